Context: an optimization exercise on an open-source flow, tuned for small area. The choices shown serve that exercise and are no tape-out recipe. Where RTL was checked, it was by simulation tests only, not by an equivalence proof against the original. Order is by start time. A run may have started before the one above it ended, and the first run may already hold edits. Not every run is shown, and edits may drop behaviour that the tests do not exercise. For runs 2, 8, 11, 13, 20, 22 and 23, only the layout was checked, not whether the RTL still works. Power figures rest on the tool's default switching activity, not on a simulated workload.

[flow/config.mk]
export PLATFORM = sky130hd
export DESIGN_NAME = LEGLiteSingle
export DESIGN_NICKNAME = LEGLiteSingle
export VERILOG_FILES = /design/flow/design.v
export SDC_FILE = /design/flow/constraint.sdc
export NUM_CORES = 4
export LEC_CHECK = 0
export CAP_MARGIN = 20
export CORE_MARGIN = 2
export CORE_UTILIZATION = 40
export SLEW_MARGIN = 20
[flow/constraint.sdc]
create_clock -name core_clock -period 12.0 [get_ports {clock}]
set_input_delay 2.4000 -clock core_clock [delete_from_list [all_inputs] [get_ports {clock}]]
set_output_delay 2.4000 -clock core_clock [all_outputs]
set_load 0.01 [all_outputs]
[flow/design.v]
module RegFile(
     output logic [15:0] rdata1,   
     output logic [15:0] rdata2,   
     input logic clock,		
     input logic [15:0] wdata,    
     input logic [2:0] waddr,    
     input logic [2:0] raddr1,   
     input logic [2:0] raddr2,   
     input logic write     
     );			
reg [15:0] regcell[0:7];		 
always_ff @(posedge clock) 
     if (write==1) regcell[waddr]<=wdata;
always_comb
     begin
     if (raddr1 == 7) 	rdata1 = 0;
     else rdata1 = regcell[raddr1];
     end
always_comb
     begin
     if (raddr2 == 7) 	rdata2 = 0;
     else rdata2 = regcell[raddr2];
     end
endmodule
module ALU(
     output logic [15:0] result,  
     output logic zero_result,  
     input logic [15:0] indata0,      
     input logic [15:0] indata1,      
     input logic [2:0] select        
     );		
always_comb
	case(select)
	0: result = indata0 + indata1;
	1: result = indata0 - indata1;
	2: result = indata0;
	3: result = indata0 | indata1;
	4: result = indata0 & indata1;
	default: result = 0;
	endcase
always_comb  
	if (result == 0) 	zero_result = 1;
	else 			  	zero_result = 0;
endmodule
module MUX2(
     output logic [15:0] result,    
     input logic [15:0] indata0,   
     input logic [15:0] indata1,   
     input logic select     
     );	
always_comb
	case(select)
	0: result = indata0;
	1: result = indata1;
	endcase
endmodule
module Control(
     output logic reg2loc,
     output logic uncondbranch,
     output logic branch,
     output logic memread,
     output logic memtoreg,
     output logic [2:0] alu_select,
     output logic memwrite,
     output logic alusrc,
     output logic regwrite,
     input logic [3:0] opcode
     );
always_comb
	case(opcode)
	0:	 
		begin
		reg2loc = 0;		 
		uncondbranch = 0;	 
		branch = 0;   		 
		memread = 0;  		 
		memtoreg = 0;		 
		alu_select = 0; 	 
		memwrite = 0; 		 
		alusrc = 0; 		 
		regwrite = 1;		 
		end
	1:	 
		begin
		reg2loc = 0;		 
		uncondbranch = 0;	 
		branch = 0;   		 
		memread = 0;  		 
		memtoreg = 0;		 
		alu_select = 1; 	 
		memwrite = 0; 		 
		alusrc = 0; 		 
		regwrite = 1;		 
		end
	4:	 
		begin
		reg2loc = 1;		 
		uncondbranch = 1;	 
		branch = 1;   		 
		memread = 0;  		 
		memtoreg = 0;		 
		alu_select = 0; 	 
		memwrite = 0; 		 
		alusrc = 0; 		 
		regwrite = 0;		 
		end
	5:	 
		begin
		reg2loc = 1;		 
		uncondbranch = 0;	 
		branch = 0;   		 
		memread = 1;  		 
		memtoreg = 1;		 
		alu_select = 0; 	 
		memwrite = 0; 		 
		alusrc = 1; 		 
		regwrite = 1;		 
		end
	6:	 
		begin
		reg2loc = 1;		 
		uncondbranch = 0;	 
		branch = 0;   		 
		memread = 0;  		 
		memtoreg = 0;		 
		alu_select = 0; 	 
		memwrite = 1; 		 
		alusrc = 1; 		 
		regwrite = 0;		 
		end
	7:	 
		begin
		reg2loc = 1;		 
		uncondbranch = 0;	 
		branch = 1;   		 
		memread = 0;  		 
		memtoreg = 0;		 
		alu_select = 2; 	 
		memwrite = 0; 		 
		alusrc = 1; 		 
		regwrite = 0;		 
		end
	8:	 
		begin
		reg2loc = 0;		 
		uncondbranch = 0;	 
		branch = 0;   		 
		memread = 0;  		 
		memtoreg = 0;		 
		alu_select = 0; 	 
		memwrite = 0; 		 
		alusrc = 1; 		 
		regwrite = 1;		 
		end
	9:	 
		begin
		reg2loc = 0;		 
		uncondbranch = 0;	 
		branch = 0;   		 
		memread = 0;  		 
		memtoreg = 0;		 
		alu_select = 4; 	 
		memwrite = 0; 		 
		alusrc = 1; 		 
		regwrite = 1;		 
		end
	10:	 
		begin
		reg2loc = 0;		 
		uncondbranch = 0;	 
		branch = 0;   		 
		memread = 0;  		 
		memtoreg = 0;		 
		alu_select = 1; 	 
		memwrite = 0; 		 
		alusrc = 1; 		 
		regwrite = 1;		 
		end
	default:
		begin
		reg2loc = 0;
		uncondbranch = 0;
		branch = 0;   
		memread = 0;   
		memtoreg = 0;  
		alu_select = 0; 
		memwrite = 0; 
		alusrc = 0;    
		regwrite = 0;
		end
	endcase
endmodule
module PCLogic(
     output logic [15:0] pc,   
     input logic clock,  
     input logic [15:0] signext,	 
     input logic uncondbranch,
     input logic branch,	
     input logic alu_zero,	
     input logic reset	
     );
always_ff @(posedge clock)
	begin
	if (reset==1) 
		pc <= 0;
    else if(branch == 1 && alu_zero ==1) 
		pc <= pc + (signext << 1) ;
   	else if( uncondbranch == 1) 
		pc <= pc + (signext << 1) ;
	else 
		pc <= pc+2;  
	end
endmodule
module LEGLiteSingle(
	iaddr,		 
	daddr,		 
	dwrite,		 
	dread,		 
	dwdata,		 
	alu_out,	 
	clock,
	idata,		 
	ddata,		 
	reset,
	probe
	);
output [15:0] iaddr; 	 
output [15:0] daddr;	 
output dwrite;			 
output dread;			 
output [15:0] dwdata;	 
output [15:0] alu_out;	 
input clock;			 
input [15:0] idata; 	 
input [15:0] ddata;		 
input reset;
output [15:0] probe;
wire reg2loc;
wire uncondbranch;
wire branch;
wire memtoreg;
wire [2:0] alu_selec;
wire alusrc;
wire regwrite;
wire [15:0] rdata1;
wire [15:0] rdata2;
wire [15:0] readReg1;
wire [15:0] readReg2;
wire [15:0] writeDataReg;
wire [15:0] ALU_input2;
wire  mainALU_z_out;
assign alu_out = daddr;
wire [15:0] signextension;
assign signextension = {{10{idata[11]}}, idata[11:6]};
assign probe = signextension;
assign dwdata = rdata2;
Control legv8_control(
	reg2loc, 
	uncondbranch, 
	branch, 
	dread, 
	memtoreg, 
	alu_selec, 
	dwrite, 
	alusrc , 
	regwrite, 
	{idata [15:12]}
	);
RegFile legv8_register(
	rdata1, 
	rdata2, 
	clock, 
	writeDataReg, 
	{idata [2:0]}, 
	{idata [5:3]},  
	readReg2[2:0], 		 
	regwrite
	);
MUX2 reg2loc_mux(
	readReg2, 
	{{13'b0},idata [11:9]}, 
	{{13'b0},idata [2:0]}, 
	reg2loc
	);
MUX2 alusrc_mux(
	ALU_input2, 
	rdata2, 
	signextension, 
	alusrc
	);
MUX2 memtoreg_mux(
	writeDataReg,
	daddr,
  	ddata,
	memtoreg
	);
ALU legv8_mainALU(
	daddr,
	mainALU_z_out,
	rdata1,
	ALU_input2,
	alu_selec
	);
PCLogic legv8_pclogic(
	iaddr,
	clock,
	signextension,
	uncondbranch,
	branch,
	mainALU_z_out,
	reset
	);
endmodule
[flow/run.sh]
#!/bin/bash
# synth_recipe.tcl (not shown) runs the flow's synth.tcl, then flattens the netlist and writes it again
# the make line also repeats each setting of config.mk as NAME=value (left out here)
make -C /OpenROAD-flow-scripts/flow DESIGN_CONFIG=/design/flow/config.mk WORK_HOME=/design/flow/orfs CLKGATE_MAP_FILE= SYNTH_SCRIPT=/design/flow/synth_recipe.tcl finish
==> out/metrics.csv, run 1 <==
metric;value;unit
synth_edf_count;121;
post-dp-hpwl;23.6;mm
drt-initial-drc-count;839;
grt_usage;0.242;
relSlewSlack;0.309;
cts.hold.buffers_added;0;
power_density;167;nW/um2
yosys_most_used_dff;edfxtp_1;
p_leak;0.00434;uW
crit_slowest_cell;clkdlybuf4s50_1;
drtPass1Iterations;5;
cp_max_fo;22;
ys_seq_area_frac;0.393;
overflow;0;
placed_cell_area;11200;um2
skew;0.0124;ns
setup_viol;0;
vdd_drop_max;85.8;uV
start_kind;input pin;
hold_violations;0;
slew_violations;0;
clock_sinks;136;
yosysWarnings;5;
drc;0;
finalSetupTns;0;ns
netlist-cell-type-count;91;
wirelength;31.7;mm
dpl.cell_count;1340;
min_period;11.44;ns
fmax;87.4;MHz
cap_violations;0;
cts_root_buf;clkbuf_16;
postSynthAreaPerCell;10.5;um2
synth_area_leaders;edfxtp_1 36%, mux4_2 5.6%, ha_1 4.9%, mux2i_1 4.8%, dfxtp_1 3.0%;
clk_pin_slew;0.06;ns
final_util;0.480;
path_cells;clkdlybuf4s50_1, and3b_1, a21o_1, buf_4, mux2i_1, o221ai_1, nand4_1, or2_2, o21ai_0, xnor2_1, o21ai_0, ha_1, o21ai_0, o21ai_0, o311a_1, a31oi_1, a31oi_1, or2_1, o311ai_1, nor3b_2, inv_1, clkdlybuf4s50_1;
arrival;9.04;ns
path_delay_family;compound AO/OA/AOI/OAI gates;
power_frac_comb;0.434;
initial_core_util;0.409;
power.internal;1250;uW
grt_setup_unrepaired;no;
crit_top_cell;o21ai_0;
die-width;162;um
ys_top_cells_by_count;121 x edfxtp_1, 74 x nand2_1, 73 x nor2_1;
p_clk_frac;0.246;
final_cells;1370;
synth_top_area_frac;0.363;
clk_latency;0.42;ns
ios;116;
gp_congestion;0.911;
grt_pass1_vias;7841;
worst_slew_pin_slew;1.03;ns
hp-class;flip-flop to flip-flop;
grt_start_max_net_pins;30;
yosysMostFrequentCell;edfxtp_1;
insertedDiodeCount;0;
dieArea;26300;um2
cts.repair.resized;0;
syn_inst;954;
slowest_delay;0.71;ns
ctsLongestPathBuffers;2;
period_share;0.953;
fin_area;11700;um2
cp.required;9.60;ns
crit_type;input pin to primary output;
rows;57;
switching_power;706;uW
yosys.area.top_type;edfxtp_1;
seqPwrFrac;0.320;
synth-async-reset-ratio;0;
nets;1110;
end_kind;primary output;
syn_area;10000;um2
grt_pass1_wl;47.6;mm
placeableCoreArea;24500;um2
area_delta_synth_final;17.3;%
path_buf_inv;4;
ys_ff_latch;136;
cts_setup_buffers;0;
die_y;162;um
outcome;complete, no violations;
port_buffers;114;
layout-drive-gt1-share;0.131;
cts_tree;done;
cts-htree-levels;4;
viasPerCell;5.98;
num_vias;8189;
wl_per_cell;23.1;um
numCtsBuffers;17;
antenna_found_initial;0;
fillers;2269;
power_switching_share;0.360;
antenna_left;0;
==> worst reg2reg max path: cells and delay by family, from the launching register on <==
family,cells,cell delay [ns]
adders and majority gates,2,0.69
buffers and inverters,1,0.08
DFF,1,0.39
AOI/OAI and AO/OA,9,1.92
and+or+nand+nor,8,2.70
xor gates and xnor gates,1,0.13
==> final timing paths <==
kind,startpoint,end,slack [ns],cells after the start
max,idata[14],alu_out[15],0.56,22
min,legv8_pclogic.pc[12]$_SDFF_PP0_,legv8_pclogic.pc[12]$_SDFF_PP0_,0.63,2
max reg2reg,legv8_register.regcell[0][1]$_DFFE_PP_,legv8_pclogic.pc[3]$_SDFF_PP0_,5.99,21
min reg2reg,legv8_pclogic.pc[12]$_SDFF_PP0_,legv8_pclogic.pc[12]$_SDFF_PP0_,0.63,2
==> logic make-up (layout without fill, tap and decap cells) <==
| logic type | after synthesis | count (layout) | synth area share |
|---|---|---|---|
| compound gates | 250 | 250 | 0.174 |
| xor+xnor | 46 | 46 | 0.0403 |
| fa+ha+maj | 41 | 41 | 0.0528 |
| buf+inv | 110 | 202 | 0.0691 |
| flops | 136 | 136 | 0.393 |
| mux | 94 | 94 | 0.131 |
| other cells | 1 | 1 | 0.000375 |
| simple gates | 276 | 276 | 0.140 |
==> area by class of cell <==
cell class | count | area [um2] | area share
Sequential cell | 136 | 3930 | 0.335
Multi-Input combinational cell | 708 | 5400 | 0.460
Timing Repair Buffer | 144 | 1360 | 0.116
Clock buffer | 18 | 429 | 0.0366
Tap cell | 324 | 405 | 0.0345
Inverter | 28 | 105 | 0.00896
Clock inverter | 12 | 105 | 0.00896
==> placed cells by master, fill, tap and decap left out, drive strengths merged, types with 4 or more instances in the layout <==
| cell | count |
|---|---|
| edfxtp | 121 |
| clkdlybuf4s50 | 112 |
| nand2 | 77 |
| nor2 | 73 |
| a21oi | 53 |
| mux2i | 49 |
| ha | 39 |
| o21ai | 38 |
| a211oi | 34 |
| buf | 32 |
| inv | 30 |
| xor2 | 27 |
| mux4 | 26 |
| nand3 | 20 |
| xnor2 | 19 |
| mux2 | 19 |
| nor3 | 19 |
| clkbuf | 18 |
| a31oi | 17 |
| dfxtp | 15 |
| nand2b | 15 |
| a21o | 15 |
| o211ai | 14 |
| and3 | 13 |
| and2 | 9 |
| or2 | 9 |
| o32ai | 8 |
| or3 | 8 |
| nor4 | 8 |
| a22oi | 7 |
| o21a | 7 |
| o31ai | 7 |
| clkinv | 7 |
| nor2b | 6 |
| a211o | 6 |
| o22ai | 5 |
| o311ai | 5 |
| nor4b | 4 |
| o221ai | 4 |
==> power groups by stage <==
stage               combinational, uW  sequential (uW)  clock (uW)
floorplan                         526              633           0
global placement                  834              637           0
detailed placement                836              637           0
CTS                               841              627         487
global route                      917              630         507
finish                            850              627         483
==> registers in the layout (all words and copies together) (netlist names) <==
| register | flops |
|---|---|
| legv8_pclogic.pc | 15 |
| legv8_register.regcell | 121 |
==> through the flow <==
step / setup WS, ns / hold slack (ns) / total power, uW
floorplan: 2.55 / 0.622 / 1160
global placement: 0.740 / 0.622 / 1470
detailed placement: 0.579 / 0.628 / 1470
CTS: 0.571 / 0.637 / 1950
finish: 0.559 / 0.629 / 1960
global route: 0.110 / 0.694 / 2050
==> routing by layer <==
metal	part of all wire	track usage	routed length, um
met1	0.44	0.337	13800
met2	0.45	0.373	14300
met3	0.087	0.0562	2760
met4	0.025	0.0809	789
met5	0	0	0
==> inputs of run 2 (changes only) <==
==> flow/design.v (replaced) <==
module RegFile(
	input  logic clock,
	input  logic [15:0] wdata,
	input  logic [2:0] waddr,
	input  logic write,
	input  logic [2:0] raddr_a,
	output logic [15:0] rdata_a,
	input  logic [2:0] raddr_b,
	input  logic en_b,
	output logic [15:0] rdata_b
	);
logic [6:0][15:0] x;
genvar k;
generate for (k = 0; k < 7; k = k + 1) begin : regs
	always_ff @(posedge clock)
		if (write && waddr == k) x[k] <= wdata;
end endgenerate
always_comb begin
	rdata_a = 16'd0;
	rdata_b = 16'd0;
	for (int j = 0; j < 7; j = j + 1) begin
		rdata_a = rdata_a | (x[j] & {16{raddr_a == j}});
		rdata_b = rdata_b | (x[j] & {16{en_b && raddr_b == j}});
	end
end
endmodule
module ALU(
	input  logic [15:0] a,
	input  logic [15:0] b,
	input  logic sub,
	output logic [15:0] sum
	);
logic [15:0] bx;
logic [16:0] c;
assign bx = b ^ {16{sub}};
assign c[0] = sub;
genvar i;
generate for (i = 0; i < 16; i = i + 1) begin : add
	assign sum[i] = a[i] ^ bx[i] ^ c[i];
	assign c[i+1] = (a[i] & bx[i]) | (a[i] & c[i]) | (bx[i] & c[i]);
end endgenerate
endmodule
module Control(
	input  logic [3:0] opcode,
	output logic is_ld,
	output logic is_st,
	output logic is_b,
	output logic is_cbz,
	output logic is_andi,
	output logic sub,        
	output logic regwrite,   
	output logic useimm,     
	output logic b_en        
	);
always_comb begin
	is_ld    = opcode == 4'd5;
	is_st    = opcode == 4'd6;
	is_b     = opcode == 4'd4;
	is_cbz   = opcode == 4'd7;
	is_andi  = opcode == 4'd9;
	sub      = opcode == 4'd1 || opcode == 4'd10;
	regwrite = opcode == 4'd0 || opcode == 4'd1 || opcode == 4'd5 ||
	           opcode == 4'd8 || opcode == 4'd9 || opcode == 4'd10;
	useimm   = opcode == 4'd5 || opcode == 4'd6 ||
	           opcode == 4'd8 || opcode == 4'd9 || opcode == 4'd10;
	b_en     = !(opcode == 4'd5 || opcode == 4'd8 || opcode == 4'd9 || opcode == 4'd10);
end
endmodule
module PCLogic(
	input  logic clock,
	input  logic reset,
	input  logic taken,
	input  logic [14:0] simm,
	output logic [14:0] pc
	);
logic [14:0] inc;
logic [14:0] nxt;
logic [15:0] c;
assign inc = taken ? simm : 15'd1;
assign c[0] = 1'b0;
genvar i;
generate for (i = 0; i < 15; i = i + 1) begin : add
	assign nxt[i] = pc[i] ^ inc[i] ^ c[i];
	assign c[i+1] = (pc[i] & inc[i]) | (pc[i] & c[i]) | (inc[i] & c[i]);
end endgenerate
always_ff @(posedge clock)
	if (reset) pc <= 15'd0;
	else       pc <= nxt;
endmodule
module LEGLiteSingle(
	iaddr,		 
	daddr,		 
	dwrite,		 
	dread,		 
	dwdata,		 
	alu_out,	 
	clock,
	idata,		 
	ddata,		 
	reset,
	probe
	);
output [15:0] iaddr;
output [15:0] daddr;
output dwrite;
output dread;
output [15:0] dwdata;
output [15:0] alu_out;
input clock;
input [15:0] idata;
input [15:0] ddata;
input reset;
output [15:0] probe;
wire [15:0] simm = {{10{idata[11]}}, idata[11:6]};
assign probe = simm;
wire is_ld, is_st, is_b, is_cbz, is_andi, sub, regwrite, useimm, b_en;
Control ctrl(
	.opcode(idata[15:12]),
	.is_ld(is_ld), .is_st(is_st), .is_b(is_b), .is_cbz(is_cbz),
	.is_andi(is_andi), .sub(sub), .regwrite(regwrite),
	.useimm(useimm), .b_en(b_en)
	);
assign dread = is_ld;
assign dwrite = is_st;
wire [15:0] rda, rdb, wd;
wire [2:0] rb_addr = is_st ? idata[2:0] : idata[11:9];
RegFile rf(
	.clock(clock),
	.wdata(wd), .waddr(idata[2:0]), .write(regwrite),
	.raddr_a(idata[5:3]), .rdata_a(rda),
	.raddr_b(rb_addr), .en_b(b_en), .rdata_b(rdb)
	);
assign dwdata = rdb;
wire [15:0] simmg = simm & {16{useimm}};
wire [15:0] opb = (rdb & {16{~is_st}}) | simmg;
wire [15:0] sum;
ALU alu(.a(rda), .b(opb), .sub(sub), .sum(sum));
assign daddr = sum;
assign alu_out = is_andi ? (rda & simm) : sum;
assign wd = is_ld ? ddata : alu_out;
wire zero = ~|rda;
wire taken = is_b | (is_cbz & zero);
wire [14:0] pc;
PCLogic pcl(.clock(clock), .reset(reset), .taken(taken), .simm(simm[14:0]), .pc(pc));
assign iaddr = {pc, 1'b0};
endmodule
==> run 2 against run 1 <==
Now fails the layout checks on negative setup slack. Routed wire length decreased by 15%. Hold slack got worse by 0.031 ns. Sequential cell count is 9 lower. Final area fell by 11%. Combinational power shrank about 30%. Global-route usage rose by 2.9 points. Final cell count decreased by 18%. Non-clock buffer count increased by 104. Via count shrank 18%. Critical path type unchanged. Largest power group unchanged.
==> out/metrics.csv, run 2 <==
metric;value;unit
clk_pin_slew;0.06;ns
power_frac_comb;0.357;
placed_cell_area;9680;um2
synth_edf_count;112;
largest-register;rf.x;
vdd_drop_max;122;uV
syn_inst;660;
timing.final.ws_setup;-0.569;ns
multi_input_area;3660;um2
syn_area;7590;um2
grt_setup_unrepaired;yes;
holdPathEnd;pcl.pc[0]$_SDFF_PP0_;
layout-drive-gt1-share;0.271;
whs;0.598;ns
insertedDiodeCount;0;
ys_ff_latch;127;
num_vias;6683;
seqPwrFrac;0.340;
grt_pass1_wl;39.9;mm
cts-htree-levels;4;
dr_wl_met2;12.6;mm
gp_congestion;1.05;
antenna_left;0;
overflow;0;
grt_start_max_net_pins;23;
reg2reg_to;pcl.pc[14]$_SDFF_PP0_;
setup_viol;4;
cap_violations;0;
ys_seq_area_frac;0.483;
numCtsBuffers;17;
crit_type;input pin to primary output;
ios;116;
dieArea;20100;um2
drt-initial-drc-count;826;
yosysMostFrequentCell;edfxtp_1;
slew_violations;0;
seq_area;3660;um2
min_period;12.57;ns
die-width;142;um
port_buffers;114;
yosys.area.top_type;edfxtp_1;
failed_checks;negative setup slack;
power.internal;1150;uW
fmax;79.6;MHz
finalSetupTns;-1.54;ns
wirelength;26.9;mm
die_y;142;um
hp-class;flip-flop to flip-flop;
worst_slew_pin_slew;0.884;ns
start_kind;input pin;
holdPathStages;2;
top_layer;met4;
cts.hold.buffers_added;0;
grt_pass1_vias;6687;
wl_met3;2.32;mm
largest_reg_flops;112;
power_switching_share;0.313;
final_common_cell;buf_4;
final_util;0.561;
hold_violations;0;
rrSetupSlack;3.61;ns
ctsLongestPathBuffers;2;
ff2ff_path_depth;24;
post-dp-hpwl;19.6;mm
wl_per_cell;24.1;um
outcome;failed layout checks;
fillers;1600;
synth_area_leaders;edfxtp_1 44%, fa_1 7.1%, mux2i_1 4.6%, a22oi_1 4.1%, dfxtp_1 4.0%;
p_clk_frac;0.303;
synth_top_area_frac;0.443;
antenna_found_initial;0;
synth-async-reset-ratio;0;
ys_top_cells_by_count;112 x edfxtp_1, 66 x nor2_1, 41 x a22oi_1;
nets;935;
fin_area;10500;um2
period_share;1.05;
drc;0;
cp_max_fo;8;
reg.largest.list;rf.x x112, pcl.pc x15;
p_leak;0.00411;uW
power_density;160;nW/um2
min_from;pcl.pc[0]$_SDFF_PP0_;
wl_met1;11.1;mm
postSynthAreaPerCell;11.5;um2
grt_usage;0.271;
r2r_start;rf.x[69]$_DFFE_PP_;
drtPass1Iterations;6;
cts_tree;done;
yosysWarnings;3;
clk_latency;0.44;ns
rows;50;
area_delta_synth_final;37.9;%
cts_root_buf;clkbuf_16;
yosys_most_used_dff;edfxtp_1;
skew;0.0148;ns
viasPerCell;5.97;
relSlewSlack;0.408;
switching_power;523;uW
netlist-cell-type-count;73;
clock_sinks;127;
arrival;10.17;ns
layout_common_cells;125 x buf_4, 112 x edfxtp_1, 96 x clkdlybuf4s50_1;
placeableCoreArea;18600;um2
initial_core_util;0.407;
cp.required;9.60;ns
end_kind;primary output;
==> run 2: per-layer routing <==
layer | vias up | global-route usage
li1 | 2930 | -
met1 | 3293 | 0.350
met2 | 394 | 0.442
met3 | 66 | 0.0577
met4 | 0 | 0.122
met5 | - | 0
==> run 2: critical path, cell delays in order <==
cell and delay (ns):
buf_6 0.09, nand4bb_4 0.32, mux2_4 0.37, o211ai_1 0.11
o2111ai_2 0.17, or3_4 0.43, mux2i_1 0.14, a211o_1 0.26
fa_2 0.35, fa_2 0.35, fa_2 0.35, fa_2 0.37
fa_2 0.35, fa_2 0.35, fa_2 0.37, fa_2 0.35
fa_2 0.36, fa_2 0.38, fa_2 0.38, fa_2 0.38
fa_2 0.35, fa_2 0.38, xnor2_2 0.16, xnor2_2 0.15
xnor2_2 0.20, buf_4 0.15, inv_2 0.03, buf_6 0.10
==> run 2: layout make-up <==
type                    count  share of cell area
flip-flops and latches    127               0.350
clock buffers              19              0.0414
inverters                  27             0.00968
well taps                 234              0.0280
multi-input cells         452               0.350
clock inverters            12              0.0130
repair buffers            248               0.208
==> run 2: timing repair <==
action                                  CTS  global route
pin swaps                                12             3
buffers inserted                         14             1
resized for setup                        71            13
endpoints found under the setup margin    9             7
endpoints found under the hold margin     0             0
==> run 2: kinds of logic after synthesis <==
logic type,Yosys count,share of synthesized area
AND/OR/NAND/NOR,186,0.125
adder cells (fa/ha/maj),28,0.0729
multiplexers,55,0.0763
XOR/XNOR,15,0.0173
buffers and inverters,81,0.0562
flip-flops,127,0.483
other,1,0.000494
AO/OA/AOI/OAI,167,0.169
==> run 2: worst max path at each step <==
stage / from / end / slack (ns) / cells after the start
floorplan: idata[12] / alu_out[15] / -0.02 / 27
finish: idata[15] / daddr[15] / -0.57 / 28
detailed placement: idata[14] / alu_out[15] / -1.40 / 27
global placement: idata[13] / alu_out[15] / -1.19 / 28
CTS: idata[15] / daddr[15] / -0.59 / 28
global route: idata[12] / daddr[15] / -0.75 / 30
==> run 2: power by group through the flow <==
stage	Combinational [uW]	Sequential, uW	Clock, uW
4_1_cts	579	567	510
3_3_place_gp	557	575	0
3_5_place_dp	566	576	0
6_report	596	568	506
2_1_floorplan	264	573	0
5_1_grt	633	569	528
==> run 2: metrics by stage <==
step,setup WS [ns],cells,total power [uW]
detailed placement,-1.40,1073,1140
global placement,-1.19,1071,1130
finish,-0.569,1119,1670
CTS,-0.590,1118,1660
floorplan,-0.0205,660,838
global route,-0.746,1119,1730
==> inputs of run 3 (changes only) <==
--- a/flow/design.v
+++ b/flow/design.v
@@ -32,12 +32,25 @@
 	);
 logic [15:0] bx;
-logic [16:0] c;
+logic [8:0] c;      
+logic [15:8] s0;    
+logic [16:8] d;     
+logic [15:8] p;     
 assign bx = b ^ {16{sub}};
 assign c[0] = sub;
 genvar i;
-generate for (i = 0; i < 16; i = i + 1) begin : add
+generate for (i = 0; i < 8; i = i + 1) begin : lo
 	assign sum[i] = a[i] ^ bx[i] ^ c[i];
 	assign c[i+1] = (a[i] & bx[i]) | (a[i] & c[i]) | (bx[i] & c[i]);
 end endgenerate
+assign d[8] = 1'b0;
+generate for (i = 8; i < 16; i = i + 1) begin : hi
+	assign s0[i] = a[i] ^ bx[i] ^ d[i];
+	assign d[i+1] = (a[i] & bx[i]) | (a[i] & d[i]) | (bx[i] & d[i]);
+end endgenerate
+assign p[8] = 1'b1;
+generate for (i = 9; i < 16; i = i + 1) begin : pre
+	assign p[i] = p[i-1] & s0[i-1];
+end endgenerate
+assign sum[15:8] = s0 ^ (p & {8{c[8]}});
 endmodule
 module Control(
==> flow/flow/run.sh (new file) <==
#!/bin/bash
# Layout flow: the standard layout (standard.sh), except that synthesis maps
# the combinational logic with an area-oriented ABC script (flow/abc.script).
# Registers, their names and cell types are as in the standard synthesis.
set -euo pipefail
W=$(pwd)
F=$(cd "$(dirname "${BASH_SOURCE[0]}")" && pwd)

# ORFS's synth.tcl with the ABC script replaced
sed '/synth_preamble.tcl/a lset abc_args 1 '"$F"'/abc.script' \
    "$FLOW_HOME/scripts/synth.tcl" > "$W/area_synth.tcl"
grep -q "lset abc_args 1" "$W/area_synth.tcl"
# The standard flow's synthesis wrapper, sourcing the copy above
sed 's#source \$::env(SCRIPTS_DIR)/synth.tcl#source '"$W"'/area_synth.tcl#' \
    "$W/synth_recipe.tcl" > "$W/area_synth_recipe.tcl"
grep -q "area_synth.tcl" "$W/area_synth_recipe.tcl"
# standard.sh with that synthesis script
sed -E 's#SYNTH_SCRIPT=[^ ]+#SYNTH_SCRIPT='"$W"'/area_synth_recipe.tcl#' \
    "$W/standard.sh" > "$W/area_standard.sh"
grep -q "area_synth_recipe.tcl" "$W/area_standard.sh"

bash "$W/area_standard.sh" > "$W/make_finish.log" 2>&1 || { tail -50 "$W/make_finish.log"; exit 1; }
tail -5 "$W/make_finish.log"
==> flow/flow/abc.script (new file) <==
strash
&get -n
&fraig -x
&put
scorr
dc2
strash
&get -n
&dch -f
&nf -p -a
&put
==> flow/standard.sh (new file) <==
#!/bin/bash
# synth_recipe.tcl (not shown) runs the flow's synth.tcl, then flattens the netlist and writes it again
# the make line also repeats each setting of config.mk as NAME=value (left out here)
make -C /OpenROAD-flow-scripts/flow DESIGN_CONFIG=/design/flow/config.mk WORK_HOME=/design/flow/orfs CLKGATE_MAP_FILE= SYNTH_SCRIPT=/design/flow/synth_recipe.tcl "${@:-finish}"
removed: flow/run.sh
==> run 3 against run 2 <==
Now clean on timing, DRC and antenna. Die area shrank 12%. Hold slack gained 0.0092 ns. Synthesized area shrank 13%. Register-to-register slack gained 0.24 ns. Critical path depth shrank 2. Sequential power is essentially flat. Routed wire length shrank 14%. Non-clock buffer count shrank 61. Power grew 2.6%. Sequential share of layout area grew 3.8 points. Critical endpoint unchanged. Largest power group is now the clock network.
==> out/metrics.csv, run 3 <==
metric;value;unit
outcome;complete, no violations;
dieArea;17600;um2
hp-class;flip-flop to flip-flop;
synth_area_leaders;edfxtp_1 51%, fa_1 7.9%, a222oi_1 6.9%, dfxtp_1 4.5%, a22oi_1 4.3%;
synth_edf_count;112;
syn_inst;500;
slowest_delay;0.52;ns
ys_seq_area_frac;0.553;
nets;752;
yosysMostFrequentCell;edfxtp_1;
finalSetupTns;0;ns
crit_top_cell;fa_2;
ff2ff_path_depth;26;
num_vias;5728;
hold_violations;0;
timing.final.ws_setup;0.237;ns
worst_slew_pin_slew;1.08;ns
wirelength;23.2;mm
numCtsBuffers;17;
setup_viol;0;
power_density;181;nW/um2
area_delta_synth_final;42.5;%
drc;0;
holdPathStages;3;
crit_slowest_cell;clkdlybuf4s50_1;
period_share;0.980;
start_kind;input pin;
arrival;9.36;ns
min_period;11.76;ns
dp_slack;-0.365;ns
clk_latency;0.43;ns
synth-async-reset-ratio;0;
layout_common_cells;112 x clkdlybuf4s50_1, 112 x edfxtp_1, 67 x buf_4;
rows;47;
rrSetupSlack;3.85;ns
placed_cell_area;8670;um2
cts_tree;done;
whs;0.607;ns
insertedDiodeCount;0;
cts_root_buf;clkbuf_16;
antenna_found_initial;0;
largest-register;rf.x;
reg2reg_to;pcl.pc[14]$_SDFF_PP0_;
ios;116;
ctsLongestPathBuffers;2;
dpl.cell_count;888;
netlist-cell-type-count;41;
holdPathEnd;pcl.pc[2]$_SDFF_PP0_;
skew;0.00824;ns
slew_violations;0;
end_kind;primary output;
yosys.area.top_type;edfxtp_1;
final_cells;922;
wl_per_cell;25.1;um
r2r_start;rf.x[28]$_DFFE_PP_;
antenna_left;0;
vdd_drop_max;113;uV
fmax;85.0;MHz
syn_area;6630;um2
yosys_most_used_dff;edfxtp_1;
grt_start_max_net_pins;19;
die-width;133;um
cts-htree-levels;4;
initial_core_util;0.404;
overflow;0;
port_buffers;114;
relSlewSlack;0.276;
reg.largest.list;rf.x x112, pcl.pc x15;
cp_max_fo;9;
postSynthAreaPerCell;13.3;um2
layout-drive-gt1-share;0.188;
ys_top_cells_by_count;112 x edfxtp_1, 46 x a222oi_1, 38 x a22oi_1;
ys_ff_latch;127;
viasPerCell;6.21;
drt-initial-drc-count;1079;
die_y;133;um
grt_pass1_vias;5657;
crit_type;input pin to primary output;
cp.required;9.60;ns
gp_congestion;0.969;
clk_pin_slew;0.06;ns
yosysWarnings;3;
post-dp-hpwl;16.3;mm
cap_violations;0;
min_from;pcl.pc[2]$_SDFF_PP0_;
placeableCoreArea;16400;um2
p_leak;0.00335;uW
clock_sinks;127;
synth_top_area_frac;0.507;
drtPass1Iterations;8;
fin_area;9450;um2
grt_usage;0.262;
largest_reg_flops;112;
grt_pass1_wl;34.4;mm
## run 3: kinds of logic after synthesis
family / share of synthesized area
xor+xnor: 0.0330
fa+ha+maj: 0.0842
flops: 0.553
simple gates: 0.108
buf+inv: 0.0362
mux: 0.0383
other cells: 0.000566
compound gates: 0.148
## run 3: where the power goes
group	switching [uW]	internal (uW)	total, uW
combinational	286	269	555
sequential	10.9	560	571
clock	199	389	588
total	496	1220	1710
## run 3: how the worst max path moves through the flow
stage                     slack (ns)     endpoint  cells past startpoint  startpoint
after floorplan                 0.05  alu_out[15]                     21   idata[12]
after global placement         -0.25  alu_out[15]                     25   idata[12]
after detailed placement       -0.37  alu_out[15]                     25   idata[12]
after CTS                       0.05  alu_out[15]                     25   idata[13]
after global routing           -0.05    daddr[15]                     26   idata[13]
final                           0.24    daddr[15]                     26   idata[13]
## run 3: timing repair
item | in CTS | in global routing
buffers inserted | 1 | 1
resized for setup | 11 | 11
setup endpoints to repair | 9 | 7
hold buffers | 0 | 0
pin swaps | 3 | 7
## run 3: stage by stage
stage	power [uW]	utilization
after global placement	1100	0.525
final	1710	0.576
after CTS	1700	0.571
after global routing	1770	0.576
after floorplan	830	-
after detailed placement	1110	0.528
## run 3: layout make-up
class                      count  area (um2)
fill                        1307        6960
sequential                   127        3660
multi-input combinational    326        3000
timing repair buffer         187        1730
clock buffer                  17         425
tap                          220         275
clock inverter                15         239
inverter                      30         113
## run 3: per-layer routing
metal	routed length, um	vias to the layer above	GRT usage
met4	775	0	0.0986
met5	0	-	0
met3	2730	71	0.0590
met2	10600	483	0.415
met1	9020	2780	0.354
li1	-	2394	-
## run 3: critical path: cells and delay by family
family	cells	cell delay, ns
xor gates and xnor gates	2	0.30
buffers and inverters	6	1.65
and+or+nand+nor	7	1.34
adders and majority gates	7	3.00
AOI/OAI and AO/OA	3	0.56
muxes	1	0.11
==> inputs of run 4 (changes only) <==
--- a/flow/flow/run.sh
+++ b/flow/flow/run.sh
@@ -20,4 +20,7 @@
 grep -q "area_synth_recipe.tcl" "$W/area_standard.sh"
 
+# port buffers: the smallest buffer; no dummy clock-tree loads
+export BUFFER_PORTS_ARGS="-buffer_cell sky130_fd_sc_hd__buf_1"
+export CTS_ARGS="-sink_clustering_enable -repair_clock_nets -dont_use_dummy_load"
 bash "$W/area_standard.sh" > "$W/make_finish.log" 2>&1 || { tail -50 "$W/make_finish.log"; exit 1; }
 tail -5 "$W/make_finish.log"
--- a/flow/config.mk
+++ b/flow/config.mk
@@ -6,6 +6,7 @@
 export NUM_CORES = 4
 export LEC_CHECK = 0
-export CAP_MARGIN = 20
+export CAP_MARGIN = 0
 export CORE_MARGIN = 2
 export CORE_UTILIZATION = 40
-export SLEW_MARGIN = 20
+export GPL_TIMING_DRIVEN = 0
+export SLEW_MARGIN = 0
==> run 4 against run 3 <==
Routed wire length fell by 4.1%. Hold slack got worse by 0.0059 ns. Global-route usage fell by 0.68 points. Maximum frequency rose by 0.89%. Combinational power fell by 24%. Critical path type unchanged. Critical path depth fell by 1. Power fell by 19%. Largest power group is now registers.
==> out/metrics.csv, run 4 <==
metric;value;unit
grt_pass1_vias;5478;
vdd_drop_max;123;uV
dp_slack;-1.99;ns
insertedDiodeCount;0;
yosys_most_used_dff;edfxtp_1;
yosysWarnings;3;
clock_sinks;127;
synth_top_area_frac;0.507;
cts_tree;done;
hp-class;flip-flop to flip-flop;
hold_violations;0;
ctsLongestPathBuffers;2;
cap_violations;0;
wl_per_cell;24.9;um
start_kind;input pin;
die_y;133;um
area_delta_synth_final;27.5;%
viasPerCell;6.18;
antenna_found_initial;0;
cp-startpoint;idata[15];
worst_slew_pin_slew;1.03;ns
layout_common_cells;112 x edfxtp_1, 109 x buf_1, 46 x a222oi_1;
cp-endpoint;alu_out[15];
outcome;complete, no violations;
numCtsBuffers;17;
ff2ff_path_depth;26;
overflow;0;
finalSetupTns;0;ns
dieArea;17600;um2
reg2reg_to;pcl.pc[14]$_SDFF_PP0_;
yosys.area.top_type;edfxtp_1;
yosysMostFrequentCell;edfxtp_1;
final_cells;892;
wl_met3;2.65;mm
die-width;133;um
clk_latency;0.43;ns
fmax;85.8;MHz
final_common_cell;edfxtp_1;
synth-async-reset-ratio;0;
grt_start_max_net_pins;18;
initial_core_util;0.404;
dr_wl_met2;10.2;mm
ios;116;
period_share;0.972;
drt-initial-drc-count;906;
ys_ff_latch;127;
rows;47;
cts.hold.buffers_added;0;
drc;0;
timing.final.ws_setup;0.341;ns
synth_edf_count;112;
skew;0.0250;ns
reg.largest.list;rf.x x112, pcl.pc x15;
slew_violations;0;
placeableCoreArea;16400;um2
dpl.cell_count;851;
largest_reg_flops;112;
grt_pass1_wl;32.8;mm
wirelength;22.2;mm
netlist-cell-type-count;41;
drtPass1Iterations;6;
gp_congestion;0.859;
min_period;11.66;ns
clk_pin_slew;0.05;ns
arrival;9.26;ns
antenna_left;0;
ys_seq_area_frac;0.553;
wl_met1;8.51;mm
crit_type;input pin to primary output;
relSlewSlack;0.315;
post-dp-hpwl;14.9;mm
cp.required;9.60;ns
top_layer;met4;
p_leak;0.00284;uW
port_buffers;114;
syn_inst;500;
layout-drive-gt1-share;0.165;
largest-register;rf.x;
num_vias;5514;
rrSetupSlack;4.07;ns
cts_root_buf;clkbuf_16;
cts-htree-levels;4;
end_kind;primary output;
r2r_start;rf.x[28]$_DFFE_PP_;
nets;737;
syn_area;6630;um2
cp_max_fo;6;
grt_setup_unrepaired;no;
grt_usage;0.255;
power_density;165;nW/um2
postSynthAreaPerCell;13.3;um2
ys_top_cells_by_count;112 x edfxtp_1, 46 x a222oi_1, 38 x a22oi_1;
synth_area_leaders;edfxtp_1 51%, fa_1 7.9%, a222oi_1 6.9%, dfxtp_1 4.5%, a22oi_1 4.3%;
setup_viol;0;
run 4: cell counts after synthesis:
No cell type changed its count.
run 4: metal layers:
layer  global-route usage  vias up
met4                0.133        0
met3               0.0755       74
met2                0.392      421
met1                0.327     2663
met5                    0        -
li1                     -     2356
run 4: where the power goes:
part / switching (uW) / total [uW] / leakage, uW / internal [uW]
Sequential: 10.2 / 571 / 0.00114 / 561
Clock: 157 / 400 / 0.000209 / 243
Combinational: 269 / 420 / 0.00149 / 151
Total: 436 / 1390 / 0.00284 / 955
run 4: timing repair:
| action | in CTS | in global routing |
|---|---|---|
| buffers inserted | 14 | 9 |
| setup endpoints to repair | 19 | 2 |
| cloned | 1 | 0 |
| gates resized for setup | 18 | 9 |
| pin swaps | 9 | 8 |
run 4: stage by stage:
stage	hold WS (ns)	utilization	total power, uW	area (um2)
2_1_floorplan	0.623	-	830	6760
3_3_place_gp	0.580	0.455	963	7460
3_5_place_dp	0.589	0.472	978	7740
4_1_cts	0.601	0.509	1380	8350
5_1_grt	0.630	0.515	1450	8460
6_report	0.601	0.515	1390	8460
run 4: worst min path at each step:
stage,from,to,cells after the start,slack (ns)
5_1_grt,pcl.pc[0]$_SDFF_PP0_,pcl.pc[0]$_SDFF_PP0_,2,0.63
4_1_cts,pcl.pc[0]$_SDFF_PP0_,pcl.pc[0]$_SDFF_PP0_,2,0.60
2_1_floorplan,pcl.pc[2]$_SDFF_PP0_,pcl.pc[2]$_SDFF_PP0_,3,0.62
3_3_place_gp,pcl.pc[0]$_SDFF_PP0_,pcl.pc[0]$_SDFF_PP0_,2,0.58
6_report,pcl.pc[0]$_SDFF_PP0_,pcl.pc[0]$_SDFF_PP0_,2,0.60
3_5_place_dp,pcl.pc[0]$_SDFF_PP0_,pcl.pc[0]$_SDFF_PP0_,2,0.59
run 4: critical path, cell delays in order:
cell and delay [ns]:
buf_2 0.15, nand4bb_4 0.28, buf_4 0.19, mux2_4 0.36, nor4_4 0.31, buf_4 0.19, a222oi_1 0.06, nand3_1 0.15
a22oi_1 0.11, xnor2_1 0.19, fa_1 0.45, fa_1 0.48, fa_1 0.47, fa_2 0.42, fa_1 0.46, fa_1 0.48
fa_1 0.48, nor3b_2 0.28, and2_4 0.22, nand4_1 0.15, nand2b_1 0.21, xnor2_1 0.14, xnor2_1 0.22, a22o_1 0.22
buf_1 0.17
run 4: cell families after synthesis:
logic type	share of synthesized area
simple gates	0.108
flops	0.553
other cells	0.000566
fa+ha+maj	0.0842
buf+inv	0.0362
mux	0.0383
xor+xnor	0.0330
compound gates	0.148
run 4: layout make-up:
| type | count | area, um2 |
|---|---|---|
| tap | 220 | 275 |
| inverter | 30 | 113 |
| fill | 1395 | 7950 |
| timing repair buffer | 154 | 853 |
| buffer | 17 | 128 |
| clock buffer | 17 | 425 |
| multi-input combinational | 327 | 3000 |
| sequential | 127 | 3660 |
==> inputs of run 5 (changes only) <==
--- a/flow/design.v
+++ b/flow/design.v
@@ -6,5 +6,7 @@
 	input  logic [2:0] raddr_a,
 	output logic [15:0] rdata_a,
-	input  logic [2:0] raddr_b,
+	input  logic [2:0] raddr_b0,    
+	input  logic [2:0] raddr_b1,    
+	input  logic sel_b1,
 	input  logic en_b,
 	output logic [15:0] rdata_b
@@ -21,5 +23,5 @@
 	for (int j = 0; j < 7; j = j + 1) begin
 		rdata_a = rdata_a | (x[j] & {16{raddr_a == j}});
-		rdata_b = rdata_b | (x[j] & {16{en_b && raddr_b == j}});
+		rdata_b = rdata_b | (x[j] & {16{en_b && (sel_b1 ? raddr_b1 == j : raddr_b0 == j)}});
 	end
 end
@@ -32,25 +34,26 @@
 	);
 logic [15:0] bx;
-logic [8:0] c;      
-logic [15:8] s0;    
-logic [16:8] d;     
-logic [15:8] p;     
+logic [16:0] c;      
+logic [15:0] s0;     
+logic [15:0] p;      
+logic c6, c11;       
 assign bx = b ^ {16{sub}};
-assign c[0] = sub;
 genvar i;
-generate for (i = 0; i < 8; i = i + 1) begin : lo
-	assign sum[i] = a[i] ^ bx[i] ^ c[i];
-	assign c[i+1] = (a[i] & bx[i]) | (a[i] & c[i]) | (bx[i] & c[i]);
+generate for (i = 0; i < 16; i = i + 1) begin : add
+	logic ci;
+	if (i == 0)                 assign ci = sub;
+	else if (i == 6 || i == 11) assign ci = 1'b0;
+	else                        assign ci = c[i];
+	assign s0[i] = a[i] ^ bx[i] ^ ci;
+	assign c[i+1] = (a[i] & bx[i]) | (a[i] & ci) | (bx[i] & ci);
+	if (i == 6 || i == 11) assign p[i] = 1'b1;
+	else if (i > 6)        assign p[i] = p[i-1] & s0[i-1];
+	else                   assign p[i] = 1'b0;
 end endgenerate
-assign d[8] = 1'b0;
-generate for (i = 8; i < 16; i = i + 1) begin : hi
-	assign s0[i] = a[i] ^ bx[i] ^ d[i];
-	assign d[i+1] = (a[i] & bx[i]) | (a[i] & d[i]) | (bx[i] & d[i]);
-end endgenerate
-assign p[8] = 1'b1;
-generate for (i = 9; i < 16; i = i + 1) begin : pre
-	assign p[i] = p[i-1] & s0[i-1];
-end endgenerate
-assign sum[15:8] = s0 ^ (p & {8{c[8]}});
+assign c6  = c[6];
+assign c11 = c[11] | (c6 & p[10] & s0[10]);
+assign sum[5:0]   = s0[5:0];
+assign sum[10:6]  = s0[10:6]  ^ (p[10:6]  & {5{c6}});
+assign sum[15:11] = s0[15:11] ^ (p[15:11] & {5{c11}});
 endmodule
 module Control(
@@ -76,5 +79,5 @@
 	           opcode == 4'd8 || opcode == 4'd9 || opcode == 4'd10;
 	useimm   = opcode == 4'd5 || opcode == 4'd6 ||
-	           opcode == 4'd8 || opcode == 4'd9 || opcode == 4'd10;
+	           opcode == 4'd8 || opcode == 4'd10;
 	b_en     = !(opcode == 4'd5 || opcode == 4'd8 || opcode == 4'd9 || opcode == 4'd10);
 end
@@ -137,20 +140,21 @@
 assign dwrite = is_st;
 wire [15:0] rda, rdb, wd;
-wire [2:0] rb_addr = is_st ? idata[2:0] : idata[11:9];
 RegFile rf(
 	.clock(clock),
 	.wdata(wd), .waddr(idata[2:0]), .write(regwrite),
 	.raddr_a(idata[5:3]), .rdata_a(rda),
-	.raddr_b(rb_addr), .en_b(b_en), .rdata_b(rdb)
+	.raddr_b0(idata[11:9]), .raddr_b1(idata[2:0]), .sel_b1(is_st), .en_b(b_en), .rdata_b(rdb)
 	);
 assign dwdata = rdb;
+wire [15:0] amask = simm | {16{~is_andi}};
+wire [15:0] opa = rda & amask;
 wire [15:0] simmg = simm & {16{useimm}};
 wire [15:0] opb = (rdb & {16{~is_st}}) | simmg;
 wire [15:0] sum;
-ALU alu(.a(rda), .b(opb), .sub(sub), .sum(sum));
+ALU alu(.a(opa), .b(opb), .sub(sub), .sum(sum));
 assign daddr = sum;
-assign alu_out = is_andi ? (rda & simm) : sum;
-assign wd = is_ld ? ddata : alu_out;
-wire zero = ~|rda;
+assign alu_out = sum;
+assign wd = is_ld ? ddata : sum;
+wire zero = ~|opa;    
 wire taken = is_b | (is_cbz & zero);
 wire [14:0] pc;
==> flow/flow/abc.script (replaced) <==
strash
&get -n
&fraig -x
&put
scorr
dc2
strash
&get -n
&dch -f
&nf -p -a -R 1000
&put
--- a/flow/config.mk
+++ b/flow/config.mk
@@ -9,4 +9,5 @@
 export CORE_MARGIN = 2
 export CORE_UTILIZATION = 40
+export CTS_BUF_LIST = sky130_fd_sc_hd__clkbuf_4
 export GPL_TIMING_DRIVEN = 0
 export SLEW_MARGIN = 0
==> run 5 against run 4 <==
Still clean on timing, DRC and antenna. Global-route usage decreased by 1.0 points. Sequential share of layout area increased by 0.21 points. Combinational power increased by 12%. Critical path type unchanged. Largest cell class unchanged.
==> out/metrics.csv, run 5 <==
metric;value;unit
outcome;complete, no violations;
drc;0;
crit_type;input pin to primary output;
start_kind;input pin;
synth_area_leaders;edfxtp_1 51%, fa_1 7.6%, a222oi_1 6.2%, a22oi_1 5.6%, dfxtp_1 4.5%;
reg.largest.list;rf.x x112, pcl.pc x15;
arrival;9.29;ns
rows;47;
ys_seq_area_frac;0.553;
final_util;0.513;
skew;0.0181;ns
overflow;0;
hp-class;flip-flop to flip-flop;
grt_pass1_wl;32.0;mm
cp.required;9.60;ns
layout_common_cells;112 x edfxtp_1, 110 x buf_1, 48 x a22oi_1;
p_leak;0.00288;uW
yosys.area.top_type;edfxtp_1;
drtPass1Iterations;8;
port_buffers;114;
switching_power;454;uW
placeableCoreArea;16400;um2
cts_root_buf;clkbuf_16;
setup_viol;0;
seqPwrFrac;0.402;
clk_pin_slew;0.06;ns
power_switching_share;0.312;
layout-drive-gt1-share;0.178;
area_delta_synth_final;27.1;%
slew_violations;0;
min_period;11.69;ns
power_frac_comb;0.322;
die_y;133;um
post-dp-hpwl;14.7;mm
synth_edf_count;112;
fin_area;8420;um2
synth_top_area_frac;0.508;
gp_congestion;0.862;
syn_inst;495;
placed_cell_area;7820;um2
cts-htree-levels;4;
syn_area;6620;um2
wirelength;21.3;mm
crit_slowest_cell;fa_1;
yosysWarnings;3;
grt_usage;0.245;
antenna_found_initial;0;
cts.hold.buffers_added;0;
fmax;85.5;MHz
num_vias;5376;
ys_ff_latch;127;
p_clk_frac;0.275;
vdd_drop_max;120;uV
ys_top_cells_by_count;112 x edfxtp_1, 49 x a22oi_1, 41 x a222oi_1;
grt_start_max_net_pins;32;
viasPerCell;6.10;
die-width;133;um
largest-register;rf.x;
ios;116;
clk_latency;0.42;ns
insertedDiodeCount;0;
worst_slew_pin_slew;1.32;ns
period_share;0.974;
relSlewSlack;0.113;
dieArea;17600;um2
antenna_left;0;
cts_tree;done;
power_density;173;nW/um2
grt_pass1_vias;5397;
hold_violations;0;
synth-async-reset-ratio;0;
cp_max_fo;16;
ctsLongestPathBuffers;2;
drt-initial-drc-count;998;
yosys_most_used_dff;edfxtp_1;
netlist-cell-type-count;43;
numCtsBuffers;17;
largest_reg_flops;112;
end_kind;primary output;
final_cells;882;
final_common_cell;edfxtp_1;
cap_violations;0;
nets;729;
dpl.cell_count;853;
initial_core_util;0.404;
wl_per_cell;24.2;um
crit_top_cell;fa_1;
yosysMostFrequentCell;edfxtp_1;
postSynthAreaPerCell;13.4;um2
power.internal;1000;uW
slowest_delay;0.49;ns
clock_sinks;127;
## run 5: cell types whose count changed after synthesis, sizes merged, moves of 9 or more
cell    before  now
o22ai       11    0
clkinv      30   13
a31oi        0   13
nand2       27   18
nor2         6   21
a22oi       38   49
a22o         3   13
buf         17   33
a21oi       16    3
o21ai        2   11
## run 5: path summary, 6_finish.rpt
path                              from                    end  slack, ns  cells after the start
hold / removal    pcl.pc[0]$_SDFF_PP0_   pcl.pc[0]$_SDFF_PP0_       0.61                      2
setup / recovery             idata[14]              daddr[15]       0.31                     29
setup reg to reg    rf.x[60]$_DFFE_PP_  pcl.pc[14]$_SDFF_PP0_       3.56                     24
hold reg to reg   pcl.pc[0]$_SDFF_PP0_   pcl.pc[0]$_SDFF_PP0_       0.61                      2
## run 5: cell families (layout without fill, tap and decap cells)
kind of cell    count (synthesis)  count (layout)  share of synthesized area
mux                            12              12                     0.0202
other cells                     1               1                   0.000566
compound gates                141             141                      0.171
simple gates                  113             114                     0.0915
flops                         127             127                      0.553
fa+ha+maj                      31              31                     0.0869
buf+inv                        46             212                     0.0448
xor+xnor                       24              24                     0.0317
## run 5: worst max-delay path, delay by kind of cell
family | cells | cell delay (ns)
compound gates | 3 | 0.87
mux | 1 | 0.16
xor+xnor | 3 | 0.66
fa+ha+maj | 6 | 2.53
simple gates | 10 | 1.73
buf+inv | 6 | 0.94
## run 5: timing repair
action / 4_1_cts / 5_1_grt
gates cloned: 1 / 0
buffers inserted: 2 / 9
endpoints found under the setup margin: 11 / 2
pin swaps: 3 / 5
resized for setup: 10 / 14
## run 5: cell type report
cell class,instances,area [um2]
Fill cell,1400,7990
Timing Repair Buffer,149,893
Multi-Input combinational cell,323,2860
Tap cell,220,275
Sequential cell,127,3660
Inverter,13,51.3
Buffer,33,248
Clock buffer,17,425
## run 5: metrics by stage
step                      total power [uW]  worst slack [ns]  hold slack (ns)  TNS, ns
final                                 1460             0.309            0.610        0
after global routing                  1520           -0.0112            0.636  -0.0112
after CTS                             1450            0.0336            0.615        0
after detailed placement              1040             -1.27            0.602    -5.54
after global placement                1020             -2.75            0.577   -36.87
after floorplan                        878             0.293            0.629        0
## run 5: layer usage
layer / vias to the layer above / wire (um) / share of wire / global-route usage
li1: 2321 / - / - / -
met1: 2644 / 8020 / 0.38 / 0.307
met2: 363 / 10800 / 0.50 / 0.412
met3: 48 / 1950 / 0.091 / 0.0441
met4: 0 / 611 / 0.029 / 0.115
met5: - / 0 / 0 / 0
## run 5: power by group through the flow
| stage | clock network (uW) | registers, uW | logic, uW |
|---|---|---|---|
| 2_1_floorplan | 0 | 591 | 287 |
| 3_3_place_gp | 0 | 593 | 430 |
| 3_5_place_dp | 0 | 593 | 451 |
| 4_1_cts | 404 | 585 | 458 |
| 5_1_grt | 426 | 587 | 509 |
| 6_report | 401 | 586 | 469 |
==> inputs of run 6 (changes only) <==
--- a/flow/flow/run.sh
+++ b/flow/flow/run.sh
@@ -22,5 +22,7 @@
 # port buffers: the smallest buffer; no dummy clock-tree loads
 export BUFFER_PORTS_ARGS="-buffer_cell sky130_fd_sc_hd__buf_1"
-export CTS_ARGS="-sink_clustering_enable -repair_clock_nets -dont_use_dummy_load"
+export CTS_ARGS="-sink_clustering_enable -repair_clock_nets -dont_use_dummy_load -buf_list {sky130_fd_sc_hd__clkbuf_4 sky130_fd_sc_hd__clkbuf_8} -root_buf sky130_fd_sc_hd__clkbuf_8"
+# repair with small buffers (and upsizing) rather than 6x-16x buffers
+export DONT_USE_CELLS="sky130_fd_sc_hd__buf_6 sky130_fd_sc_hd__buf_8 sky130_fd_sc_hd__buf_12 sky130_fd_sc_hd__buf_16"
 bash "$W/area_standard.sh" > "$W/make_finish.log" 2>&1 || { tail -50 "$W/make_finish.log"; exit 1; }
 tail -5 "$W/make_finish.log"
==> run 6 against run 5 <==
Still clean on timing, DRC and antenna. Register-to-register slack better by 0.03 ns. Non-clock buffer count is 2 lower. Synthesized area stayed put. Via count hardly changed. Clock skew is 0.0092 ns higher. Maximum frequency hardly changed. Critical path type unchanged. Largest cell class unchanged. Largest power group unchanged. Highest routed layer unchanged.
==> out/metrics.csv, run 6 <==
metric;value;unit
outcome;complete, no violations;
nets;727;
ys_ff_latch;127;
num_vias;5381;
hold_violations;0;
yosysWarnings;3;
die-width;133;um
grt_start_max_net_pins;32;
slowest_delay;0.50;ns
viasPerCell;6.11;
synth_edf_count;112;
largest_reg_flops;112;
clk_pin_slew;0.08;ns
worst_slew_pin_slew;1.21;ns
path_buf_inv;6;
whs;0.611;ns
hp-class;flip-flop to flip-flop;
grt_usage;0.242;
cap_violations;0;
vdd_drop_max;88.9;uV
synth_area_leaders;edfxtp_1 51%, fa_1 7.6%, a222oi_1 6.2%, a22oi_1 5.6%, dfxtp_1 4.5%;
end_kind;primary output;
postSynthAreaPerCell;13.4;um2
dieArea;17600;um2
ys_top_cells_by_count;112 x edfxtp_1, 49 x a22oi_1, 41 x a222oi_1;
p_leak;0.00277;uW
clock_sinks;127;
power;1320;uW
ios;116;
drt-initial-drc-count;983;
start_kind;input pin;
setup_viol;0;
cts-htree-levels;4;
largest-register;rf.x;
arrival;9.30;ns
ys_seq_area_frac;0.553;
antenna_left;0;
grt_pass1_wl;31.8;mm
yosysMostFrequentCell;edfxtp_1;
initial_core_util;0.404;
cp_max_fo;16;
drtPass1Iterations;6;
syn_inst;495;
fillers;1414;
placed_cell_area;7820;um2
crit_type;input pin to primary output;
overflow;0;
skew;0.0273;ns
clk_latency;0.44;ns
cts_tree;done;
numCtsBuffers;17;
power_density;161;nW/um2
seq_area;3660;um2
crit_slowest_cell;fa_1;
cp.required;9.60;ns
rows;47;
layout-drive-gt1-share;0.171;
layout_common_cells;112 x buf_1, 112 x edfxtp_1, 48 x a22oi_1;
drc;0;
insertedDiodeCount;0;
placeableCoreArea;16400;um2
fmax;85.5;MHz
gp_congestion;0.862;
synth_top_area_frac;0.508;
cts.hold.buffers_added;0;
crit_top_cell;fa_1;
ctsLongestPathBuffers;2;
cts_root_buf;clkbuf_8;
grt_pass1_vias;5405;
multi_input_area;2860;um2
port_buffers;114;
relSlewSlack;0.193;
antenna_found_initial;0;
netlist-cell-type-count;43;
min_period;11.70;ns
wl_per_cell;24.2;um
synth-async-reset-ratio;0;
fin_area;8200;um2
reg.largest.list;rf.x x112, pcl.pc x15;
yosys_most_used_dff;edfxtp_1;
slew_violations;0;
final_util;0.500;
wirelength;21.3;mm
path_delay_family;adder cells;
yosys.area.top_type;edfxtp_1;
period_share;0.975;
die_y;133;um
post-dp-hpwl;14.7;mm
area_delta_synth_final;23.8;%
syn_area;6620;um2
==> run 6: final timing paths <==
kind                              from               endpoint  slack (ns)  cells past startpoint
setup / recovery             idata[14]              daddr[15]        0.30                     29
hold / removal    pcl.pc[0]$_SDFF_PP0_   pcl.pc[0]$_SDFF_PP0_        0.61                      2
setup reg to reg    rf.x[60]$_DFFE_PP_  pcl.pc[14]$_SDFF_PP0_        3.59                     24
hold reg to reg   pcl.pc[0]$_SDFF_PP0_   pcl.pc[0]$_SDFF_PP0_        0.61                      2
==> run 6: timing repair <==
| item | in CTS | in global routing |
|---|---|---|
| setup endpoints to repair | 11 | 2 |
| cloned | 1 | 0 |
| resized for setup | 10 | 9 |
| hold endpoints to repair | 0 | 0 |
| pin swaps | 3 | 6 |
| setup buffers | 2 | 6 |
==> run 6: per-stage QoR <==
stage / setup slack (ns) / setup TNS, ns / instances
2_1_floorplan: 0.293 / 0 / 495
3_3_place_gp: -2.75 / -36.87 / 829
3_5_place_dp: -1.27 / -5.54 / 853
4_1_cts: 0.0358 / 0 / 873
5_1_grt: -0.0491 / -0.0491 / 880
6_report: 0.300 / 0 / 880
==> run 6: cells by family after synthesis <==
| kind of cell | Yosys count | synth area share |
|---|---|---|
| other cells | 1 | 0.000566 |
| mux | 12 | 0.0202 |
| simple gates | 113 | 0.0915 |
| compound gates | 141 | 0.171 |
| xor+xnor | 24 | 0.0317 |
| flops | 127 | 0.553 |
| fa+ha+maj | 31 | 0.0869 |
| buf+inv | 46 | 0.0448 |
==> run 6: layout make-up <==
class                   instances  share of cell area
well taps                     220              0.0336
clock buffers                  17              0.0285
multi-input cells             323               0.349
repair buffers                147               0.106
flip-flops and latches        127               0.447
plain buffers                  33              0.0302
inverters                      13             0.00610
==> run 6: tightest hold or removal path, delay by kind of cell, from the launching register on <==
family | cells | cell delay, ns
adder cells (fa/ha/maj) | 1 | 0.13
flip-flops | 1 | 0.35
AND/OR/NAND/NOR | 1 | 0.10
==> run 6: power by group <==
group	internal (uW)	switching (uW)
logic	184	285
registers	573	11.8
clock network	124	140
total	881	437
==> run 6: routing by layer <==
metal	up-vias	GRT usage	wire length, um
met5	-	0	0
met4	0	0.123	664
met3	54	0.0406	1850
met2	362	0.404	10700
met1	2653	0.303	8040
li1	2312	-	-
==> inputs of run 7 (changes only) <==
--- a/flow/flow/run.sh
+++ b/flow/flow/run.sh
@@ -22,7 +22,10 @@
 # port buffers: the smallest buffer; no dummy clock-tree loads
 export BUFFER_PORTS_ARGS="-buffer_cell sky130_fd_sc_hd__buf_1"
-export CTS_ARGS="-sink_clustering_enable -repair_clock_nets -dont_use_dummy_load -buf_list {sky130_fd_sc_hd__clkbuf_4 sky130_fd_sc_hd__clkbuf_8} -root_buf sky130_fd_sc_hd__clkbuf_8"
-# repair with small buffers (and upsizing) rather than 6x-16x buffers
-export DONT_USE_CELLS="sky130_fd_sc_hd__buf_6 sky130_fd_sc_hd__buf_8 sky130_fd_sc_hd__buf_12 sky130_fd_sc_hd__buf_16"
-bash "$W/area_standard.sh" > "$W/make_finish.log" 2>&1 || { tail -50 "$W/make_finish.log"; exit 1; }
+export CTS_ARGS="-sink_clustering_enable -repair_clock_nets -dont_use_dummy_load -sink_clustering_size 8 -buf_list {sky130_fd_sc_hd__clkbuf_4} -root_buf sky130_fd_sc_hd__clkbuf_8"
+# repair with small buffers (and upsizing) rather than 6x-16x buffers:
+# the platform's don't-use cells plus the large buffers
+DU=$(make -s -C "$FLOW_HOME" DESIGN_CONFIG="$W/config.mk" WORK_HOME="$W/orfs" print-DONT_USE_CELLS | sed -n 's/^DONT_USE_CELLS: //p')
+[ -n "$DU" ]
+DU="$DU sky130_fd_sc_hd__buf_6 sky130_fd_sc_hd__buf_8 sky130_fd_sc_hd__buf_12 sky130_fd_sc_hd__buf_16"
+bash "$W/area_standard.sh" "DONT_USE_CELLS=$DU" finish > "$W/make_finish.log" 2>&1 || { tail -50 "$W/make_finish.log"; exit 1; }
 tail -5 "$W/make_finish.log"
--- a/flow/config.mk
+++ b/flow/config.mk
@@ -8,6 +8,5 @@
 export CAP_MARGIN = 0
 export CORE_MARGIN = 2
-export CORE_UTILIZATION = 40
-export CTS_BUF_LIST = sky130_fd_sc_hd__clkbuf_4
+export CORE_UTILIZATION = 50
 export GPL_TIMING_DRIVEN = 0
 export SLEW_MARGIN = 0
==> run 7 against run 6 <==
Clock-buffer cell count did not move. Clock skew rose by 0.0012 ns. Sequential power barely moved. Sequential share of layout area rose by 2.2 points. Critical path type unchanged.
==> out/metrics.csv, run 7 <==
metric;value;unit
outcome;complete, no violations;
reg.largest.list;rf.x x112, pcl.pc x15;
cp.required;9.60;ns
area_delta_synth_final;18.1;%
dieArea;14200;um2
slowest_delay;0.51;ns
overflow;0;
gp_congestion;0.882;
drt-initial-drc-count;1186;
grt_usage;0.299;
finalSetupTns;0;ns
path_delay_family;adder cells;
grt_pass1_wl;30.9;mm
yosysMostFrequentCell;edfxtp_1;
placed_cell_area;7580;um2
rrSetupSlack;3.51;ns
cts_root_buf;clkbuf_8;
arrival;9.42;ns
cp_max_fo;10;
cts.hold.buffers_added;0;
grt_start_max_net_pins;25;
ctsLongestPathBuffers;2;
port_buffers;114;
viasPerCell;6.49;
initial_core_util;0.506;
drtPass1Iterations;7;
cap_violations;0;
clock_sinks;127;
crit_slowest_cell;fa_1;
post-dp-hpwl;14.3;mm
min_from;pcl.pc[0]$_SDFF_PP0_;
syn_inst;495;
clk_pin_slew;0.09;ns
largest_reg_flops;112;
die_y;119;um
vdd_drop_max;98.7;uV
power_density;157;nW/um2
holdPathEnd;pcl.pc[0]$_SDFF_PP0_;
ys_top_cells_by_count;112 x edfxtp_1, 49 x a22oi_1, 41 x a222oi_1;
hold_violations;0;
ios;116;
hp-class;flip-flop to flip-flop;
wl_per_cell;25.6;um
drc;0;
crit_type;input pin to primary output;
clk_latency;0.43;ns
reg2reg_to;pcl.pc[14]$_SDFF_PP0_;
layout_common_cells;112 x edfxtp_1, 111 x buf_1, 55 x buf_4;
ys_seq_area_frac;0.553;
min_period;11.82;ns
start_kind;input pin;
p_leak;0.00266;uW
final_common_cell;edfxtp_1;
ff2ff_path_depth;24;
yosys.area.top_type;edfxtp_1;
antenna_left;0;
ys_ff_latch;127;
synth_area_leaders;edfxtp_1 51%, fa_1 7.6%, a222oi_1 6.2%, a22oi_1 5.6%, dfxtp_1 4.5%;
grt_pass1_vias;5232;
num_vias;5392;
synth_top_area_frac;0.508;
multi_input_area;2850;um2
antenna_found_initial;0;
end_kind;primary output;
synth_edf_count;112;
seq_area;3660;um2
final_cells;831;
path_buf_inv;7;
skew;0.0285;ns
fmax;84.6;MHz
slew_violations;0;
syn_area;6620;um2
synth-async-reset-ratio;0;
setup_viol;0;
holdPathStages;2;
yosysWarnings;3;
cts_tree;done;
worst_slew_pin_slew;1.28;ns
fillers;1093;
die-width;119;um
yosys_most_used_dff;edfxtp_1;
relSlewSlack;0.140;
numCtsBuffers;17;
wirelength;21.3;mm
layout-drive-gt1-share;0.165;
netlist-cell-type-count;43;
fin_area;7820;um2
largest-register;rf.x;
grt_setup_unrepaired;yes;
nets;722;
placeableCoreArea;13100;um2
crit_top_cell;fa_1;
cts-htree-levels;4;
r2r_start;rf.x[60]$_DFFE_PP_;
insertedDiodeCount;0;
dpl.cell_count;810;
rows;42;
postSynthAreaPerCell;13.4;um2
period_share;0.985;
==> run 7: cell count changes in the layout (fill, tap and decap cells not counted), moves of 2 or more <==
cell and delta:
xnor2_1 +2, buf_8 -10, buf_16 -4, xnor2_2 -2
buf_4 +12, buf_2 +2, buf_6 -8, clkbuf_4 +15
clkbuf_8 -15
==> run 7: cells by family (layout without fill, tap and decap cells) <==
family                   Yosys count  count (layout)  synth area share
AO/OA/AOI/OAI                    141             141             0.171
flip-flops                       127             127             0.553
AND/OR/NAND/NOR                  113             115            0.0915
buffers and inverters             46             204            0.0448
adder cells (fa/ha/maj)           31              31            0.0869
XOR/XNOR                          24              24            0.0317
multiplexers                      12              12            0.0202
other                              1               1          0.000566
==> run 7: how the worst max path moves through the flow <==
| stage | from | end | slack (ns) | cells past startpoint |
|---|---|---|---|---|
| floorplan | idata[12] | daddr[15] | 0.29 | 24 |
| global placement | idata[14] | daddr[15] | -2.45 | 28 |
| detailed placement | idata[14] | daddr[15] | -1.10 | 29 |
| CTS | idata[14] | daddr[15] | 0.02 | 30 |
| global route | idata[15] | daddr[15] | -0.06 | 28 |
| finish | idata[14] | daddr[15] | 0.18 | 30 |
==> run 7: worst reg2reg max path, delay by kind of cell, from the launching register on <==
kind / cells / cell delay, ns
XOR/XNOR: 2 / 0.32
AO/OA/AOI/OAI: 3 / 0.86
flip-flops: 1 / 0.41
AND/OR/NAND/NOR: 5 / 1.45
adder cells (fa/ha/maj): 14 / 5.31
==> run 7: final cells by class <==
cell class	instances	share of cell area
Timing Repair Buffer	141	0.0835
Buffer	33	0.0317
Multi-Input combinational cell	324	0.364
Tap cell	176	0.0282
Clock buffer	17	0.0171
Sequential cell	127	0.469
Inverter	13	0.00640
==> run 7: repair_timing <==
item | in CTS | in global routing
gates resized for setup | 10 | 9
hold endpoints to repair | 0 | 0
gates cloned | 1 | 1
setup endpoints to repair | 10 | 3
buffers inserted | 1 | 2
pin swaps | 0 | 2
==> run 7: routing by layer <==
layer,global-route usage,part of all wire
met1,0.400,0.38
met2,0.478,0.48
met3,0.0666,0.12
met4,0.112,0.020
met5,0,0
==> run 7: through the flow <==
| step | power (uW) | setup slack, ns | hold WS, ns | utilization |
|---|---|---|---|---|
| after global placement | 1010 | -2.45 | 0.577 | 0.556 |
| after floorplan | 878 | 0.293 | 0.629 | - |
| after global routing | 1280 | -0.0577 | 0.674 | 0.597 |
| final | 1230 | 0.177 | 0.624 | 0.597 |
| after detailed placement | 1030 | -1.10 | 0.603 | 0.579 |
| after CTS | 1220 | 0.0168 | 0.629 | 0.593 |
==> run 7: power breakdown <==
part	internal (uW)	switching, uW	leakage (uW)
sequential	572	11.9	0.00114
clock	69.2	131	0.0000808
combinational	172	269	0.00144
==> inputs of run 8 (changes only) <==
--- a/flow/design.v
+++ b/flow/design.v
@@ -50,10 +50,26 @@
 	else if (i > 6)        assign p[i] = p[i-1] & s0[i-1];
 	else                   assign p[i] = 1'b0;
+	if (i < 6)       assign sum[i] = s0[i];
+	else if (i < 11) IncBit inc(.s(s0[i]), .p(p[i]), .c(c6), .y(sum[i]));
+	else             IncBit inc(.s(s0[i]), .p(p[i]), .c(c11), .y(sum[i]));
 end endgenerate
-assign c6  = c[6];
-assign c11 = c[11] | (c6 & p[10] & s0[10]);
-assign sum[5:0]   = s0[5:0];
-assign sum[10:6]  = s0[10:6]  ^ (p[10:6]  & {5{c6}});
-assign sum[15:11] = s0[15:11] ^ (p[15:11] & {5{c11}});
+assign c6 = c[6];
+CarryOr c11or(.g(c[11]), .p(p[10] & s0[10]), .c(c6), .y(c11));
+endmodule
+module IncBit(
+	input  logic s,
+	input  logic p,
+	input  logic c,
+	output logic y
+	);
+assign y = s ^ (p & c);
+endmodule
+module CarryOr(
+	input  logic g,
+	input  logic p,
+	input  logic c,
+	output logic y
+	);
+assign y = g | (p & c);
 endmodule
 module Control(
--- a/flow/flow/run.sh
+++ b/flow/flow/run.sh
@@ -1,5 +1,6 @@
 #!/bin/bash
 # Layout flow: the standard layout (standard.sh), except that synthesis maps
-# the combinational logic with an area-oriented ABC script (flow/abc.script).
+# the combinational logic with an area-oriented ABC script (flow/abc.script)
+# and keeps the modules IncBit and CarryOr apart until after mapping.
 # Registers, their names and cell types are as in the standard synthesis.
 set -euo pipefail
@@ -28,4 +29,4 @@
 [ -n "$DU" ]
 DU="$DU sky130_fd_sc_hd__buf_6 sky130_fd_sc_hd__buf_8 sky130_fd_sc_hd__buf_12 sky130_fd_sc_hd__buf_16"
-bash "$W/area_standard.sh" "DONT_USE_CELLS=$DU" finish > "$W/make_finish.log" 2>&1 || { tail -50 "$W/make_finish.log"; exit 1; }
+bash "$W/area_standard.sh" "DONT_USE_CELLS=$DU" "SYNTH_KEEP_MODULES=IncBit CarryOr" finish > "$W/make_finish.log" 2>&1 || { tail -50 "$W/make_finish.log"; exit 1; }
 tail -5 "$W/make_finish.log"
==> run 8 against run 7 <==
Synthesized cell count increased by 4.6%. Register-to-register slack improved by 0.09 ns. Final cell count increased by 2.4%. Non-clock buffer count increased by 3. Routed wire length decreased by 2.8%. Still clean on timing, DRC and antenna. Final area increased by 0.14%. Synthesized area increased by 1.7%. Setup slack improved by 0.12 ns. Critical path type unchanged. Hold slack improved by 0.0035 ns.
==> out/metrics.csv, run 8 <==
metric;value;unit
outcome;complete, no violations;
yosys_most_used_dff;edfxtp_1;
slew_violations;0;
cts.hold.buffers_added;0;
power;1260;uW
dieArea;14400;um2
yosysWarnings;3;
num_vias;5346;
whs;0.628;ns
cap_violations;0;
die-width;120;um
numCtsBuffers;17;
ctsLongestPathBuffers;2;
post-dp-hpwl;14.1;mm
finalSetupTns;0;ns
synth_top_area_frac;0.499;
gp_congestion;0.829;
antenna_found_initial;0;
grt.busiest_layer;met2;
cts_root_buf;clkbuf_8;
nets;739;
seq_area;3660;um2
wirelength;20.7;mm
initial_core_util;0.511;
power_density;161;nW/um2
reg.largest.list;rf.x x112, pcl.pc x15;
skew;0.0446;ns
die_y;120;um
drtPass1Iterations;8;
period_share;0.975;
arrival;9.30;ns
netlist-cell-type-count;40;
worst_slew_pin_slew;1.21;ns
met2_usage;0.433;
grtUsageMet1;0.417;
hp-class;flip-flop to flip-flop;
layout_common_cells;113 x buf_1, 112 x edfxtp_1, 57 x buf_4;
timing.final.ws_setup;0.300;ns
fmax;85.5;MHz
clock_sinks;127;
globalRouteMet3Util;0.0737;
setup_viol;0;
synth_area_leaders;edfxtp_1 50%, fa_1 7.4%, a222oi_1 6.1%, a22oi_1 4.9%, dfxtp_1 4.5%;
synth-async-reset-ratio;0;
end_kind;primary output;
drt-initial-drc-count;1027;
area_delta_synth_final;16.2;%
cp_max_fo;11;
yosysMostFrequentCell;edfxtp_1;
ios;116;
port_buffers;114;
antenna_left;0;
viasPerCell;6.28;
dp_slack;0.0999;ns
ys_top_cells_by_count;112 x edfxtp_1, 44 x a22oi_1, 41 x a222oi_1;
drc;0;
final_common_cell;buf_1;
largest_reg_flops;112;
relSlewSlack;0.189;
ys_ff_latch;127;
hold_violations;0;
rows;42;
grt_usage;0.293;
yosys.area.top_type;edfxtp_1;
start_kind;input pin;
cp.required;9.60;ns
largest-register;rf.x;
cts_tree;done;
clk_latency;0.42;ns
grt_start_max_net_pins;32;
wl_per_cell;24.3;um
vdd_drop_max;87.4;uV
placeableCoreArea;13200;um2
synth_edf_count;112;
fillers;1094;
cts-htree-levels;4;
layout-drive-gt1-share;0.144;
postSynthAreaPerCell;13.0;um2
ys_seq_area_frac;0.544;
p_leak;0.00265;uW
multi_input_area;2830;um2
grt_pass1_wl;30.5;mm
clk_pin_slew;0.11;ns
overflow;0;
grt_setup_unrepaired;no;
grt_pass1_vias;5147;
syn_inst;518;
crit_type;input pin to primary output;
min_period;11.70;ns
syn_area;6740;um2
insertedDiodeCount;0;
## run 8: cell type report
| type | count | share of cell area |
|---|---|---|
| plain buffers | 39 | 0.0374 |
| inverters | 19 | 0.00911 |
| repair buffers | 138 | 0.0783 |
| well taps | 176 | 0.0281 |
| multi-input cells | 335 | 0.362 |
| clock buffers | 17 | 0.0171 |
| flip-flops and latches | 127 | 0.468 |
## run 8: repair_timing
item | 4_1_cts | 5_1_grt
buffers inserted | 0 | 5
resized for setup | 0 | 0
setup endpoints to repair | 0 | 11
## run 8: kinds of logic after synthesis
logic type      synth area share
compound gates             0.168
flops                      0.544
simple gates              0.0927
buf+inv                   0.0541
xor+xnor                  0.0390
fa+ha+maj                 0.0799
mux                       0.0215
other cells              0.00112
## run 8: critical path: stages
cell and delay (ns):
buf_1 0.25, nand3b_1 0.59, clkinv_1 0.63, or4_1 0.59, a21oi_2 0.54, buf_4 0.33, nand2_1 0.07, nand3_1 0.15
a22o_1 0.24, mux2i_1 0.13, fa_1 0.49, fa_1 0.51, fa_1 0.49, fa_1 0.45, clkinv_1 0.10, fa_1 0.31
a21o_1 0.23, nand2_1 0.10, xnor2_1 0.35, buf_4 0.18, buf_1 0.14
## run 8: worst paths after layout
path / from / end / slack [ns] / cells past startpoint
worst max-delay path: idata[12] / daddr[15] / 0.30 / 21
worst min register to register: pcl.pc[0]$_SDFF_PP0_ / pcl.pc[0]$_SDFF_PP0_ / 0.63 / 2
worst min-delay path: pcl.pc[0]$_SDFF_PP0_ / pcl.pc[0]$_SDFF_PP0_ / 0.63 / 2
worst max register to register: rf.x[43]$_DFFE_PP_ / pcl.pc[14]$_SDFF_PP0_ / 3.60 / 24
## run 8: report_power, final
part | switching [uW] | total [uW] | internal [uW]
registers | 11.8 | 583 | 571
clock network | 131 | 200 | 69.4
logic | 285 | 474 | 189
## run 8: Yosys stat by module, one instance, submodules excluded
module / cells inside / flops+latches / times used
CarryOr: 1 / 0 / 1
LEGLiteSingle: 497 / 127 / 1
IncBit: 2 / 0 / 10
## run 8: stage by stage
stage           util  std cells  area (um2)
2_1_floorplan      -        519        6740
3_3_place_gp   0.560        809        7390
3_5_place_dp   0.579        828        7640
4_1_cts        0.590        845        7780
5_1_grt        0.594        851        7830
6_report       0.594        851        7830
## run 8: routing by layer
metal	share of wire	vias to the layer above
met3	0.11	43
li1	-	2355
met2	0.45	340
met1	0.42	2608
met5	0	-
met4	0.025	0
==> inputs of run 9 (changes only) <==
--- a/flow/design.v
+++ b/flow/design.v
@@ -50,26 +50,10 @@
 	else if (i > 6)        assign p[i] = p[i-1] & s0[i-1];
 	else                   assign p[i] = 1'b0;
-	if (i < 6)       assign sum[i] = s0[i];
-	else if (i < 11) IncBit inc(.s(s0[i]), .p(p[i]), .c(c6), .y(sum[i]));
-	else             IncBit inc(.s(s0[i]), .p(p[i]), .c(c11), .y(sum[i]));
 end endgenerate
-assign c6 = c[6];
-CarryOr c11or(.g(c[11]), .p(p[10] & s0[10]), .c(c6), .y(c11));
-endmodule
-module IncBit(
-	input  logic s,
-	input  logic p,
-	input  logic c,
-	output logic y
-	);
-assign y = s ^ (p & c);
-endmodule
-module CarryOr(
-	input  logic g,
-	input  logic p,
-	input  logic c,
-	output logic y
-	);
-assign y = g | (p & c);
+assign c6  = c[6];
+assign c11 = c[11] | (c6 & p[10] & s0[10]);
+assign sum[5:0]   = s0[5:0];
+assign sum[10:6]  = s0[10:6]  ^ (p[10:6]  & {5{c6}});
+assign sum[15:11] = s0[15:11] ^ (p[15:11] & {5{c11}});
 endmodule
 module Control(
--- a/flow/flow/run.sh
+++ b/flow/flow/run.sh
@@ -1,6 +1,5 @@
 #!/bin/bash
 # Layout flow: the standard layout (standard.sh), except that synthesis maps
-# the combinational logic with an area-oriented ABC script (flow/abc.script)
-# and keeps the modules IncBit and CarryOr apart until after mapping.
+# the combinational logic with an area-oriented ABC script (flow/abc.script).
 # Registers, their names and cell types are as in the standard synthesis.
 set -euo pipefail
@@ -29,4 +28,4 @@
 [ -n "$DU" ]
 DU="$DU sky130_fd_sc_hd__buf_6 sky130_fd_sc_hd__buf_8 sky130_fd_sc_hd__buf_12 sky130_fd_sc_hd__buf_16"
-bash "$W/area_standard.sh" "DONT_USE_CELLS=$DU" "SYNTH_KEEP_MODULES=IncBit CarryOr" finish > "$W/make_finish.log" 2>&1 || { tail -50 "$W/make_finish.log"; exit 1; }
+bash "$W/area_standard.sh" "DONT_USE_CELLS=$DU" finish > "$W/make_finish.log" 2>&1 || { tail -50 "$W/make_finish.log"; exit 1; }
 tail -5 "$W/make_finish.log"
--- a/flow/config.mk
+++ b/flow/config.mk
@@ -8,5 +8,5 @@
 export CAP_MARGIN = 0
 export CORE_MARGIN = 2
-export CORE_UTILIZATION = 50
+export CORE_UTILIZATION = 60
 export GPL_TIMING_DRIVEN = 0
 export SLEW_MARGIN = 0
==> run 9 against run 8 <==
Still clean on timing, DRC and antenna. Sequential cell count did not move. Clock-buffer cell count did not move. Final area rose by 0.78%. Non-clock buffer count rose by 6. Combinational power fell by 5.3%. Core utilization rose by 14 points. Critical path depth rose by 7. Critical path type unchanged. Largest power group unchanged.
==> out/metrics.csv, run 9 <==
metric;value;unit
seqPwrFrac;0.473;
yosys.area_share.simple;0.0915;
dieArea;11900;um2
antenna_left;0;
clk_latency;0.42;ns
drtPass1Iterations;8;
synth_area_leaders;edfxtp_1 51%, fa_1 7.6%, a222oi_1 6.2%, a22oi_1 5.6%, dfxtp_1 4.5%;
insertedDiodeCount;0;
final_common_cell;edfxtp_1;
syn_area;6620;um2
drt-initial-drc-count;1050;
ys_ff_latch;127;
power_density;157;nW/um2
yosys.area.top_type;edfxtp_1;
initial_core_util;0.613;
post-dp-hpwl;13.8;mm
ios;116;
muxShareOfSynthArea;0.0202;
worst_slew_pin_slew;1.28;ns
hold_violations;0;
power_frac_comb;0.363;
grt_setup_unrepaired;no;
cts_tree;done;
num_vias;5520;
drc;0;
die-width;109;um
gp_congestion;0.870;
synth_xor_area_frac;0.0317;
skew;0.0304;ns
yosys_most_used_dff;edfxtp_1;
layout-drive-gt1-share;0.157;
vdd_drop_max;112;uV
grt_pass1_vias;5266;
slowest_delay;0.51;ns
cts-htree-levels;4;
slew_violations;0;
synth_edf_count;112;
cts.hold.buffers_added;0;
cp.required;9.60;ns
grt_pass1_wl;30.2;mm
p_clk_frac;0.164;
syn_inst;495;
power.internal;817;uW
overflow;0;
holdPathStages;2;
synth_top_family_by_area;compound AO/OA/AOI/OAI gates;
reg.largest.list;rf.x x112, pcl.pc x15;
hp-class;flip-flop to flip-flop;
clock_sinks;127;
power_switching_share;0.339;
rows;38;
synthAdderAreaFrac;0.0869;
wirelength;20.6;mm
yosysWarnings;3;
end_kind;primary output;
postSynthAreaPerCell;13.4;um2
p_leak;0.00274;uW
ys_seq_area_frac;0.553;
synth-compound-area-share;0.171;
ctsLongestPathBuffers;2;
cp_max_fo;15;
synth_top_area_frac;0.508;
numCtsBuffers;17;
viasPerCell;6.87;
largest-register;rf.x;
largest_reg_flops;112;
netlist-cell-type-count;43;
relSlewSlack;0.141;
finalSetupTns;0;ns
placeableCoreArea;10800;um2
ff2ff_path_depth;24;
start_kind;input pin;
ys_top_cells_by_count;112 x edfxtp_1, 49 x a22oi_1, 41 x a222oi_1;
synth-async-reset-ratio;0;
crit_type;input pin to primary output;
arrival;9.26;ns
yosysMostFrequentCell;edfxtp_1;
clk_pin_slew;0.09;ns
cap_violations;0;
layout_common_cells;112 x edfxtp_1, 111 x buf_1, 52 x buf_4;
wl_per_cell;25.7;um
grt_usage;0.358;
area_delta_synth_final;19.2;%
outcome;complete, no violations;
crit_top_cell;fa_1;
min_period;11.66;ns
cts_root_buf;clkbuf_8;
grt_start_max_net_pins;32;
port_buffers;114;
period_share;0.972;
switching_power;418;uW
power;1230;uW
crit_slowest_cell;fa_1;
antenna_found_initial;0;
nets;730;
setup_viol;0;
fmax;85.8;MHz
die_y;109;um
==> run 9: worst max-delay path, delay by kind of cell <==
| kind | cells | cell delay (ns) |
|---|---|---|
| xor+xnor | 3 | 0.59 |
| buf+inv | 5 | 1.00 |
| mux | 1 | 0.17 |
| simple gates | 10 | 1.69 |
| fa+ha+maj | 6 | 2.52 |
| compound gates | 3 | 0.85 |
==> run 9: final timing paths <==
check                           slack [ns]                 start                    end
worst max-delay path                  0.34             idata[13]              daddr[15]
worst min register to register        0.61  pcl.pc[0]$_SDFF_PP0_   pcl.pc[0]$_SDFF_PP0_
worst max register to register        3.37    rf.x[60]$_DFFE_PP_  pcl.pc[14]$_SDFF_PP0_
worst min-delay path                  0.61  pcl.pc[0]$_SDFF_PP0_   pcl.pc[0]$_SDFF_PP0_
==> run 9: area by class of cell <==
class,count,area [um2]
flip-flops and latches,127,3660
repair buffers,150,777
well taps,140,175
multi-input cells,323,2840
plain buffers,33,248
fillers,754,2900
inverters,13,51.3
clock buffers,17,134
==> run 9: what timing repair did <==
action,in CTS,in global routing
gates resized for setup,11,12
setup endpoints to repair,10,3
cloned,1,0
setup buffers,9,6
pin swaps,5,4
==> run 9: layer usage <==
| metal | vias to the layer above | GRT usage | share of wire |
|---|---|---|---|
| li1 | 2327 | - | - |
| met1 | 2641 | 0.477 | 0.36 |
| met2 | 468 | 0.552 | 0.48 |
| met3 | 84 | 0.0885 | 0.12 |
| met4 | 0 | 0.179 | 0.038 |
| met5 | - | 0 | 0 |
==> run 9: power by group through the flow <==
| stage | registers (uW) | logic (uW) | clock network (uW) |
|---|---|---|---|
| after floorplan | 591 | 287 | 0 |
| after global placement | 593 | 412 | 0 |
| after detailed placement | 593 | 434 | 0 |
| after CTS | 583 | 441 | 204 |
| after global routing | 586 | 490 | 221 |
| final | 584 | 449 | 202 |
==> run 9: kinds of logic (layout without fill, tap and decap cells) <==
kind of cell    Yosys count  after routing
compound gates          141            141
flops                   127            127
simple gates            113            114
buf+inv                  46            213
fa+ha+maj                31             31
xor+xnor                 24             24
mux                      12             12
other cells               1              1
==> run 9: stage by stage <==
step / cells / setup slack [ns] / utilization / cell area [um2] / hold slack [ns]
CTS: 798 / 0.0291 / 0.722 / 7790 / 0.608
global route: 803 / 0.0159 / 0.731 / 7890 / 0.633
detailed placement: 771 / -0.993 / 0.697 / 7520 / 0.587
global placement: 749 / -2.14 / 0.669 / 7220 / 0.572
floorplan: 495 / 0.293 / - / 6620 / 0.629
finish: 803 / 0.340 / 0.731 / 7890 / 0.609
==> inputs of run 10 (changes only) <==
--- a/flow/config.mk
+++ b/flow/config.mk
@@ -8,5 +8,5 @@
 export CAP_MARGIN = 0
 export CORE_MARGIN = 2
-export CORE_UTILIZATION = 60
+export CORE_UTILIZATION = 55
 export GPL_TIMING_DRIVEN = 0
 export SLEW_MARGIN = 0
==> run 10 against run 9 <==
Combinational power is 0.9% lower. First-iteration DRC count shrank 1.7%. Global-route usage shrank 3.7 points. Routed wire length fell by 0.91%. Clock-buffer cell count stayed put. Still clean on timing, DRC and antenna. Hold slack improved by 0.016 ns. Final area down 1.3%. Register-to-register slack improved by 0.05 ns. Sequential power barely moved. Power shrank 0.71%. Maximum frequency up 0.33%. Core utilization is 7.4 points lower.
==> out/metrics.csv, run 10 <==
metric;value;unit
ctsLongestPathBuffers;2;
synth-async-reset-ratio;0;
syn_inst;495;
reg2reg_to;pcl.pc[14]$_SDFF_PP0_;
r2r_start;rf.x[60]$_DFFE_PP_;
cts_tree;done;
wirelength;20.4;mm
grt.busiest_layer;met2;
crit_type;input pin to primary output;
dieArea;12900;um2
gp_congestion;0.853;
reg.largest.list;rf.x x112, pcl.pc x15;
area_delta_synth_final;17.6;%
synth_edf_count;112;
hold_violations;0;
die_y;114;um
ys_ff_latch;127;
cts-htree-levels;4;
slowest_delay;0.50;ns
finalSetupTns;0;ns
grt_pass1_vias;5249;
yosysWarnings;3;
overflow;0;
crit_slowest_cell;fa_1;
post-dp-hpwl;13.9;mm
numCtsBuffers;17;
cts.hold.buffers_added;0;
nets;723;
min_period;11.62;ns
end_kind;primary output;
yosys_most_used_dff;edfxtp_1;
setup_viol;0;
power;1230;uW
cp_max_fo;15;
largest-register;rf.x;
holdPathStages;2;
ff2ff_path_depth;24;
period_share;0.969;
ios;116;
postSynthAreaPerCell;13.4;um2
layout_common_cells;113 x buf_1, 112 x edfxtp_1, 53 x buf_4;
globalRouteMet3Util;0.103;
arrival;9.22;ns
num_vias;5415;
rows;40;
initial_core_util;0.558;
layout-drive-gt1-share;0.154;
ys_seq_area_frac;0.553;
final_util;0.657;
vdd_drop_max;143;uV
drc;0;
power_density;157;nW/um2
insertedDiodeCount;0;
drtPass1Iterations;8;
whs;0.625;ns
netlist-cell-type-count;43;
synth_area_leaders;edfxtp_1 51%, fa_1 7.6%, a222oi_1 6.2%, a22oi_1 5.6%, dfxtp_1 4.5%;
relSlewSlack;0.0723;
holdPathEnd;pcl.pc[0]$_SDFF_PP0_;
ys_top_cells_by_count;112 x edfxtp_1, 49 x a22oi_1, 41 x a222oi_1;
cts_root_buf;clkbuf_8;
syn_area;6620;um2
rrSetupSlack;3.42;ns
die-width;114;um
fmax;86.0;MHz
clk_latency;0.42;ns
clk_pin_slew;0.11;ns
grt_start_max_net_pins;32;
min_from;pcl.pc[0]$_SDFF_PP0_;
port_buffers;114;
grt_pass1_wl;30.0;mm
timing.final.ws_setup;0.378;ns
antenna_left;0;
cp.required;9.60;ns
placeableCoreArea;11900;um2
wl_per_cell;25.4;um
dp_slack;-0.962;ns
crit_top_cell;fa_1;
hp-class;flip-flop to flip-flop;
viasPerCell;6.74;
grtUsageMet1;0.419;
skew;0.0553;ns
drt-initial-drc-count;1032;
start_kind;input pin;
grt_setup_unrepaired;yes;
met2_usage;0.509;
largest_reg_flops;112;
clock_sinks;127;
synth_top_area_frac;0.508;
worst_slew_pin_slew;1.38;ns
yosysMostFrequentCell;edfxtp_1;
slew_violations;0;
yosys.area.top_type;edfxtp_1;
outcome;complete, no violations;
grt_usage;0.321;
p_leak;0.00265;uW
cap_violations;0;
final_common_cell;buf_1;
antenna_found_initial;0;
[run 10: routing by layer]
metal / share of wire / vias to the layer above
met3: 0.13 / 46
met2: 0.48 / 418
met4: 0.025 / 0
met1: 0.37 / 2640
met5: 0 / -
li1: - / 2311
[run 10: how the worst max path moves through the flow]
| stage | from | end | slack [ns] | cells after the start |
|---|---|---|---|---|
| 6_report | idata[12] | daddr[15] | 0.38 | 27 |
| 5_1_grt | idata[14] | daddr[15] | -0.04 | 28 |
| 4_1_cts | idata[12] | daddr[15] | 0.01 | 27 |
| 3_5_place_dp | idata[14] | daddr[15] | -0.96 | 28 |
| 3_3_place_gp | idata[14] | daddr[15] | -2.53 | 28 |
| 2_1_floorplan | idata[12] | daddr[15] | 0.29 | 24 |
[run 10: report_power, final]
part	internal, uW	switching (uW)
combinational	173	272
sequential	572	11.8
clock	69.3	128
[run 10: area by class of cell]
cell class | count | area, um2
plain buffers | 33 | 248
clock buffers | 17 | 134
repair buffers | 143 | 673
flip-flops and latches | 127 | 3660
multi-input cells | 323 | 2840
well taps | 147 | 184
inverters | 13 | 51.3
fillers | 919 | 4070
[run 10: cells by family (layout without fill, tap and decap cells)]
kind of cell | Yosys count | count (layout) | share of synthesized area
buffers and inverters | 46 | 206 | 0.0448
and+or+nand+nor | 113 | 114 | 0.0915
adders and majority gates | 31 | 31 | 0.0869
other | 1 | 1 | 0.000566
muxes | 12 | 12 | 0.0202
xor gates and xnor gates | 24 | 24 | 0.0317
DFF | 127 | 127 | 0.553
AOI/OAI and AO/OA | 141 | 141 | 0.171
[run 10: critical path: cells and delay by family]
kind,cells,cell delay (ns)
and+or+nand+nor,10,1.90
buffers and inverters,4,0.75
AOI/OAI and AO/OA,3,0.91
muxes,1,0.15
adders and majority gates,6,2.54
xor gates and xnor gates,3,0.58
[run 10: repair_timing]
item | in CTS | in global routing
endpoints found under the setup margin | 10 | 3
gates cloned | 1 | 0
pin swaps | 2 | 1
hold endpoints to repair | 0 | 0
gates resized for setup | 8 | 11
buffers inserted | 6 | 0
[run 10: stage by stage]
stage	cells	area (um2)
6_report	803	7790
5_1_grt	803	7790
4_1_cts	802	7750
3_5_place_dp	778	7520
3_3_place_gp	756	7230
2_1_floorplan	495	6620
==> inputs of run 11 (changes only) <==
--- a/flow/design.v
+++ b/flow/design.v
@@ -1,2 +1,19 @@
+module Dec7(
+	input  logic [2:0] a,
+	input  logic en,
+	output logic [6:0] y
+	);
+always_comb
+	for (int k = 0; k < 7; k = k + 1)
+		y[k] = en && a == k;
+endmodule
+module Dec7n(
+	input  logic [2:0] a,
+	output logic [6:0] y
+	);
+always_comb
+	for (int k = 0; k < 7; k = k + 1)
+		y[k] = a == k;
+endmodule
 module RegFile(
 	input  logic clock,
@@ -13,17 +30,26 @@
 	);
 logic [6:0][15:0] x;
-genvar k;
-generate for (k = 0; k < 7; k = k + 1) begin : regs
-	always_ff @(posedge clock)
-		if (write && waddr == k) x[k] <= wdata;
+logic [1:0][6:0] we, sa, sb;
+logic [2:0] raddr_b;
+assign raddr_b = sel_b1 ? raddr_b1 : raddr_b0;
+genvar h, k;
+generate for (h = 0; h < 2; h = h + 1) begin : half
+	Dec7 wdec(.a(waddr), .en(write), .y(we[h]));
+	Dec7n adec(.a(raddr_a), .y(sa[h]));
+	Dec7 bdec(.a(raddr_b), .en(en_b), .y(sb[h]));
+	for (k = 0; k < 7; k = k + 1) begin : regs
+		always_ff @(posedge clock)
+			if (we[h][k]) x[k][8*h +: 8] <= wdata[8*h +: 8];
+	end
+	logic [55:0] ta, tb;    
+	for (k = 0; k < 7; k = k + 1) begin : terms
+		assign ta[8*k +: 8] = x[k][8*h +: 8] & {8{sa[h][k]}};
+		assign tb[8*k +: 8] = x[k][8*h +: 8] & {8{sb[h][k]}};
+	end
+	assign rdata_a[8*h +: 8] = ta[7:0] | ta[15:8] | ta[23:16] | ta[31:24] |
+	                           ta[39:32] | ta[47:40] | ta[55:48];
+	assign rdata_b[8*h +: 8] = tb[7:0] | tb[15:8] | tb[23:16] | tb[31:24] |
+	                           tb[39:32] | tb[47:40] | tb[55:48];
 end endgenerate
-always_comb begin
-	rdata_a = 16'd0;
-	rdata_b = 16'd0;
-	for (int j = 0; j < 7; j = j + 1) begin
-		rdata_a = rdata_a | (x[j] & {16{raddr_a == j}});
-		rdata_b = rdata_b | (x[j] & {16{en_b && (sel_b1 ? raddr_b1 == j : raddr_b0 == j)}});
-	end
-end
 endmodule
 module ALU(
@@ -59,13 +85,16 @@
 module Control(
 	input  logic [3:0] opcode,
-	output logic is_ld,
-	output logic is_st,
-	output logic is_b,
-	output logic is_cbz,
-	output logic is_andi,
+	output logic is_ld,      
+	output logic is_st,      
+	output logic is_b,       
+	output logic is_cbz,     
+	output logic regwrite,   
+	output logic ld_data,    
+	output logic is_andi,    
 	output logic sub,        
-	output logic regwrite,   
 	output logic useimm,     
-	output logic b_en        
+	output logic b_en,       
+	output logic b_rt,       
+	output logic b_keep      
 	);
 always_comb begin
@@ -74,11 +103,13 @@
 	is_b     = opcode == 4'd4;
 	is_cbz   = opcode == 4'd7;
-	is_andi  = opcode == 4'd9;
-	sub      = opcode == 4'd1 || opcode == 4'd10;
 	regwrite = opcode == 4'd0 || opcode == 4'd1 || opcode == 4'd5 ||
 	           opcode == 4'd8 || opcode == 4'd9 || opcode == 4'd10;
-	useimm   = opcode == 4'd5 || opcode == 4'd6 ||
-	           opcode == 4'd8 || opcode == 4'd10;
-	b_en     = !(opcode == 4'd5 || opcode == 4'd8 || opcode == 4'd9 || opcode == 4'd10);
+	ld_data  = opcode[2];
+	is_andi  = opcode[3] & opcode[0];
+	sub      = opcode[3] ? opcode[1] : (opcode[0] & ~opcode[2]);
+	useimm   = opcode[3] ? ~opcode[0] : opcode[2];
+	b_en     = ~opcode[3] & ~(opcode[2] & opcode[0]);
+	b_rt     = opcode[1];
+	b_keep   = ~opcode[2];
 end
 endmodule
@@ -130,10 +161,10 @@
 wire [15:0] simm = {{10{idata[11]}}, idata[11:6]};
 assign probe = simm;
-wire is_ld, is_st, is_b, is_cbz, is_andi, sub, regwrite, useimm, b_en;
+wire is_ld, is_st, is_b, is_cbz, regwrite, ld_data, is_andi, sub, useimm, b_en, b_rt, b_keep;
 Control ctrl(
 	.opcode(idata[15:12]),
 	.is_ld(is_ld), .is_st(is_st), .is_b(is_b), .is_cbz(is_cbz),
-	.is_andi(is_andi), .sub(sub), .regwrite(regwrite),
-	.useimm(useimm), .b_en(b_en)
+	.regwrite(regwrite), .ld_data(ld_data), .is_andi(is_andi), .sub(sub),
+	.useimm(useimm), .b_en(b_en), .b_rt(b_rt), .b_keep(b_keep)
 	);
 assign dread = is_ld;
@@ -144,5 +175,5 @@
 	.wdata(wd), .waddr(idata[2:0]), .write(regwrite),
 	.raddr_a(idata[5:3]), .rdata_a(rda),
-	.raddr_b0(idata[11:9]), .raddr_b1(idata[2:0]), .sel_b1(is_st), .en_b(b_en), .rdata_b(rdb)
+	.raddr_b0(idata[11:9]), .raddr_b1(idata[2:0]), .sel_b1(b_rt), .en_b(b_en), .rdata_b(rdb)
 	);
 assign dwdata = rdb;
@@ -150,10 +181,10 @@
 wire [15:0] opa = rda & amask;
 wire [15:0] simmg = simm & {16{useimm}};
-wire [15:0] opb = (rdb & {16{~is_st}}) | simmg;
+wire [15:0] opb = (rdb & {16{b_keep}}) | simmg;
 wire [15:0] sum;
 ALU alu(.a(opa), .b(opb), .sub(sub), .sum(sum));
 assign daddr = sum;
 assign alu_out = sum;
-assign wd = is_ld ? ddata : sum;
+assign wd = ld_data ? ddata : sum;
 wire zero = ~|opa;    
 wire taken = is_b | (is_cbz & zero);
--- a/flow/flow/run.sh
+++ b/flow/flow/run.sh
@@ -1,5 +1,7 @@
 #!/bin/bash
 # Layout flow: the standard layout (standard.sh), except that synthesis maps
-# the combinational logic with an area-oriented ABC script (flow/abc.script).
+# the combinational logic with an area-oriented ABC script (flow/abc.script)
+# and keeps the decoder modules Dec7 and Dec7n apart, so that their two copies per
+# port stay.
 # Registers, their names and cell types are as in the standard synthesis.
 set -euo pipefail
@@ -28,4 +30,4 @@
 [ -n "$DU" ]
 DU="$DU sky130_fd_sc_hd__buf_6 sky130_fd_sc_hd__buf_8 sky130_fd_sc_hd__buf_12 sky130_fd_sc_hd__buf_16"
-bash "$W/area_standard.sh" "DONT_USE_CELLS=$DU" finish > "$W/make_finish.log" 2>&1 || { tail -50 "$W/make_finish.log"; exit 1; }
+bash "$W/area_standard.sh" "DONT_USE_CELLS=$DU" "SYNTH_KEEP_MODULES=Dec7 Dec7n" finish > "$W/make_finish.log" 2>&1 || { tail -50 "$W/make_finish.log"; exit 1; }
 tail -5 "$W/make_finish.log"
--- a/flow/config.mk
+++ b/flow/config.mk
@@ -8,5 +8,5 @@
 export CAP_MARGIN = 0
 export CORE_MARGIN = 2
-export CORE_UTILIZATION = 55
+export CORE_UTILIZATION = 50
 export GPL_TIMING_DRIVEN = 0
 export SLEW_MARGIN = 0
==> run 11 against run 10 <==
The layout now fails its checks (max-capacitance violations, max-slew violations). Clock power about the same. Hold slack got worse by 0.0052 ns. Critical path depth decreased by 3. Clock skew decreased by 0.013 ns. First-iteration DRC count unchanged. Clock-buffer cell count unchanged. Global-route usage decreased by 3.4 points. Sequential cell count unchanged. Core utilization decreased by 8.3 points. Combinational power decreased by 24%. Final cell count increased by 3.9%. Sequential share of layout area increased by 1.4 points. Critical endpoint unchanged. Highest routed layer unchanged.
==> out/metrics.csv, run 11 <==
metric;value;unit
top_layer;met4;
syn_inst;525;
fmax;87.2;MHz
grt_start_max_net_pins;26;
drtPass1Iterations;9;
yosysWarnings;5;
skew;0.0421;ns
ios;116;
cap_violations;4;
antenna_found_initial;0;
ff2ff_path_depth;23;
switching_power;345;uW
ys_seq_area_frac;0.545;
synth_edf_count;112;
syn_area;6720;um2
ctsLongestPathBuffers;2;
reg2reg_to;pcl.pc[14]$_SDFF_PP0_;
dr_wl_met2;9.22;mm
crit_slowest_cell;nor2_1;
layout_common_cells;112 x buf_1, 112 x edfxtp_1, 52 x a22oi_1;
reg.largest.list;rf.x x112, pcl.pc x15;
seqPwrFrac;0.497;
cts.hold.buffers_added;0;
path_cells;buf_1, mux2_1, nand2b_1, nor2_1, a222oi_1, nand3_1, a22o_1, mux2i_1, fa_1, fa_1, fa_1, fa_1, fa_1, clkinv_1, nand4_1, nor2b_1, ha_1, or2_0, nand4_1, nor2b_1, xnor2_1, xnor2_1, buf_4, buf_1;
placeableCoreArea;13200;um2
start_kind;input pin;
postSynthAreaPerCell;12.8;um2
num_vias;5401;
dieArea;14400;um2
cts-htree-levels;4;
post-dp-hpwl;13.9;mm
r2r_start;rf.x[10]$_DFFE_PP_;
drt-initial-drc-count;1032;
cts_root_buf;clkbuf_8;
gp_congestion;0.859;
yosysMostFrequentCell;edfxtp_1;
clk_pin_slew;0.08;ns
antenna_left;0;
yosys_most_used_dff;edfxtp_1;
clk_latency;0.41;ns
grt_usage;0.287;
hp-class;flip-flop to flip-flop;
die_y;120;um
slowest_delay;0.72;ns
clock_sinks;127;
outcome;failed layout checks;
rrSetupSlack;3.64;ns
setup_viol;0;
hold_violations;0;
crit_top_cell;fa_1;
viasPerCell;6.48;
largest-register;rf.x;
wl_per_cell;24.4;um
cts_setup_buffers;0;
timing.final.ws_setup;0.533;ns
cp-endpoint;daddr[15];
fillers;1129;
ys_top_cells_by_count;112 x edfxtp_1, 52 x a22oi_1, 45 x nand2_1;
slew_violations;10;
overflow;0;
insertedDiodeCount;0;
cts_tree;done;
ys_ff_latch;127;
yosys.area.top_type;edfxtp_1;
synth_top_area_frac;0.500;
synth-async-reset-ratio;0;
largest_reg_flops;112;
drc;0;
cts.repair.resized;2;
worst_slew_pin_slew;1.60;ns
power;1070;uW
power_frac_comb;0.316;
crit_type;input pin to primary output;
power_density;141;nW/um2
numCtsBuffers;17;
rows;42;
end_kind;primary output;
p_clk_frac;0.187;
cp_max_fo;10;
initial_core_util;0.510;
cp.required;9.60;ns
synth_area_leaders;edfxtp_1 50%, fa_1 7.4%, a222oi_1 6.1%, a22oi_1 5.8%, dfxtp_1 4.5%;
area_delta_synth_final;12.6;%
port_buffers;114;
p_leak;0.00259;uW
failed_checks;max-capacitance violations, max-slew violations;
wl_met3;2.40;mm
grt_pass1_wl;30.1;mm
power.internal;722;uW
min_period;11.47;ns
grt_setup_unrepaired;no;
power_switching_share;0.323;
relSlewSlack;-0.0714;
period_share;0.956;
arrival;9.07;ns
wl_met1;8.20;mm
vdd_drop_max;80.7;uV
netlist-cell-type-count;32;
finalSetupTns;0;ns
wirelength;20.3;mm
grt_pass1_vias;5118;
cp-startpoint;idata[13];
nets;725;
die-width;120;um
dp_slack;-0.0129;ns
layout-drive-gt1-share;0.0988;
==> run 11: worst max-delay path, delay by kind of cell <==
family                     cells  cell delay (ns)
adders and majority gates      6             2.55
and+or+nand+nor                8             1.97
buffers and inverters          4             0.70
muxes                          2             0.66
AOI/OAI and AO/OA              2             0.45
xor gates and xnor gates       2             0.33
==> run 11: routing by layer <==
layer | up-vias | GRT usage
met3 | 46 | 0.0784
met1 | 2635 | 0.400
met5 | - | 0
met4 | 0 | 0.104
met2 | 390 | 0.433
li1 | 2330 | -
==> run 11: layout make-up <==
cell class,instances,area [um2],share of cell area
clock buffers,17,134,0.0177
plain buffers,33,248,0.0327
repair buffers,116,445,0.0588
well taps,176,220,0.0291
flip-flops and latches,127,3660,0.484
inverters,7,26.3,0.00347
multi-input cells,358,2830,0.374
==> run 11: cells by family after synthesis <==
kind of cell	Yosys count	synth area share
multiplexers	9	0.0149
AO/OA/AOI/OAI	129	0.155
flip-flops	127	0.545
AND/OR/NAND/NOR	159	0.120
other	1	0.000558
buffers and inverters	40	0.0408
XOR/XNOR	29	0.0378
adder cells (fa/ha/maj)	31	0.0856
==> run 11: how the worst min path moves through the flow <==
stage	start	end	slack (ns)	cells after the start
finish	pcl.pc[0]$_SDFF_PP0_	pcl.pc[0]$_SDFF_PP0_	0.62	2
global route	pcl.pc[0]$_SDFF_PP0_	pcl.pc[0]$_SDFF_PP0_	0.64	2
CTS	pcl.pc[0]$_SDFF_PP0_	pcl.pc[0]$_SDFF_PP0_	0.62	2
detailed placement	pcl.pc[0]$_SDFF_PP0_	pcl.pc[0]$_SDFF_PP0_	0.60	2
global placement	pcl.pc[0]$_SDFF_PP0_	pcl.pc[0]$_SDFF_PP0_	0.58	2
floorplan	pcl.pc[0]$_SDFF_PP0_	pcl.pc[0]$_SDFF_PP0_	0.63	2
==> run 11: stage by stage <==
step / area [um2] / utilization / hold WS (ns) / cells
6_report: 7570 / 0.574 / 0.620 / 834
4_1_cts: 7550 / 0.573 / 0.619 / 834
2_1_floorplan: 6720 / - / 0.629 / 525
5_1_grt: 7570 / 0.574 / 0.638 / 834
3_5_place_dp: 7410 / 0.562 / 0.598 / 817
3_3_place_gp: 7370 / 0.559 / 0.579 / 815
==> run 11: Yosys stat by module (local to each module, per instance) <==
module,cells inside,copies in the design
Dec7,12,4
LEGLiteSingle,461,1
Dec7n,8,2
==> run 11: power groups by stage <==
stage	sequential (uW)	combinational (uW)	clock, uW
after floorplan	539	221	0
after global placement	539	330	0
after detailed placement	540	336	0
after CTS	530	337	204
after global routing	532	369	222
final	530	338	199
==> inputs of run 12 (changes only) <==
--- a/flow/design.v
+++ b/flow/design.v
@@ -1,19 +1,2 @@
-module Dec7(
-	input  logic [2:0] a,
-	input  logic en,
-	output logic [6:0] y
-	);
-always_comb
-	for (int k = 0; k < 7; k = k + 1)
-		y[k] = en && a == k;
-endmodule
-module Dec7n(
-	input  logic [2:0] a,
-	output logic [6:0] y
-	);
-always_comb
-	for (int k = 0; k < 7; k = k + 1)
-		y[k] = a == k;
-endmodule
 module RegFile(
 	input  logic clock,
@@ -30,26 +13,17 @@
 	);
 logic [6:0][15:0] x;
-logic [1:0][6:0] we, sa, sb;
-logic [2:0] raddr_b;
-assign raddr_b = sel_b1 ? raddr_b1 : raddr_b0;
-genvar h, k;
-generate for (h = 0; h < 2; h = h + 1) begin : half
-	Dec7 wdec(.a(waddr), .en(write), .y(we[h]));
-	Dec7n adec(.a(raddr_a), .y(sa[h]));
-	Dec7 bdec(.a(raddr_b), .en(en_b), .y(sb[h]));
-	for (k = 0; k < 7; k = k + 1) begin : regs
-		always_ff @(posedge clock)
-			if (we[h][k]) x[k][8*h +: 8] <= wdata[8*h +: 8];
+genvar k;
+generate for (k = 0; k < 7; k = k + 1) begin : regs
+	always_ff @(posedge clock)
+		if (write && waddr == k) x[k] <= wdata;
+end endgenerate
+always_comb begin
+	rdata_a = 16'd0;
+	rdata_b = 16'd0;
+	for (int j = 0; j < 7; j = j + 1) begin
+		rdata_a = rdata_a | (x[j] & {16{raddr_a == j}});
+		rdata_b = rdata_b | (x[j] & {16{en_b && (sel_b1 ? raddr_b1 == j : raddr_b0 == j)}});
 	end
-	logic [55:0] ta, tb;    
-	for (k = 0; k < 7; k = k + 1) begin : terms
-		assign ta[8*k +: 8] = x[k][8*h +: 8] & {8{sa[h][k]}};
-		assign tb[8*k +: 8] = x[k][8*h +: 8] & {8{sb[h][k]}};
-	end
-	assign rdata_a[8*h +: 8] = ta[7:0] | ta[15:8] | ta[23:16] | ta[31:24] |
-	                           ta[39:32] | ta[47:40] | ta[55:48];
-	assign rdata_b[8*h +: 8] = tb[7:0] | tb[15:8] | tb[23:16] | tb[31:24] |
-	                           tb[39:32] | tb[47:40] | tb[55:48];
-end endgenerate
+end
 endmodule
 module ALU(
--- a/flow/flow/run.sh
+++ b/flow/flow/run.sh
@@ -1,7 +1,5 @@
 #!/bin/bash
 # Layout flow: the standard layout (standard.sh), except that synthesis maps
-# the combinational logic with an area-oriented ABC script (flow/abc.script)
-# and keeps the decoder modules Dec7 and Dec7n apart, so that their two copies per
-# port stay.
+# the combinational logic with an area-oriented ABC script (flow/abc.script).
 # Registers, their names and cell types are as in the standard synthesis.
 set -euo pipefail
@@ -30,4 +28,4 @@
 [ -n "$DU" ]
 DU="$DU sky130_fd_sc_hd__buf_6 sky130_fd_sc_hd__buf_8 sky130_fd_sc_hd__buf_12 sky130_fd_sc_hd__buf_16"
-bash "$W/area_standard.sh" "DONT_USE_CELLS=$DU" "SYNTH_KEEP_MODULES=Dec7 Dec7n" finish > "$W/make_finish.log" 2>&1 || { tail -50 "$W/make_finish.log"; exit 1; }
+bash "$W/area_standard.sh" "DONT_USE_CELLS=$DU" finish > "$W/make_finish.log" 2>&1 || { tail -50 "$W/make_finish.log"; exit 1; }
 tail -5 "$W/make_finish.log"
==> run 12 against run 11 <==
The run now finishes clean. Core utilization grew 1.3 points. Non-clock buffer count grew 19. Global-route usage grew 1.6 points. Die area shrank 1.4%. Clock power is essentially flat. Critical path type unchanged.
==> out/metrics.csv, run 12 <==
metric;value;unit
clock_sinks;127;
path_buf_inv;5;
die_y;119;um
cap_violations;0;
yosys.area.top_type;edfxtp_1;
slew_violations;0;
largest_reg_flops;112;
num_vias;5357;
crit_top_cell;fa_1;
antenna_left;0;
syn_area;6630;um2
clk_latency;0.43;ns
start_kind;input pin;
cts_tree;done;
timing.final.ws_setup;0.233;ns
path_cells;buf_1, nor3b_2, buf_4, a22oi_1, a31oi_1, mux2i_1, fa_1, fa_1, fa_1, fa_1, fa_1, clkinv_1, nand4_1, nor2b_1, ha_1, or2_0, nand4_1, nand2b_1, xnor2_1, xnor2_1, xnor2_1, buf_4, buf_1;
end_kind;primary output;
initial_core_util;0.506;
crit_type;input pin to primary output;
finalSetupTns;0;ns
hold_violations;0;
final_common_cell;edfxtp_1;
layout-drive-gt1-share;0.151;
path_delay_family;adder cells;
cts_root_buf;clkbuf_8;
antenna_found_initial;0;
clk_pin_slew;0.08;ns
drtPass1Iterations;7;
layout_common_cells;112 x edfxtp_1, 111 x buf_1, 53 x buf_4;
grt_setup_unrepaired;no;
cp_max_fo;9;
grt_usage;0.303;
min_period;11.77;ns
overflow;0;
fmax;85.0;MHz
postSynthAreaPerCell;13.3;um2
outcome;complete, no violations;
port_buffers;114;
ys_seq_area_frac;0.553;
grt_pass1_vias;5366;
cts_setup_buffers;0;
nets;716;
p_clk_frac;0.185;
drt-initial-drc-count;924;
yosysWarnings;3;
drc;0;
post-dp-hpwl;14.3;mm
largest-register;rf.x;
hp-class;flip-flop to flip-flop;
synth_edf_count;112;
ios;116;
cts-htree-levels;4;
p_leak;0.00263;uW
worst_slew_pin_slew;1.05;ns
insertedDiodeCount;0;
cp.required;9.60;ns
yosys_most_used_dff;edfxtp_1;
dp_slack;-0.856;ns
power_frac_comb;0.313;
ctsLongestPathBuffers;2;
grt_pass1_wl;31.4;mm
crit_slowest_cell;nor3b_2;
dieArea;14200;um2
area_delta_synth_final;15.8;%
skew;0.0511;ns
synth_area_leaders;edfxtp_1 51%, fa_1 7.6%, a22oi_1 5.4%, a222oi_1 5.3%, dfxtp_1 4.5%;
setup_viol;0;
wirelength;20.7;mm
synth-async-reset-ratio;0;
syn_inst;497;
arrival;9.37;ns
ys_ff_latch;127;
die-width;119;um
slowest_delay;0.82;ns
power_density;138;nW/um2
power.internal;724;uW
wl_per_cell;25.1;um
numCtsBuffers;17;
synth_top_area_frac;0.508;
relSlewSlack;0.298;
yosysMostFrequentCell;edfxtp_1;
switching_power;336;uW
grt_start_max_net_pins;29;
placeableCoreArea;13100;um2
fillers;1131;
viasPerCell;6.49;
vdd_drop_max;113;uV
power_switching_share;0.317;
period_share;0.981;
rows;42;
reg.largest.list;rf.x x112, pcl.pc x15;
seqPwrFrac;0.502;
gp_congestion;0.889;
netlist-cell-type-count;36;
ys_top_cells_by_count;112 x edfxtp_1, 48 x a22oi_1, 35 x a222oi_1;
==> run 12: changes by cell type after synthesis, sizes merged, moves of 4 or more <==
cell    previous run  this run
a221oi             0         4
nand2b            15         7
nor3b              8         4
nor2              25        17
a22oi             52        48
and2               0         5
a222oi            41        35
nand2             45        24
a22o              11        21
==> run 12: worst paths after layout <==
kind | cells after the start | slack [ns] | endpoint | start
max reg2reg | 25 | 3.08 | pcl.pc[14]$_SDFF_PP0_ | rf.x[12]$_DFFE_PP_
max | 23 | 0.23 | daddr[15] | idata[5]
min | 2 | 0.60 | pcl.pc[0]$_SDFF_PP0_ | pcl.pc[0]$_SDFF_PP0_
min reg2reg | 2 | 0.60 | pcl.pc[0]$_SDFF_PP0_ | pcl.pc[0]$_SDFF_PP0_
==> run 12: logic make-up after synthesis <==
group,share of synthesized area
adders and majority gates,0.0869
xor gates and xnor gates,0.0344
DFF,0.553
and+or+nand+nor,0.0944
other,0.000566
muxes,0.0202
buffers and inverters,0.0419
AOI/OAI and AO/OA,0.169
==> run 12: power groups by stage <==
stage	combinational [uW]	sequential, uW	clock, uW
final	332	532	196
after CTS	331	532	200
after detailed placement	329	542	0
after global placement	317	542	0
after floorplan	212	541	0
after global routing	361	533	220
==> run 12: through the flow <==
| step | power, uW | hold WS, ns | std cells | utilization | cell area (um2) |
|---|---|---|---|---|---|
| floorplan | 753 | 0.629 | 497 | - | 6630 |
| global placement | 859 | 0.588 | 787 | 0.556 | 7270 |
| detailed placement | 870 | 0.584 | 808 | 0.574 | 7510 |
| CTS | 1060 | 0.607 | 825 | 0.586 | 7670 |
| global route | 1110 | 0.634 | 825 | 0.587 | 7680 |
| finish | 1060 | 0.597 | 825 | 0.587 | 7680 |
==> run 12: worst min-delay path, stage by stage (launching register included) <==
cell and delay [ns]:
dfxtp_1 0.33, ha_1 0.12, nor2b_1 0.11
==> run 12: area by class of cell <==
type	count	area [um2]	area share
clock buffer	17	134	0.0174
tap	176	220	0.0287
sequential	127	3660	0.477
timing repair buffer	135	607	0.0791
inverter	8	31.3	0.00407
multi-input combinational	329	2770	0.361
buffer	33	248	0.0323
==> run 12: what timing repair did <==
action,CTS,global route
endpoints found under the hold margin,0,0
setup endpoints to repair,9,3
resized for setup,6,6
cloned,0,0
hold buffers,0,0
==> run 12: per-layer routing <==
layer | part of all wire | global-route usage
met1 | 0.40 | 0.414
met2 | 0.45 | 0.462
met3 | 0.12 | 0.0723
met4 | 0.041 | 0.135
met5 | 0 | 0
==> inputs of run 13 (changes only) <==
--- a/flow/design.v
+++ b/flow/design.v
@@ -1,2 +1,19 @@
+module Dec7(
+	input  logic [2:0] a,
+	input  logic en,
+	output logic [6:0] y
+	);
+always_comb
+	for (int k = 0; k < 7; k = k + 1)
+		y[k] = en && a == k;
+endmodule
+module Dec7n(
+	input  logic [2:0] a,
+	output logic [6:0] y
+	);
+always_comb
+	for (int k = 0; k < 7; k = k + 1)
+		y[k] = a == k;
+endmodule
 module RegFile(
 	input  logic clock,
@@ -13,17 +30,26 @@
 	);
 logic [6:0][15:0] x;
-genvar k;
-generate for (k = 0; k < 7; k = k + 1) begin : regs
-	always_ff @(posedge clock)
-		if (write && waddr == k) x[k] <= wdata;
+logic [1:0][6:0] we, sa, sb;
+logic [2:0] raddr_b;
+assign raddr_b = sel_b1 ? raddr_b1 : raddr_b0;
+genvar h, k;
+generate for (h = 0; h < 2; h = h + 1) begin : half
+	Dec7 wdec(.a(waddr), .en(write), .y(we[h]));
+	Dec7n adec(.a(raddr_a), .y(sa[h]));
+	Dec7 bdec(.a(raddr_b), .en(en_b), .y(sb[h]));
+	for (k = 0; k < 7; k = k + 1) begin : regs
+		always_ff @(posedge clock)
+			if (we[h][k]) x[k][8*h +: 8] <= wdata[8*h +: 8];
+	end
+	logic [55:0] ta, tb;    
+	for (k = 0; k < 7; k = k + 1) begin : terms
+		assign ta[8*k +: 8] = x[k][8*h +: 8] & {8{sa[h][k]}};
+		assign tb[8*k +: 8] = x[k][8*h +: 8] & {8{sb[h][k]}};
+	end
+	assign rdata_a[8*h +: 8] = ta[7:0] | ta[15:8] | ta[23:16] | ta[31:24] |
+	                           ta[39:32] | ta[47:40] | ta[55:48];
+	assign rdata_b[8*h +: 8] = tb[7:0] | tb[15:8] | tb[23:16] | tb[31:24] |
+	                           tb[39:32] | tb[47:40] | tb[55:48];
 end endgenerate
-always_comb begin
-	rdata_a = 16'd0;
-	rdata_b = 16'd0;
-	for (int j = 0; j < 7; j = j + 1) begin
-		rdata_a = rdata_a | (x[j] & {16{raddr_a == j}});
-		rdata_b = rdata_b | (x[j] & {16{en_b && (sel_b1 ? raddr_b1 == j : raddr_b0 == j)}});
-	end
-end
 endmodule
 module ALU(
--- a/flow/flow/run.sh
+++ b/flow/flow/run.sh
@@ -1,6 +1,10 @@
 #!/bin/bash
 # Layout flow: the standard layout (standard.sh), except that synthesis maps
-# the combinational logic with an area-oriented ABC script (flow/abc.script).
+# the combinational logic with an area-oriented ABC script (flow/abc.script)
+# and keeps the decoder modules Dec7 and Dec7n apart, so that their two copies per
+# port stay.
 # Registers, their names and cell types are as in the standard synthesis.
+# The floorplan removes the buffers synthesis put on pass-through wires
+# (REMOVE_ABC_BUFFERS); placement then buffers every port as usual.
 set -euo pipefail
 W=$(pwd)
@@ -28,4 +32,4 @@
 [ -n "$DU" ]
 DU="$DU sky130_fd_sc_hd__buf_6 sky130_fd_sc_hd__buf_8 sky130_fd_sc_hd__buf_12 sky130_fd_sc_hd__buf_16"
-bash "$W/area_standard.sh" "DONT_USE_CELLS=$DU" finish > "$W/make_finish.log" 2>&1 || { tail -50 "$W/make_finish.log"; exit 1; }
+bash "$W/area_standard.sh" "DONT_USE_CELLS=$DU" "SYNTH_KEEP_MODULES=Dec7 Dec7n" REMOVE_ABC_BUFFERS=1 finish > "$W/make_finish.log" 2>&1 || { tail -50 "$W/make_finish.log"; exit 1; }
 tail -5 "$W/make_finish.log"
--- a/flow/config.mk
+++ b/flow/config.mk
@@ -6,7 +6,7 @@
 export NUM_CORES = 4
 export LEC_CHECK = 0
-export CAP_MARGIN = 0
+export CAP_MARGIN = 10
 export CORE_MARGIN = 2
 export CORE_UTILIZATION = 50
 export GPL_TIMING_DRIVEN = 0
-export SLEW_MARGIN = 0
+export SLEW_MARGIN = 10
==> run 13 against run 12 <==
First-iteration DRC count grew 24%. Global-route usage fell by 1.8 points. Synthesized area grew 1.4%. Power down 3.6%. Critical path type unchanged. Critical endpoint unchanged.
==> out/metrics.csv, run 13 <==
metric;value;unit
grt_pass1_wl;29.8;mm
power;1020;uW
cap_violations;0;
slowest_delay;0.73;ns
area_delta_synth_final;9.49;%
relSlewSlack;0.215;
placed_cell_area;7190;um2
post-dp-hpwl;13.4;mm
die-width;120;um
antenna_found_initial;0;
min_period;11.45;ns
outcome;complete, no violations;
cts-htree-levels;4;
hp-class;flip-flop to flip-flop;
grt_setup_unrepaired;no;
cts.repair.resized;0;
fmax;87.4;MHz
drt-initial-drc-count;1144;
netlist-cell-type-count;32;
numCtsBuffers;17;
power_density;139;nW/um2
ys_ff_latch;127;
cp.required;9.60;ns
ys_top_cells_by_count;112 x edfxtp_1, 52 x a22oi_1, 45 x nand2_1;
yosys_most_used_dff;edfxtp_1;
synth_area_leaders;edfxtp_1 50%, fa_1 7.4%, a222oi_1 6.1%, a22oi_1 5.8%, dfxtp_1 4.5%;
hold_violations;0;
setup_viol;0;
crit_slowest_cell;nor2_1;
cts.hold.buffers_added;0;
cts_setup_buffers;0;
num_vias;5225;
die_y;120;um
ys_seq_area_frac;0.545;
clk_latency;0.44;ns
grt_usage;0.285;
layout-drive-gt1-share;0.0624;
slew_violations;0;
vdd_drop_max;62.9;uV
largest-register;rf.x;
port_buffers;114;
yosysMostFrequentCell;edfxtp_1;
skew;0.0485;ns
viasPerCell;6.52;
crit_type;input pin to primary output;
initial_core_util;0.510;
worst_slew_pin_slew;1.17;ns
clock_sinks;127;
cts_root_buf;clkbuf_8;
ctsLongestPathBuffers;2;
whs;0.608;ns
placeableCoreArea;13200;um2
overflow;0;
yosysWarnings;5;
synth_top_area_frac;0.500;
ios;116;
cts_tree;done;
yosys.area.top_type;edfxtp_1;
nets;692;
gp_congestion;0.897;
grt_pass1_vias;5095;
layout_common_cells;112 x buf_1, 112 x edfxtp_1, 52 x a22oi_1;
clk_pin_slew;0.09;ns
postSynthAreaPerCell;12.8;um2
period_share;0.954;
seq_area;3660;um2
drtPass1Iterations;8;
antenna_left;0;
start_kind;input pin;
p_leak;0.00244;uW
rows;42;
largest_reg_flops;112;
synth-async-reset-ratio;0;
reg.largest.list;rf.x x112, pcl.pc x15;
drc;0;
fillers;1122;
arrival;9.05;ns
insertedDiodeCount;0;
grt_start_max_net_pins;26;
syn_area;6720;um2
multi_input_area;2870;um2
dieArea;14400;um2
synth_edf_count;112;
fin_area;7360;um2
path_cells;buf_1, mux2_1, nand2b_1, nor2_1, a222oi_1, nand3_1, a22o_1, mux2i_1, fa_1, fa_1, fa_1, fa_1, fa_1, clkinv_1, nand4_1, nor2b_1, ha_1, or2_0, nand4_1, nor2b_1, xnor2_1, xnor2_1, buf_1;
wirelength;19.9;mm
end_kind;primary output;
wl_per_cell;24.9;um
crit_top_cell;fa_1;
syn_inst;525;
cp_max_fo;10;
==> run 13: cell types whose count changed after synthesis, sizes merged, moves of 4 or more <==
cell    delta
a22oi      +4
nor3b      +4
nand2b     +8
nand2     +21
a221oi     -4
and2       -5
nor2       +8
a22o      -10
a222oi     +6
==> run 13: power by group <==
group / total, uW / leakage [uW] / internal (uW) / switching (uW)
Combinational: 294 / 0.00122 / 96.1 / 198
Sequential: 531 / 0.00114 / 522 / 8.04
Clock: 197 / 0.0000808 / 69.2 / 128
Total: 1020 / 0.00244 / 688 / 334
==> run 13: worst paths after layout <==
| check | startpoint | cells past startpoint | slack [ns] | endpoint |
|---|---|---|---|---|
| worst max-delay path | idata[13] | 23 | 0.55 | daddr[15] |
| worst min-delay path | pcl.pc[0]$_SDFF_PP0_ | 2 | 0.61 | pcl.pc[0]$_SDFF_PP0_ |
| worst max register to register | rf.x[16]$_DFFE_PP_ | 23 | 3.78 | pcl.pc[14]$_SDFF_PP0_ |
| worst min register to register | pcl.pc[0]$_SDFF_PP0_ | 2 | 0.61 | pcl.pc[0]$_SDFF_PP0_ |
==> run 13: layer usage <==
metal  vias up  global-route usage  share of wire
li1       2266                   -              -
met4         0               0.104          0.022
met5         -             0.00368              0
met2       381               0.423           0.46
met3        45              0.0927           0.12
met1      2533               0.392           0.40
==> run 13: Yosys stat by module (local to each module, per instance) <==
module         cell area (um2)  cells  flip-flops and latches
Dec7                      55.1     12                       0
Dec7n                     52.6      8                       0
LEGLiteSingle             6400    461                     127
==> run 13: kinds of logic (layout without fill, tap and decap cells) <==
kind of cell               after synthesis  count (layout)  synth area share
and+or+nand+nor                        159             159             0.120
AOI/OAI and AO/OA                      129             129             0.155
DFF                                    127             127             0.545
buffers and inverters                   40             140            0.0408
adders and majority gates               31              31            0.0856
xor gates and xnor gates                29              29            0.0378
muxes                                    9               9            0.0149
other                                    1               1          0.000558
==> run 13: layout make-up <==
cell class / instances / share of cell area
well taps: 176 / 0.0299
multi-input cells: 358 / 0.390
flip-flops and latches: 127 / 0.498
repair buffers: 116 / 0.0605
inverters: 7 / 0.00357
clock buffers: 17 / 0.0182
==> run 13: per-stage QoR <==
stage	setup TNS, ns	cells	setup WS [ns]	util
final	0	801	0.554	0.558
after global routing	0	801	0.311	0.558
after CTS	0	801	0.0498	0.555
after detailed placement	0	784	0.0867	0.545
after global placement	-3.76	782	-0.633	0.540
after floorplan	0	492	1.30	-
==> run 13: critical path, delay by kind of cell <==
family | cells | cell delay [ns]
and+or+nand+nor | 8 | 2.11
AOI/OAI and AO/OA | 2 | 0.40
adders and majority gates | 6 | 2.53
buffers and inverters | 3 | 0.58
muxes | 2 | 0.65
xor gates and xnor gates | 2 | 0.36
==> inputs of run 14 (changes only) <==
--- a/flow/design.v
+++ b/flow/design.v
@@ -1,19 +1,2 @@
-module Dec7(
-	input  logic [2:0] a,
-	input  logic en,
-	output logic [6:0] y
-	);
-always_comb
-	for (int k = 0; k < 7; k = k + 1)
-		y[k] = en && a == k;
-endmodule
-module Dec7n(
-	input  logic [2:0] a,
-	output logic [6:0] y
-	);
-always_comb
-	for (int k = 0; k < 7; k = k + 1)
-		y[k] = a == k;
-endmodule
 module RegFile(
 	input  logic clock,
@@ -30,26 +13,17 @@
 	);
 logic [6:0][15:0] x;
-logic [1:0][6:0] we, sa, sb;
-logic [2:0] raddr_b;
-assign raddr_b = sel_b1 ? raddr_b1 : raddr_b0;
-genvar h, k;
-generate for (h = 0; h < 2; h = h + 1) begin : half
-	Dec7 wdec(.a(waddr), .en(write), .y(we[h]));
-	Dec7n adec(.a(raddr_a), .y(sa[h]));
-	Dec7 bdec(.a(raddr_b), .en(en_b), .y(sb[h]));
-	for (k = 0; k < 7; k = k + 1) begin : regs
-		always_ff @(posedge clock)
-			if (we[h][k]) x[k][8*h +: 8] <= wdata[8*h +: 8];
+genvar k;
+generate for (k = 0; k < 7; k = k + 1) begin : regs
+	always_ff @(posedge clock)
+		if (write && waddr == k) x[k] <= wdata;
+end endgenerate
+always_comb begin
+	rdata_a = 16'd0;
+	rdata_b = 16'd0;
+	for (int j = 0; j < 7; j = j + 1) begin
+		rdata_a = rdata_a | (x[j] & {16{raddr_a == j}});
+		rdata_b = rdata_b | (x[j] & {16{en_b && (sel_b1 ? raddr_b1 == j : raddr_b0 == j)}});
 	end
-	logic [55:0] ta, tb;    
-	for (k = 0; k < 7; k = k + 1) begin : terms
-		assign ta[8*k +: 8] = x[k][8*h +: 8] & {8{sa[h][k]}};
-		assign tb[8*k +: 8] = x[k][8*h +: 8] & {8{sb[h][k]}};
-	end
-	assign rdata_a[8*h +: 8] = ta[7:0] | ta[15:8] | ta[23:16] | ta[31:24] |
-	                           ta[39:32] | ta[47:40] | ta[55:48];
-	assign rdata_b[8*h +: 8] = tb[7:0] | tb[15:8] | tb[23:16] | tb[31:24] |
-	                           tb[39:32] | tb[47:40] | tb[55:48];
-end endgenerate
+end
 endmodule
 module ALU(
--- a/flow/flow/run.sh
+++ b/flow/flow/run.sh
@@ -1,7 +1,5 @@
 #!/bin/bash
 # Layout flow: the standard layout (standard.sh), except that synthesis maps
-# the combinational logic with an area-oriented ABC script (flow/abc.script)
-# and keeps the decoder modules Dec7 and Dec7n apart, so that their two copies per
-# port stay.
+# the combinational logic with an area-oriented ABC script (flow/abc.script).
 # Registers, their names and cell types are as in the standard synthesis.
 # The floorplan removes the buffers synthesis put on pass-through wires
@@ -32,4 +30,4 @@
 [ -n "$DU" ]
 DU="$DU sky130_fd_sc_hd__buf_6 sky130_fd_sc_hd__buf_8 sky130_fd_sc_hd__buf_12 sky130_fd_sc_hd__buf_16"
-bash "$W/area_standard.sh" "DONT_USE_CELLS=$DU" "SYNTH_KEEP_MODULES=Dec7 Dec7n" REMOVE_ABC_BUFFERS=1 finish > "$W/make_finish.log" 2>&1 || { tail -50 "$W/make_finish.log"; exit 1; }
+bash "$W/area_standard.sh" "DONT_USE_CELLS=$DU" REMOVE_ABC_BUFFERS=1 finish > "$W/make_finish.log" 2>&1 || { tail -50 "$W/make_finish.log"; exit 1; }
 tail -5 "$W/make_finish.log"
--- a/flow/config.mk
+++ b/flow/config.mk
@@ -6,7 +6,7 @@
 export NUM_CORES = 4
 export LEC_CHECK = 0
-export CAP_MARGIN = 10
+export CAP_MARGIN = 0
 export CORE_MARGIN = 2
 export CORE_UTILIZATION = 50
 export GPL_TIMING_DRIVEN = 0
-export SLEW_MARGIN = 10
+export SLEW_MARGIN = 0
==> run 14 against run 13 <==
Still clean on timing, DRC and antenna. Clock power about the same. Routed wire length is 1.7% higher. Setup slack better by 0.054 ns. Sequential share of layout area down 0.25 points. Synthesized area down 1.4%. Clock skew is 0.0091 ns lower. Via count is 0.23% lower. Hold slack improved by 0.0065 ns. Final cell count decreased by 1.1%. Largest cell class unchanged. Largest power group unchanged. Highest routed layer unchanged.
==> out/metrics.csv, run 14 <==
metric;value;unit
port_buffers;114;
min_period;11.39;ns
drc;0;
dieArea;14200;um2
clk_latency;0.43;ns
fillers;1102;
seq_area;3660;um2
syn_area;6630;um2
grt_pass1_vias;5232;
largest-register;rf.x;
hp-class;flip-flop to flip-flop;
yosys.area.top_type;edfxtp_1;
layout_common_cells;112 x buf_1, 112 x edfxtp_1, 48 x a22oi_1;
antenna_found_initial;0;
gp_congestion;0.812;
worst_slew_pin_slew;1.02;ns
end_kind;primary output;
grt_setup_unrepaired;no;
crit_top_cell;fa_1;
area_delta_synth_final;11.6;%
power_density;137;nW/um2
relSlewSlack;0.320;
crit_type;input pin to primary output;
outcome;complete, no violations;
vdd_drop_max;89.7;uV
netlist-cell-type-count;36;
numCtsBuffers;17;
synth_edf_count;112;
rows;42;
nets;683;
hold_violations;0;
placeableCoreArea;13100;um2
fin_area;7400;um2
largest_reg_flops;112;
grt_pass1_wl;30.2;mm
cts-htree-levels;4;
grt_start_max_net_pins;29;
holdPathStages;2;
die-width;119;um
synth_top_area_frac;0.508;
ctsLongestPathBuffers;2;
setup_viol;0;
reg.largest.list;rf.x x112, pcl.pc x15;
cts_tree;done;
ios;116;
drt-initial-drc-count;866;
clock_sinks;127;
finalSetupTns;0;ns
start_kind;input pin;
grt_usage;0.291;
crit_cells;25;
postSynthAreaPerCell;13.3;um2
synth_area_leaders;edfxtp_1 51%, fa_1 7.6%, a22oi_1 5.4%, a222oi_1 5.3%, dfxtp_1 4.5%;
path_buf_inv;4;
path_delay_family;adder cells;
yosysMostFrequentCell;edfxtp_1;
die_y;119;um
initial_core_util;0.506;
placed_cell_area;7250;um2
insertedDiodeCount;0;
multi_input_area;2760;um2
yosys_most_used_dff;edfxtp_1;
cts_root_buf;clkbuf_8;
arrival;8.99;ns
ys_seq_area_frac;0.553;
cp_max_fo;17;
fmax;87.8;MHz
syn_inst;497;
skew;0.0394;ns
ff2ff_path_depth;25;
layout-drive-gt1-share;0.102;
post-dp-hpwl;13.6;mm
synth-async-reset-ratio;0;
drtPass1Iterations;6;
antenna_left;0;
num_vias;5213;
overflow;0;
cap_violations;0;
clk_pin_slew;0.07;ns
period_share;0.949;
ys_ff_latch;127;
p_leak;0.00245;uW
yosysWarnings;3;
ys_top_cells_by_count;112 x edfxtp_1, 48 x a22oi_1, 35 x a222oi_1;
slew_violations;0;
slowest_delay;0.60;ns
cts.hold.buffers_added;0;
cp.required;9.60;ns
crit_slowest_cell;a21oi_2;
viasPerCell;6.58;
wirelength;20.3;mm
wl_per_cell;25.6;um
[run 14: changes by cell type in the layout (fill, tap and decap cells not counted), moves of 8 or more]
| cell | change |
|---|---|
| nor2_1 | -19 |
| nor2_2 | +11 |
| nand2_1 | -21 |
| nor3_2 | -8 |
| buf_4 | +19 |
| a22o_1 | +10 |
| nand2b_1 | -8 |
[run 14: path summary, 6_finish.rpt]
path,startpoint,to,slack (ns)
worst max-delay path,idata[14],daddr[15],0.61
worst min-delay path,pcl.pc[0]$_SDFF_PP0_,pcl.pc[0]$_SDFF_PP0_,0.61
worst max register to register,rf.x[12]$_DFFE_PP_,pcl.pc[14]$_SDFF_PP0_,3.26
worst min register to register,pcl.pc[0]$_SDFF_PP0_,pcl.pc[0]$_SDFF_PP0_,0.61
[run 14: logic make-up (layout without fill, tap and decap cells)]
kind of cell             after synthesis  count (layout)  share of synthesized area
XOR/XNOR                              26              26                     0.0344
other                                  1               1                   0.000566
AND/OR/NAND/NOR                      119             119                     0.0944
flip-flops                           127             127                      0.553
adder cells (fa/ha/maj)               31              31                     0.0869
buffers and inverters                 41             160                     0.0419
AO/OA/AOI/OAI                        140             140                      0.169
multiplexers                          12              12                     0.0202
[run 14: power breakdown]
| group | internal (uW) | switching [uW] | total [uW] |
|---|---|---|---|
| registers | 524 | 7.59 | 532 |
| clock network | 69.2 | 131 | 200 |
| logic | 95.3 | 189 | 284 |
| total | 689 | 328 | 1020 |
[run 14: repair_timing]
item	4_1_cts	5_1_grt
gates resized for setup	2	5
setup buffers	0	0
endpoints found under the setup margin	10	3
[run 14: metrics by stage]
| step | hold slack, ns | instances | utilization | setup WS [ns] | total power [uW] |
|---|---|---|---|---|---|
| 6_report | 0.615 | 792 | 0.565 | 0.608 | 1020 |
| 2_1_floorplan | 0.629 | 464 | - | 1.32 | 711 |
| 4_1_cts | 0.618 | 792 | 0.565 | 0.164 | 1020 |
| 3_5_place_dp | 0.601 | 775 | 0.554 | -0.704 | 824 |
| 5_1_grt | 0.677 | 792 | 0.565 | 0.219 | 1070 |
| 3_3_place_gp | 0.582 | 754 | 0.537 | -2.03 | 815 |
[run 14: worst reg2reg max path, delay by kind of cell (launching register included)]
family	cells	cell delay (ns)
xor gates and xnor gates	2	0.32
DFF	1	0.42
adders and majority gates	14	5.43
AOI/OAI and AO/OA	3	0.73
and+or+nand+nor	6	1.71
[run 14: routing by layer]
layer,GRT usage,up-vias,wire length (um)
met5,0,-,0
met4,0.131,0,490
met3,0.0848,44,2450
met2,0.449,417,9470
met1,0.383,2527,7880
li1,-,2225,-
[run 14: final cells by class]
cell class,count,area share
clock buffers,17,0.0181
inverters,8,0.00474
multi-input cells,329,0.373
flip-flops and latches,127,0.495
well taps,176,0.0298
repair buffers,135,0.0795
==> inputs of run 15 (changes only) <==
--- a/flow/design.v
+++ b/flow/design.v
@@ -1,2 +1,24 @@
+module Sel7(
+	input  logic [3:0] pn,
+	input  logic [1:0] qn,
+	output logic [6:0] y
+	);
+always_comb
+	for (int k = 0; k < 7; k = k + 1)
+		y[k] = !(pn[k % 4] || qn[k / 4]);
+endmodule
+module Pre7(
+	input  logic [2:0] a,
+	input  logic en,
+	output logic [3:0] pn,
+	output logic [1:0] qn
+	);
+always_comb begin
+	for (int j = 0; j < 4; j = j + 1)
+		pn[j] = a[1:0] != j;
+	qn[0] = !(en && !a[2]);
+	qn[1] = !(en && a[2]);
+end
+endmodule
 module RegFile(
 	input  logic clock,
@@ -13,17 +35,31 @@
 	);
 logic [6:0][15:0] x;
-genvar k;
-generate for (k = 0; k < 7; k = k + 1) begin : regs
-	always_ff @(posedge clock)
-		if (write && waddr == k) x[k] <= wdata;
+logic [1:0][6:0] we, sa, sb;
+logic [2:0] raddr_b;
+assign raddr_b = sel_b1 ? raddr_b1 : raddr_b0;
+logic [3:0] wpn, apn, bpn;
+logic [1:0] wqn, aqn, bqn;
+Pre7 wpre(.a(waddr), .en(write), .pn(wpn), .qn(wqn));
+Pre7 apre(.a(raddr_a), .en(1'b1), .pn(apn), .qn(aqn));
+Pre7 bpre(.a(raddr_b), .en(en_b), .pn(bpn), .qn(bqn));
+genvar h, k;
+generate for (h = 0; h < 2; h = h + 1) begin : half
+	Sel7 wdec(.pn(wpn), .qn(wqn), .y(we[h]));
+	Sel7 adec(.pn(apn), .qn(aqn), .y(sa[h]));
+	Sel7 bdec(.pn(bpn), .qn(bqn), .y(sb[h]));
+	for (k = 0; k < 7; k = k + 1) begin : regs
+		always_ff @(posedge clock)
+			if (we[h][k]) x[k][8*h +: 8] <= wdata[8*h +: 8];
+	end
+	logic [55:0] ta, tb;    
+	for (k = 0; k < 7; k = k + 1) begin : terms
+		assign ta[8*k +: 8] = x[k][8*h +: 8] & {8{sa[h][k]}};
+		assign tb[8*k +: 8] = x[k][8*h +: 8] & {8{sb[h][k]}};
+	end
+	assign rdata_a[8*h +: 8] = ta[7:0] | ta[15:8] | ta[23:16] | ta[31:24] |
+	                           ta[39:32] | ta[47:40] | ta[55:48];
+	assign rdata_b[8*h +: 8] = tb[7:0] | tb[15:8] | tb[23:16] | tb[31:24] |
+	                           tb[39:32] | tb[47:40] | tb[55:48];
 end endgenerate
-always_comb begin
-	rdata_a = 16'd0;
-	rdata_b = 16'd0;
-	for (int j = 0; j < 7; j = j + 1) begin
-		rdata_a = rdata_a | (x[j] & {16{raddr_a == j}});
-		rdata_b = rdata_b | (x[j] & {16{en_b && (sel_b1 ? raddr_b1 == j : raddr_b0 == j)}});
-	end
-end
 endmodule
 module ALU(
--- a/flow/flow/run.sh
+++ b/flow/flow/run.sh
@@ -1,5 +1,7 @@
 #!/bin/bash
 # Layout flow: the standard layout (standard.sh), except that synthesis maps
-# the combinational logic with an area-oriented ABC script (flow/abc.script).
+# the combinational logic with an area-oriented ABC script (flow/abc.script)
+# and keeps the decoder stage Sel7 apart, so that its two copies per
+# port stay.
 # Registers, their names and cell types are as in the standard synthesis.
 # The floorplan removes the buffers synthesis put on pass-through wires
@@ -30,4 +32,4 @@
 [ -n "$DU" ]
 DU="$DU sky130_fd_sc_hd__buf_6 sky130_fd_sc_hd__buf_8 sky130_fd_sc_hd__buf_12 sky130_fd_sc_hd__buf_16"
-bash "$W/area_standard.sh" "DONT_USE_CELLS=$DU" REMOVE_ABC_BUFFERS=1 finish > "$W/make_finish.log" 2>&1 || { tail -50 "$W/make_finish.log"; exit 1; }
+bash "$W/area_standard.sh" "DONT_USE_CELLS=$DU" "SYNTH_KEEP_MODULES=Sel7" REMOVE_ABC_BUFFERS=1 finish > "$W/make_finish.log" 2>&1 || { tail -50 "$W/make_finish.log"; exit 1; }
 tail -5 "$W/make_finish.log"
--- a/flow/config.mk
+++ b/flow/config.mk
@@ -6,7 +6,7 @@
 export NUM_CORES = 4
 export LEC_CHECK = 0
-export CAP_MARGIN = 0
+export CAP_MARGIN = 10
 export CORE_MARGIN = 2
 export CORE_UTILIZATION = 50
 export GPL_TIMING_DRIVEN = 0
-export SLEW_MARGIN = 0
+export SLEW_MARGIN = 10
==> run 15 against run 14 <==
Final area decreased by 2.8%. Still clean. First-iteration DRC count increased by 12%. Critical endpoint unchanged. Maximum frequency decreased by 2.9%. Synthesized area increased by 0.23%. Non-clock buffer count decreased by 21. Core utilization decreased by 1.6 points.
==> out/metrics.csv, run 15 <==
metric;value;unit
wl_per_cell;25.5;um
cts.repair.resized;0;
hold_violations;0;
largest_reg_flops;112;
cap_violations;0;
grt_start_max_net_pins;26;
layout-drive-gt1-share;0.0324;
clk_pin_slew;0.09;ns
ff2ff_path_depth;24;
timing.final.ws_setup;0.274;ns
min_from;pcl.pc[0]$_SDFF_PP0_;
num_vias;5208;
min_period;11.73;ns
slew_violations;0;
cts-htree-levels;4;
crit_type;input pin to primary output;
synth-async-reset-ratio;0;
reg2reg_to;pcl.pc[14]$_SDFF_PP0_;
grt_usage;0.292;
yosysWarnings;5;
gp_congestion;0.867;
cp_max_fo;25;
postSynthAreaPerCell;12.8;um2
antenna_left;0;
rows;42;
start_kind;input pin;
drt-initial-drc-count;971;
ios;116;
yosys.area.top_type;edfxtp_1;
clk_latency;0.43;ns
port_buffers;114;
cts.hold.buffers_added;0;
synth_top_area_frac;0.506;
holdPathStages;2;
numCtsBuffers;17;
fillers;1152;
ys_ff_latch;127;
largest-register;rf.x;
period_share;0.977;
grt_pass1_vias;5140;
cp.required;9.60;ns
overflow;0;
die_y;119;um
synth_edf_count;112;
p_leak;0.00240;uW
netlist-cell-type-count;29;
placeableCoreArea;13100;um2
final_cells;794;
arrival;9.33;ns
end_kind;primary output;
finalSetupTns;0;ns
hp-class;flip-flop to flip-flop;
dieArea;14200;um2
drtPass1Iterations;7;
yosys_most_used_dff;edfxtp_1;
cts_tree;done;
drc;0;
power_density;142;nW/um2
layout_common_cells;113 x buf_1, 112 x edfxtp_1, 46 x a222oi_1, 46 x nor2_1, 45 x nand2_1;
ys_seq_area_frac;0.552;
initial_core_util;0.508;
ys_top_cells_by_count;112 x edfxtp_1, 46 x a222oi_1, 46 x nor2_1;
dpl.cell_count;777;
syn_area;6640;um2
reg.largest.list;rf.x x112, pcl.pc x15;
antenna_found_initial;0;
grt_setup_unrepaired;no;
synth_area_leaders;edfxtp_1 51%, fa_1 7.5%, a222oi_1 6.9%, a22oi_1 5.0%, dfxtp_1 4.5%;
ctsLongestPathBuffers;2;
rrSetupSlack;3.67;ns
yosysMostFrequentCell;edfxtp_1;
area_delta_synth_final;8.27;%
fmax;85.3;MHz
cts_root_buf;clkbuf_8;
vdd_drop_max;76.7;uV
post-dp-hpwl;13.5;mm
wirelength;20.3;mm
holdPathEnd;pcl.pc[0]$_SDFF_PP0_;
viasPerCell;6.56;
dp_slack;0.447;ns
clock_sinks;127;
r2r_start;rf.x[41]$_DFFE_PP_;
final_common_cell;buf_1;
syn_inst;520;
nets;685;
power;1020;uW
cts_setup_buffers;0;
skew;0.0243;ns
setup_viol;0;
insertedDiodeCount;0;
die-width;119;um
worst_slew_pin_slew;1.24;ns
outcome;complete, no violations;
relSlewSlack;0.172;
grt_pass1_wl;30.3;mm
[run 15: metal layers]
layer / wire [um] / track usage
met2: 9870 / 0.472
met1: 7850 / 0.380
met3: 1810 / 0.0580
met5: 0 / 0
met4: 721 / 0.136
[run 15: per-stage QoR]
| step | hold slack [ns] | instance area (um2) | utilization |
|---|---|---|---|
| after CTS | 0.623 | 7190 | 0.549 |
| after global routing | 0.645 | 7190 | 0.550 |
| after detailed placement | 0.601 | 7050 | 0.539 |
| final | 0.618 | 7190 | 0.550 |
| after floorplan | 0.629 | 6390 | - |
| after global placement | 0.578 | 7040 | 0.538 |
[run 15: worst max path at each step]
stage | endpoint | start | slack [ns] | cells past startpoint
4_1_cts | alu_out[15] | idata[11] | 0.41 | 23
3_5_place_dp | alu_out[15] | idata[11] | 0.45 | 23
3_3_place_gp | daddr[15] | idata[14] | -0.67 | 18
6_report | daddr[15] | idata[11] | 0.27 | 23
5_1_grt | daddr[15] | idata[11] | 0.04 | 23
2_1_floorplan | alu_out[15] | idata[15] | 1.79 | 17
[run 15: Yosys stat by module (local to each module, per instance)]
module         cell area, um2  times used  flip-flops and latches
LEGLiteSingle            6480           1                     127
Sel7                     26.3           6                       0
[run 15: critical path, cell delays in order]
cell and delay, ns:
buf_1 0.89, mux2i_1 0.20, nand2b_1 0.32, nor2_1 0.72, a222oi_1 0.25, nand3_1 0.19
a22o_1 0.22, mux2i_1 0.11, fa_1 0.44, fa_1 0.40, fa_1 0.40, fa_1 0.45
clkinv_1 0.09, fa_1 0.24, nand4_1 0.18, nor2b_1 0.26, ha_1 0.18, or2_0 0.19
nand4_1 0.28, nand2b_1 0.25, xnor2_1 0.14, xnor2_1 0.31, buf_1 0.19
[run 15: kinds of logic (layout without fill, tap and decap cells)]
| kind of cell | count (synthesis) | in the layout | synth area share |
|---|---|---|---|
| DFF | 127 | 127 | 0.552 |
| other | 1 | 1 | 0.000565 |
| xor gates and xnor gates | 27 | 27 | 0.0356 |
| buffers and inverters | 40 | 138 | 0.0413 |
| muxes | 13 | 13 | 0.0213 |
| AOI/OAI and AO/OA | 124 | 124 | 0.153 |
| adders and majority gates | 31 | 31 | 0.0867 |
| and+or+nand+nor | 157 | 157 | 0.110 |
[run 15: where the power goes]
group          switching, uW  internal [uW]  total [uW]
clock network            135           69.3         204
logic                    194           94.1         288
registers               8.26            524         532
total                    337            687        1020
[run 15: area by class of cell]
type,instances,area (um2),area share
flip-flops and latches,127,3660,0.509
multi-input cells,353,2720,0.378
repair buffers,114,429,0.0597
well taps,176,220,0.0306
clock buffers,17,134,0.0186
inverters,7,26.3,0.00365
==> inputs of run 16 (changes only) <==
==> flow/flow/abc.script (replaced) <==
strash
&get -n
&fraig -x
&put
scorr
dc2
strash
&get -n
&dch -f
&nf -p -R 1000 -C 32
&put
==> run 16 against run 15 <==
Combinational power decreased by 2%. Synthesized cell count shrank 0.38%. Final area is 0.23% lower. Hold slack gained 0.0033 ns. Register-to-register slack got worse by 0.17 ns. Clock skew grew 0.010 ns. Critical path depth unchanged. Sequential power barely moved. Power decreased by 0.96%. Non-clock buffer count grew 1. Largest power group unchanged.
==> out/metrics.csv, run 16 <==
metric;value;unit
outcome;complete, no violations;
rows;42;
postSynthAreaPerCell;12.8;um2
yosysMostFrequentCell;edfxtp_1;
cts_setup_buffers;0;
ys_ff_latch;127;
vdd_drop_max;73.4;uV
power;1010;uW
finalSetupTns;0;ns
final_util;0.548;
layout_common_cells;112 x buf_1, 112 x edfxtp_1, 47 x nor2_1;
cts_root_buf;clkbuf_8;
r2r_start;rf.x[40]$_DFFE_PP_;
cts.repair.resized;0;
start_kind;input pin;
drtPass1Iterations;10;
period_share;0.941;
min_from;pcl.pc[0]$_SDFF_PP0_;
ys_top_cells_by_count;112 x edfxtp_1, 47 x nor2_1, 46 x a222oi_1;
reg.largest.list;rf.x x112, pcl.pc x15;
viasPerCell;6.62;
initial_core_util;0.506;
crit_type;input pin to primary output;
clock_sinks;127;
ys_seq_area_frac;0.553;
holdPathEnd;pcl.pc[0]$_SDFF_PP0_;
whs;0.621;ns
numCtsBuffers;17;
synth_edf_count;112;
cts.hold.buffers_added;0;
clk_pin_slew;0.07;ns
port_buffers;114;
yosys.area_share.simple;0.111;
synth-compound-area-share;0.153;
holdPathStages;2;
ff2ff_path_depth;24;
seq_area;3660;um2
dp_slack;0.330;ns
slew_violations;0;
ios;116;
gp_congestion;0.882;
multi_input_area;2690;um2
reg2reg_to;pcl.pc[14]$_SDFF_PP0_;
synth_top_area_frac;0.508;
clk_latency;0.42;ns
wl_per_cell;25.1;um
power_density;141;nW/um2
grt_setup_unrepaired;no;
setup_viol;0;
cp.required;9.60;ns
cp_max_fo;25;
post-dp-hpwl;13.3;mm
synthAdderAreaFrac;0.0869;
fillers;1143;
insertedDiodeCount;0;
grt_start_max_net_pins;26;
layout-drive-gt1-share;0.0357;
largest_reg_flops;112;
hp-class;flip-flop to flip-flop;
placeableCoreArea;13100;um2
overflow;0;
wirelength;19.9;mm
drc;0;
synth_top_family_by_area;compound AO/OA/AOI/OAI gates;
num_vias;5253;
fmax;88.5;MHz
cts-htree-levels;4;
p_leak;0.00240;uW
worst_slew_pin_slew;1.14;ns
yosys.area.top_type;edfxtp_1;
grt_pass1_wl;29.4;mm
cap_violations;0;
grt_pass1_vias;5065;
arrival;8.89;ns
antenna_left;0;
die_y;119;um
largest-register;rf.x;
end_kind;primary output;
area_delta_synth_final;8.31;%
min_period;11.29;ns
drt-initial-drc-count;858;
timing.final.ws_setup;0.706;ns
syn_inst;518;
synth-async-reset-ratio;0;
relSlewSlack;0.238;
grt_usage;0.285;
cts_tree;done;
syn_area;6620;um2
skew;0.0343;ns
yosysWarnings;5;
yosys_most_used_dff;edfxtp_1;
nets;684;
rrSetupSlack;3.50;ns
antenna_found_initial;0;
muxShareOfSynthArea;0.0213;
die-width;119;um
netlist-cell-type-count;29;
synth_area_leaders;edfxtp_1 51%, fa_1 7.6%, a222oi_1 7.0%, a22oi_1 5.0%, dfxtp_1 4.5%;
ctsLongestPathBuffers;2;
hold_violations;0;
dieArea;14200;um2
synth_xor_area_frac;0.0331;
[run 16: cell types whose count changed in the layout (fill, tap and decap cells not counted)]
cell / previous run / this run
buf_1: 113 / 112
nor2_1: 46 / 47
o21ai_4: 1 / 0
buf_4: 0 / 1
nor4b_1: 1 / 0
clkbuf_2: 0 / 1
o21ai_2: 0 / 1
nand4b_1: 0 / 1
xnor2_1: 11 / 9
nand2_1: 45 / 44
[run 16: cells by family after synthesis]
family / Yosys count
AOI/OAI and AO/OA: 124
xor gates and xnor gates: 25
adders and majority gates: 31
buffers and inverters: 40
DFF: 127
muxes: 13
other: 1
and+or+nand+nor: 157
[run 16: how the worst max path moves through the flow]
stage / startpoint / end / slack (ns) / cells after the start
5_1_grt: idata[11] / alu_out[15] / 0.49 / 23
3_3_place_gp: idata[14] / alu_out[15] / -0.54 / 18
6_report: idata[11] / daddr[15] / 0.71 / 23
2_1_floorplan: idata[15] / alu_out[15] / 2.00 / 17
3_5_place_dp: idata[11] / pcl.pc[14]$_SDFF_PP0_ / 0.33 / 25
4_1_cts: idata[11] / alu_out[15] / 0.34 / 23
[run 16: final cells by class]
class / count / share of cell area
flip-flops and latches: 127 / 0.511
clock buffers: 17 / 0.0187
repair buffers: 115 / 0.0610
multi-input cells: 351 / 0.375
inverters: 7 / 0.00366
well taps: 176 / 0.0307
[run 16: per-module statistics from Yosys (local to each module, per instance)]
module,copies in the design,flops+latches,cells
Sel7,6,0,7
LEGLiteSingle,1,127,476
[run 16: critical path, cell delays in order]
cell and delay [ns]:
clkbuf_2 0.39, mux2i_1 0.30, nand2_1 0.22, nor2_1 0.79
a222oi_1 0.24, nand3_1 0.18, a22oi_1 0.09, xor2_1 0.20
fa_1 0.47, fa_1 0.40, fa_1 0.45, fa_1 0.41
clkinv_1 0.07, fa_1 0.26, nand4_1 0.23, nor2b_1 0.24
ha_1 0.18, or2_0 0.21, nand4_1 0.23, nand2b_1 0.23
xnor2_1 0.14, xnor2_1 0.36, buf_1 0.19
[run 16: through the flow]
step	area (um2)	cells
2_1_floorplan	6380	485
3_3_place_gp	7020	775
5_1_grt	7170	793
4_1_cts	7170	793
3_5_place_dp	7040	776
6_report	7170	793
[run 16: where the power goes]
group          switching [uW]  internal [uW]
registers                8.30            523
logic                     191           92.5
clock network             130           69.4
[run 16: per-layer routing]
layer	part of all wire	global-route usage	routed length, um
met1	0.39	0.367	7730
met2	0.48	0.462	9470
met3	0.096	0.0575	1920
met4	0.040	0.141	793
met5	0	0	0
==> inputs of run 17 (changes only) <==
--- a/flow/flow/run.sh
+++ b/flow/flow/run.sh
@@ -26,5 +26,5 @@
 # port buffers: the smallest buffer; no dummy clock-tree loads
 export BUFFER_PORTS_ARGS="-buffer_cell sky130_fd_sc_hd__buf_1"
-export CTS_ARGS="-sink_clustering_enable -repair_clock_nets -dont_use_dummy_load -sink_clustering_size 8 -buf_list {sky130_fd_sc_hd__clkbuf_4} -root_buf sky130_fd_sc_hd__clkbuf_8"
+export CTS_ARGS="-sink_clustering_enable -repair_clock_nets -dont_use_dummy_load -sink_clustering_size 8 -buf_list {sky130_fd_sc_hd__clkbuf_4} -root_buf sky130_fd_sc_hd__clkbuf_4"
 # repair with small buffers (and upsizing) rather than 6x-16x buffers:
 # the platform's don't-use cells plus the large buffers
==> run 17 against run 16 <==
Hold slack worse by 0.0021 ns. Sequential share of layout area is essentially flat. First-iteration DRC count up 2.9%. Maximum frequency is 0.18% higher. Via count grew 0.19%. Global-route usage hardly changed. Sequential power barely moved. Synthesized cell count unchanged. Sequential cell count unchanged. Setup slack improved by 0.021 ns. Largest cell class unchanged.
==> out/metrics.csv, run 17 <==
metric;value;unit
outcome;complete, no violations;
gp_congestion;0.882;
yosysWarnings;5;
clock_sinks;127;
final_util;0.548;
ys_seq_area_frac;0.553;
final_cells;794;
yosys.area.top_type;edfxtp_1;
cap_violations;0;
grt_usage;0.285;
drt-initial-drc-count;883;
post-dp-hpwl;13.3;mm
ios;116;
cts-htree-levels;4;
largest_reg_flops;112;
crit_type;input pin to primary output;
power_frac_comb;0.280;
relSlewSlack;0.242;
antenna_left;0;
slew_violations;0;
wirelength;20.0;mm
skew;0.0367;ns
nets;684;
hp-class;flip-flop to flip-flop;
antenna_found_initial;1;
ys_ff_latch;127;
cp-startpoint;idata[11];
path_buf_inv;3;
p_clk_frac;0.194;
path_cells;clkbuf_2, mux2i_1, nand2b_1, nor2_1, a222oi_1, nand3_1, a22o_1, mux2i_1, fa_1, fa_1, fa_1, fa_1, clkinv_1, fa_1, nand4_1, nor2b_1, ha_1, or2_0, nand4_1, nand2b_1, xnor2_1, xnor2_1, buf_1;
cts_setup_buffers;0;
ys_top_cells_by_count;112 x edfxtp_1, 47 x nor2_1, 46 x a222oi_1;
reg.largest.list;rf.x x112, pcl.pc x15;
period_share;0.939;
grt_setup_unrepaired;no;
power;1010;uW
r2r_start;rf.x[40]$_DFFE_PP_;
layout-drive-gt1-share;0.0357;
dpl.cell_count;776;
netlist-cell-type-count;29;
vdd_drop_max;73.3;uV
seqPwrFrac;0.526;
drc;0;
syn_area;6620;um2
cts_tree;done;
wl_per_cell;25.2;um
ctsLongestPathBuffers;2;
whs;0.619;ns
die_y;119;um
cts.repair.resized;0;
grt_pass1_wl;29.4;mm
arrival;8.87;ns
synth_top_area_frac;0.508;
cts.hold.buffers_added;0;
synth_area_leaders;edfxtp_1 51%, fa_1 7.6%, a222oi_1 7.0%, a22oi_1 5.0%, dfxtp_1 4.5%;
p_leak;0.00240;uW
synth-async-reset-ratio;0;
end_kind;primary output;
layout_common_cells;112 x buf_1, 112 x edfxtp_1, 47 x nor2_1;
cts_root_buf;clkbuf_4;
dieArea;14200;um2
crit_slowest_cell;nor2_1;
postSynthAreaPerCell;12.8;um2
syn_inst;518;
power_switching_share;0.327;
switching_power;331;uW
grt_start_max_net_pins;26;
clk_pin_slew;0.08;ns
numCtsBuffers;17;
path_delay_family;simple AND/OR/NAND/NOR gates;
worst_slew_pin_slew;1.13;ns
die-width;119;um
setup_viol;0;
initial_core_util;0.506;
viasPerCell;6.63;
largest-register;rf.x;
crit_top_cell;fa_1;
min_period;11.27;ns
cp_max_fo;25;
grt_pass1_vias;5055;
hold_violations;0;
drtPass1Iterations;8;
synth_edf_count;112;
area_delta_synth_final;8.25;%
clk_latency;0.55;ns
slowest_delay;0.75;ns
fin_area;7170;um2
cp.required;9.60;ns
power.internal;680;uW
min_from;pcl.pc[0]$_SDFF_PP0_;
port_buffers;114;
rows;42;
overflow;0;
yosys_most_used_dff;edfxtp_1;
num_vias;5263;
yosysMostFrequentCell;edfxtp_1;
start_kind;input pin;
placeableCoreArea;13100;um2
fmax;88.7;MHz
placed_cell_area;7040;um2
power_density;141;nW/um2
-- run 17: cell counts after synthesis --
Identical to the previous run, type by type.
-- run 17: per-stage QoR --
| step | setup TNS [ns] | setup WS (ns) |
|---|---|---|
| floorplan | 0 | 2.00 |
| global placement | -1.47 | -0.543 |
| detailed placement | 0 | 0.330 |
| CTS | 0 | 0.337 |
| global route | 0 | 0.492 |
| finish | 0 | 0.727 |
-- run 17: layer usage --
metal  GRT usage  share of wire
met1       0.366           0.38
met5           0              0
met4       0.128          0.035
met3      0.0647           0.11
met2       0.462           0.48
-- run 17: logic make-up (layout without fill, tap and decap cells) --
group | Yosys count | after routing | share of synthesized area
adders and majority gates | 31 | 31 | 0.0869
other | 1 | 2 | 0.000566
muxes | 13 | 13 | 0.0213
buffers and inverters | 40 | 139 | 0.0414
and+or+nand+nor | 157 | 157 | 0.111
xor gates and xnor gates | 25 | 25 | 0.0331
DFF | 127 | 127 | 0.553
AOI/OAI and AO/OA | 124 | 124 | 0.153
-- run 17: worst paths after layout --
check                                        endpoint  slack [ns]  depth (start not counted)
worst max-delay path                        daddr[15]        0.73                         23
worst min register to register   pcl.pc[0]$_SDFF_PP0_        0.62                          2
worst min-delay path             pcl.pc[0]$_SDFF_PP0_        0.62                          2
worst max register to register  pcl.pc[14]$_SDFF_PP0_        3.51                         24
-- run 17: final cells by class --
| type | instances | area, um2 |
|---|---|---|
| Inverter | 7 | 26.3 |
| Sequential cell | 127 | 3660 |
| Tap cell | 176 | 220 |
| Clock buffer | 17 | 128 |
| Timing Repair Buffer | 115 | 438 |
| Fill cell | 1142 | 5910 |
| Antenna cell | 1 | 2.50 |
| Multi-Input combinational cell | 351 | 2690 |
-- run 17: per-module statistics from Yosys, one instance, submodules excluded --
| module | cell area [um2] | times used | flip-flops and latches | cells inside |
|---|---|---|---|---|
| Sel7 | 26.3 | 6 | 0 | 7 |
| LEGLiteSingle | 6470 | 1 | 127 | 476 |
-- run 17: tightest hold or removal path: stages, from the launching register on --
cell and delay (ns):
dfxtp_1 0.34, ha_1 0.13, nor2b_1 0.11
-- run 17: power by group through the flow --
stage / Sequential [uW] / Clock, uW / Combinational, uW
after floorplan: 540 / 0 / 174
after global routing: 533 / 215 / 311
after detailed placement: 541 / 0 / 281
after global placement: 541 / 0 / 277
after CTS: 531 / 199 / 282
final: 532 / 196 / 284
==> inputs of run 18 (changes only) <==
--- a/flow/flow/run.sh
+++ b/flow/flow/run.sh
@@ -26,5 +26,5 @@
 # port buffers: the smallest buffer; no dummy clock-tree loads
 export BUFFER_PORTS_ARGS="-buffer_cell sky130_fd_sc_hd__buf_1"
-export CTS_ARGS="-sink_clustering_enable -repair_clock_nets -dont_use_dummy_load -sink_clustering_size 8 -buf_list {sky130_fd_sc_hd__clkbuf_4} -root_buf sky130_fd_sc_hd__clkbuf_4"
+export CTS_ARGS="-sink_clustering_enable -repair_clock_nets -dont_use_dummy_load -sink_clustering_size 10 -buf_list {sky130_fd_sc_hd__clkbuf_4} -root_buf sky130_fd_sc_hd__clkbuf_4"
 # repair with small buffers (and upsizing) rather than 6x-16x buffers:
 # the platform's don't-use cells plus the large buffers
==> run 18 against run 17 <==
Global-route usage is the same. Hold slack is the same. Sequential power is essentially flat. Clock power is essentially flat. Highest routed layer unchanged. Register-to-register slack is essentially flat. Largest cell class unchanged. Sequential share of layout area is the same. Final area is the same. Sequential cell count is the same. Critical path depth is the same. Die area is the same.
==> out/metrics.csv, run 18 <==
metric;value;unit
grt_pass1_wl;29.4;mm
num_vias;5263;
final_cells;794;
clock_sinks;127;
cp_max_fo;25;
vdd_drop_max;73.3;uV
synth-async-reset-ratio;0;
reg.largest.list;rf.x x112, pcl.pc x15;
slew_violations;0;
holdPathEnd;pcl.pc[0]$_SDFF_PP0_;
placeableCoreArea;13100;um2
rows;42;
largest-register;rf.x;
worst_slew_pin_slew;1.13;ns
clk_latency;0.55;ns
syn_area;6620;um2
yosys_most_used_dff;edfxtp_1;
port_buffers;114;
die_y;119;um
skew;0.0367;ns
end_kind;primary output;
grt_pass1_vias;5055;
yosysMostFrequentCell;edfxtp_1;
ios;116;
postSynthAreaPerCell;12.8;um2
p_leak;0.00240;uW
fillers;1142;
min_period;11.27;ns
drtPass1Iterations;8;
setup_viol;0;
holdPathStages;2;
power;1010;uW
grt_setup_unrepaired;no;
drc;0;
cts_setup_buffers;0;
ys_seq_area_frac;0.553;
r2r_start;rf.x[40]$_DFFE_PP_;
fmax;88.7;MHz
antenna_left;0;
cts.repair.resized;0;
power_density;141;nW/um2
dpl.cell_count;776;
path_cells;clkbuf_2, mux2i_1, nand2b_1, nor2_1, a222oi_1, nand3_1, a22o_1, mux2i_1, fa_1, fa_1, fa_1, fa_1, clkinv_1, fa_1, nand4_1, nor2b_1, ha_1, or2_0, nand4_1, nand2b_1, xnor2_1, xnor2_1, buf_1;
gp_congestion;0.882;
min_from;pcl.pc[0]$_SDFF_PP0_;
initial_core_util;0.506;
viasPerCell;6.63;
cap_violations;0;
cts.hold.buffers_added;0;
wl_per_cell;25.2;um
yosys.area.top_type;edfxtp_1;
area_delta_synth_final;8.25;%
layout_common_cells;112 x buf_1, 112 x edfxtp_1, 47 x nor2_1;
largest_reg_flops;112;
nets;684;
dieArea;14200;um2
synth_edf_count;112;
crit_type;input pin to primary output;
ys_top_cells_by_count;112 x edfxtp_1, 47 x nor2_1, 46 x a222oi_1;
crit_slowest_cell;nor2_1;
syn_inst;518;
fin_area;7170;um2
rrSetupSlack;3.51;ns
antenna_found_initial;1;
drt-initial-drc-count;883;
start_kind;input pin;
die-width;119;um
layout-drive-gt1-share;0.0357;
crit_top_cell;fa_1;
numCtsBuffers;17;
period_share;0.939;
wirelength;20.0;mm
hp-class;flip-flop to flip-flop;
placed_cell_area;7040;um2
ff2ff_path_depth;24;
grt_usage;0.285;
cts_tree;done;
cts-htree-levels;4;
clk_pin_slew;0.08;ns
post-dp-hpwl;13.3;mm
relSlewSlack;0.242;
ys_ff_latch;127;
finalSetupTns;0;ns
outcome;complete, no violations;
cts_root_buf;clkbuf_4;
synth_top_area_frac;0.508;
synth_area_leaders;edfxtp_1 51%, fa_1 7.6%, a222oi_1 7.0%, a22oi_1 5.0%, dfxtp_1 4.5%;
reg2reg_to;pcl.pc[14]$_SDFF_PP0_;
netlist-cell-type-count;29;
yosysWarnings;5;
grt_start_max_net_pins;26;
hold_violations;0;
ctsLongestPathBuffers;2;
overflow;0;
slowest_delay;0.75;ns
arrival;8.87;ns
cp.required;9.60;ns
[run 18: power breakdown]
group          internal [uW]  switching [uW]  total [uW]
clock                   64.5             131         196
sequential               523            8.37         532
combinational           92.5             191         284
[run 18: metal layers]
metal / up-vias / GRT usage / routed length, um
met5: - / 0 / 0
met4: 0 / 0.128 / 695
met3: 66 / 0.0647 / 2130
met2: 413 / 0.462 / 9530
met1: 2555 / 0.366 / 7640
li1: 2229 / - / -
[run 18: cells by family (layout without fill, tap and decap cells)]
kind of cell,Yosys count,count (layout),share of synthesized area
AOI/OAI and AO/OA,124,124,0.153
other,1,2,0.000566
and+or+nand+nor,157,157,0.111
buffers and inverters,40,139,0.0414
muxes,13,13,0.0213
xor gates and xnor gates,25,25,0.0331
adders and majority gates,31,31,0.0869
DFF,127,127,0.553
[run 18: critical path: cells and delay by family]
kind	cells	cell delay [ns]
adders and majority gates	6	2.16
muxes	2	0.27
buffers and inverters	3	0.76
and+or+nand+nor	8	2.34
AOI/OAI and AO/OA	2	0.41
xor gates and xnor gates	2	0.50
[run 18: how the worst max path moves through the flow]
stage,endpoint,startpoint,cells past startpoint
floorplan,alu_out[15],idata[15],17
global placement,alu_out[15],idata[14],18
detailed placement,pcl.pc[14]$_SDFF_PP0_,idata[11],25
CTS,alu_out[15],idata[11],23
global route,alu_out[15],idata[11],23
finish,daddr[15],idata[11],23
[run 18: cell type report]
cell class | count | area, um2 | area share
diodes | 1 | 2.50 | 0.000349
clock buffers | 17 | 128 | 0.0178
inverters | 7 | 26.3 | 0.00366
multi-input cells | 351 | 2690 | 0.376
flip-flops and latches | 127 | 3660 | 0.511
well taps | 176 | 220 | 0.0307
repair buffers | 115 | 438 | 0.0611
[run 18: modules after synthesis (local to each module, per instance)]
module	copies in the design	flops+latches	cells inside
LEGLiteSingle	1	127	476
Sel7	6	0	7
[run 18: stage by stage]
step / worst slack, ns / utilization / hold slack, ns
CTS: 0.337 / 0.548 / 0.623
finish: 0.727 / 0.548 / 0.619
global route: 0.492 / 0.548 / 0.643
floorplan: 2.00 / - / 0.629
global placement: -0.543 / 0.537 / 0.573
detailed placement: 0.330 / 0.538 / 0.604
==> inputs of run 19 (changes only) <==
--- a/flow/design.v
+++ b/flow/design.v
@@ -31,5 +31,4 @@
 	input  logic [2:0] raddr_b1,    
 	input  logic sel_b1,
-	input  logic en_b,
 	output logic [15:0] rdata_b
 	);
@@ -42,5 +41,5 @@
 Pre7 wpre(.a(waddr), .en(write), .pn(wpn), .qn(wqn));
 Pre7 apre(.a(raddr_a), .en(1'b1), .pn(apn), .qn(aqn));
-Pre7 bpre(.a(raddr_b), .en(en_b), .pn(bpn), .qn(bqn));
+Pre7 bpre(.a(raddr_b), .en(1'b1), .pn(bpn), .qn(bqn));
 genvar h, k;
 generate for (h = 0; h < 2; h = h + 1) begin : half
@@ -104,5 +103,4 @@
 	output logic sub,        
 	output logic useimm,     
-	output logic b_en,       
 	output logic b_rt,       
 	output logic b_keep      
@@ -119,7 +117,6 @@
 	sub      = opcode[3] ? opcode[1] : (opcode[0] & ~opcode[2]);
 	useimm   = opcode[3] ? ~opcode[0] : opcode[2];
-	b_en     = ~opcode[3] & ~(opcode[2] & opcode[0]);
 	b_rt     = opcode[1];
-	b_keep   = ~opcode[2];
+	b_keep   = ~opcode[3] & ~opcode[2];
 end
 endmodule
@@ -171,10 +168,10 @@
 wire [15:0] simm = {{10{idata[11]}}, idata[11:6]};
 assign probe = simm;
-wire is_ld, is_st, is_b, is_cbz, regwrite, ld_data, is_andi, sub, useimm, b_en, b_rt, b_keep;
+wire is_ld, is_st, is_b, is_cbz, regwrite, ld_data, is_andi, sub, useimm, b_rt, b_keep;
 Control ctrl(
 	.opcode(idata[15:12]),
 	.is_ld(is_ld), .is_st(is_st), .is_b(is_b), .is_cbz(is_cbz),
 	.regwrite(regwrite), .ld_data(ld_data), .is_andi(is_andi), .sub(sub),
-	.useimm(useimm), .b_en(b_en), .b_rt(b_rt), .b_keep(b_keep)
+	.useimm(useimm), .b_rt(b_rt), .b_keep(b_keep)
 	);
 assign dread = is_ld;
@@ -185,5 +182,5 @@
 	.wdata(wd), .waddr(idata[2:0]), .write(regwrite),
 	.raddr_a(idata[5:3]), .rdata_a(rda),
-	.raddr_b0(idata[11:9]), .raddr_b1(idata[2:0]), .sel_b1(b_rt), .en_b(b_en), .rdata_b(rdb)
+	.raddr_b0(idata[11:9]), .raddr_b1(idata[2:0]), .sel_b1(b_rt), .rdata_b(rdb)
 	);
 assign dwdata = rdb;
--- a/flow/flow/run.sh
+++ b/flow/flow/run.sh
@@ -26,5 +26,5 @@
 # port buffers: the smallest buffer; no dummy clock-tree loads
 export BUFFER_PORTS_ARGS="-buffer_cell sky130_fd_sc_hd__buf_1"
-export CTS_ARGS="-sink_clustering_enable -repair_clock_nets -dont_use_dummy_load -sink_clustering_size 10 -buf_list {sky130_fd_sc_hd__clkbuf_4} -root_buf sky130_fd_sc_hd__clkbuf_4"
+export CTS_ARGS="-sink_clustering_enable -repair_clock_nets -dont_use_dummy_load -sink_clustering_size 8 -buf_list {sky130_fd_sc_hd__clkbuf_4} -root_buf sky130_fd_sc_hd__clkbuf_4"
 # repair with small buffers (and upsizing) rather than 6x-16x buffers:
 # the platform's don't-use cells plus the large buffers
==> run 19 against run 18 <==
Routed wire length decreased by 3.0%. Setup slack better by 0.15 ns. Critical path type unchanged. Highest routed layer unchanged. Clock power decreased by 2%. Largest power group unchanged. Synthesized cell count is 2.3% lower. Via count down 4.1%.
==> out/metrics.csv, run 19 <==
metric;value;unit
drc;0;
fin_area;7130;um2
ys_top_cells_by_count;112 x edfxtp_1, 48 x a22oi_1, 46 x nor2_1;
vdd_drop_max;88.4;uV
yosys.area.top_type;edfxtp_1;
wirelength;19.4;mm
ios;116;
final_cells;777;
placeableCoreArea;12700;um2
placed_cell_area;7000;um2
outcome;complete, no violations;
ctsLongestPathBuffers;2;
cap_violations;0;
grt_usage;0.285;
grt_start_max_net_pins;26;
cts-htree-levels;4;
reg.largest.list;rf.x x112, pcl.pc x15;
wl_per_cell;25.0;um
final_common_cell;buf_1;
yosysMostFrequentCell;edfxtp_1;
yosysWarnings;5;
syn_inst;506;
largest_reg_flops;112;
overflow;0;
post-dp-hpwl;13.3;mm
antenna_found_initial;0;
clk_pin_slew;0.08;ns
period_share;0.927;
dpl.cell_count;760;
layout_common_cells;113 x buf_1, 112 x edfxtp_1, 48 x a22oi_1;
port_buffers;114;
path_cells;buf_1, mux2_1, clkinv_1, nor2_1, a222oi_1, nand3_1, a22o_1, mux2i_1, fa_1, fa_1, fa_1, fa_1, clkinv_1, fa_1, nand4_1, nor2b_1, ha_1, or2_0, nand4_1, nor2b_1, xnor2_1, xnor2_1, buf_1;
setup_viol;0;
power;1030;uW
drtPass1Iterations;9;
layout-drive-gt1-share;0.0347;
rows;41;
synth-async-reset-ratio;0;
relSlewSlack;0.208;
netlist-cell-type-count;32;
cts_tree;done;
dieArea;14100;um2
drt-initial-drc-count;767;
viasPerCell;6.50;
slowest_delay;0.74;ns
insertedDiodeCount;0;
p_leak;0.00231;uW
crit_slowest_cell;nor2_1;
cp_max_fo;10;
worst_slew_pin_slew;1.18;ns
die-width;119;um
nets;672;
grt_setup_unrepaired;no;
hp-class;flip-flop to flip-flop;
cts_setup_buffers;0;
clock_sinks;127;
die_y;119;um
fmax;89.9;MHz
cts.repair.resized;0;
num_vias;5047;
grt_pass1_vias;5056;
ys_ff_latch;127;
antenna_left;0;
grt_pass1_wl;29.6;mm
initial_core_util;0.518;
slew_violations;0;
postSynthAreaPerCell;13.0;um2
min_period;11.13;ns
cts_root_buf;clkbuf_4;
start_kind;input pin;
synth_area_leaders;edfxtp_1 51%, fa_1 7.6%, a222oi_1 6.5%, a22oi_1 5.5%, dfxtp_1 4.6%;
ys_seq_area_frac;0.556;
final_util;0.560;
clk_latency;0.54;ns
largest-register;rf.x;
yosys_most_used_dff;edfxtp_1;
syn_area;6590;um2
hold_violations;0;
synth_edf_count;112;
crit_type;input pin to primary output;
numCtsBuffers;17;
skew;0.0332;ns
area_delta_synth_final;8.14;%
cts.hold.buffers_added;0;
crit_top_cell;fa_1;
cp.required;9.60;ns
power_density;145;nW/um2
end_kind;primary output;
synth_top_area_frac;0.510;
gp_congestion;0.876;
arrival;8.73;ns
-- run 19: cell count changes in the layout (fill, tap and decap cells not counted), moves of 2 or more --
| cell | before | now |
|---|---|---|
| a22o_1 | 9 | 1 |
| nand3b_1 | 2 | 0 |
| a22oi_1 | 44 | 48 |
| nor2_1 | 47 | 45 |
| nor3b_1 | 0 | 2 |
| nand2_1 | 44 | 23 |
| nand2b_1 | 11 | 8 |
| mux2_1 | 9 | 15 |
| clkinv_1 | 7 | 9 |
| a222oi_1 | 46 | 43 |
| xor2_1 | 16 | 4 |
| a21oi_1 | 1 | 13 |
| xnor2_1 | 9 | 20 |
-- run 19: final cells by class --
class                           count  area, um2
Fill cell                        1165       5590
Sequential cell                   127       3660
Tap cell                          172        215
Clock buffer                       17        128
Timing Repair Buffer              115        437
Multi-Input combinational cell    337       2650
Inverter                            9       33.8
-- run 19: critical path: cells and delay by family --
kind,cells,cell delay [ns]
AND/OR/NAND/NOR,7,2.04
adder cells (fa/ha/maj),6,2.03
buffers and inverters,4,0.91
multiplexers,2,0.50
AO/OA/AOI/OAI,2,0.47
XOR/XNOR,2,0.37
-- run 19: where the power goes --
group          leakage (uW)  total (uW)  internal [uW]  switching (uW)
combinational       0.00109         304            101             203
clock             0.0000782         192           64.5             128
sequential          0.00114         535            527            8.41
-- run 19: stage by stage --
step | hold slack (ns) | worst slack, ns | TNS, ns
detailed placement | 0.591 | 0.296 | 0
global placement | 0.574 | -0.0426 | -0.0846
finish | 0.600 | 0.873 | 0
floorplan | 0.614 | 1.94 | 0
global route | 0.671 | 0.322 | 0
CTS | 0.608 | 0.905 | 0
-- run 19: per-module statistics from Yosys, one instance, submodules excluded --
module / cell area (um2) / copies in the design / flip-flops and latches
LEGLiteSingle: 6430 / 1 / 127
Sel7: 26.3 / 6 / 0
-- run 19: cell families (layout without fill, tap and decap cells) --
group                      after synthesis  in the layout  share of synthesized area
adders and majority gates               31             31                     0.0873
xor gates and xnor gates                24             24                     0.0319
other                                    1              1                   0.000569
and+or+nand+nor                        134            134                     0.0987
DFF                                    127            127                      0.556
AOI/OAI and AO/OA                      129            129                      0.153
muxes                                   18             18                     0.0302
buffers and inverters                   42            141                     0.0427
-- run 19: final timing paths --
| path | to | start | slack (ns) | cells after the start |
|---|---|---|---|---|
| max | alu_out[15] | idata[13] | 0.87 | 23 |
| min | pcl.pc[0]$_SDFF_PP0_ | pcl.pc[0]$_SDFF_PP0_ | 0.60 | 2 |
| max reg2reg | pcl.pc[14]$_SDFF_PP0_ | rf.x[9]$_DFFE_PP_ | 3.27 | 25 |
| min reg2reg | pcl.pc[0]$_SDFF_PP0_ | pcl.pc[0]$_SDFF_PP0_ | 0.60 | 2 |
-- run 19: layer usage --
| metal | GRT usage | vias to the layer above | part of all wire |
|---|---|---|---|
| li1 | - | 2186 | - |
| met1 | 0.369 | 2461 | 0.39 |
| met2 | 0.449 | 326 | 0.48 |
| met3 | 0.0647 | 74 | 0.087 |
| met4 | 0.147 | 0 | 0.043 |
| met5 | 0 | - | 0 |
==> inputs of run 20 (changes only) <==
--- a/flow/design.v
+++ b/flow/design.v
@@ -72,23 +72,23 @@
 logic [15:0] s0;     
 logic [15:0] p;      
-logic c6, c11;       
+logic cm, ch;        
 assign bx = b ^ {16{sub}};
 genvar i;
 generate for (i = 0; i < 16; i = i + 1) begin : add
 	logic ci;
-	if (i == 0)                 assign ci = sub;
-	else if (i == 6 || i == 11) assign ci = 1'b0;
-	else                        assign ci = c[i];
+	if (i == 0)                   assign ci = sub;
+	else if (i == 8 || i == 12) assign ci = 1'b0;
+	else                          assign ci = c[i];
 	assign s0[i] = a[i] ^ bx[i] ^ ci;
 	assign c[i+1] = (a[i] & bx[i]) | (a[i] & ci) | (bx[i] & ci);
-	if (i == 6 || i == 11) assign p[i] = 1'b1;
-	else if (i > 6)        assign p[i] = p[i-1] & s0[i-1];
+	if (i == 8 || i == 12) assign p[i] = 1'b1;
+	else if (i > 8)       assign p[i] = p[i-1] & s0[i-1];
 	else                   assign p[i] = 1'b0;
 end endgenerate
-assign c6  = c[6];
-assign c11 = c[11] | (c6 & p[10] & s0[10]);
-assign sum[5:0]   = s0[5:0];
-assign sum[10:6]  = s0[10:6]  ^ (p[10:6]  & {5{c6}});
-assign sum[15:11] = s0[15:11] ^ (p[15:11] & {5{c11}});
+assign cm = c[8];
+assign ch = c[12] | (cm & p[11] & s0[11]);
+assign sum[7:0]   = s0[7:0];
+assign sum[11:8]  = s0[11:8]  ^ (p[11:8]  & {4{cm}});
+assign sum[15:12] = s0[15:12] ^ (p[15:12] & {4{ch}});
 endmodule
 module Control(
==> run 20 against run 19 <==
Hold slack gained 0.0028 ns. Critical path type unchanged. Routed wire length is 0.89% higher. Sequential share of layout area rose by 0.099 points. Still clean.
==> out/metrics.csv, run 20 <==
metric;value;unit
outcome;complete, no violations;
antenna_found_initial;0;
p_leak;0.00230;uW
ctsLongestPathBuffers;2;
worst_slew_pin_slew;1.12;ns
clk_pin_slew;0.08;ns
wl_per_cell;25.1;um
drc;0;
crit_type;input pin to primary output;
largest_reg_flops;112;
postSynthAreaPerCell;12.9;um2
syn_inst;510;
cts.repair.resized;0;
arrival;9.24;ns
cts_root_buf;clkbuf_4;
dieArea;14100;um2
placeableCoreArea;12700;um2
setup_viol;0;
cts-htree-levels;4;
power_density;145;nW/um2
post-dp-hpwl;13.2;mm
grt_usage;0.286;
clock_sinks;127;
cts_setup_buffers;0;
rows;41;
period_share;0.970;
port_buffers;114;
synth_area_leaders;edfxtp_1 51%, fa_1 7.6%, a222oi_1 6.5%, a22oi_1 5.5%, dfxtp_1 4.6%;
power;1030;uW
gp_congestion;0.862;
area_delta_synth_final;8.16;%
skew;0.0344;ns
largest-register;rf.x;
insertedDiodeCount;0;
synth_top_area_frac;0.511;
grt_pass1_wl;29.4;mm
final_common_cell;buf_1;
overflow;0;
fmax;85.9;MHz
synth-async-reset-ratio;0;
relSlewSlack;0.250;
grt_start_max_net_pins;29;
cts.hold.buffers_added;0;
syn_area;6580;um2
viasPerCell;6.58;
numCtsBuffers;17;
reg.largest.list;rf.x x112, pcl.pc x15;
drt-initial-drc-count;850;
cap_violations;0;
clk_latency;0.56;ns
yosysWarnings;5;
initial_core_util;0.517;
end_kind;primary output;
yosys.area.top_type;edfxtp_1;
ys_top_cells_by_count;112 x edfxtp_1, 48 x a22oi_1, 48 x nor2_1;
grt_setup_unrepaired;no;
layout-drive-gt1-share;0.0345;
slew_violations;0;
finalSetupTns;0;ns
min_period;11.64;ns
yosysMostFrequentCell;edfxtp_1;
die-width;119;um
start_kind;input pin;
vdd_drop_max;81.9;uV
dpl.cell_count;764;
antenna_left;0;
layout_common_cells;113 x buf_1, 112 x edfxtp_1, 48 x a22oi_1;
cp.required;9.60;ns
die_y;119;um
grt_pass1_vias;4910;
nets;676;
cp_max_fo;15;
synth_edf_count;112;
wirelength;19.6;mm
final_cells;781;
num_vias;5141;
yosys_most_used_dff;edfxtp_1;
cts_tree;done;
hold_violations;0;
hp-class;flip-flop to flip-flop;
ys_seq_area_frac;0.557;
netlist-cell-type-count;33;
ios;116;
fillers;1148;
drtPass1Iterations;9;
ys_ff_latch;127;
[run 20: final cells by class]
cell class / instances / area [um2] / share of cell area
tap: 172 / 215 / 0.0302
timing repair buffer: 115 / 437 / 0.0614
multi-input combinational: 337 / 2620 / 0.369
inverter: 13 / 48.8 / 0.00686
clock buffer: 17 / 128 / 0.0179
sequential: 127 / 3660 / 0.515
[run 20: cells by family after synthesis]
kind of cell | after synthesis | share of synthesized area
adders and majority gates | 31 | 0.0875
and+or+nand+nor | 136 | 0.0981
other | 1 | 0.000570
xor gates and xnor gates | 23 | 0.0306
AOI/OAI and AO/OA | 131 | 0.156
muxes | 15 | 0.0251
DFF | 127 | 0.557
buffers and inverters | 46 | 0.0451
[run 20: worst max-delay path, stage by stage]
cell	delay [ns]
buf_1	0.42
mux2_1	0.39
clkinv_1	0.23
nor2_1	0.74
a222oi_1	0.21
nand3_1	0.18
a22o_1	0.20
mux2i_1	0.12
fa_1	0.42
fa_1	0.40
fa_1	0.45
fa_1	0.43
fa_1	0.40
fa_1	0.38
clkinv_1	0.06
fa_1	0.25
and4_1	0.27
ha_1	0.16
or2_0	0.14
nand2_1	0.06
nor2_1	0.15
nand2_1	0.09
xor2_1	0.17
xnor2_1	0.31
buf_1	0.19
[run 20: power breakdown]
group,switching [uW],internal (uW),total [uW],leakage (uW)
Clock,131,64.4,196,0.0000782
Sequential,8.22,525,533,0.00114
Combinational,202,97.1,299,0.00108
[run 20: worst paths after layout]
check | start | depth (start not counted) | to | slack (ns)
max | idata[11] | 25 | daddr[15] | 0.36
min | pcl.pc[0]$_SDFF_PP0_ | 2 | pcl.pc[0]$_SDFF_PP0_ | 0.60
max reg2reg | rf.x[78]$_DFFE_PP_ | 25 | pcl.pc[14]$_SDFF_PP0_ | 3.27
min reg2reg | pcl.pc[0]$_SDFF_PP0_ | 2 | pcl.pc[0]$_SDFF_PP0_ | 0.60
[run 20: through the flow]
step           area, um2  hold WS (ns)   util  setup slack [ns]
2_1_floorplan       6330         0.614      -              1.82
3_3_place_gp        6970         0.563  0.548            -0.665
3_5_place_dp        6990         0.578  0.549             0.243
4_1_cts             7110         0.602  0.559             0.432
5_1_grt             7120         0.617  0.559            0.0925
6_report            7120         0.603  0.559             0.359
[run 20: per-layer routing]
layer  wire length [um]  global-route usage  part of all wire  vias up
li1                   -                   -                 -     2196
met1               7440               0.366              0.38     2503
met2               9220               0.454              0.47      376
met3               2170              0.0845              0.11       66
met4                728               0.124             0.037        0
met5                  0                   0                 0        -
[run 20: per-module statistics from Yosys (local to each module, per instance)]
| module | cells | flip-flops and latches |
|---|---|---|
| LEGLiteSingle | 468 | 127 |
| Sel7 | 7 | 0 |
==> inputs of run 21 (changes only) <==
--- a/flow/design.v
+++ b/flow/design.v
@@ -78,16 +78,16 @@
 	logic ci;
 	if (i == 0)                   assign ci = sub;
-	else if (i == 8 || i == 12) assign ci = 1'b0;
+	else if (i == 7 || i == 12) assign ci = 1'b0;
 	else                          assign ci = c[i];
 	assign s0[i] = a[i] ^ bx[i] ^ ci;
 	assign c[i+1] = (a[i] & bx[i]) | (a[i] & ci) | (bx[i] & ci);
-	if (i == 8 || i == 12) assign p[i] = 1'b1;
-	else if (i > 8)       assign p[i] = p[i-1] & s0[i-1];
+	if (i == 7 || i == 12) assign p[i] = 1'b1;
+	else if (i > 7)       assign p[i] = p[i-1] & s0[i-1];
 	else                   assign p[i] = 1'b0;
 end endgenerate
-assign cm = c[8];
+assign cm = c[7];
 assign ch = c[12] | (cm & p[11] & s0[11]);
-assign sum[7:0]   = s0[7:0];
-assign sum[11:8]  = s0[11:8]  ^ (p[11:8]  & {4{cm}});
+assign sum[6:0]   = s0[6:0];
+assign sum[11:7]  = s0[11:7]  ^ (p[11:7]  & {5{cm}});
 assign sum[15:12] = s0[15:12] ^ (p[15:12] & {4{ch}});
 endmodule
==> run 21 against run 20 <==
Still clean. Sequential share of layout area up 0.082 points. Clock-buffer cell count unchanged. Synthesized cell count down 0.78%. Core utilization down 0.089 points. Die area about the same. Clock power down 3%. Final cell count down 0.64%. Non-clock buffer count down 1. Synthesized area about the same. Critical path depth down 1. Hold slack better by 0.023 ns. Setup slack better by 0.29 ns. Largest power group unchanged.
==> out/metrics.csv, run 21 <==
metric;value;unit
ios;116;
grt_start_max_net_pins;27;
worst_slew_pin_slew;1.10;ns
ys_ff_latch;127;
nets;671;
synth_xor_area_frac;0.0333;
cts.hold.buffers_added;0;
synth-async-reset-ratio;0;
cts_tree;done;
placed_cell_area;6970;um2
cp_max_fo;11;
min_from;pcl.pc[0]$_SDFF_PP0_;
numCtsBuffers;17;
syn_inst;506;
ys_seq_area_frac;0.557;
overflow;0;
ys_top_cells_by_count;112 x edfxtp_1, 47 x nor2_1, 45 x a222oi_1;
dp_slack;0.695;ns
vdd_drop_max;81.0;uV
slew_violations;0;
synth-compound-area-share;0.150;
p_leak;0.00229;uW
outcome;complete, no violations;
r2r_start;rf.x[30]$_DFFE_PP_;
layout_common_cells;113 x buf_1, 112 x edfxtp_1, 46 x nor2_1;
grt.busiest_layer;met2;
wirelength;19.2;mm
grt_usage;0.278;
ctsLongestPathBuffers;2;
post-dp-hpwl;13.3;mm
grt_pass1_wl;29.0;mm
slowest_delay;0.68;ns
yosys.area.top_type;edfxtp_1;
crit_slowest_cell;nor2_1;
antenna_left;0;
reg.largest.list;rf.x x112, pcl.pc x15;
muxShareOfSynthArea;0.0285;
dieArea;14100;um2
synth_edf_count;112;
end_kind;primary output;
hp-class;flip-flop to flip-flop;
start_kind;input pin;
relSlewSlack;0.261;
yosys_most_used_dff;edfxtp_1;
antenna_found_initial;0;
crit_top_cell;fa_1;
cap_violations;0;
synth_top_family_by_area;compound AO/OA/AOI/OAI gates;
num_vias;5095;
min_period;11.35;ns
insertedDiodeCount;0;
gp_congestion;0.920;
area_delta_synth_final;8.05;%
syn_area;6580;um2
cp.required;9.60;ns
yosysMostFrequentCell;edfxtp_1;
path_buf_inv;4;
cts_root_buf;clkbuf_4;
grtUsageMet1;0.360;
cts-htree-levels;4;
setup_viol;0;
netlist-cell-type-count;33;
globalRouteMet3Util;0.0531;
holdPathEnd;pcl.pc[0]$_SDFF_PP0_;
clk_latency;0.54;ns
path_cells;buf_1, mux2_1, clkinv_1, nor2_1, a222oi_1, nand3_1, a22o_1, mux2i_1, fa_1, fa_1, fa_1, fa_1, fa_1, clkinv_1, fa_1, nand4_1, nor2b_1, ha_1, or2_0, nand3_1, nor2b_1, xnor2_1, xnor2_1, buf_1;
power;1020;uW
skew;0.0262;ns
holdPathStages;2;
crit_type;input pin to primary output;
ff2ff_path_depth;24;
final_common_cell;buf_1;
synthAdderAreaFrac;0.0875;
fmax;88.1;MHz
rrSetupSlack;3.83;ns
rows;41;
met2_usage;0.447;
power_density;144;nW/um2
largest-register;rf.x;
drtPass1Iterations;9;
hold_violations;0;
yosysWarnings;5;
viasPerCell;6.57;
cts.repair.resized;0;
yosys.area_share.simple;0.100;
fin_area;7100;um2
timing.final.ws_setup;0.653;ns
postSynthAreaPerCell;13.0;um2
layout-drive-gt1-share;0.0331;
largest_reg_flops;112;
clk_pin_slew;0.08;ns
wl_per_cell;24.7;um
drt-initial-drc-count;995;
synth_area_leaders;edfxtp_1 51%, fa_1 7.6%, a222oi_1 6.9%, a22oi_1 5.0%, dfxtp_1 4.6%;
arrival;8.95;ns
grt_pass1_vias;5095;
grt_setup_unrepaired;no;
die_y;119;um
port_buffers;114;
path_delay_family;adder cells;
cts_setup_buffers;0;
reg2reg_to;pcl.pc[14]$_SDFF_PP0_;
initial_core_util;0.517;
synth_top_area_frac;0.512;
drc;0;
die-width;119;um
clock_sinks;127;
placeableCoreArea;12700;um2
period_share;0.946;
-- run 21: cell count changes after synthesis, moves of 2 or more --
cell / delta
or4_1: -2
a31o_1: -2
mux2_1: +2
a31oi_1: +2
a222oi_1: +2
clkinv_1: -4
nor2b_1: +3
a22oi_1: -4
xnor2_1: +3
-- run 21: cell type report --
| class | count | area, um2 |
|---|---|---|
| clock buffer | 17 | 128 |
| fill | 1108 | 5620 |
| inverter | 9 | 33.8 |
| multi-input combinational | 337 | 2640 |
| sequential | 127 | 3660 |
| tap | 172 | 215 |
| timing repair buffer | 114 | 429 |
-- run 21: cell families (layout without fill, tap and decap cells) --
family                     after synthesis  after routing
muxes                                   17             17
AOI/OAI and AO/OA                      125            125
xor gates and xnor gates                25             25
adders and majority gates               31             31
DFF                                    127            127
buffers and inverters                   42            140
other                                    1              1
and+or+nand+nor                        138            138
-- run 21: Yosys stat by module, one instance, submodules excluded --
module         flip-flops and latches  cell area, um2
LEGLiteSingle                     127            6420
Sel7                                0            26.3
-- run 21: tightest hold or removal path: cells and delay by family (launching register included) --
family	cells	cell delay (ns)
AND/OR/NAND/NOR	1	0.11
adder cells (fa/ha/maj)	1	0.14
flip-flops	1	0.35
-- run 21: stage by stage --
step | instances | setup TNS (ns) | utilization | hold WS, ns
after global routing | 776 | 0 | 0.558 | 0.659
final | 776 | 0 | 0.558 | 0.626
after CTS | 776 | 0 | 0.558 | 0.620
after detailed placement | 759 | 0 | 0.548 | 0.606
after floorplan | 473 | 0 | - | 0.629
after global placement | 759 | -0.0189 | 0.548 | 0.576
-- run 21: worst max-delay path by stage --
stage                    from                    end  slack (ns)  cells past startpoint
global route        idata[11]            alu_out[15]        0.26                     24
floorplan           idata[13]            alu_out[15]        2.28                     22
detailed placement  idata[12]  pcl.pc[14]$_SDFF_PP0_        0.69                     26
finish              idata[13]            alu_out[15]        0.65                     24
CTS                 idata[13]            alu_out[15]        0.73                     24
global placement    idata[14]              daddr[15]       -0.01                     21
-- run 21: layer usage --
layer	share of wire	vias to the layer above	routed length, um
met2	0.49	350	9350
met5	0	-	0
met4	0.034	0	658
met1	0.39	2494	7470
li1	-	2185	-
met3	0.087	66	1670
-- run 21: power by group --
group	switching [uW]	internal, uW
Combinational	202	98.8
Sequential	7.89	526
Clock	126	64.5
Total	335	689
==> inputs of run 22 (changes only) <==
--- a/flow/design.v
+++ b/flow/design.v
@@ -34,5 +34,6 @@
 	);
 logic [6:0][15:0] x;
-logic [1:0][6:0] we, sa, sb;
+logic [6:0] we;
+logic [1:0][6:0] sa, sb;
 logic [2:0] raddr_b;
 assign raddr_b = sel_b1 ? raddr_b1 : raddr_b0;
@@ -42,12 +43,12 @@
 Pre7 apre(.a(raddr_a), .en(1'b1), .pn(apn), .qn(aqn));
 Pre7 bpre(.a(raddr_b), .en(1'b1), .pn(bpn), .qn(bqn));
+Sel7 wdec(.pn(wpn), .qn(wqn), .y(we));
 genvar h, k;
 generate for (h = 0; h < 2; h = h + 1) begin : half
-	Sel7 wdec(.pn(wpn), .qn(wqn), .y(we[h]));
 	Sel7 adec(.pn(apn), .qn(aqn), .y(sa[h]));
 	Sel7 bdec(.pn(bpn), .qn(bqn), .y(sb[h]));
 	for (k = 0; k < 7; k = k + 1) begin : regs
 		always_ff @(posedge clock)
-			if (we[h][k]) x[k][8*h +: 8] <= wdata[8*h +: 8];
+			if (we[k]) x[k][8*h +: 8] <= wdata[8*h +: 8];
 	end
 	logic [55:0] ta, tb;    
--- a/flow/flow/run.sh
+++ b/flow/flow/run.sh
@@ -2,6 +2,6 @@
 # Layout flow: the standard layout (standard.sh), except that synthesis maps
 # the combinational logic with an area-oriented ABC script (flow/abc.script)
-# and keeps the decoder stage Sel7 apart, so that its two copies per
-# port stay.
+# and keeps the decoder stage Sel7 apart, so that the two copies of each read
+# select decoder stay.
 # Registers, their names and cell types are as in the standard synthesis.
 # The floorplan removes the buffers synthesis put on pass-through wires
==> run 22 against run 21 <==
Sequential share of layout area is 0.40 points lower. Global-route usage is 0.36 points higher. Clock power hardly changed. Register-to-register slack worse by 0.17 ns. Routed wire length is 0.88% higher. Setup slack better by 0.22 ns. Combinational power hardly changed. Final cell count stayed put. Critical path type unchanged.
==> out/metrics.csv, run 22 <==
metric;value;unit
synth_top_area_frac;0.514;
final_common_cell;buf_1;
layout-drive-gt1-share;0.0563;
yosys.area_share.simple;0.0967;
min_from;pcl.pc[0]$_SDFF_PP0_;
dp_slack;0.694;ns
antenna_left;0;
hold_violations;0;
slew_violations;0;
ys_top_cells_by_count;112 x edfxtp_1, 45 x a222oi_1, 44 x a22oi_1;
synth_xor_area_frac;0.0334;
nets;671;
yosys.area.top_type;edfxtp_1;
ctsLongestPathBuffers;2;
power_density;143;nW/um2
wirelength;19.3;mm
r2r_start;rf.x[11]$_DFFE_PP_;
synth-compound-area-share;0.150;
synth_edf_count;112;
crit_top_cell;fa_1;
largest-register;rf.x;
cts_root_buf;clkbuf_4;
period_share;0.928;
cts.hold.buffers_added;0;
layout_common_cells;113 x buf_1, 112 x edfxtp_1, 45 x a222oi_1;
cap_violations;0;
crit_type;input pin to primary output;
cts_tree;done;
port_buffers;114;
muxShareOfSynthArea;0.0287;
crit_slowest_cell;nor2_1;
ios;116;
hp-class;flip-flop to flip-flop;
end_kind;primary output;
drc;0;
clk_pin_slew;0.07;ns
path_cells;buf_1, mux2_1, nor2_1, a222oi_1, nand3_1, a22oi_1, xnor2_1, fa_1, fa_1, fa_1, fa_1, fa_1, clkinv_1, fa_1, nand4_1, nor2b_1, ha_1, or2_0, nand3_1, nor2b_1, xnor2_1, xnor2_1, buf_1;
gp_congestion;0.880;
numCtsBuffers;17;
largest_reg_flops;112;
viasPerCell;6.54;
ys_seq_area_frac;0.559;
cts.repair.resized;0;
wl_per_cell;24.9;um
synth-async-reset-ratio;0;
initial_core_util;0.515;
power;1030;uW
synth_area_leaders;edfxtp_1 51%, fa_1 7.6%, a222oi_1 6.9%, a22oi_1 5.0%, dfxtp_1 4.6%;
drt-initial-drc-count;989;
rows;41;
cts_setup_buffers;0;
postSynthAreaPerCell;13.1;um2
cts-htree-levels;4;
netlist-cell-type-count;33;
slowest_delay;0.79;ns
timing.final.ws_setup;0.869;ns
overflow;0;
grt_usage;0.281;
path_delay_family;adder cells;
grt_setup_unrepaired;no;
cp-startpoint;idata[13];
insertedDiodeCount;0;
area_delta_synth_final;9.32;%
antenna_found_initial;0;
num_vias;5078;
skew;0.0372;ns
yosys_most_used_dff;edfxtp_1;
relSlewSlack;0.270;
setup_viol;0;
rrSetupSlack;3.66;ns
grt_start_max_net_pins;27;
start_kind;input pin;
syn_area;6550;um2
reg.largest.list;rf.x x112, pcl.pc x15;
drtPass1Iterations;9;
fmax;89.8;MHz
cp_max_fo;11;
path_buf_inv;3;
die_y;118;um
clock_sinks;127;
synthAdderAreaFrac;0.0879;
ys_ff_latch;127;
grt_pass1_vias;5025;
worst_slew_pin_slew;1.09;ns
dieArea;14000;um2
whs;0.596;ns
grt_pass1_wl;29.0;mm
outcome;complete, no violations;
cp.required;9.60;ns
vdd_drop_max;95.9;uV
yosysMostFrequentCell;edfxtp_1;
finalSetupTns;0;ns
syn_inst;499;
clk_latency;0.53;ns
yosysWarnings;5;
min_period;11.13;ns
placeableCoreArea;12700;um2
post-dp-hpwl;13.2;mm
die-width;118;um
arrival;8.73;ns
synth_top_family_by_area;compound AO/OA/AOI/OAI gates;
p_leak;0.00233;uW
==> run 22: cell count changes in the layout (fill, tap and decap cells not counted), sizes merged <==
cell | before | now
bufbuf | 0 | 1
buf | 114 | 120
nor2 | 47 | 40
==> run 22: final timing paths <==
check | to | depth (start not counted)
hold / removal | pcl.pc[0]$_SDFF_PP0_ | 2
setup / recovery | daddr[15] | 23
hold reg to reg | pcl.pc[0]$_SDFF_PP0_ | 2
setup reg to reg | pcl.pc[14]$_SDFF_PP0_ | 24
==> run 22: kinds of logic after synthesis <==
kind of cell | count (synthesis)
compound gates | 125
xor+xnor | 25
fa+ha+maj | 31
buf+inv | 42
flops | 127
mux | 17
other cells | 1
simple gates | 131
==> run 22: worst register-to-register path, delay by kind of cell, from the launching register on <==
family / cells / cell delay [ns]
AND/OR/NAND/NOR: 5 / 1.37
adder cells (fa/ha/maj): 14 / 5.29
flip-flops: 1 / 0.42
XOR/XNOR: 2 / 0.33
AO/OA/AOI/OAI: 3 / 0.77
==> run 22: area by class of cell <==
type                       count  area (um2)
clock buffer                  17         128
timing repair buffer         121         493
sequential                   127        3660
inverter                       9        33.8
multi-input combinational    330        2630
fill                        1127        5560
tap                          172         215
==> run 22: Yosys stat by module (local to each module, per instance) <==
| module | cell area [um2] | copies in the design | flip-flops and latches |
|---|---|---|---|
| Sel7 | 26.3 | 5 | 0 |
| LEGLiteSingle | 6420 | 1 | 127 |
==> run 22: metrics by stage <==
stage                      util  area, um2  cells
after floorplan               -       6300    466
after CTS                 0.563       7160    776
final                     0.563       7160    776
after detailed placement  0.553       7030    759
after global placement    0.546       6940    752
after global routing      0.563       7160    776
==> run 22: where the power goes <==
group	switching (uW)	internal [uW]	total, uW
registers	7.80	526	533
clock network	126	64.5	191
logic	202	100	302
==> run 22: routing by layer <==
| layer | track usage | up-vias | wire [um] |
|---|---|---|---|
| met1 | 0.369 | 2493 | 7550 |
| li1 | - | 2171 | - |
| met2 | 0.436 | 368 | 9060 |
| met4 | 0.128 | 0 | 419 |
| met5 | 0 | - | 0 |
| met3 | 0.0787 | 46 | 2290 |
==> inputs of run 23 (changes only) <==
--- a/flow/design.v
+++ b/flow/design.v
@@ -34,6 +34,5 @@
 	);
 logic [6:0][15:0] x;
-logic [6:0] we;
-logic [1:0][6:0] sa, sb;
+logic [1:0][6:0] we, sa, sb;
 logic [2:0] raddr_b;
 assign raddr_b = sel_b1 ? raddr_b1 : raddr_b0;
@@ -43,12 +42,12 @@
 Pre7 apre(.a(raddr_a), .en(1'b1), .pn(apn), .qn(aqn));
 Pre7 bpre(.a(raddr_b), .en(1'b1), .pn(bpn), .qn(bqn));
-Sel7 wdec(.pn(wpn), .qn(wqn), .y(we));
 genvar h, k;
 generate for (h = 0; h < 2; h = h + 1) begin : half
+	Sel7 wdec(.pn(wpn), .qn(wqn), .y(we[h]));
 	Sel7 adec(.pn(apn), .qn(aqn), .y(sa[h]));
 	Sel7 bdec(.pn(bpn), .qn(bqn), .y(sb[h]));
 	for (k = 0; k < 7; k = k + 1) begin : regs
 		always_ff @(posedge clock)
-			if (we[k]) x[k][8*h +: 8] <= wdata[8*h +: 8];
+			if (we[h][k]) x[k][8*h +: 8] <= wdata[8*h +: 8];
 	end
 	logic [55:0] ta, tb;    
@@ -72,24 +71,19 @@
 logic [16:0] c;      
 logic [15:0] s0;     
-logic [15:0] p;      
-logic cm, ch;        
+logic [15:7] p;      
 assign bx = b ^ {16{sub}};
 genvar i;
 generate for (i = 0; i < 16; i = i + 1) begin : add
 	logic ci;
-	if (i == 0)                   assign ci = sub;
-	else if (i == 7 || i == 12) assign ci = 1'b0;
-	else                          assign ci = c[i];
+	if (i == 0)      assign ci = sub;
+	else if (i == 7) assign ci = 1'b0;
+	else             assign ci = c[i];
 	assign s0[i] = a[i] ^ bx[i] ^ ci;
 	assign c[i+1] = (a[i] & bx[i]) | (a[i] & ci) | (bx[i] & ci);
-	if (i == 7 || i == 12) assign p[i] = 1'b1;
-	else if (i > 7)       assign p[i] = p[i-1] & s0[i-1];
-	else                   assign p[i] = 1'b0;
+	if (i == 7)     assign p[i] = 1'b1;
+	else if (i > 7) assign p[i] = p[i-1] & s0[i-1];
 end endgenerate
-assign cm = c[7];
-assign ch = c[12] | (cm & p[11] & s0[11]);
-assign sum[6:0]   = s0[6:0];
-assign sum[11:7]  = s0[11:7]  ^ (p[11:7]  & {5{cm}});
-assign sum[15:12] = s0[15:12] ^ (p[15:12] & {4{ch}});
+assign sum[6:0]  = s0[6:0];
+assign sum[15:7] = s0[15:7] ^ (p & {9{c[7]}});
 endmodule
 module Control(
--- a/flow/flow/run.sh
+++ b/flow/flow/run.sh
@@ -2,6 +2,6 @@
 # Layout flow: the standard layout (standard.sh), except that synthesis maps
 # the combinational logic with an area-oriented ABC script (flow/abc.script)
-# and keeps the decoder stage Sel7 apart, so that the two copies of each read
-# select decoder stay.
+# and keeps the decoder stage Sel7 apart, so that its two copies per
+# port stay.
 # Registers, their names and cell types are as in the standard synthesis.
 # The floorplan removes the buffers synthesis put on pass-through wires
==> run 23 against run 22 <==
Still clean on timing, DRC and antenna. First-iteration DRC count is 9.9% lower. Synthesized cell count increased by 1.8%. Via count down 0.30%. Register-to-register slack got worse by 0.04 ns. Combinational power about the same. Hold slack gained 0.033 ns. Sequential cell count did not move. Critical path depth down 2. Core utilization is 0.29 points lower. Routed wire length up 1.2%. Global-route usage is 0.059 points higher. Clock-buffer cell count did not move.
==> out/metrics.csv, run 23 <==
metric;value;unit
dpl.cell_count;761;
reg.largest.list;rf.x x112, pcl.pc x15;
finalSetupTns;0;ns
syn_inst;508;
numCtsBuffers;17;
power_density;145;nW/um2
yosys.area.top_type;edfxtp_1;
area_delta_synth_final;8.19;%
path_delay_family;adder cells;
path_buf_inv;3;
holdPathEnd;pcl.pc[0]$_SDFF_PP0_;
grt_setup_unrepaired;no;
ys_top_cells_by_count;112 x edfxtp_1, 46 x a22oi_1, 46 x nor2_1;
crit_type;input pin to primary output;
slew_violations;0;
cts.hold.buffers_added;0;
drtPass1Iterations;8;
rows;41;
grt_pass1_vias;5019;
syn_area;6580;um2
vdd_drop_max;90.6;uV
post-dp-hpwl;13.3;mm
p_leak;0.00229;uW
outcome;complete, no violations;
viasPerCell;6.50;
cp.required;9.60;ns
largest-register;rf.x;
cp_max_fo;11;
whs;0.630;ns
grt_usage;0.282;
drt-initial-drc-count;891;
wirelength;19.5;mm
synth_edf_count;112;
rrSetupSlack;3.62;ns
relSlewSlack;0.271;
num_vias;5063;
final_common_cell;buf_1;
hp-class;flip-flop to flip-flop;
yosysWarnings;5;
setup_viol;0;
postSynthAreaPerCell;13.0;um2
cts_tree;done;
fmax;86.7;MHz
cts_setup_buffers;0;
synth_area_leaders;edfxtp_1 51%, fa_1 7.9%, a222oi_1 6.7%, a22oi_1 5.2%, dfxtp_1 4.6%;
port_buffers;114;
yosysMostFrequentCell;edfxtp_1;
largest_reg_flops;112;
netlist-cell-type-count;34;
synth-async-reset-ratio;0;
hold_violations;0;
arrival;9.13;ns
cap_violations;0;
ctsLongestPathBuffers;2;
grt_pass1_wl;28.9;mm
ys_seq_area_frac;0.556;
initial_core_util;0.518;
cts-htree-levels;4;
grt_start_max_net_pins;28;
path_cells;buf_1, mux2_1, clkinv_1, nor2_1, a222oi_1, nand3_1, a21oi_1, xnor2_1, ha_1, fa_1, fa_1, fa_1, fa_1, fa_1, fa_1, fa_1, xor2_1, xnor2_1, xnor2_1, xnor2_1, buf_1;
layout_common_cells;113 x buf_1, 112 x edfxtp_1, 45 x a22oi_1;
crit_top_cell;fa_1;
nets;671;
skew;0.0372;ns
min_from;pcl.pc[0]$_SDFF_PP0_;
ios;116;
final_cells;779;
min_period;11.53;ns
overflow;0;
gp_congestion;0.872;
cts_root_buf;clkbuf_4;
fillers;1138;
die_y;119;um
die-width;119;um
clock_sinks;127;
dieArea;14100;um2
fin_area;7120;um2
clk_pin_slew;0.09;ns
ys_ff_latch;127;
layout-drive-gt1-share;0.0363;
placed_cell_area;6980;um2
wl_per_cell;25.1;um
crit_slowest_cell;nor2_1;
synth_top_area_frac;0.511;
antenna_left;0;
holdPathStages;2;
start_kind;input pin;
yosys_most_used_dff;edfxtp_1;
r2r_start;rf.x[78]$_DFFE_PP_;
antenna_found_initial;1;
period_share;0.961;
reg2reg_to;pcl.pc[14]$_SDFF_PP0_;
slowest_delay;0.70;ns
final_util;0.560;
ff2ff_path_depth;24;
clk_latency;0.56;ns
end_kind;primary output;
worst_slew_pin_slew;1.09;ns
placeableCoreArea;12700;um2
drc;0;
==> run 23: cell families (layout without fill, tap and decap cells) <==
logic type      Yosys count  count (layout)  synth area share
buf+inv                  43             141            0.0433
mux                      16              16            0.0268
other cells               1               2          0.000570
xor+xnor                 26              26            0.0346
flops                   127             127             0.556
fa+ha+maj                29              29            0.0848
simple gates            137             137             0.100
compound gates          129             129             0.153
==> run 23: final cells by class <==
cell class	instances	area (um2)	share of cell area
Inverter	10	37.5	0.00527
Clock buffer	17	128	0.0179
Tap cell	172	215	0.0302
Antenna cell	1	2.50	0.000351
Multi-Input combinational cell	338	2650	0.372
Timing Repair Buffer	114	429	0.0602
Sequential cell	127	3660	0.514
==> run 23: what timing repair did <==
action | in CTS | in global routing
endpoints found under the setup margin | 0 | 2
gates resized for setup | 0 | 1
hold endpoints to repair | 0 | 0
==> run 23: routing by layer <==
layer  vias to the layer above  routed length, um  GRT usage
met1                      2458               7540      0.353
met3                        65               1830     0.0681
met2                       350               9400      0.449
li1                       2190                  -          -
met4                         0                772      0.156
met5                         -                  0          0
==> run 23: how the worst max path moves through the flow <==
stage	start	to	slack, ns	depth (start not counted)
after floorplan	idata[15]	alu_out[15]	1.67	16
after global routing	idata[13]	daddr[15]	0.18	21
after detailed placement	idata[14]	daddr[15]	0.13	18
after global placement	idata[14]	daddr[15]	-0.96	18
after CTS	idata[14]	daddr[15]	0.09	18
final	idata[13]	daddr[15]	0.47	21
==> run 23: per-module statistics from Yosys, one instance, submodules excluded <==
module	flip-flops and latches	cells	cell area (um2)
LEGLiteSingle	127	466	6430
Sel7	0	7	26.3
==> run 23: worst reg2reg max path, delay by kind of cell, from the launching register on <==
family | cells | cell delay, ns
compound gates | 5 | 0.93
xor+xnor | 1 | 0.18
fa+ha+maj | 14 | 5.25
flops | 1 | 0.43
simple gates | 4 | 1.43
==> run 23: per-stage QoR <==
step                      setup WS, ns  power [uW]
final                            0.472        1030
after global routing             0.181        1080
after CTS                       0.0908        1030
after detailed placement         0.130         845
after global placement          -0.957         839
after floorplan                   1.67         727
==> run 23: power breakdown <==
group / total, uW / internal, uW / switching, uW
clock network: 194 / 64.4 / 130
logic: 304 / 99.4 / 205
registers: 533 / 525 / 8.00

## re-timing with driven ports
How much do the figures lean on ideal ports? The routed layouts below were timed once more, with nothing changed but the port constraints. Step 1 sets driving cells, clkbuf_16 on the clock port and buf_2 on the other inputs (assumed; they add their load-dependent delay and slew). Step 2 also shifts input and output timing later by t, the mid clock arrival at the registers, as if the neighbouring blocks saw the same clock. Three values: no drivers, after step 1, after step 2; two values: the first two.
run	t (ns)	setup WS [ns]	hold slack, ns
run 1	0.462	0.559 / 0.525 / 0.525	0.629 / 0.629 / 0.629
run 2	0.477	-0.569 / -0.609 / -0.609	0.598 / 0.598 / 0.598
run 3	0.466	0.237 / 0.198 / 0.198	0.607 / 0.607 / 0.607
run 4	0.464	0.341 / 0.314 / 0.314	0.601 / 0.601 / 0.601
run 5	0.453	0.309 / 0.277 / 0.050	0.610 / 0.610 / 0.610
run 6	0.462	0.300 / 0.267 / 0.069	0.611 / 0.611 / 0.611
run 7	0.454	0.177 / 0.141 / 0.141	0.624 / 0.624 / 0.624
run 8	0.436	0.300 / 0.278 / 0.269	0.628 / 0.628 / 0.628
run 9	0.441	0.340 / 0.312 / -0.057	0.609 / 0.609 / 0.609
run 10	0.427	0.378 / 0.346 / 0.206	0.625 / 0.625 / 0.625
run 11	0.432	0.533 / 0.487 / 0.483	0.620 / 0.620 / 0.620
run 12	0.445	0.233 / 0.198 / 0.133	0.597 / 0.597 / 0.597
run 13	0.454	0.554 / 0.532 / 0.532	0.608 / 0.608 / 0.608
run 14	0.442	0.608 / 0.586 / 0.341	0.615 / 0.615 / 0.615
run 15	0.455	0.274 / 0.244 / 0.244	0.618 / 0.618 / 0.618
run 16	0.448	0.706 / 0.684 / 0.448	0.621 / 0.621 / 0.621
run 17	0.567	0.727 / 0.704 / 0.460	0.619 / 0.619 / 0.619
run 18	0.567	0.727 / 0.704 / 0.460	0.619 / 0.619 / 0.619
run 19	0.554	0.873 / 0.848 / 0.325	0.600 / 0.600 / 0.600
run 20	0.579	0.359 / 0.329 / 0.222	0.603 / 0.603 / 0.603
run 21	0.556	0.653 / 0.630 / 0.630	0.626 / 0.626 / 0.626
run 22	0.552	0.869 / 0.827 / 0.584	0.596 / 0.596 / 0.596
run 23	0.578	0.472 / 0.437 / 0.437	0.630 / 0.630 / 0.630
Met with ideal ports but missed after step 2: setup timing in run 9. For run 19, which loses most, drivers alone change the setup slack by -0.025 ns; drivers and shift together by -0.548 ns.
